Context: an optimization exercise on an open-source flow, tuned for small area. The choices shown serve that exercise and are no tape-out recipe.
Where RTL was checked, it was by simulation tests only, not by an equivalence proof against the original.
Runs are listed by start time; runs that overlapped did not see each other's results, and the first one shown may already differ from the original design.
Not every run is shown, and edits may drop behaviour that the tests do not exercise.
The RTL of runs 8 to 11, 14 and 19 to 23 was laid out without a check of its function.
Power and IR drop assume default switching activity.

==> design/flow/design.v <==
`timescale 1ns / 100ps
module fixed_point_divider #(
    IN_WIDTH = 12,
    OUT_WIDTH = 12  
) (
    input clk,
    input rst_n,
    input logic din_valid,
    input  logic signed [ IN_WIDTH-1:0] rs1,
    input  logic signed [ IN_WIDTH-1:0] rs2,
    output logic        [OUT_WIDTH-1:0] rd,
    output logic                        dout_valid
);
  localparam IN_SGNFC_WIDTH = IN_WIDTH - 1;
  localparam OUT_SGNFC_WIDTH = OUT_WIDTH - 1;
  localparam TOTAL_WIDTH = IN_SGNFC_WIDTH + OUT_SGNFC_WIDTH;
  logic [TOTAL_WIDTH - 1:0] dividend[TOTAL_WIDTH - 1:0];
  logic [TOTAL_WIDTH - 1:0] divisor[TOTAL_WIDTH - 1:0];
  logic [TOTAL_WIDTH-1:0] quotient[TOTAL_WIDTH - 1:0];
  logic [TOTAL_WIDTH-1:0] quotient_msk[TOTAL_WIDTH - 1:0];
  logic [TOTAL_WIDTH - 1:0] outsign;
  logic [TOTAL_WIDTH - 1:0] counter;
  genvar num;
  generate
    for (num = 0; num < TOTAL_WIDTH; num++) begin : gen_quotient_mask
      assign quotient_msk[num] = 1 << (TOTAL_WIDTH - 1 - num);
    end
  endgenerate
  always_ff @(posedge clk or negedge rst_n) begin
    if (!rst_n) begin
      dout_valid <= 1'b0;
      rd <= 'bx;
      counter <= 0;
      quotient[0] <= 0;
    end else begin
      quotient[0] <= 0;   
      begin : IO_assign
        dividend[0] <= (rs1[IN_WIDTH-1] ? -rs1[IN_WIDTH-2:0] : rs1[IN_WIDTH-2:0]) << OUT_SGNFC_WIDTH;
        divisor[0] <= (rs2[IN_WIDTH-1] ? -rs2[IN_WIDTH-2:0] : rs2[IN_WIDTH-2:0]) << OUT_SGNFC_WIDTH;
        outsign[0] <= (rs1[IN_WIDTH-1] != rs2[IN_WIDTH-1]) && |rs2;
        rd <= {outsign[TOTAL_WIDTH-1], quotient[TOTAL_WIDTH-1][TOTAL_WIDTH-1:OUT_SGNFC_WIDTH-1]};
      end
      begin : count_logic
        counter <= {counter[TOTAL_WIDTH-2:0], din_valid};
        dout_valid <= counter[TOTAL_WIDTH-1];
      end
      for (int n = 0; n < TOTAL_WIDTH - 1; n++) begin : pipelined_divide
        if (divisor[n] <= dividend[n]) begin
          dividend[n+1] <= dividend[n] - divisor[n];
          quotient[n+1] <= quotient[n] | quotient_msk[n];
        end else begin
          dividend[n+1] <= dividend[n];
          quotient[n+1] <= quotient[n];
        end
        divisor[n+1] <= divisor[n] >> 1;
        outsign[n+1] <= outsign[n];
      end
    end
  end
endmodule
==> design/flow/run.sh <==
#!/bin/bash
# synth_recipe.tcl (not shown) runs the flow's synth.tcl, then flattens the netlist and writes it again
# the make line also repeats each setting of config.mk as NAME=value (left out here)
make -C /OpenROAD-flow-scripts/flow DESIGN_CONFIG=/design/flow/config.mk WORK_HOME=/design/flow/orfs CLKGATE_MAP_FILE= SYNTH_SCRIPT=/design/flow/synth_recipe.tcl finish
==> design/flow/config.mk <==
export PLATFORM = sky130hd
export DESIGN_NAME = fixed_point_divider
export DESIGN_NICKNAME = fixed_point_divider
export VERILOG_FILES = /design/flow/design.v
export SDC_FILE = /design/flow/constraint.sdc
export NUM_CORES = 4
export LEC_CHECK = 0
export CAP_MARGIN = 20
export CORE_MARGIN = 2
export CORE_UTILIZATION = 40
export SLEW_MARGIN = 20
==> design/flow/constraint.sdc <==
create_clock -name core_clock -period 10.0 [get_ports {clk}]
set_input_delay 2.0000 -clock core_clock [delete_from_list [all_inputs] [get_ports {clk}]]
set_output_delay 2.0000 -clock core_clock [all_outputs]
set_load 0.01 [all_outputs]
==> results of run 1 <==
## area by class of cell
cell class / instances / area share
Inverter: 171 / 0.0227
Tap cell: 837 / 0.0370
Sequential cell: 540 / 0.567
Timing Repair Buffer: 47 / 0.0170
Multi-Input combinational cell: 1148 / 0.288
Clock inverter: 31 / 0.0125
Clock buffer: 77 / 0.0566
## worst paths after layout
check	slack, ns	cells past startpoint	to	startpoint
worst max-delay path	6.41	1	rd[11]	rd[11]
worst min-delay path	0.35	0	counter[16]	counter[15]
worst max register to register	6.64	8	dividend[9][17]	dividend[8][4]
worst min register to register	0.35	0	counter[16]	counter[15]
max in group asynchronous	7.07	2	rd[6]	rst_n
min in group asynchronous	1.39	1	counter[0]	rst_n
## registers in the layout, indices dropped and copies added, names as in the netlist
name,count
dividend,187
quotient,186
divisor,132
counter,22
rd,12
dout_valid,1
## where the power goes
part	total, W	internal [W]	switching, W	leakage, nW
combinational	0.00194	0.000870	0.00107	4.42
clock	0.00215	0.00128	0.000868	0.944
sequential	0.00326	0.00300	0.000254	5.24
total	0.00735	0.00516	0.00219	10.6
## layout by cell type, fill, tap and decap left out, drive strengths merged, types with 26 or more instances in the layout
master	Yosys	layout
o31ai	26	26
a21oi	148	148
nand3	26	26
edfxtp	505	505
xnor2	79	79
clkdlybuf4s50	0	38
mux2	35	35
ha	133	133
nand2	94	94
dfrtp	35	35
inv	171	172
nor3	33	33
nor2	145	145
o21ai	84	84
clkbuf	21	77
nand2b	27	27
xor2	62	62
## layer usage
layer,up-vias,part of all wire,GRT usage
met5,-,0,0
met1,6838,0.45,0.179
met4,0,0.025,0.0440
met3,81,0.036,0.0215
li1,7122,-,-
met2,257,0.49,0.240
## cell families after synthesis
logic type,after synthesis,synth area share
simple gates,430,0.0844
compound gates,389,0.0970
flops,540,0.644
fa+ha+maj,144,0.0756
xor+xnor,141,0.0496
mux,44,0.0199
buf+inv,194,0.0298
## metrics by stage
stage               total power (W)  hold WS (ns)  setup WS [ns]
finish                      0.00735         0.347           6.41
global route                0.00779         0.351           6.36
CTS                         0.00743         0.348           6.37
detailed placement          0.00523         0.335           6.12
global placement            0.00519         0.333           6.17
floorplan                   0.00470         0.331           6.83
==> flow_summary.yaml, run 1 <==
routing:
  detailedRoute.firstIterationViolations: 956
  drt_first_pass_iters: 5
  remaining_routing_drc_violations: 0
  routed_via_density: 5.02
  post_drt_wl_per_cell_um: 15.5
  wirelength_um: 44300
  antenna_left: 0
  routed-via-count: 14300
synthesis:
  post-synth-top-area-cell: "edfxtp_1"
  synth_largest_type_area_fraction: 0.609
  netlist_top_cells_count: "edfxtp_1 (505), inv_1 (170), a21oi_1 (148)"
  post_synth_inst_count: 1882
  number_of_enable_type_register_cells_in_the_synthesized_netlist: 505
  synth-seq-area-share: 0.644
  synth.net_count: 2053
  synthMostInstantiatedCell: "edfxtp_1"
  asyncSetResetFlopFracSynth: 0.0648
  top_post_synthesis_cells_by_area: "edfxtp_1 (61%), ha_1 (6.7%), dfrtp_1 (3.5%)"
  synth.yosys.warnings: 5
  post_synth_instance_area_um2: 24900
  postSynthAreaPerCell_um2: 13.2
  synth.ff_latch_count: 540
  ys_dominant_reg_cell: "edfxtp_1"
  synth.lib_cells_used.distinct: 69
pwr:
  power.leakage_nw: 10.6
  ir_drop_v: 0.000139
  power_per_cell_area_nw_per_um2: 260
placement:
  dp.cells: 2743
  placed_cell_area_um2: 26300
  place.detailed.hpwl_um: 30500
  place.gp.congestion: 0.854
  io_buffer_count: 39
sta:
  final-setup-viol-count: 0
  worst_tran_pin_value_ns: 1.10
  drv_slew: 0
  finalHoldViolCount: 0
  period_share: 0.359
  setup_total_negative_slack_ns: 0
  grt_setup_unrepaired: "no"
  finalClockSkew_ns: 0.0237
  slew-limit-headroom: 0.269
  min_period_ns: 3.59
  fmax_ghz: 0.279
die:
  fp.dieW_um: 254
  io-pin-count: 40
  die_footprint_um2: 64300
  fp.coreArea_um2: 61600
  fp-row-count: 91
  die_height_um: 254
  initial_core_util: 0.405
cells_and_area:
  fin_cells: 2851
  flow.area_growth_from_synthesis_pct: 13.6
  area.sequential_um2: 16000
  final_area_um2: 28300
  multi_input_comb_area_um2: 8140
  insertedDiodeCount: 0
  number_of_fillers_in_the_final_layout: 5421
  final_net_count: 2136
  utilization: 0.459
  layout-drive-gt1-share: 0.0824
worst_setup_path:
  worst_ep_required_time_ns: 8.00
  worstSetupPathType: "reg2out"
  critical_path.n_buffers_inverters: 1
  cp.arrival_ns: 1.59
  timing.critical_path.from_type: "flip-flop"
  crit_path_cell_trace: "clkdlybuf4s50_1"
  timing.critical_path.max_delay_family: "buffers and inverters"
  critical_path.endpoint_type: "primary output"
  crit_slowest_cell: "clkdlybuf4s50_1"
  critical_path_peak_fanout: 1
  timing.critical_path.slowest_cell_delay_ns: 0.58
grt:
  grt_antenna_before_repair: 1
  first_global_vias: 14100
  groute.usage.overall: 0.139
  grt_pass1_wl_um: 72100
  grt_overflow_total: 0
  grt_max_degree: 198
clock_network:
  cts-root-buf: "clkbuf_16"
  htree_levels: 2
  post-cts-setup-buffers: 0
  cts_tree: "built"
  cts.path.max_buffers: 3
  cts_hold_buffers: 0
  worst_skew_pair.late_latency_ns: 0.61
  inserted_clock_buffers: 57
  cts_resized: 0
  cts.sinks: 540
  path_clk_slew_ns: 0.06
run:
  maxCapViolCount: 0
worst_hold_path:
  hp-class: "reg2reg"
outcome:
  run_status: "complete, no violations"
==> run 2: changes to the inputs <==
==> design/flow/design.v (replaced) <==
`timescale 1ns / 100ps
module fixed_point_divider #(
    IN_WIDTH = 12,
    OUT_WIDTH = 12
) (
    input clk,
    input rst_n,
    input logic din_valid,
    input  logic signed [ IN_WIDTH-1:0] rs1,
    input  logic signed [ IN_WIDTH-1:0] rs2,
    output logic        [OUT_WIDTH-1:0] rd,
    output logic                        dout_valid
);
  logic [21:0] vld;
  always_ff @(posedge clk or negedge rst_n) begin
    if (!rst_n) begin
      vld <= '0;
      dout_valid <= 1'b0;
    end else begin
      vld <= {vld[20:0], din_valid};
      dout_valid <= vld[21];
    end
  end
  function automatic [11:0] step(input [11:0] t, input [10:0] B);
    logic [11:0] bw;
    logic [10:0] d, r;
    logic q;
    bw[0] = 1'b0;
    for (int i = 0; i < 11; i++) begin
      d[i] = t[i] ^ B[i] ^ bw[i];
      bw[i+1] = (~t[i] & B[i]) | (~(t[i] ^ B[i]) & bw[i]);
    end
    q = t[11] | ~bw[11];
    for (int i = 0; i < 11; i++) r[i] = q ? d[i] : t[i];
    step = {q, r};
  endfunction
  wire [10:0] a = rs1[10:0];
  wire [10:0] b = rs2[10:0];
  wire [10:0] A0 = rs1[11] ? 11'(-a) : a;
  wire [10:0] B0 = rs2[11] ? 11'(-b) : b;
  wire sat = ({1'b0, A0[10:1]} >= B0);
  wire [11:0] s0 = step({1'b0, A0}, B0);
  wire [10:0] r1 = sat ? B0 : s0[10:0];
  logic [10:0] r_p1;
  logic [10:0] B_p1;
  logic [0:0] q_p1;
  always_ff @(posedge clk) begin
    r_p1 <= r1;
    B_p1 <= B0;
    q_p1 <= s0[11];
  end
  wire [11:0] s1 = step({r_p1, 1'b0}, B_p1);
  wire [10:0] r2 = s1[10:0];
  wire [1:0] q1 = {q_p1, s1[11]};
  wire [11:0] s2 = step({r2, 1'b0}, B_p1);
  wire [10:0] r3 = s2[10:0];
  wire [2:0] q2 = {q1, s2[11]};
  logic [10:0] r_p2;
  logic [10:0] B_p2;
  logic [2:0] q_p2;
  always_ff @(posedge clk) begin
    r_p2 <= r3;
    B_p2 <= B_p1;
    q_p2 <= q2;
  end
  wire [11:0] s3 = step({r_p2, 1'b0}, B_p2);
  wire [10:0] r4 = s3[10:0];
  wire [3:0] q3 = {q_p2, s3[11]};
  wire [11:0] s4 = step({r4, 1'b0}, B_p2);
  wire [10:0] r5 = s4[10:0];
  wire [4:0] q4 = {q3, s4[11]};
  logic [10:0] r_p3;
  logic [10:0] B_p3;
  logic [4:0] q_p3;
  always_ff @(posedge clk) begin
    r_p3 <= r5;
    B_p3 <= B_p2;
    q_p3 <= q4;
  end
  wire [11:0] s5 = step({r_p3, 1'b0}, B_p3);
  wire [10:0] r6 = s5[10:0];
  wire [5:0] q5 = {q_p3, s5[11]};
  wire [11:0] s6 = step({r6, 1'b0}, B_p3);
  wire [10:0] r7 = s6[10:0];
  wire [6:0] q6 = {q5, s6[11]};
  logic [10:0] r_p4;
  logic [10:0] B_p4;
  logic [6:0] q_p4;
  always_ff @(posedge clk) begin
    r_p4 <= r7;
    B_p4 <= B_p3;
    q_p4 <= q6;
  end
  wire [11:0] s7 = step({r_p4, 1'b0}, B_p4);
  wire [10:0] r8 = s7[10:0];
  wire [7:0] q7 = {q_p4, s7[11]};
  wire [11:0] s8 = step({r8, 1'b0}, B_p4);
  wire [10:0] r9 = s8[10:0];
  wire [8:0] q8 = {q7, s8[11]};
  logic [10:0] r_p5;
  logic [10:0] B_p5;
  logic [8:0] q_p5;
  always_ff @(posedge clk) begin
    r_p5 <= r9;
    B_p5 <= B_p4;
    q_p5 <= q8;
  end
  wire [11:0] s9 = step({r_p5, 1'b0}, B_p5);
  wire [10:0] r10 = s9[10:0];
  wire [9:0] q9 = {q_p5, s9[11]};
  wire [11:0] s10 = step({r10, 1'b0}, B_p5);
  wire [10:0] r11 = s10[10:0];
  wire [10:0] q10 = {q9, s10[11]};
  logic [10:0] r_p6;
  logic [10:0] B_p6;
  logic [10:0] q_p6;
  always_ff @(posedge clk) begin
    r_p6 <= r11;
    B_p6 <= B_p5;
    q_p6 <= q10;
  end
  wire [11:0] s11 = step({r_p6, 1'b0}, B_p6);
  wire [10:0] r12 = s11[10:0];
  wire [11:0] q11 = {q_p6, s11[11]};
  logic [11:0] q_p7;
  always_ff @(posedge clk) begin
    q_p7 <= q11;
  end
  logic [11:0] dl[15];
  always_ff @(posedge clk) begin
    dl[0] <= q_p7;
    for (int i = 1; i < 15; i++) dl[i] <= dl[i-1];
    rd <= dl[14];
  end
endmodule
==> run 2 against run 1 <==
Still clean on timing, DRC and antenna; die area decreased by 47%; wire length decreased by 58%; global-route usage decreased by 2.0 points; worst setup slack got worse by 6.0 ns; clock skew increased by 0.013 ns; non-clock buffer count increased by 5; sequential share of layout area decreased by 3.7 points; first-iteration DRC count decreased by 75%; flip-flop and latch count decreased by 145; critical path depth increased by 26; final area decreased by 46%; utilization increased by 1.8 points.
==> flow_summary.yaml, run 2 <==
run:
  maxCapViolCount: 0
sta:
  fin_worst_hold_slack_ns: 0.293
  finalHoldViolCount: 0
  slew-limit-headroom: 0.687
  final-setup-viol-count: 0
  worst_tran_pin_value_ns: 0.457
  setup_total_negative_slack_ns: 0
  grt_setup_unrepaired: "no"
  min_period_ns: 9.63
  finalClockSkew_ns: 0.0372
  fmax_ghz: 0.104
  period_share: 0.963
  drv_slew: 0
synthesis:
  ys_dominant_reg_cell: "dfxtp_1"
  synth_largest_type_area_fraction: 0.575
  netlist_top_cells_count: "dfxtp_1 (372), fa_1 (110), inv_1 (108)"
  post_synth_instance_area_um2: 13000
  top_post_synthesis_cells_by_area: "dfxtp_1 (57%), fa_1 (17%), mux2_2 (8.1%)"
  post-synth-top-area-cell: "dfxtp_1"
  postSynthAreaPerCell_um2: 14.6
  synthMostInstantiatedCell: "dfxtp_1"
  asyncSetResetFlopFracSynth: 0.0582
  synth.yosys.warnings: 2
  synth-seq-area-share: 0.619
  post_synth_inst_count: 887
  synth.net_count: 1047
  number_of_enable_type_register_cells_in_the_synthesized_netlist: 0
  synth.ff_latch_count: 395
  synth.lib_cells_used.distinct: 39
die:
  die_height_um: 184
  fp.coreArea_um2: 31700
  initial_core_util: 0.409
  fp.dieW_um: 184
  die_footprint_um2: 33900
  io-pin-count: 40
  fp-row-count: 65
routing:
  remaining_routing_drc_violations: 0
  post_drt_wl_per_cell_um: 13.4
  routed_via_density: 4.32
  antenna_left: 0
  routed-via-count: 6036
  wirelength_um: 18700
  drt_first_pass_iters: 4
  detailedRoute.firstIterationViolations: 241
worst_setup_path:
  worst_ep_required_time_ns: 10.39
  worstSetupPathType: "reg2reg"
  critical_path_peak_fanout: 11
  timing.critical_path.from_type: "flip-flop"
  rr_worst_depth: 27
  timing.critical_path.slowest_cell_delay_ns: 0.43
  critPathMostFrequentCell: "fa_1"
  cp.arrival_ns: 10.02
  crit_slowest_cell: "dfxtp_1"
  critical_path.endpoint_type: "flip-flop"
cells_and_area:
  largest_register_ff_count: 180
  largest_register: "dl"
  most-common-layout-cells: "dfxtp_1 (372), fa_1 (110), inv_1 (108)"
  number_of_fillers_in_the_final_layout: 2738
  largest_registers: "dl x180, vld x22"
  layout_commonest_cell: "dfxtp_1"
  insertedDiodeCount: 0
  final_net_count: 1129
  flow.area_growth_from_synthesis_pct: 16.9
  layout-drive-gt1-share: 0.179
clock_network:
  cts_tree: "built"
  cts.sinks: 395
  cts_hold_buffers: 0
  inserted_clock_buffers: 39
  post-cts-setup-buffers: 0
  htree_levels: 2
  path_clk_slew_ns: 0.06
  worst_skew_pair.late_latency_ns: 0.54
  cts.path.max_buffers: 3
  cts-root-buf: "clkbuf_16"
  cts_resized: 0
grt:
  grt_antenna_before_repair: 0
  grt_overflow_total: 0
  groute.usage.overall: 0.119
  first_global_vias: 6514
  grt_max_degree: 24
  grt_pass1_wl_um: 31700
placement:
  io_buffer_count: 39
  place.detailed.hpwl_um: 13900
  place.gp.congestion: 0.760
outcome:
  run_status: "complete, no violations"
worst_hold_path:
  hp-class: "reg2reg"
  hold-path-cell-count: 0
## run 2: logic make-up after synthesis
logic type	share of synthesized area
AOI/OAI and AO/OA	0.0297
xor gates and xnor gates	0.0127
adders and majority gates	0.192
buffers and inverters	0.0360
DFF	0.619
muxes	0.0909
and+or+nand+nor	0.0194
## run 2: stage by stage
| step | std cells | util | setup WS [ns] | cell area, µm² |
|---|---|---|---|---|
| 3_5_place_dp | 1330 | 0.438 | 0.402 | 13900 |
| 5_1_grt | 1398 | 0.478 | 0.0140 | 15100 |
| 2_1_floorplan | 887 | - | 0.552 | 13000 |
| 4_1_cts | 1398 | 0.478 | 0.321 | 15200 |
| 6_report | 1398 | 0.478 | 0.368 | 15100 |
| 3_3_place_gp | 1330 | 0.438 | 0.389 | 13900 |
## run 2: final timing paths
| check | startpoint | to | slack [ns] |
|---|---|---|---|
| worst max-delay path | B_p3[0] | r_p4[9] | 0.37 |
| worst min-delay path | dl[0][6] | dl[1][6] | 0.29 |
| worst max register to register | B_p3[0] | r_p4[9] | 0.37 |
| worst min register to register | dl[0][6] | dl[1][6] | 0.29 |
| max in group asynchronous | rst_n | vld[13] | 8.26 |
| min in group asynchronous | rst_n | vld[20] | 1.42 |
## run 2: layout make-up
cell class	instances	area [µm²]	area share
Tap cell	402	503	0.0332
Inverter	111	417	0.0275
Multi-Input combinational cell	370	4470	0.295
Timing Repair Buffer	52	483	0.0319
Clock buffer	52	1090	0.0723
Sequential cell	395	8020	0.530
Clock inverter	16	155	0.0102
## run 2: critical path: cells and delay by family, from the launching register on
kind	cells	cell delay [ns]
adder cells (fa/ha/maj)	20	7.78
AND/OR/NAND/NOR	2	0.33
buffers and inverters	2	0.27
flip-flops	1	0.43
multiplexers	1	0.36
AO/OA/AOI/OAI	2	0.30
## run 2: per-layer routing
metal | track usage | vias up | wire length [µm]
li1 | - | 2970 | -
met1 | 0.150 | 2948 | 8600
met2 | 0.201 | 81 | 9020
met3 | 0.0263 | 37 | 659
met4 | 0.0400 | 0 | 431
met5 | 0 | - | 0
Power of run 2 is not shown: the default activity estimate is doubtful for this run.
==> run 3: changes to the inputs <==
--- a/design/flow/config.mk
+++ b/design/flow/config.mk
@@ -8,4 +8,5 @@
 export CAP_MARGIN = 20
 export CORE_MARGIN = 2
-export CORE_UTILIZATION = 40
+export CORE_UTILIZATION = 60
+export CTS_BUF_LIST = sky130_fd_sc_hd__clkbuf_8
 export SLEW_MARGIN = 20
==> run 3 against run 2 <==
Sequential share of layout area increased by 0.37 points; clock skew shrank 0.0013 ns; utilization up 24 points; critical path depth is the same; via count up 3.5%; area after synthesis is the same; synthesized cell count is the same; worst setup slack gained 0.024 ns; critical path type unchanged; critical endpoint is now r_p6[9]; clock-buffer cell count increased by 25; flip-flop and latch count unchanged; die area is 33% lower; hold slack worse by 0.0037 ns.
==> flow_summary.yaml, run 3 <==
clock_network:
  cts_hold_buffers: 0
  cts.path.max_buffers: 3
  cts_tree: "built"
  cts.sinks: 395
  inserted_clock_buffers: 57
  worst_skew_pair.late_latency_ns: 0.60
  cts-root-buf: "clkbuf_8"
  htree_levels: 2
  post-cts-setup-buffers: 0
  cts_resized: 0
  path_clk_slew_ns: 0.06
cells_and_area:
  insertedDiodeCount: 0
  final_area_um2: 15000
  number_of_fillers_in_the_final_layout: 1400
  most-common-layout-cells: "dfxtp_1 (372), inv_1 (120), fa_1 (110)"
  final_net_count: 1147
  largest_registers: "dl x180, vld x22"
  largest_register: "dl"
  layout_commonest_cell: "dfxtp_1"
  largest_register_ff_count: 180
  utilization: 0.713
  flow.area_growth_from_synthesis_pct: 16.1
  layout-drive-gt1-share: 0.201
grt:
  grt_max_degree: 24
  grt_antenna_before_repair: 0
  grt_overflow_total: 0
  groute.usage.overall: 0.184
  grt_pass1_wl_um: 33200
  first_global_vias: 7003
routing:
  routed-via-count: 6248
  drt_first_pass_iters: 4
  post_drt_wl_per_cell_um: 14.4
  antenna_left: 0
  wirelength_um: 18800
  remaining_routing_drc_violations: 0
  detailedRoute.firstIterationViolations: 190
  routed_via_density: 4.78
placement:
  place.gp.congestion: 0.821
  io_buffer_count: 39
  placed_cell_area_um2: 13700
  place.detailed.hpwl_um: 13800
synthesis:
  synth.net_count: 1047
  post_synth_mux_area_share: 0.0909
  synth-compound-area-share: 0.0297
  synth.lib_cells_used.distinct: 39
  synth.ff_latch_count: 395
  ys_dominant_reg_cell: "dfxtp_1"
  xor_xnor_portion_of_the_synthesized_cell_area: 0.0127
  synth_top_family_by_area: "adder cells"
  asyncSetResetFlopFracSynth: 0.0582
  synthMostInstantiatedCell: "dfxtp_1"
  synth-seq-area-share: 0.619
  synth_largest_type_area_fraction: 0.575
  post_synthesis_simple_gate_area_fraction: 0.0194
  top_post_synthesis_cells_by_area: "dfxtp_1 (57%), fa_1 (17%), mux2_2 (8.1%)"
  post_synth_inst_count: 887
  synth_adder_area_share: 0.192
  netlist_top_cells_count: "dfxtp_1 (372), fa_1 (110), inv_1 (108)"
  synth.yosys.warnings: 2
  postSynthAreaPerCell_um2: 14.6
  post-synth-top-area-cell: "dfxtp_1"
  number_of_enable_type_register_cells_in_the_synthesized_netlist: 0
  post_synth_instance_area_um2: 13000
worst_setup_path:
  critical_path.endpoint_type: "flip-flop"
  rr_worst_depth: 27
  worstSetupPathType: "reg2reg"
  crit_end: "r_p6[9]"
  cp.arrival_ns: 10.08
  critical_path_peak_fanout: 11
  worst_ep_required_time_ns: 10.47
  regToRegStartpoint: "B_p5[0]"
  worstSetupStartpoint: "B_p5[0]"
  timing.critical_path.from_type: "flip-flop"
  rrSetupSlack_ns: 0.39
  crit-reg2reg-capture: "r_p6[9]"
die:
  io-pin-count: 40
  initial_core_util: 0.615
  die_height_um: 151
  fp.coreArea_um2: 21100
  fp.dieW_um: 151
  fp-row-count: 53
  die_footprint_um2: 22800
sta:
  min_period_ns: 9.61
  drv_slew: 0
  finalHoldViolCount: 0
  finalClockSkew_ns: 0.0359
  setup_total_negative_slack_ns: 0
  grt_setup_unrepaired: "no"
  slew-limit-headroom: 0.361
  period_share: 0.961
  worst_tran_pin_value_ns: 0.956
  final-setup-viol-count: 0
  fmax_ghz: 0.104
worst_hold_path:
  hp-class: "reg2reg"
outcome:
  run_status: "complete, no violations"
run:
  maxCapViolCount: 0
run 3: cell type report:
type / count / area [µm²] / area share
clock buffer: 77 / 1060 / 0.0705
clock inverter: 27 / 239 / 0.0159
inverter: 111 / 417 / 0.0277
multi-input combinational: 370 / 4470 / 0.297
sequential: 395 / 8020 / 0.533
tap: 275 / 344 / 0.0229
timing repair buffer: 52 / 488 / 0.0324
run 3: worst max-delay path, cell delays in order (launching register included):
cell and delay (ns):
dfxtp_1 0.40, fa_1 0.19, inv_1 0.05, fa_1 0.38, fa_1 0.41, fa_1 0.40, fa_1 0.39, fa_1 0.39
fa_1 0.40, fa_1 0.39, fa_1 0.42, fa_1 0.37, nor2_1 0.31, nor2_1 0.10, fa_1 0.40, fa_1 0.40
fa_1 0.41, fa_1 0.39, fa_1 0.39, fa_1 0.40, fa_1 0.39, fa_1 0.39, fa_1 0.39, fa_1 0.39
a21o_1 0.19, a21oi_1 0.15, buf_4 0.22, mux2_2 0.36
run 3: layer usage:
layer	track usage	wire length, µm	vias to the layer above
li1	-	-	3018
met2	0.304	9070	96
met4	0.0636	421	0
met1	0.246	8640	3094
met5	0	0	-
met3	0.0358	693	40
run 3: how the worst min path moves through the flow:
stage | from | endpoint | depth (start not counted)
4_1_cts | dl[0][6] | dl[1][6] | 0
6_report | dl[0][6] | dl[1][6] | 0
3_5_place_dp | q_p7[0] | dl[0][0] | 0
5_1_grt | q_p3[3] | q_p4[5] | 0
3_3_place_gp | dl[2][3] | dl[3][3] | 0
2_1_floorplan | q_p7[0] | dl[0][0] | 0
run 3: metrics by stage:
stage / setup WS (ns) / instances / hold WS [ns]
after global placement: 0.640 / 1202 / 0.310
final: 0.392 / 1307 / 0.289
after global routing: 0.0901 / 1307 / 0.289
after detailed placement: 0.476 / 1202 / 0.312
after floorplan: 0.552 / 887 / 0.310
after CTS: 0.451 / 1306 / 0.278
run 3: kinds of logic (layout without fill, tap and decap cells):
kind of cell / Yosys count / count (layout)
compound gates: 58 / 58
buf+inv: 122 / 267
xor+xnor: 18 / 18
flops: 395 / 395
mux: 106 / 106
simple gates: 55 / 55
fa+ha+maj: 133 / 133
Power of run 3 is not shown: the default activity estimate is doubtful for this run.
==> run 4: changes to the inputs <==
--- a/design/flow/config.mk
+++ b/design/flow/config.mk
@@ -9,4 +9,6 @@
 export CORE_MARGIN = 2
 export CORE_UTILIZATION = 60
-export CTS_BUF_LIST = sky130_fd_sc_hd__clkbuf_8
+export CTS_BUF_LIST = sky130_fd_sc_hd__clkbuf_4 sky130_fd_sc_hd__clkbuf_8
+export CTS_CLUSTER_DIAMETER = 40
+export CTS_CLUSTER_SIZE = 16
 export SLEW_MARGIN = 20
==> run 4 against run 3 <==
Maximum frequency hardly changed; sequential share of layout area increased by 1.8 points; still clean on timing, DRC and antenna; non-clock buffer count is the same; synthesized cell count did not move; area after synthesis is the same; via count shrank 2.7%; die area unchanged.
==> flow_summary.yaml, run 4 <==
synthesis:
  synth_top_family_by_area: "adder cells"
  post_synth_mux_area_share: 0.0909
  netlist_top_cells_count: "dfxtp_1 (372), fa_1 (110), inv_1 (108)"
  post_synth_instance_area_um2: 13000
  top_post_synthesis_cells_by_area: "dfxtp_1 (57%), fa_1 (17%), mux2_2 (8.1%)"
  synth-compound-area-share: 0.0297
  postSynthAreaPerCell_um2: 14.6
  synth.lib_cells_used.distinct: 39
  synth-seq-area-share: 0.619
  synthMostInstantiatedCell: "dfxtp_1"
  post_synth_inst_count: 887
  synth.net_count: 1047
  synth.yosys.warnings: 2
  ys_dominant_reg_cell: "dfxtp_1"
  xor_xnor_portion_of_the_synthesized_cell_area: 0.0127
  number_of_enable_type_register_cells_in_the_synthesized_netlist: 0
  post-synth-top-area-cell: "dfxtp_1"
  synth_adder_area_share: 0.192
  synth_largest_type_area_fraction: 0.575
  synth.ff_latch_count: 395
  post_synthesis_simple_gate_area_fraction: 0.0194
  asyncSetResetFlopFracSynth: 0.0582
routing:
  detailedRoute.firstIterationViolations: 238
  routed_via_density: 4.79
  post_drt_wl_per_cell_um: 14.5
  routed-via-count: 6081
  antenna_left: 0
  remaining_routing_drc_violations: 0
  wirelength_um: 18400
  drt_first_pass_iters: 4
placement:
  place.detailed.hpwl_um: 13800
  dp_worst_setup_slack_ns: 0.476
  place.gp.congestion: 0.821
  io_buffer_count: 39
sta:
  setup_total_negative_slack_ns: 0
  grt_setup_unrepaired: "no"
  fmax_ghz: 0.104
  period_share: 0.962
  timing.final.ws_setup_ns: 0.384
  drv_slew: 0
  worst_tran_pin_value_ns: 0.949
  final-setup-viol-count: 0
  finalHoldViolCount: 0
  finalClockSkew_ns: 0.0229
  min_period_ns: 9.62
  slew-limit-headroom: 0.365
  fin_worst_hold_slack_ns: 0.314
clock_network:
  cts-root-buf: "clkbuf_8"
  cts_hold_buffers: 0
  cts.sinks: 395
  path_clk_slew_ns: 0.09
  worst_skew_pair.late_latency_ns: 0.57
  cts.path.max_buffers: 3
  inserted_clock_buffers: 38
  post-cts-setup-buffers: 0
  htree_levels: 2
  cts_tree: "built"
  cts_resized: 0
cells_and_area:
  flow.area_growth_from_synthesis_pct: 12.2
  final_net_count: 1128
  largest_register_ff_count: 180
  largest_register: "dl"
  most-common-layout-cells: "dfxtp_1 (372), fa_1 (110), inv_1 (108)"
  layout-drive-gt1-share: 0.183
  largest_registers: "dl x180, vld x22"
  layout_commonest_cell: "dfxtp_1"
  utilization: 0.690
  area.sequential_um2: 8020
  number_of_fillers_in_the_final_layout: 1465
  multi_input_comb_area_um2: 4470
  insertedDiodeCount: 0
worst_setup_path:
  timing.critical_path.from_type: "flip-flop"
  crit_slowest_cell: "fa_1"
  worst_ep_required_time_ns: 10.46
  worstSetupPathType: "reg2reg"
  timing.critical_path.slowest_cell_delay_ns: 0.42
  critical_path.endpoint_type: "flip-flop"
  critical_path_peak_fanout: 11
  critPathMostFrequentCell: "fa_1"
  cp.arrival_ns: 10.08
die:
  io-pin-count: 40
  fp.dieW_um: 151
  die_height_um: 151
  fp-row-count: 53
  fp.coreArea_um2: 21100
  initial_core_util: 0.615
  die_footprint_um2: 22800
outcome:
  run_status: "complete, no violations"
grt:
  grt_antenna_before_repair: 0
  groute.usage.overall: 0.181
  first_global_vias: 6742
  grt_pass1_wl_um: 32500
  grt_max_degree: 24
  grt_overflow_total: 0
worst_hold_path:
  hp-class: "reg2reg"
run:
  maxCapViolCount: 0
==> run 4: changes by cell type in the layout (fill, tap and decap cells not counted), sizes merged <==
cell | previous run | this run
inv | 124 | 123
clkinv | 10 | 7
clkbuf | 77 | 46
bufinv | 3 | 1
==> run 4: path summary, 6_finish.rpt <==
kind	startpoint	end	slack, ns	cells past startpoint
max in group asynchronous	rst_n	vld[0]	7.44	1
min reg2reg	dl[3][2]	dl[4][2]	0.31	0
min	dl[3][2]	dl[4][2]	0.31	0
min in group asynchronous	rst_n	vld[16]	1.96	1
max reg2reg	B_p5[0]	r_p6[7]	0.38	27
max	B_p5[0]	r_p6[7]	0.38	27
==> run 4: logic make-up (layout without fill, tap and decap cells) <==
logic type | count (synthesis) | in the layout
adder cells (fa/ha/maj) | 133 | 133
multiplexers | 106 | 106
AO/OA/AOI/OAI | 58 | 58
XOR/XNOR | 18 | 18
flip-flops | 395 | 395
buffers and inverters | 122 | 230
AND/OR/NAND/NOR | 55 | 55
==> run 4: through the flow <==
step                instances  area [µm²]
finish                   1270       14500
detailed placement       1202       13700
global route             1270       14500
CTS                      1269       14500
floorplan                 887       13000
global placement         1202       13700
==> run 4: critical path: cells and delay by family (launching register included) <==
kind,cells,cell delay [ns]
mux,1,0.36
simple gates,2,0.41
flops,1,0.41
buf+inv,2,0.28
fa+ha+maj,20,7.72
compound gates,2,0.33
==> run 4: final cells by class <==
cell class | instances | area share
flip-flops and latches | 395 | 0.552
multi-input cells | 370 | 0.307
clock inverters | 21 | 0.0150
repair buffers | 52 | 0.0336
clock buffers | 46 | 0.0401
well taps | 275 | 0.0237
inverters | 111 | 0.0287
==> run 4: layer usage <==
metal  GRT usage  part of all wire  up-vias
met5           0                 0        -
met4      0.0636             0.022        0
met3      0.0383             0.042       36
met2       0.292              0.47       97
met1       0.247              0.47     2986
li1            -                 -     2962
Power of run 4 is not shown: the default activity estimate is doubtful for this run.
==> run 5: changes to the inputs <==
--- a/design/flow/config.mk
+++ b/design/flow/config.mk
@@ -9,6 +9,6 @@
 export CORE_MARGIN = 2
 export CORE_UTILIZATION = 60
-export CTS_BUF_LIST = sky130_fd_sc_hd__clkbuf_4 sky130_fd_sc_hd__clkbuf_8
-export CTS_CLUSTER_DIAMETER = 40
-export CTS_CLUSTER_SIZE = 16
+export CTS_BUF_LIST = sky130_fd_sc_hd__clkbuf_8
+export CTS_CLUSTER_DIAMETER = 50
+export CTS_CLUSTER_SIZE = 20
 export SLEW_MARGIN = 20
==> run 5 against run 4 <==
Worst setup slack got worse by 0.013 ns; maximum frequency fell by 0.14%; clock skew rose by 0.0030 ns.
==> flow_summary.yaml, run 5 <==
sta:
  finalHoldViolCount: 0
  period_share: 0.963
  worst_tran_pin_value_ns: 0.948
  slew-limit-headroom: 0.366
  grt_setup_unrepaired: "no"
  drv_slew: 0
  setup_total_negative_slack_ns: 0
  final-setup-viol-count: 0
  fin_worst_hold_slack_ns: 0.330
  finalClockSkew_ns: 0.0259
  min_period_ns: 9.63
  fmax_ghz: 0.104
worst_setup_path:
  worst_ep_required_time_ns: 10.44
  critical_path_peak_fanout: 11
  timing.critical_path.from_type: "flip-flop"
  timing.critical_path.slowest_cell_delay_ns: 0.43
  cp.arrival_ns: 10.07
  timing.critical_path.max_delay_family: "adder cells"
  critPathMostFrequentCell: "fa_1"
  critical_path.n_buffers_inverters: 2
  crit_slowest_cell: "fa_1"
  critical_path.endpoint_type: "flip-flop"
  worstSetupPathType: "reg2reg"
die:
  die_footprint_um2: 22800
  fp.dieW_um: 151
  io-pin-count: 40
  fp.coreArea_um2: 21100
  die_height_um: 151
  initial_core_util: 0.615
  fp-row-count: 53
routing:
  remaining_routing_drc_violations: 0
  drt_first_pass_iters: 5
  post_drt_wl_per_cell_um: 14.6
  antenna_left: 0
  routed_via_density: 4.81
  routed-via-count: 6067
  wirelength_um: 18400
  detailedRoute.firstIterationViolations: 224
cells_and_area:
  final_area_um2: 14500
  most-common-layout-cells: "dfxtp_1 (372), inv_1 (111), fa_1 (110)"
  insertedDiodeCount: 0
  layout-drive-gt1-share: 0.172
  area.sequential_um2: 8020
  number_of_fillers_in_the_final_layout: 1478
  final_net_count: 1124
  largest_registers: "dl x180, vld x22"
  largest_register: "dl"
  layout_commonest_cell: "dfxtp_1"
  largest_register_ff_count: 180
  flow.area_growth_from_synthesis_pct: 11.7
  multi_input_comb_area_um2: 4470
clock_network:
  cts_tree: "built"
  post-cts-setup-buffers: 0
  cts.path.max_buffers: 3
  cts-root-buf: "clkbuf_8"
  inserted_clock_buffers: 34
  cts_hold_buffers: 0
  cts_resized: 0
  cts.sinks: 395
  path_clk_slew_ns: 0.10
  worst_skew_pair.late_latency_ns: 0.54
  htree_levels: 2
grt:
  first_global_vias: 6734
  grt_overflow_total: 0
  grt_antenna_before_repair: 0
  grt_pass1_wl_um: 32400
  groute.usage.overall: 0.180
  grt_max_degree: 24
synthesis:
  synth.ff_latch_count: 395
  synth.yosys.warnings: 2
  ys_dominant_reg_cell: "dfxtp_1"
  postSynthAreaPerCell_um2: 14.6
  synth.net_count: 1047
  synth.lib_cells_used.distinct: 39
  asyncSetResetFlopFracSynth: 0.0582
  number_of_enable_type_register_cells_in_the_synthesized_netlist: 0
  post_synth_inst_count: 887
  post-synth-top-area-cell: "dfxtp_1"
  post_synth_instance_area_um2: 13000
  top_post_synthesis_cells_by_area: "dfxtp_1 (57%), fa_1 (17%), mux2_2 (8.1%)"
  netlist_top_cells_count: "dfxtp_1 (372), fa_1 (110), inv_1 (108)"
  synthMostInstantiatedCell: "dfxtp_1"
  synth-seq-area-share: 0.619
  synth_largest_type_area_fraction: 0.575
outcome:
  run_status: "complete, no violations"
placement:
  place.detailed.hpwl_um: 13800
  io_buffer_count: 39
  placed_cell_area_um2: 13700
  place.gp.congestion: 0.821
worst_hold_path:
  hp-class: "reg2reg"
run:
  maxCapViolCount: 0
## run 5: cell type report
class | count | area share
Timing Repair Buffer | 52 | 0.0337
Tap cell | 275 | 0.0238
Clock inverter | 21 | 0.0158
Inverter | 111 | 0.0288
Multi-Input combinational cell | 370 | 0.309
Clock buffer | 37 | 0.0352
Sequential cell | 395 | 0.554
## run 5: worst paths after layout
path | startpoint | to | slack, ns | cells past startpoint
hold reg to reg | dl[2][11] | dl[3][11] | 0.33 | 0
setup reg to reg | B_p5[0] | r_p6[7] | 0.37 | 27
min in group asynchronous | rst_n | vld[15] | 1.97 | 1
setup / recovery | B_p5[0] | r_p6[7] | 0.37 | 27
hold / removal | dl[2][11] | dl[3][11] | 0.33 | 0
max in group asynchronous | rst_n | vld[1] | 7.43 | 1
## run 5: worst register-to-register path: stages, from the launching register on
cell and delay [ns]:
dfxtp_1 0.42, fa_1 0.20, inv_1 0.06, fa_1 0.38, fa_1 0.41, fa_1 0.40, fa_1 0.39, fa_1 0.39
fa_1 0.40, fa_1 0.40, fa_1 0.43, fa_1 0.37, nor2_1 0.31, nor2_1 0.10, fa_1 0.40, fa_1 0.40
fa_1 0.41, fa_1 0.39, fa_1 0.39, fa_1 0.40, fa_1 0.40, fa_1 0.39, fa_1 0.39, fa_1 0.39
a21o_1 0.18, a21oi_1 0.15, buf_4 0.22, mux2_2 0.36
## run 5: logic make-up (layout without fill, tap and decap cells)
| kind of cell | after synthesis | in the layout | synth area share |
|---|---|---|---|
| DFF | 395 | 395 | 0.619 |
| xor gates and xnor gates | 18 | 18 | 0.0127 |
| adders and majority gates | 133 | 133 | 0.192 |
| AOI/OAI and AO/OA | 58 | 58 | 0.0297 |
| muxes | 106 | 106 | 0.0909 |
| and+or+nand+nor | 55 | 55 | 0.0194 |
| buffers and inverters | 122 | 221 | 0.0360 |
## run 5: layer usage
layer | global-route usage | vias to the layer above | part of all wire
met2 | 0.293 | 92 | 0.47
met5 | 0 | - | 0
met3 | 0.0380 | 34 | 0.040
li1 | - | 2954 | -
met1 | 0.245 | 2987 | 0.47
met4 | 0.0579 | 0 | 0.020
## run 5: stage by stage
stage          setup WS [ns]   util  cells
6_report               0.371  0.687   1261
3_5_place_dp           0.476  0.651   1202
4_1_cts                0.445  0.686   1260
5_1_grt               0.0851  0.687   1261
2_1_floorplan          0.552      -    887
3_3_place_gp           0.640  0.651   1202
Power of run 5 is not shown: the default activity estimate is doubtful for this run.
==> run 6: changes to the inputs <==
--- a/design/flow/config.mk
+++ b/design/flow/config.mk
@@ -9,6 +9,6 @@
 export CORE_MARGIN = 2
 export CORE_UTILIZATION = 60
-export CTS_BUF_LIST = sky130_fd_sc_hd__clkbuf_8
-export CTS_CLUSTER_DIAMETER = 50
-export CTS_CLUSTER_SIZE = 20
+export CTS_BUF_LIST = sky130_fd_sc_hd__clkbuf_16
+export CTS_CLUSTER_DIAMETER = 80
+export CTS_CLUSTER_SIZE = 30
 export SLEW_MARGIN = 20
==> run 6 against run 5 <==
Flip-flop and latch count did not move; final cell count fell by 2.5%; first-iteration DRC count rose by 15%; highest routed layer unchanged; utilization fell by 0.89 points; register-to-register slack barely moved.
==> flow_summary.yaml, run 6 <==
routing:
  remaining_routing_drc_violations: 0
  routed-via-count: 5960
  routed_via_density: 4.85
  post_drt_wl_per_cell_um: 14.7
  drt_first_pass_iters: 4
  wirelength_um: 18100
  antenna_left: 0
  detailedRoute.firstIterationViolations: 258
worst_setup_path:
  cp.arrival_ns: 10.04
  timing.critical_path.from_type: "flip-flop"
  critical_path_peak_fanout: 11
  worstSetupPathType: "reg2reg"
  critical_path.endpoint_type: "flip-flop"
  worst_ep_required_time_ns: 10.42
sta:
  drv_slew: 0
  finalClockSkew_ns: 0.0363
  min_period_ns: 9.62
  grt_setup_unrepaired: "no"
  fin_worst_hold_slack_ns: 0.316
  period_share: 0.962
  final-setup-viol-count: 0
  finalHoldViolCount: 0
  slew-limit-headroom: 0.519
  setup_total_negative_slack_ns: 0
  fmax_ghz: 0.104
  worst_tran_pin_value_ns: 0.721
synthesis:
  synth.ff_latch_count: 395
  post-synth-top-area-cell: "dfxtp_1"
  number_of_enable_type_register_cells_in_the_synthesized_netlist: 0
  synth-seq-area-share: 0.619
  synthMostInstantiatedCell: "dfxtp_1"
  ys_dominant_reg_cell: "dfxtp_1"
  postSynthAreaPerCell_um2: 14.6
  synth.lib_cells_used.distinct: 39
  top_post_synthesis_cells_by_area: "dfxtp_1 (57%), fa_1 (17%), mux2_2 (8.1%)"
  netlist_top_cells_count: "dfxtp_1 (372), fa_1 (110), inv_1 (108)"
  synth.net_count: 1047
  synth_largest_type_area_fraction: 0.575
  post_synth_instance_area_um2: 13000
  synth.yosys.warnings: 2
  asyncSetResetFlopFracSynth: 0.0582
  post_synth_inst_count: 887
cells_and_area:
  flow.area_growth_from_synthesis_pct: 10.3
  final_net_count: 1108
  insertedDiodeCount: 0
  most-common-layout-cells: "dfxtp_1 (372), inv_1 (111), fa_1 (110)"
  layout-drive-gt1-share: 0.146
  number_of_fillers_in_the_final_layout: 1475
  layout_commonest_cell: "dfxtp_1"
  fin_cells: 1230
  largest_register: "dl"
  largest_registers: "dl x180, vld x22"
  final_area_um2: 14300
  area.sequential_um2: 8020
  largest_register_ff_count: 180
  multi_input_comb_area_um2: 4470
placement:
  place.detailed.hpwl_um: 13800
  place.gp.congestion: 0.821
  dp.cells: 1202
  placed_cell_area_um2: 13700
  io_buffer_count: 39
clock_network:
  htree_levels: 1
  path_clk_slew_ns: 0.10
  cts.path.max_buffers: 3
  cts_resized: 0
  cts-root-buf: "clkbuf_16"
  inserted_clock_buffers: 18
  cts.sinks: 395
  cts_hold_buffers: 0
  post-cts-setup-buffers: 0
  worst_skew_pair.late_latency_ns: 0.52
  cts_tree: "built"
run:
  maxCapViolCount: 0
grt:
  first_global_vias: 6555
  grt_pass1_wl_um: 31800
  groute.usage.overall: 0.175
  grt_antenna_before_repair: 0
  grt_max_degree: 32
  grt_overflow_total: 0
die:
  fp-row-count: 53
  die_footprint_um2: 22800
  die_height_um: 151
  fp.dieW_um: 151
  initial_core_util: 0.615
  io-pin-count: 40
  fp.coreArea_um2: 21100
worst_hold_path:
  hp-class: "reg2reg"
outcome:
  run_status: "complete, no violations"
==> run 6: cell counts after synthesis <==
No cell type changed its count.
==> run 6: cell type report <==
cell class              count  share of cell area
clock buffers              18              0.0315
clock inverters             9             0.00630
inverters                 111              0.0292
multi-input cells         370               0.313
flip-flops and latches    395               0.561
well taps                 275              0.0241
repair buffers             52              0.0347
==> run 6: cell families (layout without fill, tap and decap cells) <==
| logic type | count (synthesis) | in the layout | synth area share |
|---|---|---|---|
| simple gates | 55 | 55 | 0.0194 |
| compound gates | 58 | 58 | 0.0297 |
| buf+inv | 122 | 190 | 0.0360 |
| fa+ha+maj | 133 | 133 | 0.192 |
| xor+xnor | 18 | 18 | 0.0127 |
| flops | 395 | 395 | 0.619 |
| mux | 106 | 106 | 0.0909 |
==> run 6: path summary, 6_finish.rpt <==
check / slack (ns) / cells past startpoint / from / endpoint
max in group asynchronous: 7.86 / 2 / rst_n / vld[11]
min in group asynchronous: 1.73 / 1 / rst_n / vld[4]
setup / recovery: 0.38 / 27 / B_p5[0] / r_p6[7]
setup reg to reg: 0.38 / 27 / B_p5[0] / r_p6[7]
hold / removal: 0.32 / 0 / vld[0] / vld[1]
hold reg to reg: 0.32 / 0 / vld[0] / vld[1]
==> run 6: critical path: stages, from the launching register on <==
cell     delay, ns
dfxtp_1       0.42
fa_1          0.20
inv_1         0.05
fa_1          0.38
fa_1          0.41
fa_1          0.40
fa_1          0.39
fa_1          0.39
fa_1          0.40
fa_1          0.40
fa_1          0.43
fa_1          0.37
nor2_1        0.30
nor2_1        0.10
fa_1          0.40
fa_1          0.40
fa_1          0.41
fa_1          0.39
fa_1          0.39
fa_1          0.40
fa_1          0.40
fa_1          0.39
fa_1          0.39
fa_1          0.39
a21o_1        0.19
a21oi_1       0.15
buf_4         0.22
mux2_2        0.36
==> run 6: through the flow <==
step	setup WS (ns)	util
after global routing	0.0846	0.678
final	0.377	0.678
after CTS	0.443	0.677
after floorplan	0.552	-
after detailed placement	0.476	0.651
after global placement	0.640	0.651
==> run 6: metal layers <==
metal  routed length (µm)  track usage  vias up
li1                     -            -     2907
met1                 8580        0.245     2958
met2                 8640        0.294       65
met3                  501       0.0238       30
met4                  362       0.0407        0
met5                    0            0        -
Power of run 6 is not shown: the default activity estimate is doubtful for this run.
==> run 7: changes to the inputs <==
--- a/design/flow/config.mk
+++ b/design/flow/config.mk
@@ -9,6 +9,6 @@
 export CORE_MARGIN = 2
 export CORE_UTILIZATION = 60
-export CTS_BUF_LIST = sky130_fd_sc_hd__clkbuf_16
-export CTS_CLUSTER_DIAMETER = 80
-export CTS_CLUSTER_SIZE = 30
+export CTS_BUF_LIST = sky130_fd_sc_hd__clkbuf_8
+export CTS_CLUSTER_DIAMETER = 60
+export CTS_CLUSTER_SIZE = 24
 export SLEW_MARGIN = 20
==> run 7 against run 6 <==
Area after synthesis did not move; first-iteration DRC count fell by 20%; hold slack improved by 0.0042 ns; final area fell by 0.94%; worst setup slack got worse by 0.016 ns; critical path depth did not move; critical endpoint is now r_p6[2].
==> flow_summary.yaml, run 7 <==
outcome:
  run_status: "complete, no violations"
sta:
  drv_slew: 0
  final-setup-viol-count: 0
  finalClockSkew_ns: 0.0319
  worst_tran_pin_value_ns: 0.955
  period_share: 0.964
  setup_total_negative_slack_ns: 0
  fmax_ghz: 0.104
  grt_setup_unrepaired: "no"
  fin_worst_hold_slack_ns: 0.320
  min_period_ns: 9.64
  finalHoldViolCount: 0
  slew-limit-headroom: 0.362
  timing.final.ws_setup_ns: 0.361
placement:
  place.gp.congestion: 0.821
  place.detailed.hpwl_um: 13800
  placed_cell_area_um2: 13700
  dp_worst_setup_slack_ns: 0.476
  io_buffer_count: 39
routing:
  remaining_routing_drc_violations: 0
  detailedRoute.firstIterationViolations: 207
  post_drt_wl_per_cell_um: 14.5
  routed-via-count: 5989
  drt_first_pass_iters: 4
  antenna_left: 0
  routed_via_density: 4.85
  wirelength_um: 17900
synthesis:
  synth-compound-area-share: 0.0297
  synth.ff_latch_count: 395
  netlist_top_cells_count: "dfxtp_1 (372), fa_1 (110), inv_1 (108)"
  post_synth_mux_area_share: 0.0909
  postSynthAreaPerCell_um2: 14.6
  synthMostInstantiatedCell: "dfxtp_1"
  synth.yosys.warnings: 2
  synth.net_count: 1047
  synth_adder_area_share: 0.192
  xor_xnor_portion_of_the_synthesized_cell_area: 0.0127
  post_synth_instance_area_um2: 13000
  synth.lib_cells_used.distinct: 39
  ys_dominant_reg_cell: "dfxtp_1"
  top_post_synthesis_cells_by_area: "dfxtp_1 (57%), fa_1 (17%), mux2_2 (8.1%)"
  post_synth_inst_count: 887
  synth-seq-area-share: 0.619
  asyncSetResetFlopFracSynth: 0.0582
  number_of_enable_type_register_cells_in_the_synthesized_netlist: 0
  post_synthesis_simple_gate_area_fraction: 0.0194
  synth_largest_type_area_fraction: 0.575
  post-synth-top-area-cell: "dfxtp_1"
  synth_top_family_by_area: "adder cells"
clock_network:
  cts_resized: 0
  cts_tree: "built"
  htree_levels: 1
  cts.sinks: 395
  path_clk_slew_ns: 0.13
  worst_skew_pair.late_latency_ns: 0.57
  post-cts-setup-buffers: 0
  cts.path.max_buffers: 3
  cts-root-buf: "clkbuf_8"
  inserted_clock_buffers: 22
  cts_hold_buffers: 0
die:
  initial_core_util: 0.615
  die_footprint_um2: 22800
  fp.coreArea_um2: 21100
  fp.dieW_um: 151
  die_height_um: 151
  io-pin-count: 40
  fp-row-count: 53
run:
  maxCapViolCount: 0
cells_and_area:
  largest_registers: "dl x180, vld x22"
  final_net_count: 1111
  layout-drive-gt1-share: 0.153
  layout_commonest_cell: "dfxtp_1"
  largest_register_ff_count: 180
  insertedDiodeCount: 0
  final_area_um2: 14200
  most-common-layout-cells: "dfxtp_1 (372), inv_1 (110), fa_1 (110)"
  flow.area_growth_from_synthesis_pct: 9.25
  largest_register: "dl"
grt:
  grt_util_met1: 0.241
  grt_antenna_before_repair: 0
  grt_max_degree: 26
  grtUsageMet2: 0.289
  grt_overflow_total: 0
  grt_pass1_wl_um: 31500
  first_global_vias: 6568
  gr-usage-met3: 0.0289
  grt-busiest-layer: "met2"
  groute.usage.overall: 0.173
worst_setup_path:
  timing.critical_path.from_type: "flip-flop"
  cp.arrival_ns: 10.09
  critical_path.endpoint_type: "flip-flop"
  worst_ep_required_time_ns: 10.45
  worstSetupPathType: "reg2reg"
  critical_path_peak_fanout: 11
worst_hold_path:
  hp-class: "reg2reg"
-- run 7: cell types whose count changed in the layout (fill, tap and decap cells not counted), sizes merged --
cell,change
clkinv,+1
inv,+1
clkbuf,+4
bufinv,+1
buf,-1
-- run 7: final timing paths --
check	start	to	slack, ns	depth (start not counted)
setup reg to reg	B_p5[0]	r_p6[2]	0.36	27
min in group asynchronous	rst_n	vld[1]	1.97	1
hold / removal	q_p6[3]	q_p7[4]	0.32	0
max in group asynchronous	rst_n	vld[0]	7.45	1
hold reg to reg	q_p6[3]	q_p7[4]	0.32	0
setup / recovery	B_p5[0]	r_p6[2]	0.36	27
-- run 7: layer usage --
layer  up-vias  wire, µm
li1       2911         -
met1      2978      8470
met2        71      8530
met3        29       596
met4         0       291
met5         -         0
-- run 7: area by class of cell --
| class | instances | area [µm²] |
|---|---|---|
| timing repair buffer | 51 | 480 |
| multi-input combinational | 370 | 4470 |
| clock inverter | 12 | 119 |
| clock buffer | 22 | 303 |
| fill | 1505 | 6930 |
| sequential | 395 | 8020 |
| tap | 275 | 344 |
| inverter | 111 | 417 |
-- run 7: logic make-up (layout without fill, tap and decap cells) --
group                      after synthesis  in the layout
DFF                                    395            395
adders and majority gates              133            133
buffers and inverters                  122            196
muxes                                  106            106
AOI/OAI and AO/OA                       58             58
and+or+nand+nor                         55             55
xor gates and xnor gates                18             18
-- run 7: critical path: stages (launching register included) --
cell	delay (ns)
dfxtp_1	0.42
fa_1	0.20
inv_1	0.06
fa_1	0.38
fa_1	0.41
fa_1	0.40
fa_1	0.39
fa_1	0.39
fa_1	0.41
fa_1	0.40
fa_1	0.43
fa_1	0.37
nor2_1	0.31
nor2_1	0.10
fa_1	0.40
fa_1	0.40
fa_1	0.41
fa_1	0.39
fa_1	0.39
fa_1	0.40
fa_1	0.40
fa_1	0.39
fa_1	0.39
fa_1	0.39
a21o_1	0.18
a21oi_1	0.15
buf_4	0.22
mux2_2	0.35
-- run 7: per-stage QoR --
stage,util,std cells
after floorplan,-,887
after global placement,0.651,1202
after detailed placement,0.651,1202
after CTS,0.671,1236
after global routing,0.671,1236
final,0.671,1236
Power of run 7 is not shown: the default activity estimate is doubtful for this run.
==> run 8: changes to the inputs <==
==> design/flow/design.v (replaced) <==
`timescale 1ns / 100ps
module fixed_point_divider #(
    IN_WIDTH = 12,
    OUT_WIDTH = 12
) (
    input clk,
    input rst_n,
    input logic din_valid,
    input  logic signed [ IN_WIDTH-1:0] rs1,
    input  logic signed [ IN_WIDTH-1:0] rs2,
    output logic        [OUT_WIDTH-1:0] rd,
    output logic                        dout_valid
);
  logic [21:0] vld;
  always_ff @(posedge clk or negedge rst_n) begin
    if (!rst_n) begin
      vld <= '0;
      dout_valid <= 1'b0;
    end else begin
      vld <= {vld[20:0], din_valid};
      dout_valid <= vld[21];
    end
  end
  wire [10:0] a = rs1[10:0];
  wire [10:0] b = rs2[10:0];
  wire [10:0] A0 = rs1[11] ? 11'(-a) : a;
  wire [10:0] B0 = rs2[11] ? 11'(-b) : b;
  wire [10:0] nB0 = ~B0;
  wire sat = ({1'b0, A0[10:1]} >= B0);
  wire [11:0] s0_t = {1'b0, A0};
  wire [10:0] s0_g = ~s0_t[10:0] & ~nB0;
  wire [10:0] s0_p = ~(s0_t[10:0] ^ ~nB0);
  wire s0_G1_0 = s0_g[1] | (s0_p[1] & s0_g[0]);
  wire s0_G2_0 = s0_g[2] | (s0_p[2] & s0_G1_0);
  wire s0_G3_0 = s0_g[3] | (s0_p[3] & s0_G2_0);
  wire s0_G4_0 = s0_g[4] | (s0_p[4] & s0_G3_0);
  wire s0_G5_0 = s0_g[5] | (s0_p[5] & s0_G4_0);
  wire s0_G6_0 = s0_g[6] | (s0_p[6] & s0_G5_0);
  wire s0_G7_0 = s0_g[7] | (s0_p[7] & s0_G6_0);
  wire s0_G8_0 = s0_g[8] | (s0_p[8] & s0_G7_0);
  wire s0_G9_0 = s0_g[9] | (s0_p[9] & s0_G8_0);
  wire s0_G10_0 = s0_g[10] | (s0_p[10] & s0_G9_0);
  wire [11:0] s0_c = {s0_G10_0, s0_G9_0, s0_G8_0, s0_G7_0, s0_G6_0, s0_G5_0, s0_G4_0, s0_G3_0, s0_G2_0, s0_G1_0, s0_g[0], 1'b0};
  wire [11:0] s0_bw = s0_c;
  wire s0_q = s0_t[11] | ~s0_bw[11];
  wire [11:0] s0_cc = ~s0_bw;
  wire [10:0] s0_r = s0_q ? (s0_t[10:0] ^ nB0 ^ s0_cc[10:0]) : s0_t[10:0];
  wire [10:0] nB1 = nB0 | {11{sat}};
  wire [0:0] q0 = s0_q;
  logic [10:0] r_p1;
  logic [10:0] nB_p1;
  logic [0:0] q_p1;
  always_ff @(posedge clk) begin
    r_p1 <= ~s0_r;
    nB_p1 <= ~nB1;
    q_p1 <= q0;
  end
  wire [11:0] s1_t = {(~r_p1), 1'b0};
  wire [10:0] s1_g = ~s1_t[10:0] & ~(~nB_p1);
  wire [10:0] s1_p = ~(s1_t[10:0] ^ ~(~nB_p1));
  wire s1_G1_0 = s1_g[1] | (s1_p[1] & s1_g[0]);
  wire s1_G2_0 = s1_g[2] | (s1_p[2] & s1_G1_0);
  wire s1_G3_0 = s1_g[3] | (s1_p[3] & s1_G2_0);
  wire s1_G4_0 = s1_g[4] | (s1_p[4] & s1_G3_0);
  wire s1_G5_0 = s1_g[5] | (s1_p[5] & s1_G4_0);
  wire s1_G6_0 = s1_g[6] | (s1_p[6] & s1_G5_0);
  wire s1_G7_0 = s1_g[7] | (s1_p[7] & s1_G6_0);
  wire s1_G8_0 = s1_g[8] | (s1_p[8] & s1_G7_0);
  wire s1_G9_0 = s1_g[9] | (s1_p[9] & s1_G8_0);
  wire s1_G10_0 = s1_g[10] | (s1_p[10] & s1_G9_0);
  wire [11:0] s1_c = {s1_G10_0, s1_G9_0, s1_G8_0, s1_G7_0, s1_G6_0, s1_G5_0, s1_G4_0, s1_G3_0, s1_G2_0, s1_G1_0, s1_g[0], 1'b0};
  wire [11:0] s1_bw = s1_c;
  wire s1_q = s1_t[11] | ~s1_bw[11];
  wire [11:0] s1_cc = ~s1_bw;
  wire [10:0] s1_r = s1_q ? (s1_t[10:0] ^ (~nB_p1) ^ s1_cc[10:0]) : s1_t[10:0];
  wire [1:0] q1 = {q_p1, s1_q};
  wire [11:0] s2_t = {s1_r, 1'b0};
  wire [10:0] s2_g = ~s2_t[10:0] & ~(~nB_p1);
  wire [10:0] s2_p = ~(s2_t[10:0] ^ ~(~nB_p1));
  wire s2_G1_0 = s2_g[1] | (s2_p[1] & s2_g[0]);
  wire s2_G2_0 = s2_g[2] | (s2_p[2] & s2_G1_0);
  wire s2_G3_0 = s2_g[3] | (s2_p[3] & s2_G2_0);
  wire s2_G4_0 = s2_g[4] | (s2_p[4] & s2_G3_0);
  wire s2_G5_0 = s2_g[5] | (s2_p[5] & s2_G4_0);
  wire s2_G6_0 = s2_g[6] | (s2_p[6] & s2_G5_0);
  wire s2_G7_0 = s2_g[7] | (s2_p[7] & s2_G6_0);
  wire s2_G8_0 = s2_g[8] | (s2_p[8] & s2_G7_0);
  wire s2_G9_0 = s2_g[9] | (s2_p[9] & s2_G8_0);
  wire s2_G10_0 = s2_g[10] | (s2_p[10] & s2_G9_0);
  wire [11:0] s2_c = {s2_G10_0, s2_G9_0, s2_G8_0, s2_G7_0, s2_G6_0, s2_G5_0, s2_G4_0, s2_G3_0, s2_G2_0, s2_G1_0, s2_g[0], 1'b0};
  wire [11:0] s2_bw = s2_c;
  wire s2_q = s2_t[11] | ~s2_bw[11];
  wire [11:0] s2_cc = ~s2_bw;
  wire [10:0] s2_r = s2_q ? (s2_t[10:0] ^ (~nB_p1) ^ s2_cc[10:0]) : s2_t[10:0];
  wire [2:0] q2 = {q1, s2_q};
  logic [10:0] r_p2;
  logic [10:0] nB_p2;
  logic [2:0] q_p2;
  always_ff @(posedge clk) begin
    r_p2 <= ~s2_r;
    nB_p2 <= ~(~nB_p1);
    q_p2 <= q2;
  end
  wire [11:0] s3_t = {(~r_p2), 1'b0};
  wire [10:0] s3_g = ~s3_t[10:0] & ~(~nB_p2);
  wire [10:0] s3_p = ~(s3_t[10:0] ^ ~(~nB_p2));
  wire s3_G1_0 = s3_g[1] | (s3_p[1] & s3_g[0]);
  wire s3_G2_0 = s3_g[2] | (s3_p[2] & s3_G1_0);
  wire s3_G3_0 = s3_g[3] | (s3_p[3] & s3_G2_0);
  wire s3_G4_0 = s3_g[4] | (s3_p[4] & s3_G3_0);
  wire s3_G5_0 = s3_g[5] | (s3_p[5] & s3_G4_0);
  wire s3_G6_0 = s3_g[6] | (s3_p[6] & s3_G5_0);
  wire s3_G7_0 = s3_g[7] | (s3_p[7] & s3_G6_0);
  wire s3_G8_0 = s3_g[8] | (s3_p[8] & s3_G7_0);
  wire s3_G9_0 = s3_g[9] | (s3_p[9] & s3_G8_0);
  wire s3_G10_0 = s3_g[10] | (s3_p[10] & s3_G9_0);
  wire [11:0] s3_c = {s3_G10_0, s3_G9_0, s3_G8_0, s3_G7_0, s3_G6_0, s3_G5_0, s3_G4_0, s3_G3_0, s3_G2_0, s3_G1_0, s3_g[0], 1'b0};
  wire [11:0] s3_bw = s3_c;
  wire s3_q = s3_t[11] | ~s3_bw[11];
  wire [11:0] s3_cc = ~s3_bw;
  wire [10:0] s3_r = s3_q ? (s3_t[10:0] ^ (~nB_p2) ^ s3_cc[10:0]) : s3_t[10:0];
  wire [3:0] q3 = {q_p2, s3_q};
  wire [11:0] s4_t = {s3_r, 1'b0};
  wire [10:0] s4_g = ~s4_t[10:0] & ~(~nB_p2);
  wire [10:0] s4_p = ~(s4_t[10:0] ^ ~(~nB_p2));
  wire s4_G1_0 = s4_g[1] | (s4_p[1] & s4_g[0]);
  wire s4_G2_0 = s4_g[2] | (s4_p[2] & s4_G1_0);
  wire s4_G3_0 = s4_g[3] | (s4_p[3] & s4_G2_0);
  wire s4_G4_0 = s4_g[4] | (s4_p[4] & s4_G3_0);
  wire s4_G5_0 = s4_g[5] | (s4_p[5] & s4_G4_0);
  wire s4_G6_0 = s4_g[6] | (s4_p[6] & s4_G5_0);
  wire s4_G7_0 = s4_g[7] | (s4_p[7] & s4_G6_0);
  wire s4_G8_0 = s4_g[8] | (s4_p[8] & s4_G7_0);
  wire s4_G9_0 = s4_g[9] | (s4_p[9] & s4_G8_0);
  wire s4_G10_0 = s4_g[10] | (s4_p[10] & s4_G9_0);
  wire [11:0] s4_c = {s4_G10_0, s4_G9_0, s4_G8_0, s4_G7_0, s4_G6_0, s4_G5_0, s4_G4_0, s4_G3_0, s4_G2_0, s4_G1_0, s4_g[0], 1'b0};
  wire [11:0] s4_bw = s4_c;
  wire s4_q = s4_t[11] | ~s4_bw[11];
  wire [11:0] s4_cc = ~s4_bw;
  wire [10:0] s4_r = s4_q ? (s4_t[10:0] ^ (~nB_p2) ^ s4_cc[10:0]) : s4_t[10:0];
  wire [4:0] q4 = {q3, s4_q};
  logic [10:0] r_p3;
  logic [10:0] nB_p3;
  logic [4:0] q_p3;
  always_ff @(posedge clk) begin
    r_p3 <= ~s4_r;
    nB_p3 <= ~(~nB_p2);
    q_p3 <= q4;
  end
  wire [11:0] s5_t = {(~r_p3), 1'b0};
  wire [10:0] s5_g = ~s5_t[10:0] & ~(~nB_p3);
  wire [10:0] s5_p = ~(s5_t[10:0] ^ ~(~nB_p3));
  wire s5_G1_0 = s5_g[1] | (s5_p[1] & s5_g[0]);
  wire s5_G2_0 = s5_g[2] | (s5_p[2] & s5_G1_0);
  wire s5_G3_0 = s5_g[3] | (s5_p[3] & s5_G2_0);
  wire s5_G4_0 = s5_g[4] | (s5_p[4] & s5_G3_0);
  wire s5_G5_0 = s5_g[5] | (s5_p[5] & s5_G4_0);
  wire s5_G6_0 = s5_g[6] | (s5_p[6] & s5_G5_0);
  wire s5_G7_0 = s5_g[7] | (s5_p[7] & s5_G6_0);
  wire s5_G8_0 = s5_g[8] | (s5_p[8] & s5_G7_0);
  wire s5_G9_0 = s5_g[9] | (s5_p[9] & s5_G8_0);
  wire s5_G10_0 = s5_g[10] | (s5_p[10] & s5_G9_0);
  wire [11:0] s5_c = {s5_G10_0, s5_G9_0, s5_G8_0, s5_G7_0, s5_G6_0, s5_G5_0, s5_G4_0, s5_G3_0, s5_G2_0, s5_G1_0, s5_g[0], 1'b0};
  wire [11:0] s5_bw = s5_c;
  wire s5_q = s5_t[11] | ~s5_bw[11];
  wire [11:0] s5_cc = ~s5_bw;
  wire [10:0] s5_r = s5_q ? (s5_t[10:0] ^ (~nB_p3) ^ s5_cc[10:0]) : s5_t[10:0];
  wire [5:0] q5 = {q_p3, s5_q};
  wire [11:0] s6_t = {s5_r, 1'b0};
  wire [10:0] s6_g = ~s6_t[10:0] & ~(~nB_p3);
  wire [10:0] s6_p = ~(s6_t[10:0] ^ ~(~nB_p3));
  wire s6_G1_0 = s6_g[1] | (s6_p[1] & s6_g[0]);
  wire s6_G2_0 = s6_g[2] | (s6_p[2] & s6_G1_0);
  wire s6_G3_0 = s6_g[3] | (s6_p[3] & s6_G2_0);
  wire s6_G4_0 = s6_g[4] | (s6_p[4] & s6_G3_0);
  wire s6_G5_0 = s6_g[5] | (s6_p[5] & s6_G4_0);
  wire s6_G6_0 = s6_g[6] | (s6_p[6] & s6_G5_0);
  wire s6_G7_0 = s6_g[7] | (s6_p[7] & s6_G6_0);
  wire s6_G8_0 = s6_g[8] | (s6_p[8] & s6_G7_0);
  wire s6_G9_0 = s6_g[9] | (s6_p[9] & s6_G8_0);
  wire s6_G10_0 = s6_g[10] | (s6_p[10] & s6_G9_0);
  wire [11:0] s6_c = {s6_G10_0, s6_G9_0, s6_G8_0, s6_G7_0, s6_G6_0, s6_G5_0, s6_G4_0, s6_G3_0, s6_G2_0, s6_G1_0, s6_g[0], 1'b0};
  wire [11:0] s6_bw = s6_c;
  wire s6_q = s6_t[11] | ~s6_bw[11];
  wire [11:0] s6_cc = ~s6_bw;
  wire [10:0] s6_r = s6_q ? (s6_t[10:0] ^ (~nB_p3) ^ s6_cc[10:0]) : s6_t[10:0];
  wire [6:0] q6 = {q5, s6_q};
  logic [10:0] r_p4;
  logic [10:0] nB_p4;
  logic [6:0] q_p4;
  always_ff @(posedge clk) begin
    r_p4 <= ~s6_r;
    nB_p4 <= ~(~nB_p3);
    q_p4 <= q6;
  end
  wire [11:0] s7_t = {(~r_p4), 1'b0};
  wire [10:0] s7_g = ~s7_t[10:0] & ~(~nB_p4);
  wire [10:0] s7_p = ~(s7_t[10:0] ^ ~(~nB_p4));
  wire s7_G1_0 = s7_g[1] | (s7_p[1] & s7_g[0]);
  wire s7_G2_0 = s7_g[2] | (s7_p[2] & s7_G1_0);
  wire s7_G3_0 = s7_g[3] | (s7_p[3] & s7_G2_0);
  wire s7_G4_0 = s7_g[4] | (s7_p[4] & s7_G3_0);
  wire s7_G5_0 = s7_g[5] | (s7_p[5] & s7_G4_0);
  wire s7_G6_0 = s7_g[6] | (s7_p[6] & s7_G5_0);
  wire s7_G7_0 = s7_g[7] | (s7_p[7] & s7_G6_0);
  wire s7_G8_0 = s7_g[8] | (s7_p[8] & s7_G7_0);
  wire s7_G9_0 = s7_g[9] | (s7_p[9] & s7_G8_0);
  wire s7_G10_0 = s7_g[10] | (s7_p[10] & s7_G9_0);
  wire [11:0] s7_c = {s7_G10_0, s7_G9_0, s7_G8_0, s7_G7_0, s7_G6_0, s7_G5_0, s7_G4_0, s7_G3_0, s7_G2_0, s7_G1_0, s7_g[0], 1'b0};
  wire [11:0] s7_bw = s7_c;
  wire s7_q = s7_t[11] | ~s7_bw[11];
  wire [11:0] s7_cc = ~s7_bw;
  wire [10:0] s7_r = s7_q ? (s7_t[10:0] ^ (~nB_p4) ^ s7_cc[10:0]) : s7_t[10:0];
  wire [7:0] q7 = {q_p4, s7_q};
  wire [11:0] s8_t = {s7_r, 1'b0};
  wire [10:0] s8_g = ~s8_t[10:0] & ~(~nB_p4);
  wire [10:0] s8_p = ~(s8_t[10:0] ^ ~(~nB_p4));
  wire s8_G1_0 = s8_g[1] | (s8_p[1] & s8_g[0]);
  wire s8_G2_0 = s8_g[2] | (s8_p[2] & s8_G1_0);
  wire s8_G3_0 = s8_g[3] | (s8_p[3] & s8_G2_0);
  wire s8_G4_0 = s8_g[4] | (s8_p[4] & s8_G3_0);
  wire s8_G5_0 = s8_g[5] | (s8_p[5] & s8_G4_0);
  wire s8_G6_0 = s8_g[6] | (s8_p[6] & s8_G5_0);
  wire s8_G7_0 = s8_g[7] | (s8_p[7] & s8_G6_0);
  wire s8_G8_0 = s8_g[8] | (s8_p[8] & s8_G7_0);
  wire s8_G9_0 = s8_g[9] | (s8_p[9] & s8_G8_0);
  wire s8_G10_0 = s8_g[10] | (s8_p[10] & s8_G9_0);
  wire [11:0] s8_c = {s8_G10_0, s8_G9_0, s8_G8_0, s8_G7_0, s8_G6_0, s8_G5_0, s8_G4_0, s8_G3_0, s8_G2_0, s8_G1_0, s8_g[0], 1'b0};
  wire [11:0] s8_bw = s8_c;
  wire s8_q = s8_t[11] | ~s8_bw[11];
  wire [11:0] s8_cc = ~s8_bw;
  wire [10:0] s8_r = s8_q ? (s8_t[10:0] ^ (~nB_p4) ^ s8_cc[10:0]) : s8_t[10:0];
  wire [8:0] q8 = {q7, s8_q};
  logic [10:0] r_p5;
  logic [10:0] nB_p5;
  logic [8:0] q_p5;
  always_ff @(posedge clk) begin
    r_p5 <= ~s8_r;
    nB_p5 <= ~(~nB_p4);
    q_p5 <= q8;
  end
  wire [11:0] s9_t = {(~r_p5), 1'b0};
  wire [10:0] s9_g = ~s9_t[10:0] & ~(~nB_p5);
  wire [10:0] s9_p = ~(s9_t[10:0] ^ ~(~nB_p5));
  wire s9_G1_0 = s9_g[1] | (s9_p[1] & s9_g[0]);
  wire s9_G2_0 = s9_g[2] | (s9_p[2] & s9_G1_0);
  wire s9_G3_0 = s9_g[3] | (s9_p[3] & s9_G2_0);
  wire s9_G4_0 = s9_g[4] | (s9_p[4] & s9_G3_0);
  wire s9_G5_0 = s9_g[5] | (s9_p[5] & s9_G4_0);
  wire s9_G6_0 = s9_g[6] | (s9_p[6] & s9_G5_0);
  wire s9_G7_0 = s9_g[7] | (s9_p[7] & s9_G6_0);
  wire s9_G8_0 = s9_g[8] | (s9_p[8] & s9_G7_0);
  wire s9_G9_0 = s9_g[9] | (s9_p[9] & s9_G8_0);
  wire s9_G10_0 = s9_g[10] | (s9_p[10] & s9_G9_0);
  wire [11:0] s9_c = {s9_G10_0, s9_G9_0, s9_G8_0, s9_G7_0, s9_G6_0, s9_G5_0, s9_G4_0, s9_G3_0, s9_G2_0, s9_G1_0, s9_g[0], 1'b0};
  wire [11:0] s9_bw = s9_c;
  wire s9_q = s9_t[11] | ~s9_bw[11];
  wire [11:0] s9_cc = ~s9_bw;
  wire [10:0] s9_r = s9_q ? (s9_t[10:0] ^ (~nB_p5) ^ s9_cc[10:0]) : s9_t[10:0];
  wire [9:0] q9 = {q_p5, s9_q};
  wire [11:0] s10_t = {s9_r, 1'b0};
  wire [10:0] s10_g = ~s10_t[10:0] & ~(~nB_p5);
  wire [10:0] s10_p = ~(s10_t[10:0] ^ ~(~nB_p5));
  wire s10_G1_0 = s10_g[1] | (s10_p[1] & s10_g[0]);
  wire s10_G3_2 = s10_g[3] | (s10_p[3] & s10_g[2]);
  wire s10_P3_2 = s10_p[3] & s10_p[2];
  wire s10_G5_4 = s10_g[5] | (s10_p[5] & s10_g[4]);
  wire s10_P5_4 = s10_p[5] & s10_p[4];
  wire s10_G7_6 = s10_g[7] | (s10_p[7] & s10_g[6]);
  wire s10_P7_6 = s10_p[7] & s10_p[6];
  wire s10_G9_8 = s10_g[9] | (s10_p[9] & s10_g[8]);
  wire s10_P9_8 = s10_p[9] & s10_p[8];
  wire s10_G3_0 = s10_G3_2 | (s10_P3_2 & s10_G1_0);
  wire s10_G7_4 = s10_G7_6 | (s10_P7_6 & s10_G5_4);
  wire s10_P7_4 = s10_P7_6 & s10_P5_4;
  wire s10_G7_0 = s10_G7_4 | (s10_P7_4 & s10_G3_0);
  wire s10_G5_0 = s10_G5_4 | (s10_P5_4 & s10_G3_0);
  wire s10_G9_0 = s10_G9_8 | (s10_P9_8 & s10_G7_0);
  wire s10_G2_0 = s10_g[2] | (s10_p[2] & s10_G1_0);
  wire s10_G4_0 = s10_g[4] | (s10_p[4] & s10_G3_0);
  wire s10_G6_0 = s10_g[6] | (s10_p[6] & s10_G5_0);
  wire s10_G8_0 = s10_g[8] | (s10_p[8] & s10_G7_0);
  wire s10_G10_0 = s10_g[10] | (s10_p[10] & s10_G9_0);
  wire [11:0] s10_c = {s10_G10_0, s10_G9_0, s10_G8_0, s10_G7_0, s10_G6_0, s10_G5_0, s10_G4_0, s10_G3_0, s10_G2_0, s10_G1_0, s10_g[0], 1'b0};
  wire [11:0] s10_bw = s10_c;
  wire s10_q = s10_t[11] | ~s10_bw[11];
  wire [11:0] s10_cc = ~s10_bw;
  wire [10:0] s10_r = s10_q ? (s10_t[10:0] ^ (~nB_p5) ^ s10_cc[10:0]) : s10_t[10:0];
  wire [10:0] q10 = {q9, s10_q};
  wire [11:0] s11_t = {s10_r, 1'b0};
  wire [10:0] s11_g = ~s11_t[10:0] & ~(~nB_p5);
  wire [10:0] s11_p = ~(s11_t[10:0] ^ ~(~nB_p5));
  wire s11_G1_0 = s11_g[1] | (s11_p[1] & s11_g[0]);
  wire s11_G3_2 = s11_g[3] | (s11_p[3] & s11_g[2]);
  wire s11_P3_2 = s11_p[3] & s11_p[2];
  wire s11_G5_4 = s11_g[5] | (s11_p[5] & s11_g[4]);
  wire s11_P5_4 = s11_p[5] & s11_p[4];
  wire s11_G7_6 = s11_g[7] | (s11_p[7] & s11_g[6]);
  wire s11_P7_6 = s11_p[7] & s11_p[6];
  wire s11_G9_8 = s11_g[9] | (s11_p[9] & s11_g[8]);
  wire s11_P9_8 = s11_p[9] & s11_p[8];
  wire s11_G2_0 = s11_g[2] | (s11_p[2] & s11_G1_0);
  wire s11_G3_0 = s11_G3_2 | (s11_P3_2 & s11_G1_0);
  wire s11_G6_4 = s11_g[6] | (s11_p[6] & s11_G5_4);
  wire s11_P6_4 = s11_p[6] & s11_P5_4;
  wire s11_G7_4 = s11_G7_6 | (s11_P7_6 & s11_G5_4);
  wire s11_P7_4 = s11_P7_6 & s11_P5_4;
  wire s11_G10_8 = s11_g[10] | (s11_p[10] & s11_G9_8);
  wire s11_P10_8 = s11_p[10] & s11_P9_8;
  wire s11_G4_0 = s11_g[4] | (s11_p[4] & s11_G3_0);
  wire s11_G5_0 = s11_G5_4 | (s11_P5_4 & s11_G3_0);
  wire s11_G6_0 = s11_G6_4 | (s11_P6_4 & s11_G3_0);
  wire s11_G7_0 = s11_G7_4 | (s11_P7_4 & s11_G3_0);
  wire s11_G8_0 = s11_g[8] | (s11_p[8] & s11_G7_0);
  wire s11_G9_0 = s11_G9_8 | (s11_P9_8 & s11_G7_0);
  wire s11_G10_0 = s11_G10_8 | (s11_P10_8 & s11_G7_0);
  wire [11:0] s11_c = {s11_G10_0, s11_G9_0, s11_G8_0, s11_G7_0, s11_G6_0, s11_G5_0, s11_G4_0, s11_G3_0, s11_G2_0, s11_G1_0, s11_g[0], 1'b0};
  wire [11:0] s11_bw = s11_c;
  wire s11_q = s11_t[11] | ~s11_bw[11];
  wire [11:0] s11_cc = ~s11_bw;
  wire [11:0] q11 = {q10, s11_q};
  logic [11:0] q_p6;
  always_ff @(posedge clk) begin
    q_p6 <= q11;
  end
  logic [11:0] dl[16];
  always_ff @(posedge clk) begin
    dl[0] <= q_p6;
    for (int i = 1; i < 16; i++) dl[i] <= dl[i-1];
    rd <= dl[15];
  end
endmodule
==> design/flow/flow/run.sh (new file) <==
#!/bin/bash
# Layout flow: the standard ORFS flow (standard.sh), with two changes to
# how the layout is built:
#  - ports are buffered with sky130_fd_sc_hd__buf_1 instead of the buffer
#    ORFS picks by itself (a 10 um2 clock-delay buffer);
#  - clock tree synthesis uses clkbuf_8 leaf clusters and no dummy loads.
# Everything else (synthesis, floorplan, power grid, placement, routing) is
# the standard flow.  The full output goes to flow.log in this folder; the
# per-step ORFS logs are under orfs/logs/.
set -euo pipefail
cd "$(dirname "$0")/.."
export BUFFER_PORTS_ARGS="-buffer_cell sky130_fd_sc_hd__buf_1"
export CTS_ARGS="-sink_clustering_enable -repair_clock_nets -dont_use_dummy_load -buf_list sky130_fd_sc_hd__clkbuf_8 -sink_clustering_size 24 -sink_clustering_max_diameter 60"
bash standard.sh > flow.log 2>&1
==> design/flow/standard.sh (new file) <==
#!/bin/bash
# synth_recipe.tcl (not shown) runs the flow's synth.tcl, then flattens the netlist and writes it again
# the make line also repeats each setting of config.mk as NAME=value (left out here)
make -C /OpenROAD-flow-scripts/flow DESIGN_CONFIG=/design/flow/config.mk WORK_HOME=/design/flow/orfs CLKGATE_MAP_FILE= SYNTH_SCRIPT=/design/flow/synth_recipe.tcl "${@:-finish}"
--- a/design/flow/config.mk
+++ b/design/flow/config.mk
@@ -9,6 +9,3 @@
 export CORE_MARGIN = 2
 export CORE_UTILIZATION = 60
-export CTS_BUF_LIST = sky130_fd_sc_hd__clkbuf_8
-export CTS_CLUSTER_DIAMETER = 60
-export CTS_CLUSTER_SIZE = 24
 export SLEW_MARGIN = 20
removed: design/flow/run.sh
==> run 8 against run 7 <==
Still clean; worst setup slack better by 0.28 ns; critical path depth up 1; non-clock buffer count down 8; clock-buffer cell count up 2.
==> flow_summary.yaml, run 8 <==
outcome:
  run_status: "complete, no violations"
worst_setup_path:
  timing.critical_path.from_type: "flip-flop"
  worst_ep_required_time_ns: 10.40
  timing.critical_path.max_delay_family: "adder cells"
  cp.arrival_ns: 9.76
  critPathMostFrequentCell: "fa_1"
  rr_worst_depth: 28
  rrSetupSlack_ns: 0.64
  critical_path.endpoint_type: "flip-flop"
  critical_path.n_buffers_inverters: 4
  regToRegStartpoint: "nB_p3[0]"
  timing.critical_path.slowest_cell_delay_ns: 0.44
  critical_path_peak_fanout: 12
  crit-reg2reg-capture: "r_p4[6]"
  worstSetupPathType: "reg2reg"
  crit_slowest_cell: "fa_1"
cells_and_area:
  insertedDiodeCount: 0
  largest_registers: "dl x192, vld x22"
  layout-drive-gt1-share: 0.113
  largest_register_ff_count: 192
  number_of_fillers_in_the_final_layout: 1514
  flow.area_growth_from_synthesis_pct: 6.34
  largest_register: "dl"
  most-common-layout-cells: "dfxtp_1 (351), fa_1 (106), mux2_2 (69)"
  layout_commonest_cell: "dfxtp_1"
  final_net_count: 1076
sta:
  min_period_ns: 9.36
  fmax_ghz: 0.107
  drv_slew: 0
  setup_total_negative_slack_ns: 0
  final-setup-viol-count: 0
  slew-limit-headroom: 0.516
  finalHoldViolCount: 0
  finalClockSkew_ns: 0.0651
  grt_setup_unrepaired: "no"
  period_share: 0.936
  worst_tran_pin_value_ns: 0.724
worst_hold_path:
  hp-class: "reg2reg"
  hold-path-cell-count: 0
  holdPathEnd: "q_p3[4]"
  worst_hold_startpoint: "q_p2[2]"
synthesis:
  synth_largest_type_area_fraction: 0.569
  number_of_enable_type_register_cells_in_the_synthesized_netlist: 0
  synth.ff_latch_count: 374
  netlist_top_cells_count: "dfxtp_1 (351), fa_1 (106), mux2_2 (69)"
  post-synth-top-area-cell: "dfxtp_1"
  top_post_synthesis_cells_by_area: "dfxtp_1 (57%), fa_1 (17%), mux2_2 (6.3%)"
  synth-seq-area-share: 0.616
  post_synth_instance_area_um2: 12400
  synth.lib_cells_used.distinct: 41
  post_synth_inst_count: 858
  synth.yosys.warnings: 2
  asyncSetResetFlopFracSynth: 0.0615
  ys_dominant_reg_cell: "dfxtp_1"
  synthMostInstantiatedCell: "dfxtp_1"
  synth.net_count: 1022
  postSynthAreaPerCell_um2: 14.4
die:
  fp-row-count: 52
  initial_core_util: 0.610
  io-pin-count: 40
  die_footprint_um2: 21700
  fp.dieW_um: 147
  fp.coreArea_um2: 20200
  die_height_um: 147
routing:
  drt_first_pass_iters: 4
  routed_via_density: 4.93
  antenna_left: 0
  post_drt_wl_per_cell_um: 13.6
  routed-via-count: 5814
  detailedRoute.firstIterationViolations: 183
  wirelength_um: 16100
  remaining_routing_drc_violations: 0
clock_network:
  cts.path.max_buffers: 3
  htree_levels: 1
  worst_skew_pair.late_latency_ns: 0.52
  inserted_clock_buffers: 24
  path_clk_slew_ns: 0.11
  cts.sinks: 374
  post-cts-setup-buffers: 0
  cts_tree: "built"
  cts_hold_buffers: 0
  cts_resized: 0
  cts-root-buf: "clkbuf_8"
grt:
  grt_antenna_before_repair: 0
  first_global_vias: 6303
  grt_overflow_total: 0
  grt_pass1_wl_um: 29700
  grt_max_degree: 25
  groute.usage.overall: 0.165
run:
  maxCapViolCount: 0
placement:
  place.gp.congestion: 0.788
  io_buffer_count: 39
  place.detailed.hpwl_um: 12200
-- run 8: final cells by class --
type | count | area [µm²] | share of cell area
Inverter | 58 | 218 | 0.0166
Multi-Input combinational cell | 411 | 4470 | 0.340
Clock buffer | 24 | 330 | 0.0252
Tap cell | 270 | 338 | 0.0257
Sequential cell | 374 | 7600 | 0.579
Timing Repair Buffer | 43 | 178 | 0.0135
-- run 8: worst max-delay path by stage --
| stage | slack, ns | depth (start not counted) | endpoint | startpoint |
|---|---|---|---|---|
| 2_1_floorplan | 0.90 | 30 | r_p2[2] | nB_p1[0] |
| 3_3_place_gp | 0.66 | 28 | r_p5[3] | nB_p4[0] |
| 3_5_place_dp | 0.57 | 28 | r_p5[3] | nB_p4[0] |
| 4_1_cts | 0.48 | 28 | r_p4[6] | nB_p3[0] |
| 5_1_grt | 0.08 | 28 | r_p4[6] | nB_p3[0] |
| 6_report | 0.64 | 28 | r_p4[6] | nB_p3[0] |
-- run 8: kinds of logic (layout without fill, tap and decap cells) --
family | Yosys count | count (layout) | synth area share
XOR/XNOR | 22 | 22 | 0.0156
AO/OA/AOI/OAI | 61 | 61 | 0.0333
multiplexers | 80 | 80 | 0.0718
AND/OR/NAND/NOR | 111 | 111 | 0.0378
buffers and inverters | 73 | 125 | 0.0227
adder cells (fa/ha/maj) | 137 | 137 | 0.203
flip-flops | 374 | 374 | 0.616
-- run 8: metal layers --
metal  part of all wire  GRT usage  routed length, µm
met5                  0          0                  0
met4              0.018     0.0404                287
met3              0.035     0.0241                557
met2               0.48      0.277               7630
met1               0.47      0.230               7580
-- run 8: metrics by stage --
step	std cells	hold slack [ns]	worst slack [ns]	utilization	cell area (µm²)
finish	1180	0.249	0.637	0.649	13100
global route	1180	0.246	0.0827	0.649	13100
CTS	1180	0.249	0.481	0.649	13100
detailed placement	1156	0.312	0.566	0.633	12800
global placement	1156	0.310	0.661	0.633	12800
floorplan	858	0.310	0.902	-	12400
Power of run 8 is not shown: the default activity estimate is doubtful for this run.
==> run 9: changes to the inputs <==
==> design/flow/run.sh (new file) <==
#!/bin/bash
# synth_recipe.tcl (not shown) runs the flow's synth.tcl, then flattens the netlist and writes it again
# the make line also repeats each setting of config.mk as NAME=value (left out here)
make -C /OpenROAD-flow-scripts/flow DESIGN_CONFIG=/design/flow/config.mk WORK_HOME=/design/flow/orfs CLKGATE_MAP_FILE= SYNTH_SCRIPT=/design/flow/synth_recipe.tcl finish
--- a/design/flow/config.mk
+++ b/design/flow/config.mk
@@ -9,3 +9,6 @@
 export CORE_MARGIN = 2
 export CORE_UTILIZATION = 60
+export CTS_BUF_LIST = sky130_fd_sc_hd__clkbuf_8
+export CTS_CLUSTER_DIAMETER = 50
+export CTS_CLUSTER_SIZE = 20
 export SLEW_MARGIN = 20
removed: design/flow/flow/run.sh
removed: design/flow/standard.sh
==> run 9 against run 8 <==
Clock-buffer cell count is 6 higher; area after synthesis stayed put; non-clock buffer count stayed put; hold slack gained 0.065 ns; maximum frequency is 0.82% higher; flip-flop and latch count is the same; synthesized cell count unchanged; register-to-register slack improved by 0.08 ns; die area unchanged; worst setup slack gained 0.076 ns; critical endpoint is now r_p4[1].
==> flow_summary.yaml, run 9 <==
clock_network:
  htree_levels: 1
  cts.path.max_buffers: 3
  cts_resized: 0
  path_clk_slew_ns: 0.10
  inserted_clock_buffers: 29
  cts-root-buf: "clkbuf_8"
  worst_skew_pair.late_latency_ns: 0.59
  cts_tree: "built"
  cts.sinks: 374
  post-cts-setup-buffers: 0
  cts_hold_buffers: 0
synthesis:
  ys_dominant_reg_cell: "dfxtp_1"
  post_synth_inst_count: 858
  number_of_enable_type_register_cells_in_the_synthesized_netlist: 0
  synth.ff_latch_count: 374
  synth.lib_cells_used.distinct: 41
  post-synth-top-area-cell: "dfxtp_1"
  synth-seq-area-share: 0.616
  synth-compound-area-share: 0.0333
  post_synth_instance_area_um2: 12400
  synth.yosys.warnings: 2
  top_post_synthesis_cells_by_area: "dfxtp_1 (57%), fa_1 (17%), mux2_2 (6.3%)"
  xor_xnor_portion_of_the_synthesized_cell_area: 0.0156
  post_synth_mux_area_share: 0.0718
  post_synthesis_simple_gate_area_fraction: 0.0378
  postSynthAreaPerCell_um2: 14.4
  synth_adder_area_share: 0.203
  asyncSetResetFlopFracSynth: 0.0615
  synthMostInstantiatedCell: "dfxtp_1"
  synth_largest_type_area_fraction: 0.569
  netlist_top_cells_count: "dfxtp_1 (351), fa_1 (106), mux2_2 (69)"
  synth.net_count: 1022
  synth_top_family_by_area: "adder cells"
worst_setup_path:
  timing.critical_path.slowest_cell_delay_ns: 0.44
  critPathMostFrequentCell: "fa_1"
  worstSetupPathType: "reg2reg"
  critical_path.n_buffers_inverters: 4
  critical_path_peak_fanout: 12
  timing.critical_path.from_type: "flip-flop"
  crit_slowest_cell: "fa_1"
  timing.critical_path.max_delay_family: "adder cells"
  critical_path.endpoint_type: "flip-flop"
  cp.arrival_ns: 9.74
  worst_ep_required_time_ns: 10.45
grt:
  grt-busiest-layer: "met2"
  groute.usage.overall: 0.167
  grt_antenna_before_repair: 0
  grt_pass1_wl_um: 30100
  first_global_vias: 6327
  grt_overflow_total: 0
  grt_util_met1: 0.239
  gr-usage-met3: 0.0265
  grtUsageMet2: 0.271
  grt_max_degree: 24
die:
  die_height_um: 147
  fp-row-count: 52
  io-pin-count: 40
  fp.dieW_um: 147
  die_footprint_um2: 21700
  initial_core_util: 0.610
  fp.coreArea_um2: 20200
placement:
  place.gp.congestion: 0.796
  io_buffer_count: 39
  place.detailed.hpwl_um: 12400
sta:
  drv_slew: 0
  worst_tran_pin_value_ns: 0.741
  finalClockSkew_ns: 0.0362
  period_share: 0.929
  grt_setup_unrepaired: "no"
  final-setup-viol-count: 0
  setup_total_negative_slack_ns: 0
  slew-limit-headroom: 0.504
  fmax_ghz: 0.108
  min_period_ns: 9.29
  finalHoldViolCount: 0
cells_and_area:
  layout_commonest_cell: "dfxtp_1"
  largest_register_ff_count: 192
  insertedDiodeCount: 0
  largest_register: "dl"
  most-common-layout-cells: "dfxtp_1 (351), fa_1 (106), mux2_2 (69)"
  largest_registers: "dl x192, vld x22"
  flow.area_growth_from_synthesis_pct: 10.3
  layout-drive-gt1-share: 0.133
  final_net_count: 1081
routing:
  wirelength_um: 16500
  drt_first_pass_iters: 4
  routed_via_density: 4.82
  detailedRoute.firstIterationViolations: 196
  antenna_left: 0
  routed-via-count: 5813
  post_drt_wl_per_cell_um: 13.7
  remaining_routing_drc_violations: 0
worst_hold_path:
  hp-class: "reg2reg"
run:
  maxCapViolCount: 0
outcome:
  run_status: "complete, no violations"
run 9: routing by layer:
metal  part of all wire  vias to the layer above
li1                   -                     2865
met1               0.49                     2857
met2               0.46                       65
met3              0.029                       26
met4              0.022                        0
met5                  0                        -
run 9: final timing paths:
check / start / to / depth (start not counted) / slack [ns]
max in group asynchronous: rst_n / vld[8] / 1 / 8.32
max reg2reg: nB_p3[0] / r_p4[1] / 28 / 0.71
max: nB_p3[0] / r_p4[1] / 28 / 0.71
min in group asynchronous: rst_n / vld[19] / 1 / 1.35
min: dl[0][7] / dl[1][7] / 0 / 0.31
min reg2reg: dl[0][7] / dl[1][7] / 0 / 0.31
run 9: layout make-up:
class	count	area [µm²]
clock inverters	19	168
inverters	58	218
repair buffers	43	415
flip-flops and latches	374	7600
clock buffers	30	413
multi-input cells	411	4470
fillers	1471	6610
well taps	270	338
run 9: cells by family after synthesis:
family	Yosys count
xor gates and xnor gates	22
and+or+nand+nor	111
buffers and inverters	73
muxes	80
adders and majority gates	137
DFF	374
AOI/OAI and AO/OA	61
run 9: per-stage QoR:
| step | cells | setup WS [ns] | util | hold WS (ns) | instance area [µm²] |
|---|---|---|---|---|---|
| floorplan | 858 | 0.902 | - | 0.310 | 12400 |
| global placement | 1156 | 0.739 | 0.645 | 0.310 | 13000 |
| detailed placement | 1156 | 0.703 | 0.645 | 0.312 | 13000 |
| CTS | 1205 | 0.619 | 0.673 | 0.308 | 13600 |
| global route | 1205 | 0.216 | 0.673 | 0.313 | 13600 |
| finish | 1205 | 0.713 | 0.673 | 0.315 | 13600 |
Power of run 9 is not shown: the default activity estimate is doubtful for this run.
==> run 10: changes to the inputs <==
==> design/flow/flow/run.sh (new file) <==
#!/bin/bash
# Layout flow: the standard ORFS flow (standard.sh), with two changes to
# how the layout is built:
#  - ports are buffered with sky130_fd_sc_hd__buf_1 instead of the buffer
#    ORFS picks by itself (a 10 um2 clock-delay buffer);
#  - clock tree synthesis uses clkbuf_8 leaf clusters and no dummy loads.
# Everything else (synthesis, floorplan, power grid, placement, routing) is
# the standard flow.  The full output goes to flow.log in this folder; the
# per-step ORFS logs are under orfs/logs/.
set -euo pipefail
cd "$(dirname "$0")/.."
export BUFFER_PORTS_ARGS="-buffer_cell sky130_fd_sc_hd__buf_1"
export CTS_ARGS="-sink_clustering_enable -repair_clock_nets -dont_use_dummy_load -buf_list sky130_fd_sc_hd__clkbuf_8 -sink_clustering_size 20 -sink_clustering_max_diameter 50"
bash standard.sh > flow.log 2>&1
==> design/flow/standard.sh (new file) <==
#!/bin/bash
# synth_recipe.tcl (not shown) runs the flow's synth.tcl, then flattens the netlist and writes it again
# the make line also repeats each setting of config.mk as NAME=value (left out here)
make -C /OpenROAD-flow-scripts/flow DESIGN_CONFIG=/design/flow/config.mk WORK_HOME=/design/flow/orfs CLKGATE_MAP_FILE= SYNTH_SCRIPT=/design/flow/synth_recipe.tcl "${@:-finish}"
--- a/design/flow/config.mk
+++ b/design/flow/config.mk
@@ -9,6 +9,3 @@
 export CORE_MARGIN = 2
 export CORE_UTILIZATION = 60
-export CTS_BUF_LIST = sky130_fd_sc_hd__clkbuf_8
-export CTS_CLUSTER_DIAMETER = 50
-export CTS_CLUSTER_SIZE = 20
 export SLEW_MARGIN = 20
removed: design/flow/run.sh
==> run 10 against run 9 <==
Still clean on timing, DRC and antenna; utilization decreased by 2.1 points; maximum frequency down 0.75%; clock skew rose by 0.021 ns; critical endpoint is now r_p5[3].
==> flow_summary.yaml, run 10 <==
synthesis:
  netlist_top_cells_count: "dfxtp_1 (351), fa_1 (106), mux2_2 (69)"
  synth.yosys.warnings: 2
  postSynthAreaPerCell_um2: 14.4
  post-synth-top-area-cell: "dfxtp_1"
  synth.net_count: 1022
  post_synth_instance_area_um2: 12400
  synth.lib_cells_used.distinct: 41
  synth.ff_latch_count: 374
  synth_largest_type_area_fraction: 0.569
  synth-seq-area-share: 0.616
  post_synth_inst_count: 858
  number_of_enable_type_register_cells_in_the_synthesized_netlist: 0
  synthMostInstantiatedCell: "dfxtp_1"
  ys_dominant_reg_cell: "dfxtp_1"
  asyncSetResetFlopFracSynth: 0.0615
  top_post_synthesis_cells_by_area: "dfxtp_1 (57%), fa_1 (17%), mux2_2 (6.3%)"
cells_and_area:
  layout_commonest_cell: "dfxtp_1"
  largest_register_ff_count: 192
  layout-drive-gt1-share: 0.118
  final_net_count: 1081
  number_of_fillers_in_the_final_layout: 1510
  largest_register: "dl"
  final_area_um2: 13200
  largest_registers: "dl x192, vld x22"
  insertedDiodeCount: 0
  flow.area_growth_from_synthesis_pct: 6.90
  most-common-layout-cells: "dfxtp_1 (351), fa_1 (106), mux2_2 (69)"
routing:
  m1WireLength_um: 7410
  wirelength_um: 16100
  detailroute.wirelength.met3_um: 617
  remaining_routing_drc_violations: 0
  detailedRoute.firstIterationViolations: 158
  antenna_left: 0
  post_drt_wl_per_cell_um: 13.6
  top_layer_used: "met4"
  routed_wl_met2_um: 7720
  routed_via_density: 4.95
  drt_first_pass_iters: 4
  routed-via-count: 5867
sta:
  min_period_ns: 9.36
  period_share: 0.936
  finalHoldViolCount: 0
  timing.final.ws_setup_ns: 0.643
  fin_worst_hold_slack_ns: 0.263
  finalClockSkew_ns: 0.0571
  fmax_ghz: 0.107
  slew-limit-headroom: 0.519
  setup_total_negative_slack_ns: 0
  drv_slew: 0
  worst_tran_pin_value_ns: 0.720
  final-setup-viol-count: 0
  grt_setup_unrepaired: "no"
worst_setup_path:
  worstSetupPathType: "reg2reg"
  critical_path_peak_fanout: 12
  critical_path.n_buffers_inverters: 4
  cp_num_cells: 28
  timing.critical_path.max_delay_family: "adder cells"
  timing.critical_path.from_type: "flip-flop"
  critical_path.endpoint_type: "flip-flop"
  timing.critical_path.slowest_cell_delay_ns: 0.45
  rr_worst_depth: 28
  regToRegStartpoint: "nB_p4[0]"
  worstSetupStartpoint: "nB_p4[0]"
  critPathMostFrequentCell: "fa_1"
  cp.arrival_ns: 9.77
  worst_ep_required_time_ns: 10.41
  crit_slowest_cell: "fa_1"
grt:
  grt_pass1_wl_um: 29900
  grt_antenna_before_repair: 0
  grt_max_degree: 24
  grt_overflow_total: 0
  first_global_vias: 6368
  groute.usage.overall: 0.166
outcome:
  run_status: "complete, no violations"
clock_network:
  htree_levels: 1
  cts.path.max_buffers: 3
  cts_resized: 0
  inserted_clock_buffers: 29
  worst_skew_pair.late_latency_ns: 0.54
  cts.sinks: 374
  cts-root-buf: "clkbuf_8"
  cts_tree: "built"
  path_clk_slew_ns: 0.10
  cts_hold_buffers: 0
  post-cts-setup-buffers: 0
worst_hold_path:
  hp-class: "reg2reg"
  hold-path-cell-count: 0
  worst_hold_startpoint: "q_p2[2]"
die:
  die_height_um: 147
  fp.dieW_um: 147
  initial_core_util: 0.610
  fp.coreArea_um2: 20200
  fp-row-count: 52
  die_footprint_um2: 21700
  io-pin-count: 40
placement:
  placed_cell_area_um2: 12800
  place.detailed.hpwl_um: 12200
  dp_worst_setup_slack_ns: 0.566
  place.gp.congestion: 0.788
  io_buffer_count: 39
run:
  maxCapViolCount: 0
[run 10: area by class of cell]
cell class | instances | area [µm²] | share of cell area
flip-flops and latches | 374 | 7600 | 0.576
multi-input cells | 411 | 4470 | 0.338
clock buffers | 29 | 399 | 0.0302
well taps | 270 | 338 | 0.0256
inverters | 58 | 218 | 0.0165
repair buffers | 43 | 178 | 0.0135
[run 10: worst reg2reg max path: cells and delay by family, from the launching register on]
kind	cells	cell delay (ns)
DFF	1	0.36
muxes	1	0.40
buffers and inverters	4	0.27
adders and majority gates	20	7.49
and+or+nand+nor	3	0.74
[run 10: cell families (layout without fill, tap and decap cells)]
kind of cell / Yosys count / after routing / share of synthesized area
xor gates and xnor gates: 22 / 22 / 0.0156
AOI/OAI and AO/OA: 61 / 61 / 0.0333
and+or+nand+nor: 111 / 111 / 0.0378
DFF: 374 / 374 / 0.616
buffers and inverters: 73 / 130 / 0.0227
adders and majority gates: 137 / 137 / 0.203
muxes: 80 / 80 / 0.0718
[run 10: per-stage QoR]
stage | util | std cells
after floorplan | - | 858
after global placement | 0.633 | 1156
after detailed placement | 0.633 | 1156
after CTS | 0.652 | 1185
after global routing | 0.652 | 1185
final | 0.652 | 1185
[run 10: path summary, 6_finish.rpt]
check	end	slack [ns]
hold reg to reg	q_p3[4]	0.26
hold / removal	q_p3[4]	0.26
setup reg to reg	r_p5[3]	0.64
min in group asynchronous	dout_valid	1.40
setup / recovery	r_p5[3]	0.64
max in group asynchronous	vld[7]	8.22
[run 10: per-layer routing]
| metal | global-route usage | vias up |
|---|---|---|
| met5 | 0 | - |
| met4 | 0.0457 | 0 |
| met3 | 0.0228 | 25 |
| met2 | 0.279 | 85 |
| met1 | 0.230 | 2910 |
| li1 | - | 2847 |
Power of run 10 is not shown: the default activity estimate is doubtful for this run.
==> run 11: changes to the inputs <==
--- a/design/flow/flow/run.sh
+++ b/design/flow/flow/run.sh
@@ -11,4 +11,4 @@
 cd "$(dirname "$0")/.."
 export BUFFER_PORTS_ARGS="-buffer_cell sky130_fd_sc_hd__buf_1"
-export CTS_ARGS="-sink_clustering_enable -repair_clock_nets -dont_use_dummy_load -buf_list sky130_fd_sc_hd__clkbuf_8 -sink_clustering_size 20 -sink_clustering_max_diameter 50"
+export CTS_ARGS="-sink_clustering_enable -repair_clock_nets -dont_use_dummy_load -buf_list sky130_fd_sc_hd__clkbuf_8 -sink_clustering_size 24 -sink_clustering_max_diameter 60"
 bash standard.sh > flow.log 2>&1
--- a/design/flow/config.mk
+++ b/design/flow/config.mk
@@ -8,4 +8,4 @@
 export CAP_MARGIN = 20
 export CORE_MARGIN = 2
-export CORE_UTILIZATION = 60
+export CORE_UTILIZATION = 70
 export SLEW_MARGIN = 20
==> run 11 against run 10 <==
Sequential share of layout area up 0.76 points; hold slack gained 0.041 ns; flip-flop and latch count stayed put; via count shrank 1.5%; wire length grew 1.9%; utilization increased by 10 points; global-route usage up 2.6 points; area after synthesis unchanged.
==> flow_summary.yaml, run 11 <==
grt:
  grt_antenna_before_repair: 1
  grt_pass1_wl_um: 28900
  first_global_vias: 6294
  groute.usage.overall: 0.192
  grt_overflow_total: 0
  grt_max_degree: 25
sta:
  finalClockSkew_ns: 0.0719
  final-setup-viol-count: 0
  drv_slew: 0
  setup_total_negative_slack_ns: 0
  worst_tran_pin_value_ns: 0.774
  timing.final.ws_setup_ns: 0.682
  fmax_ghz: 0.107
  grt_setup_unrepaired: "no"
  min_period_ns: 9.32
  period_share: 0.932
  finalHoldViolCount: 0
  slew-limit-headroom: 0.483
cells_and_area:
  largest_register: "dl"
  layout_commonest_cell: "dfxtp_1"
  utilization: 0.753
  most-common-layout-cells: "dfxtp_1 (351), fa_1 (106), mux2_2 (69)"
  largest_registers: "dl x192, vld x22"
  final_net_count: 1072
  insertedDiodeCount: 0
  flow.area_growth_from_synthesis_pct: 5.51
  largest_register_ff_count: 192
  layout-drive-gt1-share: 0.110
outcome:
  run_status: "complete, no violations"
placement:
  dp_worst_setup_slack_ns: 0.419
  place.gp.congestion: 0.846
  place.detailed.hpwl_um: 12500
  io_buffer_count: 39
clock_network:
  cts.path.max_buffers: 3
  worst_skew_pair.late_latency_ns: 0.54
  cts-root-buf: "clkbuf_8"
  post-cts-setup-buffers: 0
  inserted_clock_buffers: 21
  cts_hold_buffers: 0
  cts.sinks: 374
  cts_resized: 0
  cts_tree: "built"
  htree_levels: 1
  path_clk_slew_ns: 0.12
synthesis:
  synthMostInstantiatedCell: "dfxtp_1"
  synth.ff_latch_count: 374
  synth.net_count: 1022
  synth_largest_type_area_fraction: 0.569
  asyncSetResetFlopFracSynth: 0.0615
  synth.yosys.warnings: 2
  synth-seq-area-share: 0.616
  top_post_synthesis_cells_by_area: "dfxtp_1 (57%), fa_1 (17%), mux2_2 (6.3%)"
  ys_dominant_reg_cell: "dfxtp_1"
  postSynthAreaPerCell_um2: 14.4
  netlist_top_cells_count: "dfxtp_1 (351), fa_1 (106), mux2_2 (69)"
  post-synth-top-area-cell: "dfxtp_1"
  post_synth_instance_area_um2: 12400
  synth.lib_cells_used.distinct: 41
  number_of_enable_type_register_cells_in_the_synthesized_netlist: 0
  post_synth_inst_count: 858
routing:
  detailedRoute.firstIterationViolations: 162
  remaining_routing_drc_violations: 0
  drt_first_pass_iters: 4
  wirelength_um: 16400
  routed_via_density: 5.11
  post_drt_wl_per_cell_um: 14.5
  routed-via-count: 5780
  antenna_left: 0
die:
  fp.dieW_um: 137
  die_footprint_um2: 18700
  fp-row-count: 48
  io-pin-count: 40
  fp.coreArea_um2: 17300
  initial_core_util: 0.714
  die_height_um: 137
worst_setup_path:
  timing.critical_path.from_type: "flip-flop"
  critical_path.endpoint_type: "flip-flop"
  critical_path_peak_fanout: 15
  crit_slowest_cell: "fa_1"
  cp.arrival_ns: 9.72
  timing.critical_path.slowest_cell_delay_ns: 0.44
  critPathMostFrequentCell: "fa_1"
  worstSetupPathType: "reg2reg"
  worst_ep_required_time_ns: 10.40
  rrSetupSlack_ns: 0.68
run:
  maxCapViolCount: 0
worst_hold_path:
  hp-class: "reg2reg"
-- run 11: cell counts after synthesis --
No cell type changed its count.
-- run 11: routing by layer --
metal / routed length, µm / GRT usage / vias up
li1: - / - / 2827
met4: 257 / 0.0430 / 0
met2: 8060 / 0.327 / 72
met3: 571 / 0.0359 / 24
met1: 7510 / 0.261 / 2857
met5: 0 / 0 / -
-- run 11: kinds of logic (layout without fill, tap and decap cells) --
family | Yosys count | after routing | synth area share
AO/OA/AOI/OAI | 61 | 61 | 0.0333
multiplexers | 80 | 80 | 0.0718
flip-flops | 374 | 374 | 0.616
adder cells (fa/ha/maj) | 137 | 137 | 0.203
AND/OR/NAND/NOR | 111 | 111 | 0.0378
buffers and inverters | 73 | 121 | 0.0227
XOR/XNOR | 22 | 22 | 0.0156
-- run 11: final timing paths --
kind	depth (start not counted)	startpoint	endpoint
min in group asynchronous	1	rst_n	dout_valid
hold reg to reg	0	dl[0][4]	dl[1][4]
max in group asynchronous	1	rst_n	vld[4]
setup reg to reg	28	nB_p3[0]	r_p4[9]
hold / removal	0	dl[0][4]	dl[1][4]
setup / recovery	28	nB_p3[0]	r_p4[9]
-- run 11: layout make-up --
class                           count  area, µm²
Clock buffer                       21        289
Fill cell                        1098       4270
Inverter                           58        218
Multi-Input combinational cell    411       4470
Sequential cell                   374       7600
Tap cell                          225        282
Timing Repair Buffer               42        170
-- run 11: critical path: cells and delay by family (launching register included) --
kind / cells / cell delay, ns
fa+ha+maj: 20 / 7.36
simple gates: 3 / 0.79
mux: 1 / 0.39
flops: 1 / 0.37
buf+inv: 4 / 0.28
-- run 11: stage by stage --
stage / instance area (µm²) / std cells / hold slack [ns]
after detailed placement: 12700 / 1110 / 0.312
after global routing: 13000 / 1131 / 0.311
after global placement: 12700 / 1110 / 0.310
after floorplan: 12400 / 858 / 0.310
after CTS: 13000 / 1131 / 0.295
final: 13000 / 1131 / 0.304
Power of run 11 is not shown: the default activity estimate is doubtful for this run.
==> run 12: changes to the inputs <==
--- a/design/flow/design.v
+++ b/design/flow/design.v
@@ -24,6 +24,13 @@
   wire [10:0] a = rs1[10:0];
   wire [10:0] b = rs2[10:0];
-  wire [10:0] A0 = rs1[11] ? 11'(-a) : a;
-  wire [10:0] B0 = rs2[11] ? 11'(-b) : b;
+  wire [11:0] ma, mb;
+  assign ma[0] = 1'b0;
+  assign mb[0] = 1'b0;
+  for (genvar i = 0; i < 11; i++) begin : g_neg
+    assign ma[i+1] = ma[i] | (rs1[11] & a[i]);
+    assign mb[i+1] = mb[i] | (rs2[11] & b[i]);
+  end
+  wire [10:0] A0 = a ^ ma[10:0];
+  wire [10:0] B0 = b ^ mb[10:0];
   wire [10:0] nB0 = ~B0;
   wire sat = ({1'b0, A0[10:1]} >= B0);
--- a/design/flow/flow/run.sh
+++ b/design/flow/flow/run.sh
@@ -11,4 +11,4 @@
 cd "$(dirname "$0")/.."
 export BUFFER_PORTS_ARGS="-buffer_cell sky130_fd_sc_hd__buf_1"
-export CTS_ARGS="-sink_clustering_enable -repair_clock_nets -dont_use_dummy_load -buf_list sky130_fd_sc_hd__clkbuf_8 -sink_clustering_size 24 -sink_clustering_max_diameter 60"
+export CTS_ARGS="-sink_clustering_enable -repair_clock_nets -dont_use_dummy_load -buf_list sky130_fd_sc_hd__clkbuf_8 -sink_clustering_size 22 -sink_clustering_max_diameter 50"
 bash standard.sh > flow.log 2>&1
--- a/design/flow/config.mk
+++ b/design/flow/config.mk
@@ -8,4 +8,4 @@
 export CAP_MARGIN = 20
 export CORE_MARGIN = 2
-export CORE_UTILIZATION = 70
+export CORE_UTILIZATION = 75
 export SLEW_MARGIN = 20
==> run 12 against run 11 <==
Final cell count is 1.4% lower; register-to-register slack worse by 0.06 ns; global-route usage is 5.0 points higher; clock-buffer cell count is 5 higher; first-iteration DRC count is 49% higher; flip-flop and latch count stayed put; via count is 2.1% higher.
==> flow_summary.yaml, run 12 <==
cells_and_area:
  most-common-layout-cells: "dfxtp_1 (351), fa_1 (106), mux2_2 (77)"
  layout_commonest_cell: "dfxtp_1"
  fin_cells: 1115
  largest_register: "dl"
  final_net_count: 1063
  flow.area_growth_from_synthesis_pct: 6.18
  largest_register_ff_count: 192
  final_area_um2: 13100
  layout-drive-gt1-share: 0.129
  insertedDiodeCount: 0
  number_of_fillers_in_the_final_layout: 795
  largest_registers: "dl x192, vld x22"
worst_setup_path:
  timing.critical_path.slowest_cell_delay_ns: 0.44
  timing.critical_path.from_type: "flip-flop"
  regToRegStartpoint: "nB_p2[0]"
  rr_worst_depth: 28
  crit-reg2reg-capture: "r_p3[5]"
  critical_path.endpoint_type: "flip-flop"
  cp.arrival_ns: 9.79
  critPathMostFrequentCell: "fa_1"
  worstSetupPathType: "reg2reg"
  worstSetupStartpoint: "nB_p2[0]"
  critical_path_peak_fanout: 12
  rrSetupSlack_ns: 0.62
  crit_slowest_cell: "fa_1"
  worst_ep_required_time_ns: 10.40
sta:
  slew-limit-headroom: 0.512
  finalClockSkew_ns: 0.0679
  fmax_ghz: 0.107
  period_share: 0.938
  min_period_ns: 9.38
  setup_total_negative_slack_ns: 0
  worst_tran_pin_value_ns: 0.714
  timing.final.ws_setup_ns: 0.617
  drv_slew: 0
  finalHoldViolCount: 0
  grt_setup_unrepaired: "no"
  final-setup-viol-count: 0
routing:
  routed-via-count: 5904
  routed_via_density: 5.30
  post_drt_wl_per_cell_um: 17.2
  antenna_left: 0
  drt_first_pass_iters: 5
  wirelength_um: 19100
  remaining_routing_drc_violations: 0
  detailedRoute.firstIterationViolations: 241
grt:
  groute.usage.overall: 0.243
  grt_pass1_wl_um: 33800
  grt_antenna_before_repair: 0
  grt_overflow_total: 0
  grt_max_degree: 24
  first_global_vias: 6801
clock_network:
  cts.path.max_buffers: 3
  cts_tree: "built"
  cts-root-buf: "clkbuf_8"
  cts_hold_buffers: 0
  htree_levels: 1
  path_clk_slew_ns: 0.11
  cts.sinks: 374
  worst_skew_pair.late_latency_ns: 0.56
  cts_resized: 0
  post-cts-setup-buffers: 0
  inserted_clock_buffers: 26
synthesis:
  top_post_synthesis_cells_by_area: "dfxtp_1 (57%), fa_1 (17%), mux2_2 (7.0%)"
  synth.net_count: 1005
  synth.lib_cells_used.distinct: 42
  synthMostInstantiatedCell: "dfxtp_1"
  synth-compound-area-share: 0.0303
  asyncSetResetFlopFracSynth: 0.0615
  post-synth-top-area-cell: "dfxtp_1"
  ys_dominant_reg_cell: "dfxtp_1"
  synth.ff_latch_count: 374
  synth_largest_type_area_fraction: 0.570
  postSynthAreaPerCell_um2: 14.6
  post_synth_mux_area_share: 0.0785
  synth_adder_area_share: 0.202
  synth_top_family_by_area: "adder cells"
  xor_xnor_portion_of_the_synthesized_cell_area: 0.0178
  netlist_top_cells_count: "dfxtp_1 (351), fa_1 (106), mux2_2 (77)"
  synth-seq-area-share: 0.617
  post_synth_instance_area_um2: 12300
  post_synth_inst_count: 843
  number_of_enable_type_register_cells_in_the_synthesized_netlist: 0
  post_synthesis_simple_gate_area_fraction: 0.0325
  synth.yosys.warnings: 2
worst_hold_path:
  holdPathEnd: "q_p2[2]"
  worst_hold_startpoint: "q_p1"
  hold-path-cell-count: 0
  hp-class: "reg2reg"
placement:
  place.gp.congestion: 0.796
  io_buffer_count: 39
  dp_worst_setup_slack_ns: 0.575
  placed_cell_area_um2: 12700
  place.detailed.hpwl_um: 13000
  dp.cells: 1089
die:
  die_footprint_um2: 17500
  fp-row-count: 46
  fp.coreArea_um2: 15900
  initial_core_util: 0.773
  io-pin-count: 40
  fp.dieW_um: 132
  die_height_um: 132
outcome:
  run_status: "complete, no violations"
run:
  maxCapViolCount: 0
[run 12: area by class of cell]
class / count / area (µm²) / area share
tap: 216 / 270 / 0.0207
inverter: 58 / 218 / 0.0166
clock buffer: 26 / 358 / 0.0274
sequential: 374 / 7600 / 0.581
timing repair buffer: 44 / 185 / 0.0142
multi-input combinational: 397 / 4440 / 0.340
[run 12: metrics by stage]
stage	hold WS, ns	utilization
floorplan	0.310	-
global placement	0.311	0.798
detailed placement	0.312	0.798
CTS	0.254	0.820
global route	0.259	0.820
finish	0.264	0.820
[run 12: worst max-delay path, delay by kind of cell (launching register included)]
family,cells,cell delay [ns]
mux,1,0.39
buf+inv,4,0.29
fa+ha+maj,20,7.40
flops,1,0.37
simple gates,3,0.77
[run 12: kinds of logic after synthesis]
family | count (synthesis)
AO/OA/AOI/OAI | 56
XOR/XNOR | 25
adder cells (fa/ha/maj) | 135
buffers and inverters | 72
flip-flops | 374
multiplexers | 87
AND/OR/NAND/NOR | 94
[run 12: how the worst max path moves through the flow]
stage	end	slack, ns	cells after the start
2_1_floorplan	r_p2[2]	0.76	30
3_3_place_gp	r_p3[8]	0.78	28
3_5_place_dp	r_p3[9]	0.58	28
4_1_cts	r_p3[5]	0.52	28
5_1_grt	r_p3[5]	0.08	28
6_report	r_p3[5]	0.62	28
[run 12: routing by layer]
layer	vias to the layer above	wire (µm)	share of wire	track usage
met2	107	9970	0.52	0.433
met1	2953	7910	0.41	0.308
met4	0	444	0.023	0.0682
met5	-	0	0	0
li1	2800	-	-	-
met3	44	803	0.042	0.0419
Power of run 12 is not shown: the default activity estimate is doubtful for this run.
==> run 13: changes to the inputs <==
--- a/design/flow/config.mk
+++ b/design/flow/config.mk
@@ -8,4 +8,4 @@
 export CAP_MARGIN = 20
 export CORE_MARGIN = 2
-export CORE_UTILIZATION = 75
+export CORE_UTILIZATION = 70
 export SLEW_MARGIN = 20
==> run 13 against run 12 <==
Critical endpoint is now r_p3[9]; global-route usage fell by 4.5 points; clock skew fell by 0.013 ns; worst setup slack improved by 0.0033 ns; still clean; via count fell by 2.0%; synthesized cell count did not move; largest cell class unchanged.
==> flow_summary.yaml, run 13 <==
outcome:
  run_status: "complete, no violations"
die:
  initial_core_util: 0.715
  die_footprint_um2: 18700
  fp.dieW_um: 137
  fp.coreArea_um2: 17200
  fp-row-count: 48
  io-pin-count: 40
  die_height_um: 137
routing:
  routed-via-count: 5788
  antenna_left: 0
  drt_first_pass_iters: 4
  routed_wl_met2_um: 8050
  detailroute.wirelength.met3_um: 725
  remaining_routing_drc_violations: 0
  detailedRoute.firstIterationViolations: 199
  wirelength_um: 16500
  routed_via_density: 5.14
  post_drt_wl_per_cell_um: 14.7
  top_layer_used: "met4"
  m1WireLength_um: 7400
grt:
  grt_antenna_before_repair: 0
  groute.usage.overall: 0.198
  grt_max_degree: 24
  grt_overflow_total: 0
  first_global_vias: 6411
  grt_pass1_wl_um: 29600
sta:
  fin_worst_hold_slack_ns: 0.278
  worst_tran_pin_value_ns: 0.732
  grt_setup_unrepaired: "no"
  period_share: 0.938
  final-setup-viol-count: 0
  drv_slew: 0
  finalHoldViolCount: 0
  min_period_ns: 9.38
  setup_total_negative_slack_ns: 0
  slew-limit-headroom: 0.500
  finalClockSkew_ns: 0.0549
  fmax_ghz: 0.107
worst_setup_path:
  critical_path_peak_fanout: 12
  critical_path.endpoint_type: "flip-flop"
  timing.critical_path.slowest_cell_delay_ns: 0.45
  cp.arrival_ns: 9.80
  critPathMostFrequentCell: "fa_1"
  worstSetupPathType: "reg2reg"
  timing.critical_path.from_type: "flip-flop"
  worst_ep_required_time_ns: 10.42
  crit_slowest_cell: "fa_1"
clock_network:
  inserted_clock_buffers: 27
  path_clk_slew_ns: 0.09
  cts-root-buf: "clkbuf_8"
  htree_levels: 1
  cts_resized: 0
  post-cts-setup-buffers: 0
  worst_skew_pair.late_latency_ns: 0.56
  cts_tree: "built"
  cts_hold_buffers: 0
  cts.path.max_buffers: 3
  cts.sinks: 374
cells_and_area:
  number_of_fillers_in_the_final_layout: 1061
  layout_commonest_cell: "dfxtp_1"
  largest_registers: "dl x192, vld x22"
  most-common-layout-cells: "dfxtp_1 (351), fa_1 (106), mux2_2 (77)"
  largest_register_ff_count: 192
  flow.area_growth_from_synthesis_pct: 6.36
  layout-drive-gt1-share: 0.130
  largest_register: "dl"
  insertedDiodeCount: 0
  final_net_count: 1064
synthesis:
  netlist_top_cells_count: "dfxtp_1 (351), fa_1 (106), mux2_2 (77)"
  number_of_enable_type_register_cells_in_the_synthesized_netlist: 0
  synth.yosys.warnings: 2
  post-synth-top-area-cell: "dfxtp_1"
  ys_dominant_reg_cell: "dfxtp_1"
  post_synth_instance_area_um2: 12300
  top_post_synthesis_cells_by_area: "dfxtp_1 (57%), fa_1 (17%), mux2_2 (7.0%)"
  synth.lib_cells_used.distinct: 42
  postSynthAreaPerCell_um2: 14.6
  synth.net_count: 1005
  synth.ff_latch_count: 374
  synth-seq-area-share: 0.617
  post_synth_inst_count: 843
  asyncSetResetFlopFracSynth: 0.0615
  synth_largest_type_area_fraction: 0.570
  synthMostInstantiatedCell: "dfxtp_1"
placement:
  place.gp.congestion: 0.787
  io_buffer_count: 39
  place.detailed.hpwl_um: 12500
worst_hold_path:
  hp-class: "reg2reg"
run:
  maxCapViolCount: 0
==> run 13: cell counts after synthesis <==
No cell type changed its count.
==> run 13: final timing paths <==
| check | end | slack [ns] | depth (start not counted) | startpoint |
|---|---|---|---|---|
| worst max-delay path | r_p3[9] | 0.62 | 28 | nB_p2[0] |
| worst min-delay path | q_p5[8] | 0.28 | 0 | q_p4[6] |
| worst max register to register | r_p3[9] | 0.62 | 28 | nB_p2[0] |
| worst min register to register | q_p5[8] | 0.28 | 0 | q_p4[6] |
| max in group asynchronous | vld[12] | 8.19 | 1 | rst_n |
| min in group asynchronous | vld[17] | 1.41 | 1 | rst_n |
==> run 13: metal layers <==
metal / global-route usage / vias up
li1: - / 2801
met5: 0 / -
met1: 0.257 / 2852
met4: 0.0590 / 0
met3: 0.0341 / 39
met2: 0.344 / 96
==> run 13: kinds of logic (layout without fill, tap and decap cells) <==
group | Yosys count | count (layout) | synth area share
muxes | 87 | 87 | 0.0785
and+or+nand+nor | 94 | 94 | 0.0325
DFF | 374 | 374 | 0.617
AOI/OAI and AO/OA | 56 | 56 | 0.0303
xor gates and xnor gates | 25 | 25 | 0.0178
buffers and inverters | 72 | 129 | 0.0219
adders and majority gates | 135 | 135 | 0.202
==> run 13: cell type report <==
type,instances,area (µm²),area share
inverters,58,218,0.0166
multi-input cells,397,4440,0.339
repair buffers,44,183,0.0139
flip-flops and latches,374,7600,0.580
well taps,225,282,0.0215
clock buffers,27,372,0.0284
==> run 13: critical path: cells and delay by family (launching register included) <==
kind          cells  cell delay [ns]
buf+inv           4             0.27
simple gates      3             0.75
mux               1             0.40
fa+ha+maj        20             7.47
flops             1             0.38
==> run 13: metrics by stage <==
step,utilization,setup WS (ns),cell area (µm²),cells
global placement,0.738,0.727,12700,1097
floorplan,-,0.756,12300,843
detailed placement,0.738,0.624,12700,1097
CTS,0.760,0.529,13100,1124
global route,0.760,0.136,13100,1125
finish,0.760,0.620,13100,1125
Power of run 13 is not shown: the default activity estimate is doubtful for this run.
==> run 14: changes to the inputs <==
--- a/design/flow/design.v
+++ b/design/flow/design.v
@@ -270,22 +270,12 @@
   wire [10:0] s10_p = ~(s10_t[10:0] ^ ~(~nB_p5));
   wire s10_G1_0 = s10_g[1] | (s10_p[1] & s10_g[0]);
-  wire s10_G3_2 = s10_g[3] | (s10_p[3] & s10_g[2]);
-  wire s10_P3_2 = s10_p[3] & s10_p[2];
-  wire s10_G5_4 = s10_g[5] | (s10_p[5] & s10_g[4]);
-  wire s10_P5_4 = s10_p[5] & s10_p[4];
-  wire s10_G7_6 = s10_g[7] | (s10_p[7] & s10_g[6]);
-  wire s10_P7_6 = s10_p[7] & s10_p[6];
-  wire s10_G9_8 = s10_g[9] | (s10_p[9] & s10_g[8]);
-  wire s10_P9_8 = s10_p[9] & s10_p[8];
-  wire s10_G3_0 = s10_G3_2 | (s10_P3_2 & s10_G1_0);
-  wire s10_G7_4 = s10_G7_6 | (s10_P7_6 & s10_G5_4);
-  wire s10_P7_4 = s10_P7_6 & s10_P5_4;
-  wire s10_G7_0 = s10_G7_4 | (s10_P7_4 & s10_G3_0);
-  wire s10_G5_0 = s10_G5_4 | (s10_P5_4 & s10_G3_0);
-  wire s10_G9_0 = s10_G9_8 | (s10_P9_8 & s10_G7_0);
   wire s10_G2_0 = s10_g[2] | (s10_p[2] & s10_G1_0);
+  wire s10_G3_0 = s10_g[3] | (s10_p[3] & s10_G2_0);
   wire s10_G4_0 = s10_g[4] | (s10_p[4] & s10_G3_0);
+  wire s10_G5_0 = s10_g[5] | (s10_p[5] & s10_G4_0);
   wire s10_G6_0 = s10_g[6] | (s10_p[6] & s10_G5_0);
+  wire s10_G7_0 = s10_g[7] | (s10_p[7] & s10_G6_0);
   wire s10_G8_0 = s10_g[8] | (s10_p[8] & s10_G7_0);
+  wire s10_G9_0 = s10_g[9] | (s10_p[9] & s10_G8_0);
   wire s10_G10_0 = s10_g[10] | (s10_p[10] & s10_G9_0);
   wire [11:0] s10_c = {s10_G10_0, s10_G9_0, s10_G8_0, s10_G7_0, s10_G6_0, s10_G5_0, s10_G4_0, s10_G3_0, s10_G2_0, s10_G1_0, s10_g[0], 1'b0};
==> run 14 against run 13 <==
Still clean; die area fell by 0.38%; worst setup slack got worse by 0.16 ns; final cell count fell by 0.98%; area after synthesis fell by 0.40%; global-route usage fell by 0.36 points; critical path depth rose by 7; first-iteration DRC count fell by 9.5%; clock-buffer cell count rose by 1; maximum frequency fell by 1.7%; wire length fell by 1.5%; via count fell by 2.5%.
==> flow_summary.yaml, run 14 <==
cells_and_area:
  final_net_count: 1049
  final_area_um2: 13100
  largest_register_ff_count: 192
  number_of_fillers_in_the_final_layout: 1052
  layout_commonest_cell: "dfxtp_1"
  area.sequential_um2: 7600
  flow.area_growth_from_synthesis_pct: 7.16
  largest_registers: "dl x192, vld x22"
  most-common-layout-cells: "dfxtp_1 (350), fa_1 (99), mux2_2 (75)"
  insertedDiodeCount: 0
  multi_input_comb_area_um2: 4440
  largest_register: "dl"
  layout-drive-gt1-share: 0.159
sta:
  fin_worst_hold_slack_ns: 0.286
  final-setup-viol-count: 0
  finalClockSkew_ns: 0.0738
  finalHoldViolCount: 0
  min_period_ns: 9.54
  period_share: 0.954
  fmax_ghz: 0.105
  slew-limit-headroom: 0.553
  grt_setup_unrepaired: "no"
  worst_tran_pin_value_ns: 0.668
  drv_slew: 0
  timing.final.ws_setup_ns: 0.458
clock_network:
  path_clk_slew_ns: 0.11
  inserted_clock_buffers: 28
  cts-root-buf: "clkbuf_8"
  worst_skew_pair.late_latency_ns: 0.58
  cts_tree: "built"
  cts.sinks: 374
  htree_levels: 1
  cts.path.max_buffers: 3
  cts_hold_buffers: 0
worst_setup_path:
  crit_end: "q_p6[0]"
  worst_ep_required_time_ns: 10.44
  timing.critical_path.from_type: "flip-flop"
  critical_path_peak_fanout: 4
  rrSetupSlack_ns: 0.46
  regToRegStartpoint: "nB_p5[1]"
  rr_worst_depth: 35
  critPathMostFrequentCell: "fa_2"
  worstSetupPathType: "reg2reg"
  worstSetupStartpoint: "nB_p5[1]"
  timing.critical_path.slowest_cell_delay_ns: 0.40
  crit_slowest_cell: "fa_1"
  cp.arrival_ns: 9.98
  crit-reg2reg-capture: "q_p6[0]"
  critical_path.endpoint_type: "flip-flop"
synthesis:
  netlist_top_cells_count: "dfxtp_1 (351), fa_1 (110), mux2_2 (75)"
  ys_dominant_reg_cell: "dfxtp_1"
  synth.yosys.warnings: 2
  synth.net_count: 983
  number_of_enable_type_register_cells_in_the_synthesized_netlist: 0
  synth.lib_cells_used.distinct: 40
  post_synth_inst_count: 825
  postSynthAreaPerCell_um2: 14.9
  synth.ff_latch_count: 374
  post-synth-top-area-cell: "dfxtp_1"
  synthMostInstantiatedCell: "dfxtp_1"
  top_post_synthesis_cells_by_area: "dfxtp_1 (57%), fa_1 (18%), mux2_2 (6.9%)"
  synth_largest_type_area_fraction: 0.573
  post_synth_instance_area_um2: 12300
  synth-seq-area-share: 0.620
  asyncSetResetFlopFracSynth: 0.0615
die:
  io-pin-count: 40
  die_height_um: 136
  fp.coreArea_um2: 17200
  initial_core_util: 0.712
  die_footprint_um2: 18600
  fp.dieW_um: 136
  fp-row-count: 48
routing:
  post_drt_wl_per_cell_um: 14.6
  remaining_routing_drc_violations: 0
  routed_via_density: 5.07
  routed-via-count: 5644
  drt_first_pass_iters: 4
  antenna_left: 0
  wirelength_um: 16300
  detailedRoute.firstIterationViolations: 180
grt:
  grt_antenna_before_repair: 0
  grt_max_degree: 24
  grt_pass1_wl_um: 28800
  groute.usage.overall: 0.195
  grt_overflow_total: 0
  first_global_vias: 6290
placement:
  io_buffer_count: 39
  placed_cell_area_um2: 12700
  place.detailed.hpwl_um: 12400
  place.gp.congestion: 0.803
  dp_worst_setup_slack_ns: -0.241
outcome:
  run_status: "complete, no violations"
run:
  maxCapViolCount: 0
worst_hold_path:
  hp-class: "reg2reg"
-- run 14: changes by cell type after synthesis, moves of 4 or more --
cell      change
clkbuf_1     -10
ha_1          -8
xor2_1        -7
buf_2         +6
buf_4         +5
inv_1         -5
a21o_1        -4
fa_1          +4
-- run 14: cell type report --
cell class | count | area share
clock buffers | 28 | 0.0293
inverters | 54 | 0.0154
multi-input cells | 383 | 0.338
flip-flops and latches | 374 | 0.578
well taps | 225 | 0.0214
repair buffers | 50 | 0.0175
-- run 14: through the flow --
| step | setup TNS (ns) | instances | utilization |
|---|---|---|---|
| 3_3_place_gp | 0 | 1085 | 0.736 |
| 5_1_grt | 0 | 1114 | 0.763 |
| 3_5_place_dp | -0.241 | 1085 | 0.736 |
| 6_report | 0 | 1114 | 0.763 |
| 2_1_floorplan | 0 | 825 | - |
| 4_1_cts | 0 | 1114 | 0.760 |
-- run 14: kinds of logic after synthesis --
group / Yosys count / share of synthesized area
simple gates: 96 / 0.0357
xor+xnor: 19 / 0.0136
compound gates: 49 / 0.0274
buf+inv: 68 / 0.0229
flops: 374 / 0.620
mux: 88 / 0.0798
fa+ha+maj: 131 / 0.201
-- run 14: metal layers --
layer	vias to the layer above	global-route usage	share of wire
li1	2745	-	-
met1	2801	0.253	0.45
met2	69	0.342	0.50
met3	29	0.0328	0.029
met4	0	0.0509	0.023
met5	-	0	0
-- run 14: worst max-delay path, delay by kind of cell, from the launching register on --
family | cells | cell delay, ns
muxes | 1 | 0.34
and+or+nand+nor | 2 | 0.15
buffers and inverters | 5 | 0.47
adders and majority gates | 21 | 7.04
AOI/OAI and AO/OA | 6 | 1.04
DFF | 1 | 0.36
-- run 14: what timing repair did --
item	in CTS	in global routing
resized for setup	6	9
setup endpoints to repair	1	1
buffers inserted	1	0
pin swaps	2	2
-- run 14: worst min-delay path by stage --
stage	cells after the start	end	from
after detailed placement	0	dl[10][8]	dl[9][8]
after global routing	0	dl[3][7]	dl[2][7]
after floorplan	0	dl[0][0]	q_p6[0]
after global placement	0	dl[9][4]	dl[8][4]
after CTS	0	dl[3][7]	dl[2][7]
final	0	dl[3][7]	dl[2][7]
Power of run 14 is not shown: the default activity estimate is doubtful for this run.
==> run 15: changes to the inputs <==
--- a/design/flow/design.v
+++ b/design/flow/design.v
@@ -12,14 +12,11 @@
     output logic                        dout_valid
 );
-  logic [21:0] vld;
+  logic [4:0] rcnt;
+  wire rdone = (rcnt == 5'd23);
   always_ff @(posedge clk or negedge rst_n) begin
-    if (!rst_n) begin
-      vld <= '0;
-      dout_valid <= 1'b0;
-    end else begin
-      vld <= {vld[20:0], din_valid};
-      dout_valid <= vld[21];
-    end
+    if (!rst_n) rcnt <= '0;
+    else if (!rdone) rcnt <= rcnt + 5'd1;
   end
+  assign dout_valid = rdone & (rd != 12'h7ff);
   wire [10:0] a = rs1[10:0];
   wire [10:0] b = rs2[10:0];
@@ -53,6 +50,6 @@
   wire [11:0] s0_cc = ~s0_bw;
   wire [10:0] s0_r = s0_q ? (s0_t[10:0] ^ nB0 ^ s0_cc[10:0]) : s0_t[10:0];
-  wire [10:0] nB1 = nB0 | {11{sat}};
-  wire [0:0] q0 = s0_q;
+  wire [10:0] nB1 = nB0 | {11{sat | ~din_valid}};
+  wire [0:0] q0 = s0_q & din_valid;
   logic [10:0] r_p1;
   logic [10:0] nB_p1;
@@ -270,12 +267,22 @@
   wire [10:0] s10_p = ~(s10_t[10:0] ^ ~(~nB_p5));
   wire s10_G1_0 = s10_g[1] | (s10_p[1] & s10_g[0]);
+  wire s10_G3_2 = s10_g[3] | (s10_p[3] & s10_g[2]);
+  wire s10_P3_2 = s10_p[3] & s10_p[2];
+  wire s10_G5_4 = s10_g[5] | (s10_p[5] & s10_g[4]);
+  wire s10_P5_4 = s10_p[5] & s10_p[4];
+  wire s10_G7_6 = s10_g[7] | (s10_p[7] & s10_g[6]);
+  wire s10_P7_6 = s10_p[7] & s10_p[6];
+  wire s10_G9_8 = s10_g[9] | (s10_p[9] & s10_g[8]);
+  wire s10_P9_8 = s10_p[9] & s10_p[8];
+  wire s10_G3_0 = s10_G3_2 | (s10_P3_2 & s10_G1_0);
+  wire s10_G7_4 = s10_G7_6 | (s10_P7_6 & s10_G5_4);
+  wire s10_P7_4 = s10_P7_6 & s10_P5_4;
+  wire s10_G7_0 = s10_G7_4 | (s10_P7_4 & s10_G3_0);
+  wire s10_G5_0 = s10_G5_4 | (s10_P5_4 & s10_G3_0);
+  wire s10_G9_0 = s10_G9_8 | (s10_P9_8 & s10_G7_0);
   wire s10_G2_0 = s10_g[2] | (s10_p[2] & s10_G1_0);
-  wire s10_G3_0 = s10_g[3] | (s10_p[3] & s10_G2_0);
   wire s10_G4_0 = s10_g[4] | (s10_p[4] & s10_G3_0);
-  wire s10_G5_0 = s10_g[5] | (s10_p[5] & s10_G4_0);
   wire s10_G6_0 = s10_g[6] | (s10_p[6] & s10_G5_0);
-  wire s10_G7_0 = s10_g[7] | (s10_p[7] & s10_G6_0);
   wire s10_G8_0 = s10_g[8] | (s10_p[8] & s10_G7_0);
-  wire s10_G9_0 = s10_g[9] | (s10_p[9] & s10_G8_0);
   wire s10_G10_0 = s10_g[10] | (s10_p[10] & s10_G9_0);
   wire [11:0] s10_c = {s10_G10_0, s10_G9_0, s10_G8_0, s10_G7_0, s10_G6_0, s10_G5_0, s10_G4_0, s10_G3_0, s10_G2_0, s10_G1_0, s10_g[0], 1'b0};
==> run 15 against run 14 <==
Non-clock buffer count down 6; synthesized cell count up 4.1%; flip-flop and latch count down 18; die area down 1.8%; worst setup slack better by 0.059 ns.
==> flow_summary.yaml, run 15 <==
worst_setup_path:
  critical_path_peak_fanout: 12
  worst_ep_required_time_ns: 10.41
  timing.critical_path.slowest_cell_delay_ns: 0.46
  critPathMostFrequentCell: "fa_1"
  critical_path.endpoint_type: "flip-flop"
  worstSetupPathType: "reg2reg"
  crit_slowest_cell: "fa_1"
  timing.critical_path.from_type: "flip-flop"
  cp.arrival_ns: 9.89
sta:
  setup_total_negative_slack_ns: 0
  period_share: 0.948
  drv_slew: 0
  finalHoldViolCount: 0
  slew-limit-headroom: 0.475
  finalClockSkew_ns: 0.0586
  final-setup-viol-count: 0
  grt_setup_unrepaired: "no"
  worst_tran_pin_value_ns: 0.767
  fmax_ghz: 0.105
  min_period_ns: 9.48
clock_network:
  cts_tree: "built"
  worst_skew_pair.late_latency_ns: 0.55
  htree_levels: 1
  cts.sinks: 356
  cts_resized: 0
  inserted_clock_buffers: 26
  cts-root-buf: "clkbuf_8"
  path_clk_slew_ns: 0.11
  post-cts-setup-buffers: 0
  cts.path.max_buffers: 3
  cts_hold_buffers: 0
cells_and_area:
  number_of_fillers_in_the_final_layout: 1059
  layout-drive-gt1-share: 0.126
  flow.area_growth_from_synthesis_pct: 6.31
  largest_register_ff_count: 192
  layout_commonest_cell: "dfxtp_1"
  largest_registers: "dl x192, q_p6 x12, rd x12"
  fin_cells: 1134
  largest_register: "dl"
  final_net_count: 1079
  insertedDiodeCount: 0
  multi_input_comb_area_um2: 4600
  area.sequential_um2: 7150
  most-common-layout-cells: "dfxtp_1 (351), fa_1 (106), mux2_2 (79)"
synthesis:
  netlist_top_cells_count: "dfxtp_1 (351), fa_1 (106), mux2_2 (79)"
  xor_xnor_portion_of_the_synthesized_cell_area: 0.0203
  synth.net_count: 1022
  post_synth_inst_count: 859
  synth-compound-area-share: 0.0290
  top_post_synthesis_cells_by_area: "dfxtp_1 (58%), fa_1 (18%), mux2_2 (7.4%)"
  post-synth-top-area-cell: "dfxtp_1"
  number_of_enable_type_register_cells_in_the_synthesized_netlist: 0
  post_synth_mux_area_share: 0.0815
  synthMostInstantiatedCell: "dfxtp_1"
  postSynthAreaPerCell_um2: 14.0
  synth.lib_cells_used.distinct: 44
  ys_dominant_reg_cell: "dfxtp_1"
  synth-seq-area-share: 0.594
  post_synthesis_simple_gate_area_fraction: 0.0437
  post_synth_instance_area_um2: 12000
  synth.yosys.warnings: 2
  synth_top_family_by_area: "adder cells"
  asyncSetResetFlopFracSynth: 0.0140
  synth.ff_latch_count: 356
  synth_adder_area_share: 0.207
  synth_largest_type_area_fraction: 0.584
grt:
  groute.usage.overall: 0.205
  grt_antenna_before_repair: 0
  grt_max_degree: 23
  first_global_vias: 6387
  grt_pass1_wl_um: 30200
  grt_overflow_total: 0
die:
  fp-row-count: 47
  die_height_um: 135
  fp.coreArea_um2: 16700
  fp.dieW_um: 135
  initial_core_util: 0.721
  io-pin-count: 40
  die_footprint_um2: 18300
routing:
  drt_first_pass_iters: 5
  m1WireLength_um: 7590
  detailedRoute.firstIterationViolations: 215
  detailroute.wirelength.met3_um: 632
  routed_via_density: 5.15
  top_layer_used: "met4"
  routed_wl_met2_um: 8400
  remaining_routing_drc_violations: 0
  wirelength_um: 16900
  antenna_left: 0
  post_drt_wl_per_cell_um: 14.9
  routed-via-count: 5836
placement:
  dp.cells: 1107
  place.detailed.hpwl_um: 13000
  place.gp.congestion: 0.791
  io_buffer_count: 39
worst_hold_path:
  hp-class: "reg2reg"
run:
  maxCapViolCount: 0
outcome:
  run_status: "complete, no violations"
-- run 15: changes by cell type after synthesis, moves of 5 or more --
cell / before / now
ha_1: 21 / 30
xor2_1: 8 / 15
a21oi_1: 18 / 24
buf_4: 5 / 0
clkbuf_1: 2 / 12
buf_2: 6 / 1
inv_1: 53 / 62
dfrtp_1: 23 / 5
-- run 15: stage by stage --
step / hold slack (ns) / area (µm²) / setup WS (ns) / util
floorplan: 0.310 / 12000 / 0.756 / -
global placement: 0.310 / 12400 / 0.574 / 0.745
detailed placement: 0.312 / 12400 / 0.489 / 0.745
CTS: 0.263 / 12800 / 0.409 / 0.766
global route: 0.257 / 12800 / 0.0678 / 0.766
finish: 0.264 / 12800 / 0.517 / 0.766
-- run 15: final timing paths --
| path | start | end | slack, ns | cells after the start |
|---|---|---|---|---|
| min in group asynchronous | rst_n | rcnt[2] | 1.26 | 1 |
| hold reg to reg | q_p2[2] | q_p3[4] | 0.26 | 0 |
| setup / recovery | nB_p3[0] | r_p4[6] | 0.52 | 28 |
| max in group asynchronous | rst_n | rcnt[3] | 8.55 | 1 |
| setup reg to reg | nB_p3[0] | r_p4[6] | 0.52 | 28 |
| hold / removal | q_p2[2] | q_p3[4] | 0.26 | 0 |
-- run 15: cell type report --
class / instances / area share
Clock buffer: 26 / 0.0280
Inverter: 62 / 0.0182
Multi-Input combinational cell: 426 / 0.359
Sequential cell: 356 / 0.559
Tap cell: 220 / 0.0215
Timing Repair Buffer: 44 / 0.0144
-- run 15: cell families (layout without fill, tap and decap cells) --
kind of cell / count (synthesis) / count (layout)
adder cells (fa/ha/maj): 136 / 136
XOR/XNOR: 27 / 27
AND/OR/NAND/NOR: 118 / 118
buffers and inverters: 77 / 132
AO/OA/AOI/OAI: 57 / 57
multiplexers: 88 / 88
flip-flops: 356 / 356
-- run 15: worst max-delay path: cells and delay by family (launching register included) --
kind / cells / cell delay (ns)
buf+inv: 4 / 0.28
simple gates: 3 / 0.69
mux: 1 / 0.40
fa+ha+maj: 20 / 7.55
flops: 1 / 0.40
-- run 15: metal layers --
metal / GRT usage / vias to the layer above
met5: 0 / -
met4: 0.0451 / 0
met3: 0.0329 / 22
met2: 0.356 / 76
met1: 0.275 / 2892
li1: - / 2846
Power of run 15 is not shown: the default activity estimate is doubtful for this run.
==> run 16: changes to the inputs <==
--- a/design/flow/flow/run.sh
+++ b/design/flow/flow/run.sh
@@ -11,4 +11,4 @@
 cd "$(dirname "$0")/.."
 export BUFFER_PORTS_ARGS="-buffer_cell sky130_fd_sc_hd__buf_1"
-export CTS_ARGS="-sink_clustering_enable -repair_clock_nets -dont_use_dummy_load -buf_list sky130_fd_sc_hd__clkbuf_8 -sink_clustering_size 22 -sink_clustering_max_diameter 50"
+export CTS_ARGS="-sink_clustering_enable -repair_clock_nets -dont_use_dummy_load -buf_list sky130_fd_sc_hd__clkbuf_4 -sink_clustering_size 10 -sink_clustering_max_diameter 30"
 bash standard.sh > flow.log 2>&1
==> run 16 against run 15 <==
Still clean on timing, DRC and antenna; synthesized cell count is the same; area after synthesis is the same; hold slack lost 0.0063 ns; global-route usage grew 0.53 points; non-clock buffer count is the same; final area is essentially flat; register-to-register slack lost 0.02 ns; critical path depth is the same; flip-flop and latch count is the same; clock-buffer cell count grew 22; first-iteration DRC count shrank 17%; wire length grew 0.38%.
==> flow_summary.yaml, run 16 <==
outcome:
  run_status: "complete, no violations"
clock_network:
  inserted_clock_buffers: 48
  cts.sinks: 356
  cts.path.max_buffers: 3
  cts_resized: 0
  post-cts-setup-buffers: 0
  cts_tree: "built"
  cts_hold_buffers: 0
  cts-root-buf: "clkbuf_4"
  htree_levels: 2
  worst_skew_pair.late_latency_ns: 0.64
  path_clk_slew_ns: 0.10
cells_and_area:
  final_net_count: 1101
  layout-drive-gt1-share: 0.146
  layout_commonest_cell: "dfxtp_1"
  largest_register: "dl"
  largest_register_ff_count: 192
  number_of_fillers_in_the_final_layout: 1066
  largest_registers: "dl x192, q_p6 x12, rd x12"
  flow.area_growth_from_synthesis_pct: 6.35
  final_area_um2: 12800
  fin_cells: 1157
  most-common-layout-cells: "dfxtp_1 (351), fa_1 (106), mux2_2 (79)"
sta:
  fmax_ghz: 0.105
  drv_slew: 0
  finalHoldViolCount: 0
  min_period_ns: 9.50
  worst_tran_pin_value_ns: 0.767
  finalClockSkew_ns: 0.0752
  grt_setup_unrepaired: "no"
  setup_total_negative_slack_ns: 0
  final-setup-viol-count: 0
  slew-limit-headroom: 0.475
  period_share: 0.950
routing:
  detailedRoute.firstIterationViolations: 179
  detailroute.wirelength.met3_um: 715
  top_layer_used: "met4"
  post_drt_wl_per_cell_um: 14.7
  remaining_routing_drc_violations: 0
  drt_first_pass_iters: 8
  wirelength_um: 17000
  routed-via-count: 5972
  m1WireLength_um: 7380
  antenna_left: 0
  routed_wl_met2_um: 8540
  routed_via_density: 5.16
worst_setup_path:
  timing.critical_path.slowest_cell_delay_ns: 0.46
  regToRegStartpoint: "nB_p3[0]"
  rrSetupSlack_ns: 0.50
  crit-reg2reg-capture: "r_p4[4]"
  critPathMostFrequentCell: "fa_1"
  critical_path_peak_fanout: 12
  critical_path.endpoint_type: "flip-flop"
  crit_slowest_cell: "fa_1"
  worst_ep_required_time_ns: 10.49
  worstSetupStartpoint: "nB_p3[0]"
  rr_worst_depth: 28
  timing.critical_path.from_type: "flip-flop"
  worstSetupPathType: "reg2reg"
  cp.arrival_ns: 9.99
synthesis:
  post_synth_instance_area_um2: 12000
  synth_largest_type_area_fraction: 0.584
  asyncSetResetFlopFracSynth: 0.0140
  synthMostInstantiatedCell: "dfxtp_1"
  synth.net_count: 1022
  post-synth-top-area-cell: "dfxtp_1"
  synth.yosys.warnings: 2
  synth.lib_cells_used.distinct: 44
  synth-seq-area-share: 0.594
  synth.ff_latch_count: 356
  netlist_top_cells_count: "dfxtp_1 (351), fa_1 (106), mux2_2 (79)"
  ys_dominant_reg_cell: "dfxtp_1"
  post_synth_inst_count: 859
  postSynthAreaPerCell_um2: 14.0
  number_of_enable_type_register_cells_in_the_synthesized_netlist: 0
  top_post_synthesis_cells_by_area: "dfxtp_1 (58%), fa_1 (18%), mux2_2 (7.4%)"
die:
  fp.dieW_um: 135
  io-pin-count: 40
  fp.coreArea_um2: 16700
  initial_core_util: 0.721
  die_footprint_um2: 18300
  fp-row-count: 47
  die_height_um: 135
placement:
  place.detailed.hpwl_um: 13000
  place.gp.congestion: 0.791
  dp.cells: 1107
  placed_cell_area_um2: 12400
  io_buffer_count: 39
grt:
  grt_pass1_wl_um: 30700
  grt_overflow_total: 0
  groute.usage.overall: 0.210
  grt_max_degree: 16
  grt_antenna_before_repair: 1
  first_global_vias: 6652
worst_hold_path:
  holdPathEnd: "dl[2][11]"
  worst_hold_startpoint: "dl[1][11]"
  hold-path-cell-count: 0
  hp-class: "reg2reg"
run:
  maxCapViolCount: 0
==> run 16: cell count changes in the layout (fill, tap and decap cells not counted), sizes merged <==
cell	delta
clkbuf	+22
diode	+1
==> run 16: how the worst max path moves through the flow <==
stage / to / slack, ns / cells past startpoint
final: r_p4[4] / 0.50 / 28
after global routing: r_p4[4] / 0.02 / 28
after CTS: r_p4[4] / 0.37 / 28
after detailed placement: r_p4[4] / 0.49 / 28
after global placement: r_p4[4] / 0.57 / 28
after floorplan: r_p2[2] / 0.76 / 30
==> run 16: area by class of cell <==
| cell class | instances | area, µm² | area share |
|---|---|---|---|
| Antenna cell | 1 | 2.50 | 0.000195 |
| Clock buffer | 48 | 360 | 0.0281 |
| Timing Repair Buffer | 44 | 184 | 0.0144 |
| Sequential cell | 356 | 7150 | 0.559 |
| Inverter | 62 | 233 | 0.0182 |
| Multi-Input combinational cell | 426 | 4600 | 0.359 |
| Tap cell | 220 | 275 | 0.0215 |
==> run 16: logic make-up after synthesis <==
kind of cell | synth area share
XOR/XNOR | 0.0203
adder cells (fa/ha/maj) | 0.207
AND/OR/NAND/NOR | 0.0438
flip-flops | 0.594
AO/OA/AOI/OAI | 0.0290
buffers and inverters | 0.0241
multiplexers | 0.0815
==> run 16: routing by layer <==
layer,GRT usage,vias to the layer above
met1,0.271,2933
met5,0,-
met2,0.362,89
li1,-,2915
met3,0.0445,35
met4,0.0619,0
==> run 16: critical path: cells and delay by family, from the launching register on <==
family	cells	cell delay, ns
multiplexers	1	0.41
buffers and inverters	4	0.28
flip-flops	1	0.39
adder cells (fa/ha/maj)	20	7.52
AND/OR/NAND/NOR	3	0.69
==> run 16: stage by stage <==
step / utilization / worst slack, ns / hold WS [ns]
CTS: 0.766 / 0.366 / 0.240
finish: 0.767 / 0.496 / 0.258
global placement: 0.745 / 0.574 / 0.310
detailed placement: 0.745 / 0.489 / 0.312
floorplan: - / 0.756 / 0.310
global route: 0.767 / 0.0175 / 0.230
Power of run 16 is not shown: the default activity estimate is doubtful for this run.
==> run 17: changes to the inputs <==
--- a/design/flow/design.v
+++ b/design/flow/design.v
@@ -60,7 +60,9 @@
     q_p1 <= q0;
   end
-  wire [11:0] s1_t = {(~r_p1), 1'b0};
-  wire [10:0] s1_g = ~s1_t[10:0] & ~(~nB_p1);
-  wire [10:0] s1_p = ~(s1_t[10:0] ^ ~(~nB_p1));
+  wire [10:0] r_p1_n = ~r_p1;
+  wire [10:0] nB_p1_n = ~nB_p1;
+  wire [11:0] s1_t = {r_p1_n, 1'b0};
+  wire [10:0] s1_g = ~s1_t[10:0] & ~nB_p1_n;
+  wire [10:0] s1_p = ~(s1_t[10:0] ^ ~nB_p1_n);
   wire s1_G1_0 = s1_g[1] | (s1_p[1] & s1_g[0]);
   wire s1_G2_0 = s1_g[2] | (s1_p[2] & s1_G1_0);
@@ -77,9 +79,9 @@
   wire s1_q = s1_t[11] | ~s1_bw[11];
   wire [11:0] s1_cc = ~s1_bw;
-  wire [10:0] s1_r = s1_q ? (s1_t[10:0] ^ (~nB_p1) ^ s1_cc[10:0]) : s1_t[10:0];
+  wire [10:0] s1_r = s1_q ? (s1_t[10:0] ^ nB_p1_n ^ s1_cc[10:0]) : s1_t[10:0];
   wire [1:0] q1 = {q_p1, s1_q};
   wire [11:0] s2_t = {s1_r, 1'b0};
-  wire [10:0] s2_g = ~s2_t[10:0] & ~(~nB_p1);
-  wire [10:0] s2_p = ~(s2_t[10:0] ^ ~(~nB_p1));
+  wire [10:0] s2_g = ~s2_t[10:0] & ~nB_p1_n;
+  wire [10:0] s2_p = ~(s2_t[10:0] ^ ~nB_p1_n);
   wire s2_G1_0 = s2_g[1] | (s2_p[1] & s2_g[0]);
   wire s2_G2_0 = s2_g[2] | (s2_p[2] & s2_G1_0);
@@ -96,5 +98,5 @@
   wire s2_q = s2_t[11] | ~s2_bw[11];
   wire [11:0] s2_cc = ~s2_bw;
-  wire [10:0] s2_r = s2_q ? (s2_t[10:0] ^ (~nB_p1) ^ s2_cc[10:0]) : s2_t[10:0];
+  wire [10:0] s2_r = s2_q ? (s2_t[10:0] ^ nB_p1_n ^ s2_cc[10:0]) : s2_t[10:0];
   wire [2:0] q2 = {q1, s2_q};
   logic [10:0] r_p2;
@@ -103,10 +105,12 @@
   always_ff @(posedge clk) begin
     r_p2 <= ~s2_r;
-    nB_p2 <= ~(~nB_p1);
+    nB_p2 <= ~nB_p1_n;
     q_p2 <= q2;
   end
-  wire [11:0] s3_t = {(~r_p2), 1'b0};
-  wire [10:0] s3_g = ~s3_t[10:0] & ~(~nB_p2);
-  wire [10:0] s3_p = ~(s3_t[10:0] ^ ~(~nB_p2));
+  wire [10:0] r_p2_n = ~r_p2;
+  wire [10:0] nB_p2_n = ~nB_p2;
+  wire [11:0] s3_t = {r_p2_n, 1'b0};
+  wire [10:0] s3_g = ~s3_t[10:0] & ~nB_p2_n;
+  wire [10:0] s3_p = ~(s3_t[10:0] ^ ~nB_p2_n);
   wire s3_G1_0 = s3_g[1] | (s3_p[1] & s3_g[0]);
   wire s3_G2_0 = s3_g[2] | (s3_p[2] & s3_G1_0);
@@ -123,9 +127,9 @@
   wire s3_q = s3_t[11] | ~s3_bw[11];
   wire [11:0] s3_cc = ~s3_bw;
-  wire [10:0] s3_r = s3_q ? (s3_t[10:0] ^ (~nB_p2) ^ s3_cc[10:0]) : s3_t[10:0];
+  wire [10:0] s3_r = s3_q ? (s3_t[10:0] ^ nB_p2_n ^ s3_cc[10:0]) : s3_t[10:0];
   wire [3:0] q3 = {q_p2, s3_q};
   wire [11:0] s4_t = {s3_r, 1'b0};
-  wire [10:0] s4_g = ~s4_t[10:0] & ~(~nB_p2);
-  wire [10:0] s4_p = ~(s4_t[10:0] ^ ~(~nB_p2));
+  wire [10:0] s4_g = ~s4_t[10:0] & ~nB_p2_n;
+  wire [10:0] s4_p = ~(s4_t[10:0] ^ ~nB_p2_n);
   wire s4_G1_0 = s4_g[1] | (s4_p[1] & s4_g[0]);
   wire s4_G2_0 = s4_g[2] | (s4_p[2] & s4_G1_0);
@@ -142,5 +146,5 @@
   wire s4_q = s4_t[11] | ~s4_bw[11];
   wire [11:0] s4_cc = ~s4_bw;
-  wire [10:0] s4_r = s4_q ? (s4_t[10:0] ^ (~nB_p2) ^ s4_cc[10:0]) : s4_t[10:0];
+  wire [10:0] s4_r = s4_q ? (s4_t[10:0] ^ nB_p2_n ^ s4_cc[10:0]) : s4_t[10:0];
   wire [4:0] q4 = {q3, s4_q};
   logic [10:0] r_p3;
@@ -149,10 +153,12 @@
   always_ff @(posedge clk) begin
     r_p3 <= ~s4_r;
-    nB_p3 <= ~(~nB_p2);
+    nB_p3 <= ~nB_p2_n;
     q_p3 <= q4;
   end
-  wire [11:0] s5_t = {(~r_p3), 1'b0};
-  wire [10:0] s5_g = ~s5_t[10:0] & ~(~nB_p3);
-  wire [10:0] s5_p = ~(s5_t[10:0] ^ ~(~nB_p3));
+  wire [10:0] r_p3_n = ~r_p3;
+  wire [10:0] nB_p3_n = ~nB_p3;
+  wire [11:0] s5_t = {r_p3_n, 1'b0};
+  wire [10:0] s5_g = ~s5_t[10:0] & ~nB_p3_n;
+  wire [10:0] s5_p = ~(s5_t[10:0] ^ ~nB_p3_n);
   wire s5_G1_0 = s5_g[1] | (s5_p[1] & s5_g[0]);
   wire s5_G2_0 = s5_g[2] | (s5_p[2] & s5_G1_0);
@@ -169,9 +175,9 @@
   wire s5_q = s5_t[11] | ~s5_bw[11];
   wire [11:0] s5_cc = ~s5_bw;
-  wire [10:0] s5_r = s5_q ? (s5_t[10:0] ^ (~nB_p3) ^ s5_cc[10:0]) : s5_t[10:0];
+  wire [10:0] s5_r = s5_q ? (s5_t[10:0] ^ nB_p3_n ^ s5_cc[10:0]) : s5_t[10:0];
   wire [5:0] q5 = {q_p3, s5_q};
   wire [11:0] s6_t = {s5_r, 1'b0};
-  wire [10:0] s6_g = ~s6_t[10:0] & ~(~nB_p3);
-  wire [10:0] s6_p = ~(s6_t[10:0] ^ ~(~nB_p3));
+  wire [10:0] s6_g = ~s6_t[10:0] & ~nB_p3_n;
+  wire [10:0] s6_p = ~(s6_t[10:0] ^ ~nB_p3_n);
   wire s6_G1_0 = s6_g[1] | (s6_p[1] & s6_g[0]);
   wire s6_G2_0 = s6_g[2] | (s6_p[2] & s6_G1_0);
@@ -188,5 +194,5 @@
   wire s6_q = s6_t[11] | ~s6_bw[11];
   wire [11:0] s6_cc = ~s6_bw;
-  wire [10:0] s6_r = s6_q ? (s6_t[10:0] ^ (~nB_p3) ^ s6_cc[10:0]) : s6_t[10:0];
+  wire [10:0] s6_r = s6_q ? (s6_t[10:0] ^ nB_p3_n ^ s6_cc[10:0]) : s6_t[10:0];
   wire [6:0] q6 = {q5, s6_q};
   logic [10:0] r_p4;
@@ -195,10 +201,12 @@
   always_ff @(posedge clk) begin
     r_p4 <= ~s6_r;
-    nB_p4 <= ~(~nB_p3);
+    nB_p4 <= ~nB_p3_n;
     q_p4 <= q6;
   end
-  wire [11:0] s7_t = {(~r_p4), 1'b0};
-  wire [10:0] s7_g = ~s7_t[10:0] & ~(~nB_p4);
-  wire [10:0] s7_p = ~(s7_t[10:0] ^ ~(~nB_p4));
+  wire [10:0] r_p4_n = ~r_p4;
+  wire [10:0] nB_p4_n = ~nB_p4;
+  wire [11:0] s7_t = {r_p4_n, 1'b0};
+  wire [10:0] s7_g = ~s7_t[10:0] & ~nB_p4_n;
+  wire [10:0] s7_p = ~(s7_t[10:0] ^ ~nB_p4_n);
   wire s7_G1_0 = s7_g[1] | (s7_p[1] & s7_g[0]);
   wire s7_G2_0 = s7_g[2] | (s7_p[2] & s7_G1_0);
@@ -215,9 +223,9 @@
   wire s7_q = s7_t[11] | ~s7_bw[11];
   wire [11:0] s7_cc = ~s7_bw;
-  wire [10:0] s7_r = s7_q ? (s7_t[10:0] ^ (~nB_p4) ^ s7_cc[10:0]) : s7_t[10:0];
+  wire [10:0] s7_r = s7_q ? (s7_t[10:0] ^ nB_p4_n ^ s7_cc[10:0]) : s7_t[10:0];
   wire [7:0] q7 = {q_p4, s7_q};
   wire [11:0] s8_t = {s7_r, 1'b0};
-  wire [10:0] s8_g = ~s8_t[10:0] & ~(~nB_p4);
-  wire [10:0] s8_p = ~(s8_t[10:0] ^ ~(~nB_p4));
+  wire [10:0] s8_g = ~s8_t[10:0] & ~nB_p4_n;
+  wire [10:0] s8_p = ~(s8_t[10:0] ^ ~nB_p4_n);
   wire s8_G1_0 = s8_g[1] | (s8_p[1] & s8_g[0]);
   wire s8_G2_0 = s8_g[2] | (s8_p[2] & s8_G1_0);
@@ -234,5 +242,5 @@
   wire s8_q = s8_t[11] | ~s8_bw[11];
   wire [11:0] s8_cc = ~s8_bw;
-  wire [10:0] s8_r = s8_q ? (s8_t[10:0] ^ (~nB_p4) ^ s8_cc[10:0]) : s8_t[10:0];
+  wire [10:0] s8_r = s8_q ? (s8_t[10:0] ^ nB_p4_n ^ s8_cc[10:0]) : s8_t[10:0];
   wire [8:0] q8 = {q7, s8_q};
   logic [10:0] r_p5;
@@ -241,10 +249,12 @@
   always_ff @(posedge clk) begin
     r_p5 <= ~s8_r;
-    nB_p5 <= ~(~nB_p4);
+    nB_p5 <= ~nB_p4_n;
     q_p5 <= q8;
   end
-  wire [11:0] s9_t = {(~r_p5), 1'b0};
-  wire [10:0] s9_g = ~s9_t[10:0] & ~(~nB_p5);
-  wire [10:0] s9_p = ~(s9_t[10:0] ^ ~(~nB_p5));
+  wire [10:0] r_p5_n = ~r_p5;
+  wire [10:0] nB_p5_n = ~nB_p5;
+  wire [11:0] s9_t = {r_p5_n, 1'b0};
+  wire [10:0] s9_g = ~s9_t[10:0] & ~nB_p5_n;
+  wire [10:0] s9_p = ~(s9_t[10:0] ^ ~nB_p5_n);
   wire s9_G1_0 = s9_g[1] | (s9_p[1] & s9_g[0]);
   wire s9_G2_0 = s9_g[2] | (s9_p[2] & s9_G1_0);
@@ -261,28 +271,18 @@
   wire s9_q = s9_t[11] | ~s9_bw[11];
   wire [11:0] s9_cc = ~s9_bw;
-  wire [10:0] s9_r = s9_q ? (s9_t[10:0] ^ (~nB_p5) ^ s9_cc[10:0]) : s9_t[10:0];
+  wire [10:0] s9_r = s9_q ? (s9_t[10:0] ^ nB_p5_n ^ s9_cc[10:0]) : s9_t[10:0];
   wire [9:0] q9 = {q_p5, s9_q};
   wire [11:0] s10_t = {s9_r, 1'b0};
-  wire [10:0] s10_g = ~s10_t[10:0] & ~(~nB_p5);
-  wire [10:0] s10_p = ~(s10_t[10:0] ^ ~(~nB_p5));
+  wire [10:0] s10_g = ~s10_t[10:0] & ~nB_p5_n;
+  wire [10:0] s10_p = ~(s10_t[10:0] ^ ~nB_p5_n);
   wire s10_G1_0 = s10_g[1] | (s10_p[1] & s10_g[0]);
-  wire s10_G3_2 = s10_g[3] | (s10_p[3] & s10_g[2]);
-  wire s10_P3_2 = s10_p[3] & s10_p[2];
-  wire s10_G5_4 = s10_g[5] | (s10_p[5] & s10_g[4]);
-  wire s10_P5_4 = s10_p[5] & s10_p[4];
-  wire s10_G7_6 = s10_g[7] | (s10_p[7] & s10_g[6]);
-  wire s10_P7_6 = s10_p[7] & s10_p[6];
-  wire s10_G9_8 = s10_g[9] | (s10_p[9] & s10_g[8]);
-  wire s10_P9_8 = s10_p[9] & s10_p[8];
-  wire s10_G3_0 = s10_G3_2 | (s10_P3_2 & s10_G1_0);
-  wire s10_G7_4 = s10_G7_6 | (s10_P7_6 & s10_G5_4);
-  wire s10_P7_4 = s10_P7_6 & s10_P5_4;
-  wire s10_G7_0 = s10_G7_4 | (s10_P7_4 & s10_G3_0);
-  wire s10_G5_0 = s10_G5_4 | (s10_P5_4 & s10_G3_0);
-  wire s10_G9_0 = s10_G9_8 | (s10_P9_8 & s10_G7_0);
   wire s10_G2_0 = s10_g[2] | (s10_p[2] & s10_G1_0);
+  wire s10_G3_0 = s10_g[3] | (s10_p[3] & s10_G2_0);
   wire s10_G4_0 = s10_g[4] | (s10_p[4] & s10_G3_0);
+  wire s10_G5_0 = s10_g[5] | (s10_p[5] & s10_G4_0);
   wire s10_G6_0 = s10_g[6] | (s10_p[6] & s10_G5_0);
+  wire s10_G7_0 = s10_g[7] | (s10_p[7] & s10_G6_0);
   wire s10_G8_0 = s10_g[8] | (s10_p[8] & s10_G7_0);
+  wire s10_G9_0 = s10_g[9] | (s10_p[9] & s10_G8_0);
   wire s10_G10_0 = s10_g[10] | (s10_p[10] & s10_G9_0);
   wire [11:0] s10_c = {s10_G10_0, s10_G9_0, s10_G8_0, s10_G7_0, s10_G6_0, s10_G5_0, s10_G4_0, s10_G3_0, s10_G2_0, s10_G1_0, s10_g[0], 1'b0};
@@ -290,9 +290,9 @@
   wire s10_q = s10_t[11] | ~s10_bw[11];
   wire [11:0] s10_cc = ~s10_bw;
-  wire [10:0] s10_r = s10_q ? (s10_t[10:0] ^ (~nB_p5) ^ s10_cc[10:0]) : s10_t[10:0];
+  wire [10:0] s10_r = s10_q ? (s10_t[10:0] ^ nB_p5_n ^ s10_cc[10:0]) : s10_t[10:0];
   wire [10:0] q10 = {q9, s10_q};
   wire [11:0] s11_t = {s10_r, 1'b0};
-  wire [10:0] s11_g = ~s11_t[10:0] & ~(~nB_p5);
-  wire [10:0] s11_p = ~(s11_t[10:0] ^ ~(~nB_p5));
+  wire [10:0] s11_g = ~s11_t[10:0] & ~nB_p5_n;
+  wire [10:0] s11_p = ~(s11_t[10:0] ^ ~nB_p5_n);
   wire s11_G1_0 = s11_g[1] | (s11_p[1] & s11_g[0]);
   wire s11_G3_2 = s11_g[3] | (s11_p[3] & s11_g[2]);
--- a/design/flow/flow/run.sh
+++ b/design/flow/flow/run.sh
@@ -11,4 +11,4 @@
 cd "$(dirname "$0")/.."
 export BUFFER_PORTS_ARGS="-buffer_cell sky130_fd_sc_hd__buf_1"
-export CTS_ARGS="-sink_clustering_enable -repair_clock_nets -dont_use_dummy_load -buf_list sky130_fd_sc_hd__clkbuf_4 -sink_clustering_size 10 -sink_clustering_max_diameter 30"
+export CTS_ARGS="-sink_clustering_enable -repair_clock_nets -dont_use_dummy_load -buf_list sky130_fd_sc_hd__clkbuf_8 -sink_clustering_size 22 -sink_clustering_max_diameter 50"
 bash standard.sh > flow.log 2>&1
==> run 17 against run 16 <==
Critical path depth rose by 5; wire length fell by 7.5%; via count fell by 5.3%; first-iteration DRC count rose by 4.5%; die area fell by 1.2%; clock-buffer cell count fell by 21; highest routed layer unchanged; global-route usage fell by 1.8 points; area after synthesis fell by 1.2%; clock skew fell by 0.016 ns; final cell count fell by 4.4%; synthesized cell count fell by 3.7%; maximum frequency fell by 1.1%.
==> flow_summary.yaml, run 17 <==
worst_setup_path:
  critical_path.endpoint_type: "flip-flop"
  critical_path.n_buffers_inverters: 4
  critPathMostFrequentCell: "fa_1"
  critical_path_peak_fanout: 12
  crit_slowest_cell: "fa_1"
  cp_num_cells: 33
  rr_worst_depth: 33
  crit-reg2reg-capture: "q_p6[0]"
  timing.critical_path.slowest_cell_delay_ns: 0.43
  timing.critical_path.from_type: "flip-flop"
  timing.critical_path.max_delay_family: "adder cells"
  regToRegStartpoint: "nB_p5[0]"
  worstSetupPathType: "reg2reg"
  rrSetupSlack_ns: 0.39
  cp.arrival_ns: 10.04
  worst_ep_required_time_ns: 10.43
die:
  die_footprint_um2: 18000
  io-pin-count: 40
  initial_core_util: 0.717
  fp-row-count: 47
  fp.coreArea_um2: 16600
  fp.dieW_um: 134
  die_height_um: 134
sta:
  min_period_ns: 9.61
  finalHoldViolCount: 0
  slew-limit-headroom: 0.537
  worst_tran_pin_value_ns: 0.692
  finalClockSkew_ns: 0.0596
  final-setup-viol-count: 0
  grt_setup_unrepaired: "no"
  drv_slew: 0
  fmax_ghz: 0.104
  period_share: 0.961
grt:
  first_global_vias: 6226
  grt_pass1_wl_um: 28200
  grt_max_degree: 23
  grt_antenna_before_repair: 0
  grt_overflow_total: 0
  groute.usage.overall: 0.193
routing:
  drt_first_pass_iters: 4
  wirelength_um: 15700
  routed_via_density: 5.11
  detailedRoute.firstIterationViolations: 187
  routed-via-count: 5654
  remaining_routing_drc_violations: 0
  post_drt_wl_per_cell_um: 14.2
  antenna_left: 0
synthesis:
  synthMostInstantiatedCell: "dfxtp_1"
  synth.net_count: 986
  synth.lib_cells_used.distinct: 43
  netlist_top_cells_count: "dfxtp_1 (351), fa_1 (110), mux2_2 (79)"
  synth.yosys.warnings: 2
  post_synth_instance_area_um2: 11900
  number_of_enable_type_register_cells_in_the_synthesized_netlist: 0
  asyncSetResetFlopFracSynth: 0.0140
  synth_largest_type_area_fraction: 0.591
  synth.ff_latch_count: 356
  synth-seq-area-share: 0.601
  postSynthAreaPerCell_um2: 14.4
  ys_dominant_reg_cell: "dfxtp_1"
  post_synth_inst_count: 827
  top_post_synthesis_cells_by_area: "dfxtp_1 (59%), fa_1 (19%), mux2_2 (7.5%)"
  post-synth-top-area-cell: "dfxtp_1"
cells_and_area:
  insertedDiodeCount: 0
  final_net_count: 1047
  flow.area_growth_from_synthesis_pct: 6.89
  utilization: 0.766
  layout-drive-gt1-share: 0.144
  most-common-layout-cells: "dfxtp_1 (350), fa_1 (105), mux2_2 (79)"
  largest_register: "dl"
  largest_register_ff_count: 192
  layout_commonest_cell: "dfxtp_1"
  largest_registers: "dl x192, q_p6 x12, rd x12"
clock_network:
  worst_skew_pair.late_latency_ns: 0.55
  cts_hold_buffers: 0
  cts_tree: "built"
  cts.sinks: 356
  cts.path.max_buffers: 3
  inserted_clock_buffers: 27
  path_clk_slew_ns: 0.11
  htree_levels: 1
  cts-root-buf: "clkbuf_8"
placement:
  place.gp.congestion: 0.792
  io_buffer_count: 39
  place.detailed.hpwl_um: 12000
worst_hold_path:
  worst_hold_startpoint: "dl[2][11]"
  holdPathEnd: "dl[3][11]"
  hp-class: "reg2reg"
  hold-path-cell-count: 0
outcome:
  run_status: "complete, no violations"
run:
  maxCapViolCount: 0
-- run 17: cell types whose count changed after synthesis, moves of 3 or more --
cell,delta
inv_1,-5
o31ai_1,-3
a21oi_1,-6
nand2_1,-4
fa_1,+4
ha_1,-8
xor2_1,-4
-- run 17: how the worst max path moves through the flow --
| stage | from | endpoint |
|---|---|---|
| after floorplan | nB_p5[0] | q_p6[0] |
| after global placement | nB_p5[0] | q_p6[0] |
| after detailed placement | nB_p5[0] | q_p6[0] |
| after CTS | nB_p5[0] | q_p6[0] |
| after global routing | nB_p5[0] | q_p6[0] |
| final | nB_p5[0] | q_p6[0] |
-- run 17: timing repair --
item / 4_1_cts / 5_1_grt
resized for setup: 3 / 7
setup buffers: 1 / 0
endpoints found under the setup margin: 1 / 1
-- run 17: per-layer routing --
metal | share of wire | vias to the layer above | track usage
met1 | 0.44 | 2807 | 0.248
met4 | 0.022 | 0 | 0.0550
met5 | 0 | - | 0
met2 | 0.51 | 70 | 0.343
met3 | 0.029 | 33 | 0.0276
li1 | - | 2744 | -
-- run 17: cells by family after synthesis --
| kind of cell | synth area share |
|---|---|
| mux | 0.0833 |
| buf+inv | 0.0224 |
| flops | 0.601 |
| fa+ha+maj | 0.208 |
| compound gates | 0.0242 |
| xor+xnor | 0.0176 |
| simple gates | 0.0426 |
-- run 17: area by class of cell --
cell class | instances | area (µm²)
Inverter | 57 | 214
Timing Repair Buffer | 46 | 199
Clock buffer | 27 | 372
Fill cell | 1049 | 3870
Tap cell | 220 | 275
Multi-Input combinational cell | 400 | 4500
Sequential cell | 356 | 7150
-- run 17: worst reg2reg max path: cells and delay by family (launching register included) --
kind	cells	cell delay [ns]
AND/OR/NAND/NOR	4	0.48
adder cells (fa/ha/maj)	21	7.46
AO/OA/AOI/OAI	3	0.61
multiplexers	1	0.29
buffers and inverters	4	0.31
flip-flops	1	0.36
-- run 17: stage by stage --
stage	setup TNS (ns)	worst slack [ns]	cells	instance area (µm²)	hold slack, ns
6_report	0	0.391	1106	12700	0.257
5_1_grt	0	0.00387	1106	12700	0.253
4_1_cts	0	0.0389	1106	12700	0.260
3_5_place_dp	-0.145	-0.145	1078	12300	0.312
3_3_place_gp	0	0.230	1078	12300	0.309
2_1_floorplan	0	0.00869	827	11900	0.310
Power of run 17 is not shown: the default activity estimate is doubtful for this run.
==> run 18: changes to the inputs <==
--- a/design/flow/config.mk
+++ b/design/flow/config.mk
@@ -8,4 +8,5 @@
 export CAP_MARGIN = 20
 export CORE_MARGIN = 2
-export CORE_UTILIZATION = 70
+export CORE_UTILIZATION = 75
+export PLACE_DENSITY = 0.85
 export SLEW_MARGIN = 20
==> run 18 against run 17 <==
First-iteration DRC count grew 7.0%; still clean; sequential share of layout area grew 0.16 points; flip-flop and latch count is the same; critical path depth is the same; clock skew shrank 0.012 ns; highest routed layer unchanged; hold slack gained 0.032 ns; largest cell class unchanged.
==> flow_summary.yaml, run 18 <==
worst_setup_path:
  crit_end: "q_p6[0]"
  timing.critical_path.from_type: "flip-flop"
  crit_slowest_cell: "fa_1"
  crit-reg2reg-capture: "q_p6[0]"
  worstSetupPathType: "reg2reg"
  critPathMostFrequentCell: "fa_1"
  cp.arrival_ns: 9.98
  rr_worst_depth: 33
  rrSetupSlack_ns: 0.48
  critical_path_peak_fanout: 10
  worst_ep_required_time_ns: 10.47
  critical_path.endpoint_type: "flip-flop"
  worstSetupStartpoint: "nB_p5[0]"
  timing.critical_path.slowest_cell_delay_ns: 0.43
  regToRegStartpoint: "nB_p5[0]"
worst_hold_path:
  hp-class: "reg2reg"
clock_network:
  cts.sinks: 356
  cts.path.max_buffers: 3
  htree_levels: 1
  path_clk_slew_ns: 0.11
  cts_tree: "built"
  worst_skew_pair.late_latency_ns: 0.55
  inserted_clock_buffers: 24
  cts_hold_buffers: 0
  cts-root-buf: "clkbuf_8"
die:
  fp.coreArea_um2: 15700
  fp-row-count: 46
  initial_core_util: 0.757
  die_footprint_um2: 16900
  io-pin-count: 40
  die_height_um: 130
  fp.dieW_um: 130
sta:
  worst_tran_pin_value_ns: 0.698
  timing.final.ws_setup_ns: 0.485
  finalHoldViolCount: 0
  drv_slew: 0
  min_period_ns: 9.52
  period_share: 0.952
  final-setup-viol-count: 0
  slew-limit-headroom: 0.534
  fmax_ghz: 0.105
  finalClockSkew_ns: 0.0477
synthesis:
  number_of_enable_type_register_cells_in_the_synthesized_netlist: 0
  post_synth_instance_area_um2: 11900
  synth.yosys.warnings: 2
  synth_largest_type_area_fraction: 0.591
  synth-seq-area-share: 0.601
  ys_dominant_reg_cell: "dfxtp_1"
  top_post_synthesis_cells_by_area: "dfxtp_1 (59%), fa_1 (19%), mux2_2 (7.5%)"
  synth.ff_latch_count: 356
  post-synth-top-area-cell: "dfxtp_1"
  postSynthAreaPerCell_um2: 14.4
  synthMostInstantiatedCell: "dfxtp_1"
  netlist_top_cells_count: "dfxtp_1 (351), fa_1 (110), mux2_2 (79)"
  post_synth_inst_count: 827
  synth.lib_cells_used.distinct: 43
  synth.net_count: 986
  asyncSetResetFlopFracSynth: 0.0140
run:
  maxCapViolCount: 0
cells_and_area:
  most-common-layout-cells: "dfxtp_1 (350), fa_1 (104), mux2_2 (79)"
  insertedDiodeCount: 0
  flow.area_growth_from_synthesis_pct: 6.59
  layout-drive-gt1-share: 0.144
  layout_commonest_cell: "dfxtp_1"
  fin_cells: 1100
  final_net_count: 1045
  number_of_fillers_in_the_final_layout: 858
  largest_registers: "dl x192, q_p6 x12, rd x12"
  largest_register_ff_count: 192
  largest_register: "dl"
placement:
  dp.cells: 1074
  io_buffer_count: 39
  place.detailed.hpwl_um: 12800
  place.gp.congestion: 0.769
  dp_worst_setup_slack_ns: -0.142
grt:
  grt_overflow_total: 0
  grt_antenna_before_repair: 0
  grt_pass1_wl_um: 29000
  first_global_vias: 6365
  groute.usage.overall: 0.217
  grt_max_degree: 23
routing:
  routed_via_density: 5.16
  wirelength_um: 16800
  detailedRoute.firstIterationViolations: 200
  drt_first_pass_iters: 4
  post_drt_wl_per_cell_um: 15.3
  antenna_left: 0
  routed-via-count: 5677
  remaining_routing_drc_violations: 0
outcome:
  run_status: "complete, no violations"
==> run 18: cell count changes in the layout (fill, tap and decap cells not counted), sizes merged <==
cell,before,now
clkbuf,27,24
buf,46,47
==> run 18: cells by family (layout without fill, tap and decap cells) <==
| kind of cell | count (synthesis) | count (layout) | synth area share |
|---|---|---|---|
| compound gates | 45 | 45 | 0.0242 |
| simple gates | 111 | 111 | 0.0426 |
| xor+xnor | 23 | 23 | 0.0176 |
| mux | 89 | 89 | 0.0833 |
| fa+ha+maj | 132 | 132 | 0.208 |
| flops | 356 | 356 | 0.601 |
| buf+inv | 71 | 128 | 0.0224 |
==> run 18: final cells by class <==
cell class | instances | area (µm²) | area share
Inverter | 57 | 214 | 0.0169
Timing Repair Buffer | 47 | 206 | 0.0163
Tap cell | 216 | 270 | 0.0213
Sequential cell | 356 | 7150 | 0.564
Clock buffer | 24 | 330 | 0.0261
Multi-Input combinational cell | 400 | 4500 | 0.355
==> run 18: how the worst min path moves through the flow <==
| stage | from | end | slack, ns | depth (start not counted) |
|---|---|---|---|---|
| 3_5_place_dp | dl[11][11] | dl[12][11] | 0.31 | 0 |
| 4_1_cts | dl[1][11] | dl[2][11] | 0.29 | 0 |
| 6_report | dl[1][11] | dl[2][11] | 0.29 | 0 |
| 2_1_floorplan | q_p6[0] | dl[0][0] | 0.31 | 0 |
| 5_1_grt | dl[1][11] | dl[2][11] | 0.28 | 0 |
| 3_3_place_gp | q_p3[4] | q_p4[6] | 0.31 | 0 |
==> run 18: layer usage <==
layer | track usage | vias up | share of wire
met5 | 0 | - | 0
met4 | 0.0601 | 0 | 0.021
met3 | 0.0340 | 29 | 0.028
met2 | 0.409 | 77 | 0.53
met1 | 0.260 | 2827 | 0.42
li1 | - | 2744 | -
==> run 18: through the flow <==
step                setup TNS [ns]   util  hold slack, ns  instance area, µm²
CTS                              0  0.804           0.295               12600
finish                           0  0.807           0.289               12700
detailed placement          -0.142  0.783           0.312               12300
global placement                 0  0.783           0.309               12300
floorplan                        0      -           0.310               11900
global route              -0.00364  0.807           0.283               12700
==> run 18: timing repair <==
item                                    in CTS  in global routing
buffers inserted                             0                  2
pin swaps                                    0                  0
endpoints found under the setup margin       1                  1
gates resized for setup                      3                  8
==> run 18: critical path, delay by kind of cell (launching register included) <==
kind	cells	cell delay [ns]
muxes	1	0.28
adders and majority gates	21	7.46
DFF	1	0.37
buffers and inverters	4	0.30
and+or+nand+nor	4	0.46
AOI/OAI and AO/OA	3	0.56
Power of run 18 is not shown: the default activity estimate is doubtful for this run.
==> run 19: changes to the inputs <==
--- a/design/flow/design.v
+++ b/design/flow/design.v
@@ -12,9 +12,14 @@
     output logic                        dout_valid
 );
-  logic [4:0] rcnt;
-  wire rdone = (rcnt == 5'd23);
+  logic [4:0] rlf;
+  logic rdone;
   always_ff @(posedge clk or negedge rst_n) begin
-    if (!rst_n) rcnt <= '0;
-    else if (!rdone) rcnt <= rcnt + 5'd1;
+    if (!rst_n) begin
+      rlf <= '0;
+      rdone <= 1'b0;
+    end else begin
+      rlf <= {rlf[3:0], ~(rlf[4] ^ rlf[2])};
+      rdone <= rdone | (rlf == 5'b01101);
+    end
   end
   assign dout_valid = rdone & (rd != 12'h7ff);
--- a/design/flow/flow/run.sh
+++ b/design/flow/flow/run.sh
@@ -11,4 +11,4 @@
 cd "$(dirname "$0")/.."
 export BUFFER_PORTS_ARGS="-buffer_cell sky130_fd_sc_hd__buf_1"
-export CTS_ARGS="-sink_clustering_enable -repair_clock_nets -dont_use_dummy_load -buf_list sky130_fd_sc_hd__clkbuf_8 -sink_clustering_size 22 -sink_clustering_max_diameter 50"
+export CTS_ARGS="-sink_clustering_enable -repair_clock_nets -dont_use_dummy_load -buf_list sky130_fd_sc_hd__clkbuf_8 -sink_clustering_size 22 -sink_clustering_max_diameter 40"
 bash standard.sh > flow.log 2>&1
==> run 19 against run 18 <==
Global-route usage up 2.6 points; hold slack worse by 0.012 ns; final cell count about the same; clock-buffer cell count up 11; maximum frequency down 1.5%; register-to-register slack worse by 0.15 ns; critical path type unchanged; largest cell class unchanged; highest routed layer unchanged.
==> flow_summary.yaml, run 19 <==
outcome:
  run_status: "complete, no violations"
clock_network:
  htree_levels: 2
  path_clk_slew_ns: 0.11
  cts_hold_buffers: 0
  cts-root-buf: "clkbuf_8"
  cts.sinks: 357
  worst_skew_pair.late_latency_ns: 0.54
  inserted_clock_buffers: 35
  cts.path.max_buffers: 3
  cts_tree: "built"
sta:
  fin_worst_hold_slack_ns: 0.277
  finalHoldViolCount: 0
  period_share: 0.966
  worst_tran_pin_value_ns: 0.689
  finalClockSkew_ns: 0.0647
  setup_total_negative_slack_ns: 0
  fmax_ghz: 0.103
  final-setup-viol-count: 0
  slew-limit-headroom: 0.540
  drv_slew: 0
  min_period_ns: 9.66
cells_and_area:
  layout_commonest_cell: "dfxtp_1"
  most-common-layout-cells: "dfxtp_1 (350), fa_1 (103), mux2_2 (78)"
  flow.area_growth_from_synthesis_pct: 8.16
  final_net_count: 1048
  layout-drive-gt1-share: 0.160
  largest_register_ff_count: 192
  utilization: 0.836
  largest_registers: "dl x192, q_p6 x12, rd x12"
  fin_cells: 1099
  number_of_fillers_in_the_final_layout: 765
  largest_register: "dl"
  insertedDiodeCount: 0
worst_setup_path:
  crit_slowest_cell: "fa_1"
  regToRegStartpoint: "nB_p5[1]"
  timing.critical_path.from_type: "flip-flop"
  crit-reg2reg-capture: "q_p6[0]"
  timing.critical_path.max_delay_family: "adder cells"
  critical_path.n_buffers_inverters: 5
  crit_end: "q_p6[0]"
  worstSetupStartpoint: "nB_p5[1]"
  critPathMostFrequentCell: "fa_1"
  timing.critical_path.slowest_cell_delay_ns: 0.43
  cp_num_cells: 33
  cp.arrival_ns: 10.00
  worstSetupPathType: "reg2reg"
  rr_worst_depth: 33
  critical_path_peak_fanout: 11
  critical_path.endpoint_type: "flip-flop"
  worst_ep_required_time_ns: 10.34
  rrSetupSlack_ns: 0.34
worst_hold_path:
  worst_hold_startpoint: "dl[5][11]"
  hp-class: "reg2reg"
synthesis:
  synth-seq-area-share: 0.606
  post_synth_inst_count: 817
  postSynthAreaPerCell_um2: 14.5
  asyncSetResetFlopFracSynth: 0.0168
  number_of_enable_type_register_cells_in_the_synthesized_netlist: 0
  synthMostInstantiatedCell: "dfxtp_1"
  ys_dominant_reg_cell: "dfxtp_1"
  synth.net_count: 975
  synth.yosys.warnings: 2
  synth_largest_type_area_fraction: 0.594
  post-synth-top-area-cell: "dfxtp_1"
  top_post_synthesis_cells_by_area: "dfxtp_1 (59%), fa_1 (19%), mux2_2 (7.4%)"
  synth.ff_latch_count: 357
  netlist_top_cells_count: "dfxtp_1 (351), fa_1 (110), mux2_2 (78)"
  synth.lib_cells_used.distinct: 43
  post_synth_instance_area_um2: 11800
routing:
  post_drt_wl_per_cell_um: 16.7
  routed_via_density: 5.31
  antenna_left: 0
  remaining_routing_drc_violations: 0
  detailedRoute.firstIterationViolations: 213
  routed-via-count: 5840
  wirelength_um: 18400
  drt_first_pass_iters: 4
grt:
  first_global_vias: 6582
  grt_pass1_wl_um: 31500
  grt_overflow_total: 0
  grt_max_degree: 23
  groute.usage.overall: 0.243
  grt_antenna_before_repair: 0
die:
  die_height_um: 130
  fp.dieW_um: 130
  io-pin-count: 40
  initial_core_util: 0.773
  fp.coreArea_um2: 15300
  die_footprint_um2: 16800
  fp-row-count: 45
run:
  maxCapViolCount: 0
placement:
  place.detailed.hpwl_um: 13300
  io_buffer_count: 39
  dp.cells: 1058
  place.gp.congestion: 0.774
==> run 19: worst min-delay path by stage <==
stage                      to  cells past startpoint  slack, ns
floorplan            dl[0][0]                      0       0.31
global placement     dl[2][0]                      0       0.31
detailed placement   dl[2][4]                      0       0.31
CTS                 dl[6][11]                      0       0.27
global route          q_p6[9]                      0       0.28
finish              dl[6][11]                      0       0.28
==> run 19: cell families after synthesis <==
family	after synthesis	synth area share
buf+inv	71	0.0225
flops	357	0.606
compound gates	47	0.0257
fa+ha+maj	131	0.208
simple gates	102	0.0385
xor+xnor	21	0.0162
mux	88	0.0828
==> run 19: final cells by class <==
| cell class | count | area [µm²] | area share |
|---|---|---|---|
| Sequential cell | 357 | 7180 | 0.561 |
| Multi-Input combinational cell | 389 | 4440 | 0.347 |
| Inverter | 57 | 214 | 0.0167 |
| Timing Repair Buffer | 50 | 229 | 0.0179 |
| Tap cell | 211 | 264 | 0.0206 |
| Clock buffer | 35 | 482 | 0.0376 |
==> run 19: timing repair <==
action	in CTS	in global routing
setup endpoints to repair	1	1
setup buffers	0	6
pin swaps	0	1
gates resized for setup	5	8
==> run 19: metal layers <==
| metal | GRT usage | up-vias | wire length [µm] |
|---|---|---|---|
| met5 | 0 | - | 0 |
| met4 | 0.0999 | 0 | 503 |
| met3 | 0.0434 | 42 | 599 |
| met2 | 0.440 | 112 | 9860 |
| met1 | 0.288 | 2943 | 7440 |
| li1 | - | 2743 | - |
==> run 19: stage by stage <==
stage                     setup WS (ns)  cell area (µm²)
after floorplan                  0.0242            11800
after global placement            0.250            12200
after detailed placement         -0.194            12200
after CTS                       0.00644            12700
after global routing            -0.0485            12800
final                             0.338            12800
Power of run 19 is not shown: the default activity estimate is doubtful for this run.
==> run 20: changes to the inputs <==
--- a/design/flow/flow/run.sh
+++ b/design/flow/flow/run.sh
@@ -11,4 +11,4 @@
 cd "$(dirname "$0")/.."
 export BUFFER_PORTS_ARGS="-buffer_cell sky130_fd_sc_hd__buf_1"
-export CTS_ARGS="-sink_clustering_enable -repair_clock_nets -dont_use_dummy_load -buf_list sky130_fd_sc_hd__clkbuf_8 -sink_clustering_size 22 -sink_clustering_max_diameter 40"
+export CTS_ARGS="-sink_clustering_enable -repair_clock_nets -dont_use_dummy_load -buf_list sky130_fd_sc_hd__clkbuf_8 -sink_clustering_size 18 -sink_clustering_max_diameter 50"
 bash standard.sh > flow.log 2>&1
==> run 20 against run 19 <==
Synthesized cell count stayed put; utilization is 0.87 points lower; still clean; maximum frequency is 0.52% higher; register-to-register slack better by 0.05 ns; hold slack worse by 0.030 ns; die area stayed put; flip-flop and latch count stayed put; critical endpoint unchanged; clock-buffer cell count is 8 lower; final area is 1.0% lower.
==> flow_summary.yaml, run 20 <==
routing:
  m1WireLength_um: 7360
  remaining_routing_drc_violations: 0
  antenna_left: 0
  routed-via-count: 5797
  drt_first_pass_iters: 4
  post_drt_wl_per_cell_um: 17.0
  routed_wl_met2_um: 9780
  routed_via_density: 5.34
  top_layer_used: "met4"
  detailroute.wirelength.met3_um: 712
  detailedRoute.firstIterationViolations: 203
  wirelength_um: 18400
clock_network:
  cts.sinks: 357
  cts.path.max_buffers: 3
  path_clk_slew_ns: 0.10
  inserted_clock_buffers: 27
  worst_skew_pair.late_latency_ns: 0.57
  cts_tree: "built"
  htree_levels: 1
  cts_hold_buffers: 0
  cts-root-buf: "clkbuf_8"
sta:
  min_period_ns: 9.61
  fin_worst_hold_slack_ns: 0.247
  drv_slew: 0
  period_share: 0.961
  worst_tran_pin_value_ns: 0.688
  finalClockSkew_ns: 0.0741
  final-setup-viol-count: 0
  timing.final.ws_setup_ns: 0.388
  grt_setup_unrepaired: "no"
  fmax_ghz: 0.104
  finalHoldViolCount: 0
  slew-limit-headroom: 0.540
worst_setup_path:
  worstSetupPathType: "reg2reg"
  crit_slowest_cell: "fa_1"
  worst_ep_required_time_ns: 10.41
  timing.critical_path.from_type: "flip-flop"
  critical_path_peak_fanout: 8
  cp.arrival_ns: 10.03
  critical_path.endpoint_type: "flip-flop"
  timing.critical_path.slowest_cell_delay_ns: 0.43
  rr_worst_depth: 33
  rrSetupSlack_ns: 0.39
  critPathMostFrequentCell: "fa_1"
outcome:
  run_status: "complete, no violations"
worst_hold_path:
  hp-class: "reg2reg"
  hold-path-cell-count: 0
synthesis:
  synth_largest_type_area_fraction: 0.594
  netlist_top_cells_count: "dfxtp_1 (351), fa_1 (110), mux2_2 (78)"
  ys_dominant_reg_cell: "dfxtp_1"
  number_of_enable_type_register_cells_in_the_synthesized_netlist: 0
  synth.yosys.warnings: 2
  synth.ff_latch_count: 357
  asyncSetResetFlopFracSynth: 0.0168
  post-synth-top-area-cell: "dfxtp_1"
  synth.net_count: 975
  synth-seq-area-share: 0.606
  postSynthAreaPerCell_um2: 14.5
  post_synth_instance_area_um2: 11800
  synth.lib_cells_used.distinct: 43
  top_post_synthesis_cells_by_area: "dfxtp_1 (59%), fa_1 (19%), mux2_2 (7.4%)"
  synthMostInstantiatedCell: "dfxtp_1"
  post_synth_inst_count: 817
placement:
  io_buffer_count: 39
  placed_cell_area_um2: 12200
  place.detailed.hpwl_um: 13300
  place.gp.congestion: 0.774
  dp_worst_setup_slack_ns: -0.194
cells_and_area:
  insertedDiodeCount: 0
  area.sequential_um2: 7180
  largest_register: "dl"
  final_net_count: 1035
  most-common-layout-cells: "dfxtp_1 (349), fa_1 (101), mux2_2 (78)"
  layout_commonest_cell: "dfxtp_1"
  flow.area_growth_from_synthesis_pct: 7.03
  layout-drive-gt1-share: 0.152
  largest_register_ff_count: 192
  number_of_fillers_in_the_final_layout: 790
  largest_registers: "dl x192, q_p6 x12, rd x12"
  multi_input_comb_area_um2: 4460
  final_area_um2: 12700
run:
  maxCapViolCount: 0
die:
  fp.coreArea_um2: 15300
  fp-row-count: 45
  die_height_um: 130
  die_footprint_um2: 16800
  fp.dieW_um: 130
  initial_core_util: 0.773
  io-pin-count: 40
grt:
  groute.usage.overall: 0.243
  grt_overflow_total: 0
  grt_max_degree: 19
  first_global_vias: 6544
  grt_pass1_wl_um: 31700
  grt_antenna_before_repair: 0
[run 20: worst max-delay path: cells and delay by family, from the launching register on]
| kind | cells | cell delay, ns |
|---|---|---|
| fa+ha+maj | 21 | 7.38 |
| flops | 1 | 0.38 |
| compound gates | 4 | 0.76 |
| buf+inv | 4 | 0.36 |
| mux | 1 | 0.29 |
| simple gates | 3 | 0.27 |
[run 20: path summary, 6_finish.rpt]
kind                       startpoint  endpoint
min in group asynchronous       rst_n    rlf[1]
min reg2reg                   q_p6[0]  dl[0][0]
max reg2reg                  nB_p5[0]   q_p6[0]
max                          nB_p5[0]   q_p6[0]
max in group asynchronous       rst_n     rdone
min                           q_p6[0]  dl[0][0]
[run 20: area by class of cell]
cell class | instances | area share
clock buffer | 27 | 0.0293
inverter | 57 | 0.0169
multi-input combinational | 390 | 0.352
sequential | 357 | 0.567
tap | 211 | 0.0208
timing repair buffer | 44 | 0.0145
[run 20: cells by family after synthesis]
family	after synthesis	share of synthesized area
adders and majority gates	131	0.208
xor gates and xnor gates	21	0.0162
muxes	88	0.0828
buffers and inverters	71	0.0225
DFF	357	0.606
AOI/OAI and AO/OA	47	0.0257
and+or+nand+nor	102	0.0385
[run 20: repair_timing]
item / CTS / global route
endpoints found under the setup margin: 1 / 11
resized for setup: 7 / 12
setup buffers: 0 / 0
gates cloned: 1 / 0
[run 20: routing by layer]
layer  up-vias  GRT usage
met2       129      0.439
met1      2898      0.294
met5         -          0
met3        50     0.0409
met4         0     0.0917
li1       2720          -
[run 20: metrics by stage]
step	instances	TNS [ns]	utilization
2_1_floorplan	817	0	-
6_report	1086	0	0.827
4_1_cts	1086	0	0.825
5_1_grt	1086	0	0.827
3_5_place_dp	1058	-0.194	0.799
3_3_place_gp	1058	0	0.799
Power of run 20 is not shown: the default activity estimate is doubtful for this run.
==> run 21: changes to the inputs <==
--- a/design/flow/flow/run.sh
+++ b/design/flow/flow/run.sh
@@ -11,4 +11,4 @@
 cd "$(dirname "$0")/.."
 export BUFFER_PORTS_ARGS="-buffer_cell sky130_fd_sc_hd__buf_1"
-export CTS_ARGS="-sink_clustering_enable -repair_clock_nets -dont_use_dummy_load -buf_list sky130_fd_sc_hd__clkbuf_8 -sink_clustering_size 18 -sink_clustering_max_diameter 50"
+export CTS_ARGS="-sink_clustering_enable -repair_clock_nets -dont_use_dummy_load -buf_list sky130_fd_sc_hd__clkbuf_8 sky130_fd_sc_hd__clkbuf_16 -sink_clustering_size 30 -sink_clustering_max_diameter 50"
 bash standard.sh > flow.log 2>&1
==> run 21 against run 20 <==
The flow now stops in clock tree synthesis (4_1_cts); synthesized cell count is the same; area after synthesis is the same.
==> flow_summary.yaml, run 21 <==
synthesis:
  post-synth-top-area-cell: "dfxtp_1"
  ys_dominant_reg_cell: "dfxtp_1"
  synth-seq-area-share: 0.606
  number_of_enable_type_register_cells_in_the_synthesized_netlist: 0
  postSynthAreaPerCell_um2: 14.5
  asyncSetResetFlopFracSynth: 0.0168
  post_synth_instance_area_um2: 11800
  netlist_top_cells_count: "dfxtp_1 (351), fa_1 (110), mux2_2 (78)"
  synth.lib_cells_used.distinct: 43
  synth_largest_type_area_fraction: 0.594
  top_post_synthesis_cells_by_area: "dfxtp_1 (59%), fa_1 (19%), mux2_2 (7.4%)"
  synth.net_count: 975
  synthMostInstantiatedCell: "dfxtp_1"
  synth.yosys.warnings: 2
  post_synth_inst_count: 817
  synth.ff_latch_count: 357
die:
  die_height_um: 130
  initial_core_util: 0.773
  fp-row-count: 45
  io-pin-count: 40
  fp.dieW_um: 130
placement:
  place.gp.congestion: 0.774
  placed_cell_area_um2: 12200
  dp.cells: 1058
  place.detailed.hpwl_um: 13300
  dp_worst_setup_slack_ns: -0.194
  io_buffer_count: 39
outcome:
  run_status: "aborted with a tool error"
  lastStage: "clock tree synthesis (4_1_cts)"
  error_line: "[ERROR STA-0564] clock_tree_synthesis positional arguments not supported."
run 21: cell counts after synthesis:
No cell type changed its count.
run 21: cell families after synthesis:
| logic type | Yosys count | share of synthesized area |
|---|---|---|
| AOI/OAI and AO/OA | 47 | 0.0257 |
| xor gates and xnor gates | 21 | 0.0162 |
| adders and majority gates | 131 | 0.208 |
| buffers and inverters | 71 | 0.0225 |
| DFF | 357 | 0.606 |
| muxes | 88 | 0.0828 |
| and+or+nand+nor | 102 | 0.0385 |
run 21: how the worst max path moves through the flow:
stage	end	slack, ns
after floorplan	q_p6[0]	0.02
after global placement	q_p6[0]	0.25
after detailed placement	q_p6[0]	-0.19
run 21: stage by stage:
| step | hold WS [ns] | TNS [ns] |
|---|---|---|
| after detailed placement | 0.312 | -0.194 |
| after global placement | 0.310 | 0 |
| after floorplan | 0.310 | 0 |
==> run 22: changes to the inputs <==
--- a/design/flow/flow/run.sh
+++ b/design/flow/flow/run.sh
@@ -11,4 +11,4 @@
 cd "$(dirname "$0")/.."
 export BUFFER_PORTS_ARGS="-buffer_cell sky130_fd_sc_hd__buf_1"
-export CTS_ARGS="-sink_clustering_enable -repair_clock_nets -dont_use_dummy_load -buf_list sky130_fd_sc_hd__clkbuf_8 sky130_fd_sc_hd__clkbuf_16 -sink_clustering_size 30 -sink_clustering_max_diameter 50"
+export CTS_ARGS="-sink_clustering_enable -repair_clock_nets -dont_use_dummy_load -buf_list sky130_fd_sc_hd__clkbuf_16 -sink_clustering_size 30 -sink_clustering_max_diameter 50"
 bash standard.sh > flow.log 2>&1
==> run 22 against run 21 <==
The run now finishes clean; area after synthesis unchanged; synthesized cell count unchanged.
==> flow_summary.yaml, run 22 <==
synthesis:
  synth.ff_latch_count: 357
  synth-seq-area-share: 0.606
  synth.net_count: 975
  post_synth_instance_area_um2: 11800
  postSynthAreaPerCell_um2: 14.5
  netlist_top_cells_count: "dfxtp_1 (351), fa_1 (110), mux2_2 (78)"
  synthMostInstantiatedCell: "dfxtp_1"
  synth.yosys.warnings: 2
  number_of_enable_type_register_cells_in_the_synthesized_netlist: 0
  synth_largest_type_area_fraction: 0.594
  ys_dominant_reg_cell: "dfxtp_1"
  top_post_synthesis_cells_by_area: "dfxtp_1 (59%), fa_1 (19%), mux2_2 (7.4%)"
  post_synth_inst_count: 817
  post-synth-top-area-cell: "dfxtp_1"
  synth.lib_cells_used.distinct: 43
  asyncSetResetFlopFracSynth: 0.0168
clock_network:
  cts_hold_buffers: 0
  inserted_clock_buffers: 24
  cts_tree: "built"
  path_clk_slew_ns: 0.09
  worst_skew_pair.late_latency_ns: 0.54
  cts-root-buf: "clkbuf_16"
  htree_levels: 1
  cts.path.max_buffers: 3
  cts.sinks: 357
sta:
  timing.final.ws_setup_ns: 0.140
  min_period_ns: 9.86
  finalClockSkew_ns: 0.0636
  fmax_ghz: 0.101
  drv_slew: 0
  final-setup-viol-count: 0
  slew-limit-headroom: 0.535
  period_share: 0.986
  setup_total_negative_slack_ns: 0
  finalHoldViolCount: 0
  worst_tran_pin_value_ns: 0.696
grt:
  groute.usage.overall: 0.272
  grt_antenna_before_repair: 0
  first_global_vias: 6662
  grt_max_degree: 31
  grt_pass1_wl_um: 34800
  grt_overflow_total: 0
cells_and_area:
  multi_input_comb_area_um2: 4460
  number_of_fillers_in_the_final_layout: 716
  final_net_count: 1034
  layout_commonest_cell: "dfxtp_1"
  largest_register: "dl"
  most-common-layout-cells: "dfxtp_1 (349), fa_1 (100), mux2_2 (78)"
  flow.area_growth_from_synthesis_pct: 9.09
  layout-drive-gt1-share: 0.152
  largest_registers: "dl x192, q_p6 x12, rd x12"
  final_area_um2: 12900
  area.sequential_um2: 7180
  largest_register_ff_count: 192
  insertedDiodeCount: 0
  fin_cells: 1085
placement:
  placed_cell_area_um2: 12200
  io_buffer_count: 39
  dp_worst_setup_slack_ns: -0.194
  place.detailed.hpwl_um: 13300
  dp.cells: 1058
  place.gp.congestion: 0.774
worst_setup_path:
  timing.critical_path.from_type: "flip-flop"
  timing.critical_path.slowest_cell_delay_ns: 0.43
  regToRegStartpoint: "nB_p5[0]"
  worst_ep_required_time_ns: 10.40
  cp.arrival_ns: 10.26
  worstSetupPathType: "reg2reg"
  critical_path.endpoint_type: "flip-flop"
  rr_worst_depth: 33
  rrSetupSlack_ns: 0.14
  critical_path_peak_fanout: 8
  crit-reg2reg-capture: "q_p6[0]"
  crit_slowest_cell: "fa_1"
worst_hold_path:
  holdPathEnd: "dl[0][0]"
  hold-path-cell-count: 0
  hp-class: "reg2reg"
  worst_hold_startpoint: "q_p6[0]"
die:
  initial_core_util: 0.773
  fp-row-count: 45
  io-pin-count: 40
  fp.coreArea_um2: 15300
  die_height_um: 130
  fp.dieW_um: 130
  die_footprint_um2: 16800
routing:
  routed_via_density: 5.65
  remaining_routing_drc_violations: 0
  detailedRoute.firstIterationViolations: 393
  post_drt_wl_per_cell_um: 19.7
  antenna_left: 0
  routed-via-count: 6125
  drt_first_pass_iters: 5
  wirelength_um: 21400
run:
  maxCapViolCount: 0
outcome:
  run_status: "complete, no violations"
==> run 22: cell counts after synthesis <==
No cell type changed its count.
==> run 22: layer usage <==
metal / track usage / share of wire / up-vias
met5: 0 / 0 / -
met1: 0.326 / 0.39 / 3098
met4: 0.106 / 0.045 / 0
li1: - / - / 2722
met3: 0.0438 / 0.045 / 85
met2: 0.494 / 0.52 / 220
==> run 22: area by class of cell <==
cell class	count	area share
Tap cell	211	0.0204
Sequential cell	357	0.556
Inverter	57	0.0166
Timing Repair Buffer	46	0.0154
Multi-Input combinational cell	390	0.345
Clock buffer	24	0.0465
==> run 22: metrics by stage <==
step            util  hold slack, ns
6_report       0.843           0.276
5_1_grt        0.843           0.270
4_1_cts        0.841           0.273
3_5_place_dp   0.799           0.312
3_3_place_gp   0.799           0.310
2_1_floorplan      -           0.310
==> run 22: timing repair <==
item                                    CTS  global route
gates cloned                              1             0
buffers inserted                          2             0
endpoints found under the setup margin    1            11
resized for setup                         9             9
==> run 22: cells by family after synthesis <==
logic type	count (synthesis)	synth area share
mux	88	0.0828
xor+xnor	21	0.0162
simple gates	102	0.0385
compound gates	47	0.0257
buf+inv	71	0.0225
flops	357	0.606
fa+ha+maj	131	0.208
==> run 22: worst max-delay path by stage <==
stage	startpoint	to	cells after the start	slack (ns)
2_1_floorplan	nB_p5[0]	q_p6[0]	36	0.02
3_3_place_gp	nB_p5[0]	q_p6[0]	33	0.25
3_5_place_dp	nB_p5[0]	q_p6[0]	35	-0.19
4_1_cts	nB_p5[1]	q_p6[0]	33	0.05
5_1_grt	nB_p5[0]	q_p6[0]	33	-0.11
6_report	nB_p5[0]	q_p6[0]	33	0.14
==> run 22: critical path, delay by kind of cell, from the launching register on <==
kind | cells | cell delay (ns)
simple gates | 3 | 0.28
compound gates | 4 | 0.81
mux | 1 | 0.31
buf+inv | 4 | 0.36
flops | 1 | 0.38
fa+ha+maj | 21 | 7.56
Power of run 22 is not shown: the default activity estimate is doubtful for this run.
==> run 23: changes to the inputs <==
--- a/design/flow/flow/run.sh
+++ b/design/flow/flow/run.sh
@@ -11,4 +11,4 @@
 cd "$(dirname "$0")/.."
 export BUFFER_PORTS_ARGS="-buffer_cell sky130_fd_sc_hd__buf_1"
-export CTS_ARGS="-sink_clustering_enable -repair_clock_nets -dont_use_dummy_load -buf_list sky130_fd_sc_hd__clkbuf_16 -sink_clustering_size 30 -sink_clustering_max_diameter 50"
+export CTS_ARGS="-sink_clustering_enable -repair_clock_nets -dont_use_dummy_load -buf_list sky130_fd_sc_hd__clkbuf_16 -sink_clustering_size 36 -sink_clustering_max_diameter 60"
 bash standard.sh > flow.log 2>&1
==> run 23 against run 22 <==
Still clean on timing, DRC and antenna; register-to-register slack improved by 0.21 ns; clock skew decreased by 0.00082 ns; worst setup slack improved by 0.21 ns; highest routed layer unchanged.
==> flow_summary.yaml, run 23 <==
grt:
  grt_max_degree: 37
  grt_pass1_wl_um: 33300
  groute.usage.overall: 0.259
  first_global_vias: 6592
  grt_antenna_before_repair: 0
  grt_overflow_total: 0
clock_network:
  inserted_clock_buffers: 16
  path_clk_slew_ns: 0.12
  cts.path.max_buffers: 3
  htree_levels: 1
  cts.sinks: 357
  worst_skew_pair.late_latency_ns: 0.51
  cts_hold_buffers: 0
  cts-root-buf: "clkbuf_16"
  cts_tree: "built"
synthesis:
  netlist_top_cells_count: "dfxtp_1 (351), fa_1 (110), mux2_2 (78)"
  synth_largest_type_area_fraction: 0.594
  synth.lib_cells_used.distinct: 43
  ys_dominant_reg_cell: "dfxtp_1"
  post-synth-top-area-cell: "dfxtp_1"
  synth.ff_latch_count: 357
  postSynthAreaPerCell_um2: 14.5
  synthMostInstantiatedCell: "dfxtp_1"
  synth.yosys.warnings: 2
  number_of_enable_type_register_cells_in_the_synthesized_netlist: 0
  post_synth_inst_count: 817
  asyncSetResetFlopFracSynth: 0.0168
  synth.net_count: 975
  synth-seq-area-share: 0.606
  top_post_synthesis_cells_by_area: "dfxtp_1 (59%), fa_1 (19%), mux2_2 (7.4%)"
  post_synth_instance_area_um2: 11800
worst_setup_path:
  rr_worst_depth: 35
  timing.critical_path.slowest_cell_delay_ns: 0.43
  crit-reg2reg-capture: "q_p6[0]"
  critPathMostFrequentCell: "fa_1"
  worst_ep_required_time_ns: 10.34
  crit_slowest_cell: "fa_1"
  timing.critical_path.from_type: "flip-flop"
  rrSetupSlack_ns: 0.35
  critical_path_peak_fanout: 8
  critical_path.endpoint_type: "flip-flop"
  cp.arrival_ns: 9.99
  cp_num_cells: 35
  regToRegStartpoint: "nB_p5[0]"
  timing.critical_path.max_delay_family: "adder cells"
  worstSetupPathType: "reg2reg"
  critical_path.n_buffers_inverters: 5
die:
  io-pin-count: 40
  die_footprint_um2: 16800
  fp-row-count: 45
  fp.coreArea_um2: 15300
  initial_core_util: 0.773
  die_height_um: 130
  fp.dieW_um: 130
cells_and_area:
  largest_registers: "dl x192, q_p6 x12, rd x12"
  largest_register: "dl"
  utilization: 0.830
  flow.area_growth_from_synthesis_pct: 7.31
  layout-drive-gt1-share: 0.141
  layout_commonest_cell: "dfxtp_1"
  final_net_count: 1025
  final_area_um2: 12700
  insertedDiodeCount: 0
  number_of_fillers_in_the_final_layout: 778
  largest_register_ff_count: 192
  most-common-layout-cells: "dfxtp_1 (350), fa_1 (101), mux2_2 (78)"
routing:
  remaining_routing_drc_violations: 0
  routed-via-count: 5860
  antenna_left: 0
  routed_via_density: 5.45
  detailedRoute.firstIterationViolations: 276
  wirelength_um: 19800
  post_drt_wl_per_cell_um: 18.4
  drt_first_pass_iters: 4
run:
  maxCapViolCount: 0
placement:
  place.gp.congestion: 0.774
  placed_cell_area_um2: 12200
  place.detailed.hpwl_um: 13300
  io_buffer_count: 39
outcome:
  run_status: "complete, no violations"
sta:
  period_share: 0.965
  min_period_ns: 9.65
  finalHoldViolCount: 0
  fmax_ghz: 0.104
  final-setup-viol-count: 0
  worst_tran_pin_value_ns: 0.682
  slew-limit-headroom: 0.545
  drv_slew: 0
  finalClockSkew_ns: 0.0628
worst_hold_path:
  hp-class: "reg2reg"
  worst_hold_startpoint: "q_p5[6]"
  hold-path-cell-count: 0
  holdPathEnd: "q_p6[9]"
-- run 23: cell counts after synthesis --
Identical to the previous run, type by type.
-- run 23: layer usage --
| layer | part of all wire | GRT usage |
|---|---|---|
| met1 | 0.38 | 0.303 |
| met5 | 0 | 0 |
| met3 | 0.043 | 0.0454 |
| met2 | 0.53 | 0.467 |
| met4 | 0.048 | 0.118 |
-- run 23: layout make-up --
| class | instances | area, µm² | share of cell area |
|---|---|---|---|
| Clock buffer | 16 | 400 | 0.0315 |
| Inverter | 57 | 214 | 0.0168 |
| Multi-Input combinational cell | 390 | 4450 | 0.351 |
| Sequential cell | 357 | 7180 | 0.565 |
| Tap cell | 211 | 264 | 0.0208 |
| Timing Repair Buffer | 45 | 195 | 0.0154 |
-- run 23: logic make-up after synthesis --
logic type | count (synthesis) | synth area share
xor gates and xnor gates | 21 | 0.0162
DFF | 357 | 0.606
AOI/OAI and AO/OA | 47 | 0.0257
and+or+nand+nor | 102 | 0.0385
buffers and inverters | 71 | 0.0225
muxes | 88 | 0.0828
adders and majority gates | 131 | 0.208
-- run 23: worst reg2reg max path, delay by kind of cell, from the launching register on --
kind / cells / cell delay [ns]
AOI/OAI and AO/OA: 5 / 0.82
and+or+nand+nor: 4 / 0.43
DFF: 1 / 0.39
buffers and inverters: 5 / 0.42
adders and majority gates: 21 / 7.41
-- run 23: how the worst max path moves through the flow --
stage          startpoint      end  slack [ns]
2_1_floorplan    nB_p5[0]  q_p6[0]        0.02
3_3_place_gp     nB_p5[0]  q_p6[0]        0.25
3_5_place_dp     nB_p5[0]  q_p6[0]       -0.19
4_1_cts          nB_p5[0]  q_p6[0]        0.04
5_1_grt          nB_p5[0]  q_p6[0]       -0.03
6_report         nB_p5[0]  q_p6[0]        0.35
-- run 23: repair_timing --
action	CTS	global route
pin swaps	1	1
setup endpoints to repair	1	11
cloned	1	0
setup buffers	1	0
gates resized for setup	8	10
-- run 23: per-stage QoR --
stage          hold slack (ns)  cells  setup slack [ns]  setup TNS, ns
2_1_floorplan            0.310    817            0.0242              0
4_1_cts                  0.272   1076            0.0432              0
5_1_grt                  0.273   1076           -0.0291        -0.0291
6_report                 0.272   1076             0.353              0
3_5_place_dp             0.312   1058            -0.194         -0.194
3_3_place_gp             0.310   1058             0.250              0
Power of run 23 is not shown: the default activity estimate is doubtful for this run.

## separate check: timing with driven ports
The results above use ideal ports. As a check the final layouts listed here were re-extracted and re-timed, cells and wires unchanged.
Step 1: set_driving_cell puts a clkbuf_16 on clk and a buf_2 on each other input, an assumption about the parent block.
Step 2 also shifts input and output timing later by t, the mid clock arrival at the registers, as if the neighbouring blocks saw the same clock.
Slacks: ideal ports / drivers / drivers and shift; pairs: ideal ports / drivers.
run | shift t [ns] | setup WS [ns] | slew at the worst register clock pin (ns) | cell pins on the clock port's net
run 1 | 0.658 | 6.412 / 6.355 / 6.085 | 0.06 / 0.06 | 1
run 2 | 0.564 | 0.368 / 0.368 / 0.368 | 0.06 / 0.06 | 1
run 3 | 0.626 | 0.392 / 0.392 / 0.392 | 0.07 / 0.07 | 1
run 4 | 0.598 | 0.384 / 0.384 / 0.384 | 0.10 / 0.10 | 1
run 5 | 0.569 | 0.371 / 0.371 / 0.371 | 0.11 / 0.11 | 1
run 6 | 0.546 | 0.377 / 0.377 / 0.377 | 0.10 / 0.10 | 1
run 7 | 0.590 | 0.361 / 0.361 / 0.361 | 0.13 / 0.13 | 1
run 8 | 0.547 | 0.637 / 0.637 / 0.637 | 0.13 / 0.13 | 1
run 9 | 0.615 | 0.713 / 0.713 / 0.713 | 0.11 / 0.11 | 1
run 10 | 0.564 | 0.643 / 0.643 / 0.643 | 0.11 / 0.11 | 1
run 11 | 0.552 | 0.682 / 0.682 / 0.682 | 0.12 / 0.12 | 1
run 12 | 0.568 | 0.617 / 0.617 / 0.617 | 0.12 / 0.12 | 1
run 13 | 0.579 | 0.620 / 0.620 / 0.620 | 0.11 / 0.11 | 1
run 14 | 0.586 | 0.458 / 0.458 / 0.458 | 0.12 / 0.12 | 1
run 15 | 0.568 | 0.517 / 0.517 / 0.517 | 0.12 / 0.12 | 1
run 16 | 0.647 | 0.496 / 0.496 / 0.496 | 0.10 / 0.10 | 1
run 17 | 0.565 | 0.391 / 0.391 / 0.391 | 0.12 / 0.12 | 1
run 18 | 0.560 | 0.485 / 0.485 / 0.485 | 0.11 / 0.11 | 1
run 19 | 0.548 | 0.338 / 0.338 / 0.338 | 0.11 / 0.11 | 1
run 20 | 0.570 | 0.388 / 0.388 / 0.388 | 0.11 / 0.11 | 1
run 22 | 0.550 | 0.140 / 0.140 / 0.140 | 0.10 / 0.10 | 1
run 23 | 0.522 | 0.353 / 0.353 / 0.353 | 0.12 / 0.12 | 1
After both steps setup and hold are still met in every run listed. For run 1, which loses most, drivers alone change the setup slack by -0.057 ns; drivers and shift together by -0.327 ns.
